Background: an optimization exercise with open tools, aiming at small area. Do not read the settings as production practice.
The RTL was checked by simulation tests, not by an equivalence proof against the original design.
The runs stand in the order in which they began. Some may have run side by side, so a run need not build on the results above it, and the first need not be the original design.
The series may have gaps, and a smaller design here may also do less where the tests do not look.
Power is estimated from default activity; no workload was simulated. No driver is modelled on the clock port, so clocking that relies on it looks cheaper here than on a real chip.

File: flow/config.mk
export PLATFORM = sky130hd
export DESIGN_NAME = UART_TOP_own
export DESIGN_NICKNAME = UART_TOP_own
export VERILOG_FILES = /design/flow/design.v
export SDC_FILE = /design/flow/constraint.sdc
export NUM_CORES = 4
export LEC_CHECK = 0
export CAP_MARGIN = 20
export CORE_MARGIN = 2
export CORE_UTILIZATION = 40
export SLEW_MARGIN = 20
File: flow/constraint.sdc
create_clock -name core_clock -period 8.0 [get_ports {clk}]
set_input_delay 1.6000 -clock core_clock [delete_from_list [all_inputs] [get_ports {clk}]]
set_output_delay 1.6000 -clock core_clock [all_outputs]
set_load 0.01 [all_outputs]
File: flow/design.v
`timescale 1ns/1ps
module    UART_FIFO_own(
    input clk,                  
    input rstn,                 
    input fifo_rst,             
    input rd_en,                
    input wr_en,                 
    input [7:0] data_in,         
    output reg [7:0] data_out,   
    output wr_full,               
    output rd_empty,              
    output reg [4:0] fifo_cnt     
);
wire             full;
wire             empty;   
reg  [4:0]      wptr;                 
reg  [4:0]      rptr;                 
reg  [7:0]      ram[15:0];            
assign wr_full=full;
assign rd_empty=empty;
always@(posedge clk or negedge rstn) begin
    if(!rstn) begin
        data_out <= 8'd0;
        rptr   <= 5'd0;
    end
    else begin
        if(fifo_rst) begin
            rptr <= 5'd0;
        end
        else begin
            if(rd_en && !empty) begin
                data_out <= ram[rptr[3:0]];
                rptr   <= rptr + 1'b1;
            end
        end
    end
end
always@(posedge clk or negedge rstn) begin
    if(!rstn) begin
        wptr <= 5'd0;
    end
    else begin
        if(fifo_rst) begin
            wptr <= 5'd0;
        end
        else begin
            if(wr_en && !full) begin
                ram[wptr[3:0]] <= data_in;
                wptr            <= wptr + 1'b1; 
            end
        end
    end
end
always@(posedge clk or negedge rstn) begin
    if(!rstn) begin
        fifo_cnt <= 5'd0;
    end
    else begin
        fifo_cnt <= wptr - rptr;
    end
end
assign    full  = ({!wptr[4],wptr[3:0]}==rptr)? 1'b1 : 1'b0;
assign    empty = (wptr==rptr)? 1'b1:1'b0;
endmodule
`timescale 1ns/1ps
module    UART_BAUD_own(
    input           clk26m, 
    input           rstn, 
    input           tx_bps_en,  
    input           rx_bps_en,
    input    [9:0]  baud_div, 
    output          rx_bpsclk,  
    output          tx_bpsclk 
);
reg  [13:0]     cnt_value;            
reg  [13:0]     cnt_baud_rx;          
reg  [13:0]     cnt_baud_tx;          
always@(posedge clk26m or negedge rstn) begin
    if(!rstn) begin
        cnt_baud_rx <= 14'd0;
    end
    else begin
        if(rx_bps_en) begin
            if(cnt_baud_rx > cnt_value - 1'b1) begin
                cnt_baud_rx <= 14'd0;
            end
            else begin
                cnt_baud_rx <= cnt_baud_rx + 1'b1;
            end
        end
        else begin
            cnt_baud_rx <= 14'd0;
        end
    end
end
assign  rx_bpsclk = (cnt_baud_rx == (cnt_value/2))? 1'b1:1'b0;
always@(posedge clk26m or negedge rstn) begin
    if(!rstn) begin
        cnt_baud_tx <= 14'd0;
    end
    else begin
        if(tx_bps_en) begin
            if(cnt_baud_tx > cnt_value - 1'b1) begin
                cnt_baud_tx <= 14'd0;
            end
            else begin
                cnt_baud_tx <= cnt_baud_tx + 1'b1;
            end
        end
        else begin
            cnt_baud_tx <= 14'd0;
        end
    end
end
assign  tx_bpsclk = (cnt_baud_tx == (cnt_value/2))? 1'b1:1'b0;
always@(posedge clk26m or negedge rstn) begin
    if(!rstn) begin
        cnt_value <= (10'd338+ 1'b1) << 4;
    end
    else begin
        cnt_value <= (baud_div + 1'b1) << 4;
    end
end
endmodule
module UART_REG_IF_own (
    input               clk,
    input               rstn,
    input       [3:0]   paddr_i,    
    input       [31:0]  pwdata_i,   
    input               psel_i,     
    input               penable_i,
    input               pwrite_i,
    input               st_error,        
    input               p_error,         
    input               rx_fifo_rempty,  
    input       [4:0]   rx_fifo_cnt,     
    input       [7:0]   rx_data,         
    input               tx_fifo_wfull,   
    input       [4:0]   tx_fifo_cnt,     
    output  reg         uart_int_o,      
    output  reg [31:0]  prdata_o,
    output  reg         st_check,
    output  reg         p_error_ack,
    output  reg         st_error_ack,
    output  reg         rx_fifo_rst,
    output  reg         stop_bit,
    output  reg [3:0]   two_tx_delay,
    output  reg [7:0]   tx_data,
    output  reg          tx_fifo_rst,
    output reg          check,
    output reg          parity,
    output reg          rx_fifo_rd_en,
    output reg          tx_fifo_wr_en,
    output reg [9:0]    baud_div
);
reg  [31:0]     uart_tx;              
reg  [31:0]     uart_rx;              
reg  [31:0]     uart_baud;            
reg  [31:0]     uart_conf;            
reg  [31:0]     uart_rxtrig;          
reg  [31:0]     uart_txtrig;          
reg  [31:0]     uart_delay;           
reg  [31:0]     uart_status;          
reg  [31:0]     uart_rxfifo_stat;     
reg  [31:0]     uart_txfifo_stat;     
reg             rx_state;                
reg  [1:0]      tx_state;             
reg             rx_state_int;             
reg             tx_state_int;             
reg             uart_status3_delay1;
reg             uart_status3_delay2;
wire            neg_uart_status3;
reg             uart_status2_delay1;
reg             uart_status2_delay2;
wire            neg_uart_status2;
reg             st_error_syn1;
reg             st_error_syn2;
reg             st_error_syn3;
wire            st_error_syn;
reg             p_error_syn1;
reg             p_error_syn2;
reg             p_error_syn3;
wire            p_error_syn;
always@(posedge clk or negedge rstn) begin
    if(!rstn) begin
        uart_status3_delay1 <= 1'b0;
        uart_status3_delay2 <= 1'b0;
    end
    else begin
        uart_status3_delay1 <= uart_status[3];
        uart_status3_delay2 <= uart_status3_delay1;
    end
end
assign  neg_uart_status3 = (!uart_status3_delay1) && uart_status3_delay2;
always@(posedge clk or negedge rstn) begin
    if(!rstn) begin
        uart_status2_delay1 <= 1'b0;
        uart_status2_delay2 <= 1'b0;
    end
    else begin
        uart_status2_delay1 <= uart_status[2];
        uart_status2_delay2 <= uart_status2_delay1;
    end
end
assign  neg_uart_status2 = (!uart_status2_delay1) && uart_status2_delay2;
always@(posedge clk or negedge rstn) begin
    if(!rstn) begin
        p_error_syn1 <= 1'b0;
        p_error_syn2 <= 1'b0;
        p_error_syn3 <= 1'b0;
    end
    else begin
        p_error_syn1 <= p_error;
        p_error_syn2 <= p_error_syn1;
        p_error_syn3 <= p_error_syn2;
    end
end
assign  p_error_syn = p_error_syn2 && (!p_error_syn3);
always@(posedge clk or negedge rstn) begin
    if(!rstn) begin
        st_error_syn1 <= 1'b0;
        st_error_syn2 <= 1'b0;
        st_error_syn3 <= 1'b0;
    end
    else begin
        st_error_syn1 <= st_error;
        st_error_syn2 <= st_error_syn1;
        st_error_syn3 <= st_error_syn2;
    end
end
assign  st_error_syn = st_error_syn2 && (!st_error_syn3);
always@(posedge clk or negedge rstn) begin
    if(!rstn) begin
        uart_tx     <= 32'h0;
        uart_baud   <= 32'hf152;
        uart_conf   <= 32'h34;
        uart_rxtrig <= 32'h1;
        uart_txtrig <= 32'h0;
        uart_delay  <= 32'h2;
    end
    else begin
        if(psel_i && penable_i && pwrite_i) begin
            case(paddr_i)
            4'h0:
                uart_tx     <= pwdata_i;
            4'h2:
                uart_baud   <= pwdata_i;
            4'h3:
                uart_conf   <= pwdata_i;
            4'h4:
                uart_rxtrig <= pwdata_i;
            4'h5:
                uart_txtrig <= pwdata_i;
            4'h6:
                uart_delay  <= pwdata_i;
            endcase
        end
    end
end
always@(posedge clk or negedge rstn) begin
    if(!rstn) begin
        prdata_o <= 32'h0;
    end
    else begin
        if(psel_i && (!penable_i) && (!pwrite_i)) begin
            case(paddr_i)
            4'h0:
                prdata_o <= uart_tx;
            4'h1:
                prdata_o <= uart_rx;
            4'h2:
                prdata_o <= uart_baud;
            4'h3:
                prdata_o <= uart_conf;
            4'h4:
                prdata_o <= uart_rxtrig;
            4'h5:
                prdata_o <= uart_txtrig;
            4'h6:
                prdata_o <= uart_delay;
            4'h7:
                prdata_o <= uart_status;
            4'h8:
                prdata_o <= uart_rxfifo_stat;
            4'h9:
                prdata_o <= uart_txfifo_stat;
            endcase
        end
    end
end
always@(posedge clk or negedge rstn) begin
    if(!rstn) begin
        uart_rxfifo_stat <= 32'h0;
        uart_txfifo_stat <= 32'h0;
    end
    else begin
        uart_rxfifo_stat <= {27'b0,rx_fifo_cnt};
        uart_txfifo_stat <= {27'b0,tx_fifo_cnt};
    end
end
always@(posedge clk or negedge rstn) begin
    if(!rstn) begin
        rx_fifo_rd_en <= 1'b0;
        rx_state       <= 1'b0;
    end
    else begin
        case(rx_state)
        1'b0: begin
            if(psel_i && (!penable_i)&&(!pwrite_i)&&(paddr_i==4'h7)) begin
                if(uart_status[1] && !rx_fifo_rempty) begin
                    rx_fifo_rd_en <= 1'b1;
                    rx_state        <= 1'b1;
                end
            end
            if(psel_i &&(!penable_i)&&(!pwrite_i)&&(paddr_i==4'h1)) begin
                rx_fifo_rd_en <= 1'b1;
                rx_state        <= 1'b1;
            end
        end
        1'b1: begin
            rx_fifo_rd_en <= 1'b0;
            rx_state        <= 1'b0;
        end
        endcase
    end
end
always@(posedge clk or negedge rstn) begin
    if(!rstn) begin
        tx_fifo_wr_en <= 1'b0;
        tx_state     <= 2'b0;
    end
    else begin
        case(tx_state)
        2'b0: begin
            if(psel_i && penable_i && pwrite_i && (paddr_i==4'h0)) begin
                tx_state <= 2'b01;
            end
        end
        2'b01: begin
            tx_state    <= 2'b10;
            tx_fifo_wr_en <= 1'b1;
        end
        2'b10: begin
            tx_fifo_wr_en <= 1'b0;
            tx_state     <= 2'b0;
        end
        endcase
    end
end
always@(posedge clk or negedge rstn) begin
    if(!rstn) begin
        p_error_ack  <= 1'b0;
        st_error_ack <= 1'b0;
        uart_status  <= 32'h0;
        rx_state_int     <= 1'b0;
        tx_state_int     <= 1'b0;
    end
    else begin
        if(st_error_syn) begin
            uart_status[3]   <= 1'b1;
        end
        else begin
            if(neg_uart_status3) begin
                st_error_ack <= 1'b1;
            end
            else begin
                if(!st_error_syn2) begin
                    st_error_ack <= 1'b0;
                end
            end
        end
        if(p_error_syn) begin
            uart_status[2]   <= 1'b1;
        end
        else begin
            if(neg_uart_status2) begin
                p_error_ack  <= 1'b1;
            end
            else begin
                if(!p_error_syn2) begin
                    p_error_ack  <= 1'b0;
                end
            end
        end
        case(rx_state_int)
        1'b0: begin
            if(rx_fifo_cnt == (uart_rxtrig[3:0] - 1'b1)) begin
                rx_state_int      <= 1'b1;
            end
            else begin
                rx_state_int      <= 1'b0;
            end
        end
        1'b1: begin
            if(rx_fifo_cnt == uart_rxtrig[3:0]) begin
                uart_status[1] <= 1'b1;
                rx_state_int       <= 1'b0;
            end
            else begin
                rx_state_int       <= 1'b1;
            end
        end
        endcase
        case(tx_state_int)
        1'b0: begin
            if(tx_fifo_cnt == (uart_txtrig[3:0] + 1'b1)) begin
                tx_state_int       <= 1'b1;
            end
            else begin
                tx_state_int       <= 1'b0;
            end
        end
        1'b1: begin
            if(tx_fifo_cnt == uart_txtrig[3:0]) begin
                uart_status[0] <= 1'b1;
                tx_state_int       <= 1'b0;
            end
            else begin
                tx_state_int       <= 1'b1;
            end
        end
        endcase
        if(psel_i && penable_i && pwrite_i && (paddr_i==4'h7)) begin
            uart_status <= uart_status & (~pwdata_i);
        end
    end
end
always @(posedge clk or negedge rstn) begin
    if(!rstn) begin
	      uart_int_o <= 1'b0;
		end
	  else begin
	      if(|uart_status[3:0]) begin
            uart_int_o <= 1'b1;
        end
		    else begin
            uart_int_o <= 1'b0;
        end
		end
end
always@(posedge clk or negedge rstn) begin
    if(!rstn) begin
        uart_rx <= 8'h0;
    end
    else begin
        uart_rx <= {24'b0,rx_data};
    end
end
always@(posedge clk or negedge rstn) begin
    if(!rstn) begin
        tx_data         <= 8'h0;
        baud_div        <= 10'h152;
        rx_fifo_rst     <= 1'b0;
        tx_fifo_rst     <= 1'b0;
        st_check        <= 1'b0;
        stop_bit        <= 1'b0;
        parity          <= 1'b0;
        check           <= 1'b0;
        two_tx_delay    <= 4'h2;
    end
    else begin
        tx_data         <= uart_tx[7:0];
        baud_div        <= uart_baud[9:0];
        rx_fifo_rst     <= uart_conf[15];
        tx_fifo_rst     <= uart_conf[14];
        st_check        <= uart_conf[3];
        stop_bit        <= uart_conf[2];
        parity          <= uart_conf[1];
        check           <= uart_conf[0];
        two_tx_delay    <= uart_delay[3:0];
    end
end
endmodule
module UART_RX_own (
    input           clk,                 
    input           rstn,               
    input           clk26m,              
    input           rst26m_n,            
    input           rx_in,               
    input           rx_bps_clk,          
    input           st_check,            
    input           parity,              
    input           check_en,            
    input           p_error_ack,         
    input           st_error_ack,        
    input           rx_fifo_rst,         
    input           rx_fifo_rd_en,       
    output  reg     rx_bps_en,           
    output  reg     st_error,            
    output  reg     p_error,             
    output          rx_fifo_rempty,      
    output [4:0]    rx_fifo_cnt,         
    output [7:0]    data_to_regif        
);
    reg             rx_fifo_wr_en;       
    reg    [2:0]    state;
    reg    [2:0]    nextstate;
    reg    [1:0]    wdata_state;
    reg    [4:0]    data_cnt;
    reg    [7:0]    data_rx;
    wire            rx_fifo_wfull;
    wire            neg_rx_in;           
    reg             start_right;         
    reg             rx_start;            
    reg             rx_ack;              
    reg             rx_in_delay1;
    reg             rx_in_delay2;
    reg             rx_ack_delay1;
    reg             rx_ack_delay2;
    reg             st_error_ack_delay1;
    reg             st_error_ack_delay2;
    reg             p_error_ack_delay1;
    reg             p_error_ack_delay2;
    reg             rx_start_delay1;
    reg             rx_start_delay2;
    reg             st_check_syn1;
    reg             st_check_syn2;
    reg             parity_syn1;
    reg             parity_syn2;
    reg             check_en_syn1;
    reg             check_en_syn2;
parameter           IDLE        = 3'b000;
parameter           START       = 3'b001;
parameter           RX_DATA     = 3'b010;
parameter           CHECK_DATA  = 3'b011;
parameter           STOP        = 3'b110;
parameter           SEND        = 3'b111;
UART_FIFO_own   uart_rx_fifo(
    .clk(clk),
    .rstn(rstn),
    .fifo_rst(rx_fifo_rst),
    .rd_en(rx_fifo_rd_en),
    .wr_en(rx_fifo_wr_en),
    .data_in(data_rx),
    .data_out(data_to_regif),
    .wr_full(rx_fifo_wfull),
    .rd_empty(rx_fifo_rempty),
    .fifo_cnt(rx_fifo_cnt)
);
always @(posedge clk26m or negedge rst26m_n) begin
    if(!rst26m_n)begin
        rx_ack_delay1 <= 1'b0;
        rx_ack_delay2 <= 1'b0;
    end
    else begin
        rx_ack_delay1 <= rx_ack;
        rx_ack_delay2 <= rx_ack_delay1;
    end 
end
always @(posedge clk26m or negedge rst26m_n) begin
    if(!rst26m_n)begin
        st_error_ack_delay1 <= 1'b0;
        st_error_ack_delay2 <= 1'b0;
    end
    else begin
       st_error_ack_delay1 <= st_error_ack;
       st_error_ack_delay2 <= st_error_ack_delay1; 
    end
end
always @(posedge clk26m or negedge rst26m_n) begin
    if(!rst26m_n)begin
        p_error_ack_delay1 <= 1'b0;
        p_error_ack_delay2 <= 1'b0;
    end
    else begin
        p_error_ack_delay1 <= p_error_ack;
        p_error_ack_delay2 <= p_error_ack_delay1; 
    end
end
always @(posedge clk or negedge rstn) begin
    if(!rstn)begin
        rx_start_delay1 <= 1'b0;
        rx_start_delay2 <= 1'b0;       
    end
    else begin
       rx_start_delay1 <= rx_start;
       rx_start_delay2 <= rx_start_delay1; 
    end
end
always @(posedge clk26m or negedge rst26m_n) begin
    if(!rst26m_n)begin
        st_check_syn1 <= 1'b0;
        st_check_syn2 <= 1'b0;
    end
    else begin
        st_check_syn1 <= st_check;
        st_check_syn2 <= st_check_syn1;
    end
end
always @(posedge clk26m or negedge rst26m_n) begin
    if(!rst26m_n)begin
        parity_syn1 <= 1'b0;
        parity_syn2 <= 1'b0;
    end
    else begin
        parity_syn1 <= parity;
        parity_syn2 <= parity_syn1;
    end
end
always@(posedge clk26m or negedge rst26m_n)begin
    if(!rst26m_n)begin
        check_en_syn1 <= 1'b0;
        check_en_syn2 <= 1'b0;
    end
    else begin
        check_en_syn1 <= check_en;
        check_en_syn2 <= check_en_syn1;
    end
end
always @(posedge clk26m or negedge rst26m_n) begin
    if(!rst26m_n)begin
        rx_in_delay1 <= 1'b0;
        rx_in_delay2 <= 1'b0;
    end
    else begin
        rx_in_delay1 <= rx_in;
        rx_in_delay2 <= rx_in_delay1;
    end
end
assign neg_rx_in = !rx_in_delay1 && rx_in_delay2;
always @(posedge clk26m or negedge rst26m_n) begin
    if(!rst26m_n)begin
        state <= IDLE;
    end
    else begin
        state <= nextstate;
    end
end
always @(*) begin
    case(state)
    IDLE:begin
        if(neg_rx_in)begin
            nextstate = START;
        end
        else begin
            nextstate = IDLE; 
        end 
    end
    START:begin
        if(start_right==1)begin
            nextstate = RX_DATA;
        end
        else if(rx_bps_clk && rx_in)begin
            nextstate = IDLE;
        end
        else begin
            nextstate = START;
        end
    end
    RX_DATA:begin
        if(data_cnt < 4'd8)begin
            nextstate = RX_DATA;
        end
        else begin
            if(rx_bps_clk) begin 
                if(check_en_syn2) begin
                    nextstate = CHECK_DATA; 
                end
                else begin
                    nextstate = STOP;
                end
            end
            else begin
                nextstate = RX_DATA;
            end 
        end 
    end
    CHECK_DATA:begin
        if(p_error_ack_delay2)begin
            nextstate = IDLE;
        end
        else begin
            if(rx_bps_clk)begin
                    if(p_error)begin
                        nextstate = CHECK_DATA;  
                    end
                    else begin
                        if(st_check_syn2)begin
                            nextstate = STOP;
                        end
                        else begin
                            nextstate = SEND;
                        end
                end
            end
            else begin
                nextstate = CHECK_DATA;
            end
        end
    end
    STOP:begin
        if(st_error_ack_delay2)begin
            nextstate = IDLE;
        end
        else begin
            if(rx_bps_clk)begin
                if(st_error) begin
                    nextstate = STOP;
                end
                else begin
                    nextstate = SEND;
                end
            end
            else begin
                nextstate = STOP;
            end
        end    
    end
    SEND: begin
        if(rx_ack_delay2)begin
            nextstate = IDLE;
        end
        else begin
            nextstate = SEND;
        end
    end
    default:begin
        nextstate = IDLE;
    end
    endcase
end    
always @(posedge clk26m or negedge rst26m_n) begin
    if(!rst26m_n)begin
        rx_bps_en   <= 1'b0;
        st_error    <= 1'b0;
        p_error     <= 1'b0;
        data_cnt    <= 4'd0;
        data_rx     <= 8'd0;
        start_right <= 1'b0;
        rx_start    <= 1'b0;
    end
    else begin
        case(nextstate)
        IDLE:begin
            rx_bps_en   <= 1'b0;
            st_error    <= 1'b0;
            p_error     <= 1'b0;
            data_cnt    <= 4'b0;
            data_rx     <= 8'b0;
            start_right <= 1'b0;
            rx_start    <= 1'b0;
        end
        START:begin
            rx_bps_en   <= 1'b1;
            if(rx_bps_clk)begin
                if(rx_in == 1'b0)begin
                    start_right <= 1'b1;
                end
                else begin
                    start_right <= 1'b0;
                end
            end
        end
        RX_DATA:begin
            if(rx_bps_clk)begin
                data_rx[data_cnt] <= rx_in;
                data_cnt <=data_cnt +1'b1;
            end
        end
        CHECK_DATA:begin
            if(rx_bps_clk)begin
                if(parity_syn2)begin
                    if(^data_rx ==  rx_in) begin
                        p_error     <= 1'b1;
                        rx_bps_en   <= 1'b0;
                    end
                end
                else begin
                    if (^data_rx == !rx_in) begin
                        p_error     <= 1'b1;
                        rx_bps_en   <= 1'b0;
                    end
                end
            end
        end    
        STOP:begin
            if(rx_bps_clk)begin
                if(rx_in == 1'b0) begin
                    st_error    <= 1'b1;
                    rx_bps_en   <= 1'b0;
                end
            end
        end
        SEND:begin
            rx_start <= 1'b1;
        end
        endcase
    end
end
always @(posedge clk or negedge rstn) begin
    if(!rstn)begin
        rx_ack          <= 1'b0;
        rx_fifo_wr_en   <= 1'b0;
        wdata_state     <= 2'b0;
    end
    else begin
        case(wdata_state)
        2'b00:begin
            if(!rx_fifo_wfull && rx_start_delay2)begin
                rx_ack          <= 1'b1;
                rx_fifo_wr_en   <= 1'b1;
                wdata_state     <= 2'b01;
            end
        end
        2'b01:begin
            rx_fifo_wr_en       <=1'b0;
            if(!rx_start_delay2)begin
                rx_ack          <=1'b0;
                wdata_state     <=2'b10;
            end 
        end
        2'b10:begin
            wdata_state         <=2'b00;
        end
        endcase
    end
end
endmodule
 module UART_TX_own(
    input           clk,                 
    input           rstn,               
    input           clk26m,              
    input           rst26m_n,            
    input           tx_bps_clk,          
    input           check_en,            
    input           parity,              
    input           stop_bit,            
    input [7:0]     data_from_regif,     
    input [3:0]     two_tx_delay,        
    input           tx_fifo_rst,         
    input           tx_fifo_wr_en,       
    output  reg     tx_bps_en,           
    output  reg     tx_out,              
    output          tx_fifo_wfull,       
    output [4:0]    tx_fifo_cnt          
);
    reg  [2:0]      state;
    reg  [2:0]      nextstate;
    reg  [1:0]      rdata_state;
    reg  [3:0]      data_cnt;              
    reg  [3:0]      baud_cnt;              
    reg             tx_fifo_rd_en;         
    wire [7:0]      data_tx;               
    wire            tx_fifo_rempty;        
    reg             tx_ack;                
    reg             tx_start;             
    reg            tx_ack_delay1;
    reg            tx_ack_delay2;
    reg            tx_start_delay1;
    reg            tx_start_delay2;
    reg            stop_bit_syn1;
    reg            stop_bit_syn2;
    reg            check_en_syn1;
    reg            check_en_syn2;
    reg            parity_syn1;
    reg            parity_syn2;
    reg  [3:0]     two_tx_delay_syn1;
    reg  [3:0]     two_tx_delay_syn2;
    parameter     IDLE      = 3'b000;
    parameter     IRQ       = 3'b001;
    parameter     START_BIT = 3'b011;
    parameter     TX_DATA   = 3'b010;
    parameter     CHECK_BIT = 3'b110;
    parameter     STOP      = 3'b111;
    parameter     DELAY     = 3'b101;
UART_FIFO_own   uart_tx_fifo(
    .clk(clk),
    .rstn(rstn),
    .fifo_rst(tx_fifo_rst),
    .rd_en(tx_fifo_rd_en),
    .wr_en(tx_fifo_wr_en),
    .data_in(data_from_regif),
    .data_out(data_tx),
    .wr_full(tx_fifo_wfull),
    .rd_empty(tx_fifo_rempty),
    .fifo_cnt(tx_fifo_cnt)
);
always@(posedge clk26m or negedge rst26m_n) begin
    if(!rst26m_n) begin
        tx_ack_delay1 <= 1'b0;
        tx_ack_delay2 <= 1'b0;
    end
    else begin
        tx_ack_delay1 <= tx_ack;
        tx_ack_delay2 <= tx_ack_delay1;
    end
end
always@(posedge clk or negedge rstn) begin
    if(!rstn) begin
        tx_start_delay1 <= 1'b0;
        tx_start_delay2 <= 1'b0;
    end
    else begin
        tx_start_delay1 <= tx_start;
        tx_start_delay2 <= tx_start_delay1;
    end
end
always@(posedge clk26m or negedge rst26m_n) begin
    if(!rst26m_n) begin
        stop_bit_syn1 <= 1'b1;
        stop_bit_syn2 <= 1'b1;
    end
    else begin
        stop_bit_syn1 <= stop_bit;
        stop_bit_syn2 <= stop_bit_syn1;
    end
end
always@(posedge clk26m or negedge rst26m_n) begin
    if(!rst26m_n) begin
        check_en_syn1 <= 1'b0;
        check_en_syn2 <= 1'b0;
    end
    else begin
        check_en_syn1 <= check_en;
        check_en_syn2 <= check_en_syn1;
    end
end
always@(posedge clk26m or negedge rst26m_n) begin
    if(!rst26m_n) begin
        parity_syn1 <= 1'b0;
        parity_syn2 <= 1'b0;
    end
    else begin
        parity_syn1 <= parity;
        parity_syn2 <= parity_syn1;
    end
end
always@(posedge clk26m or negedge rst26m_n) begin
    if(!rst26m_n) begin
        two_tx_delay_syn1 <= 4'h2;
        two_tx_delay_syn2 <= 4'h2;
    end
    else begin
        two_tx_delay_syn1 <= two_tx_delay;
        two_tx_delay_syn2 <= two_tx_delay_syn1;
    end
end
always @(posedge clk26m or negedge rst26m_n) begin
    if(!rst26m_n)begin
        state <= IDLE;
    end
    else begin
        state <= nextstate;
    end
end
always@(*) begin
    case(state)
    IDLE: begin
        if(tx_ack_delay2) begin
            nextstate = IRQ;
        end
        else begin
            nextstate = IDLE;
        end
    end
    IRQ: begin
        if(tx_bps_clk) begin
            nextstate = START_BIT;
        end
        else begin
            nextstate = IRQ;
        end
    end
    START_BIT: begin
        if(tx_bps_clk) begin
            nextstate = TX_DATA;
        end
        else begin
            nextstate = START_BIT;
        end
    end
    TX_DATA: begin
        if(data_cnt < 4'd8) begin
            nextstate = TX_DATA;
        end
        else begin
            if(tx_bps_clk) begin
                if(check_en_syn2) begin
                    nextstate = CHECK_BIT;
                end
                else begin
                    nextstate = STOP;
                end
            end 
            else begin
                nextstate = TX_DATA;
            end
        end
    end
    CHECK_BIT: begin
        if(tx_bps_clk) begin
            if(stop_bit_syn2) begin
                nextstate = STOP;
            end
            else begin
                nextstate = DELAY;
            end
        end
        else begin
            nextstate = CHECK_BIT;
        end
    end
    STOP: begin
        if(tx_bps_clk) begin
            nextstate = DELAY;
        end
        else begin
            nextstate = STOP;
        end
    end
    DELAY: begin
        if(baud_cnt < two_tx_delay_syn2) begin
            nextstate = DELAY;
        end
        else begin
            nextstate = IDLE;
        end
    end
    default: begin
        nextstate = IDLE;
    end
    endcase
end
always@(posedge clk26m or negedge rst26m_n) begin
    if(!rst26m_n) begin
        tx_bps_en <= 1'b0;
        tx_start <= 1'b0;
        tx_out   <= 1'b1;
        data_cnt <= 4'd0;
        baud_cnt <= 4'd0;
    end
    else begin
        case(nextstate)
        IDLE: begin
            tx_start   <= 1'b1;
            baud_cnt   <= 4'd0;
            data_cnt   <= 4'd0;
        end
        IRQ: begin
            tx_bps_en   <= 1'b1;
            tx_start   <= 1'b0;
        end
        START_BIT: begin
            if(tx_bps_clk) begin
                tx_out <= 1'b0;
            end
        end
        TX_DATA: begin
            if(tx_bps_clk) begin
                tx_out   <= data_tx[data_cnt];
                data_cnt <= data_cnt + 1'b1;
            end
        end
        CHECK_BIT: begin
            if(tx_bps_clk) begin
                if(parity_syn2) begin
                    tx_out <= ^data_tx;
                end
                else begin
                    tx_out <= ^~data_tx;
                end
            end
        end
        STOP: begin
            if(tx_bps_clk) begin
                tx_out <= 1'b1;
            end
        end
        DELAY: begin
            if(tx_bps_clk) begin
                baud_cnt <= baud_cnt + 1'b1;
                tx_out   <= 1'b1;     
            end
        end
        endcase
    end
end
always @(posedge clk or negedge rstn) begin
    if(!rstn)begin
        tx_ack              <= 1'b0;
        tx_fifo_rd_en       <= 1'b0;
        rdata_state         <= 2'b0;
    end
    else begin
        case(rdata_state)
        2'b00: begin
            if(!tx_fifo_rempty && tx_start_delay2) begin
                tx_ack       <= 1'b1;
                tx_fifo_rd_en <= 1'b1;
                rdata_state  <= 2'b01;
            end
        end
        2'b01: begin
            tx_fifo_rd_en <= 1'b0;
            if(!tx_start_delay2) begin
                tx_ack      <= 1'b0;
                rdata_state <= 2'b10;
            end
        end
        2'b10: begin
            rdata_state <= 2'b0;
        end
        endcase
    end
end
endmodule
module UART_TOP_own (
    input               clk,
    input               rstn,
    input       [3:0]   paddr_i,    
    input       [31:0]  pwdata_i,   
    input               psel_i,     
    input               penable_i,
    input               pwrite_i,
    input               rx_in,
    output              tx_out,
    output              uart_int_o,
    output      [31:0]  prdata_o
);
    wire                clk26m   = clk;
    wire                rst26m_n = rstn;
    wire                rx_bps_clk;
    wire                st_check;
    wire                parity;
    wire                check_en;
    wire                p_error_ack;
    wire                st_error_ack;
    wire                rx_fifo_rst;
    wire                rx_fifo_rd_en;
    wire                rx_bps_en;
    wire                st_error;
    wire                p_error;
    wire                rx_fifo_rempty;
    wire        [4:0]   rx_fifo_cnt;
    wire        [7:0]   data_to_regif; 
    wire                tx_bps_clk;
    wire                stop_bit;
    wire        [3:0]   two_tx_delay;
    wire                tx_fifo_rst;
    wire                tx_fifo_wr_en;
    wire                tx_bps_en;
    wire                tx_fifo_wfull;
    wire        [4:0]   tx_fifo_cnt;
    wire        [7:0]   data_from_regif; 
    wire        [9:0]   baud_div;
    UART_RX_own    uart_rx(
        .clk(clk),
        .rstn(rstn),
        .clk26m(clk26m),
        .rst26m_n(rst26m_n),
        .rx_in(rx_in),
        .rx_bps_clk(rx_bps_clk),
        .st_check(st_check),
        .parity(parity),
        .check_en(check_en),
        .p_error_ack(p_error_ack),
        .st_error_ack(st_error_ack),
        .rx_fifo_rst(rx_fifo_rst),
        .rx_fifo_rd_en(rx_fifo_rd_en),
        .rx_bps_en(rx_bps_en),
        .st_error(st_error),
        .p_error(p_error),
        .rx_fifo_rempty(rx_fifo_rempty),
        .rx_fifo_cnt(rx_fifo_cnt),
        .data_to_regif(data_to_regif)
);
    UART_TX_own    uart_tx(
        .clk(clk),
        .rstn(rstn),
        .clk26m(clk26m),
        .rst26m_n(rst26m_n),
        .check_en(check_en),
        .parity(parity),
        .tx_bps_clk(tx_bps_clk),
        .stop_bit(stop_bit),
        .data_from_regif(data_from_regif),
        .two_tx_delay(two_tx_delay),
        .tx_fifo_rst(tx_fifo_rst),
        .tx_fifo_wr_en(tx_fifo_wr_en),
        .tx_bps_en(tx_bps_en),
        .tx_out(tx_out),
        .tx_fifo_wfull(tx_fifo_wfull),
        .tx_fifo_cnt(tx_fifo_cnt)
);
    UART_BAUD_own    uart_baud(
        .clk26m(clk26m),
        .rstn(rst26m_n),
        .tx_bps_en(tx_bps_en),
        .rx_bps_en(rx_bps_en),
        .baud_div(baud_div),
        .rx_bpsclk(rx_bps_clk),
        .tx_bpsclk(tx_bps_clk)
);
    UART_REG_IF_own uart_reg_if_own(
        .clk(clk),
        .rstn(rstn),
        .paddr_i(paddr_i),
        .pwdata_i(pwdata_i),
        .psel_i(psel_i),
        .penable_i(penable_i),
        .pwrite_i(pwrite_i),
        .st_error(st_error),
        .p_error(p_error),
        .rx_fifo_rempty(rx_fifo_rempty),
        .rx_fifo_cnt(rx_fifo_cnt),
        .rx_data(data_to_regif),
        .tx_fifo_wfull(tx_fifo_wfull),
        .tx_fifo_cnt(tx_fifo_cnt),
        .uart_int_o(uart_int_o),
        .prdata_o(prdata_o),
        .st_check(st_check),
        .p_error_ack(p_error_ack),
        .st_error_ack(st_error_ack),
        .rx_fifo_rst(rx_fifo_rst),
        .stop_bit(stop_bit),
        .two_tx_delay(two_tx_delay),
        .tx_data(data_from_regif),
        .tx_fifo_rst(tx_fifo_rst),
        .check(check_en),
        .parity(parity),
        .rx_fifo_rd_en(rx_fifo_rd_en),
        .tx_fifo_wr_en(tx_fifo_wr_en),
        .baud_div(baud_div)
);
endmodule
File: flow/run.sh
#!/bin/bash
# synth_recipe.tcl (not shown) runs the flow's synth.tcl, then flattens the netlist and writes it again
# the make line also repeats each setting of config.mk as NAME=value (left out here)
make -C /OpenROAD-flow-scripts/flow DESIGN_CONFIG=/design/flow/config.mk WORK_HOME=/design/flow/orfs CLKGATE_MAP_FILE= SYNTH_SCRIPT=/design/flow/synth_recipe.tcl finish
==> flow_metrics.tcl, run 1 <==
set metrics [dict create \
    status "no timing/DRC/antenna violations" \
    relSlewSlack 0.242 \
    die_x_um 285 \
    synth_area_mm2 0.0316 \
    worstPathRequired_ns 8.52 \
    synthArstFlopShare 0.652 \
    clockRootBuffer "clkbuf_16" \
    avgSynthCellArea_um2 12.9 \
    grt_max_degree 170 \
    timing.hold.ws_ns 0.340 \
    chipHeight_um 285 \
    place_congestion 0.852 \
    core_area_mm2 0.0786 \
    synth_cell_type_count 89 \
    yosys_register_bits 735 \
    synth_top_cells_by_area "dfrtp_1 (36%), edfxtp_1 (24%), mux2_2 (7.1%), ha_1 (2.9%), dfstp_2 (2.3%)" \
    synth_edf_count 256 \
    reg2reg_to "uart_tx.uart_tx_fifo.ram[10][1]" \
    leakage_uw 0.0146 \
    cts_tree "yes" \
    nFillCells 7021 \
    die_area_mm2 0.0812 \
    hold_start "uart_tx.two_tx_delay_syn1[0]" \
    arrival_ns 5.13 \
    h-tree-depth 3 \
    finalCritPeriodShare 0.576 \
    synth_ff_type "dfrtp_1" \
    cts_hold_buf 0 \
    yosys.area.top_type "dfrtp_1" \
    yosysTopAreaCellShare 0.357 \
    grt_usage 0.193 \
    tightest_slew_ns 1.13 \
    worst-path-max-fanout 24 \
    grt_pass1_wl_um 124000 \
    drt_drc_violations_left 0 \
    hold_viol 0 \
    port_buffers 75 \
    yosys-top-cells-count "dfrtp_1 (451), edfxtp_1 (256), mux2_2 (198), nand2_1 (133), o21ai_0 (131)" \
    cts_setup_buffers 0 \
    setup_viol 0 \
    hold_path_class "register to register" \
    viasPerCell 5.64 \
    clock_sinks 735 \
    worstSetupPathType "input port to register" \
    synth_nets 2564 \
    fmax_ghz 0.217 \
    row_count 103 \
    tns_ns 0 \
    fin_skew_ns 0.0208 \
    ys_seq_area_frac 0.624 \
    wl_per_cell_um 21.7 \
    min_to "uart_tx.two_tx_delay_syn2[0]" \
    clock_path_buffers 3 \
    num_vias 20419 \
    grt_pass1_vias 21245 \
    overflow 0 \
    ant_nets 0 \
    cp-end-kind "register" \
    yosysMostFrequentCell "dfrtp_1" \
    routed_wl_um 78400 \
    antenna_found_initial 5 \
    drt_iter0_markers 1711 \
    layout-drive-gt1-share 0.168 \
    synthCells 2447 \
    ff2ff_setup_slack_ns 3.92 \
    drtPass1Iterations 8 \
    cts_buffers 77 \
    slew_violations 0 \
    diodes 0 \
    ys_warn_count 6 \
    cts_resized 0 \
    synthToLayoutAreaGrowth_pct 14.2 \
    start_util 0.402 \
    r2r_start "uart_tx.uart_tx_fifo.rptr[2]" \
    dp.final_hpwl_um 48600 \
    power_density_mw_per_mm2 302 \
    clkTransAtPathRegs_ns 0.06 \
    io-pin-count 76 \
    cp-start-kind "input port" \
    hold_path_depth 0 \
    post-route-min-period_ns 4.61 \
    clk_latency_ns 0.62 \
    ir_worst_vdd_mv 0.167 \
    rsz0062_at_grt "no" \
    nets 2625 \
    maxCapViolCount 0 \
    r2r_cells 8 \
]
metal layers:
layer | vias to the layer above | GRT usage | part of all wire
met5 | - | 0 | 0.00013
met4 | 2 | 0.0500 | 0.015
met3 | 89 | 0.0329 | 0.061
met2 | 611 | 0.319 | 0.48
met1 | 10488 | 0.266 | 0.44
li1 | 9229 | - | -
how the worst max path moves through the flow:
stage	start	end	slack, ns
after global placement	paddr_i[0]	uart_reg_if_own.prdata_o[4]	2.85
after detailed placement	paddr_i[0]	uart_reg_if_own.prdata_o[4]	2.80
after floorplan	paddr_i[3]	uart_reg_if_own.uart_rxtrig[10]	4.67
final	paddr_i[0]	uart_reg_if_own.prdata_o[4]	3.39
after global routing	paddr_i[0]	uart_reg_if_own.prdata_o[4]	3.18
after CTS	paddr_i[0]	uart_reg_if_own.prdata_o[4]	3.44
final cells by class:
type                            count  area (um^2)  area share
Sequential cell                   735        19700       0.547
Multi-Input combinational cell   1495        11100       0.308
Clock inverter                     35          334     0.00926
Timing Repair Buffer              112         1070      0.0298
Clock buffer                      105         2190      0.0606
Tap cell                         1050         1310      0.0364
Inverter                           87          327     0.00906
power breakdown:
part	switching [uW]	internal, uW	total [uW]
clock	1480	2030	3510
combinational	1280	986	2270
sequential	561	4540	5100
cells by family (layout without fill, tap and decap cells):
| kind of cell | after synthesis | after routing | share of synthesized area |
|---|---|---|---|
| buffers and inverters | 217 | 339 | 0.0269 |
| adders and majority gates | 75 | 75 | 0.0302 |
| xor gates and xnor gates | 114 | 114 | 0.0330 |
| muxes | 216 | 216 | 0.0780 |
| and+or+nand+nor | 538 | 538 | 0.0857 |
| AOI/OAI and AO/OA | 552 | 552 | 0.122 |
| DFF | 735 | 735 | 0.624 |
sequential cells by signal (all words and copies together) (netlist names), 8 cells and up:
name                           cells
uart_rx.uart_rx_fifo.data_out      8
uart_baud.cnt_baud_tx             14
uart_reg_if_own.uart_conf         32
uart_tx.uart_tx_fifo.ram         128
uart_reg_if_own.tx_data            8
uart_reg_if_own.uart_tx           32
uart_reg_if_own.uart_rx            8
uart_reg_if_own.uart_status       32
uart_reg_if_own.uart_baud         32
uart_reg_if_own.uart_rxtrig       32
uart_baud.cnt_baud_rx             14
uart_baud.cnt_value               10
uart_reg_if_own.baud_div          10
uart_reg_if_own.uart_delay        32
uart_tx.uart_tx_fifo.data_out      8
uart_rx.data_rx                    8
uart_reg_if_own.uart_txtrig       32
uart_rx.uart_rx_fifo.ram         128
uart_reg_if_own.prdata_o          32
metrics by stage:
stage	setup WS [ns]	area [um^2]	total power, uW	std cells	util
after floorplan	4.67	31600	6570	2447	-
after global placement	2.85	33500	7320	3478	0.426
after detailed placement	2.80	33500	7420	3479	0.427
after CTS	3.44	36100	11000	3619	0.459
after global routing	3.18	36100	11500	3619	0.459
final	3.39	36100	10900	3619	0.459
layout by cell type, fill, tap and decap left out, drive strengths merged, types with 30 or more instances in the layout:
cell type        n
buf             38
mux2           201
ha              73
nand2          133
nand3           86
a21boi          30
clkdlybuf4s50   74
inv             88
edfxtp         256
nor2           128
clkbuf         105
nor3            31
a22oi           70
a221oi          44
a21oi           79
o21ai          134
dfrtp          451
a222oi          36
xnor2           85
worst max-delay path: stages:
cell	delay, ns
clkdlybuf4s50_1	1.16
clkinv_1	0.62
nor3_4	0.76
buf_4	0.39
a222oi_1	0.15
o21ai_0	0.13
a211oi_1	0.07
o31ai_1	0.24
==> run 2, diff against run 1 <==
==> flow/design.v (replaced) <==
module UART_TOP_own (
    input               clk,
    input               rstn,
    input       [3:0]   paddr_i,
    input       [31:0]  pwdata_i,
    input               psel_i,
    input               penable_i,
    input               pwrite_i,
    input               rx_in,
    output reg          tx_out,
    output reg          uart_int_o,
    output reg  [31:0]  prdata_o
);
wire apb_wr = psel_i & penable_i & pwrite_i;
wire apb_rs = psel_i & ~penable_i & ~pwrite_i;       
reg  [31:0] r_tx, r_baud, r_conf, r_rxtrig, r_txtrig, r_delay;
reg         wv_tx, wv_baud, wv_conf, wv_rxtrig, wv_txtrig, wv_delay;
always @(posedge clk) begin
    if (apb_wr && paddr_i == 4'h0) r_tx     <= pwdata_i;
    if (apb_wr && paddr_i == 4'h2) r_baud   <= pwdata_i;
    if (apb_wr && paddr_i == 4'h3) r_conf   <= pwdata_i;
    if (apb_wr && paddr_i == 4'h4) r_rxtrig <= pwdata_i;
    if (apb_wr && paddr_i == 4'h5) r_txtrig <= pwdata_i;
    if (apb_wr && paddr_i == 4'h6) r_delay  <= pwdata_i;
end
always @(posedge clk or negedge rstn) begin
    if (!rstn) begin
        wv_tx <= 1'b0; wv_baud <= 1'b0; wv_conf <= 1'b0;
        wv_rxtrig <= 1'b0; wv_txtrig <= 1'b0; wv_delay <= 1'b0;
    end else begin
        if (apb_wr && paddr_i == 4'h0) wv_tx     <= 1'b1;
        if (apb_wr && paddr_i == 4'h2) wv_baud   <= 1'b1;
        if (apb_wr && paddr_i == 4'h3) wv_conf   <= 1'b1;
        if (apb_wr && paddr_i == 4'h4) wv_rxtrig <= 1'b1;
        if (apb_wr && paddr_i == 4'h5) wv_txtrig <= 1'b1;
        if (apb_wr && paddr_i == 4'h6) wv_delay  <= 1'b1;
    end
end
wire [31:0] uart_tx     = wv_tx     ? r_tx     : 32'h0;
wire [31:0] uart_baud   = wv_baud   ? r_baud   : 32'hf152;
wire [31:0] uart_conf   = wv_conf   ? r_conf   : 32'h34;
wire [31:0] uart_rxtrig = wv_rxtrig ? r_rxtrig : 32'h1;
wire [31:0] uart_txtrig = wv_txtrig ? r_txtrig : 32'h0;
wire [31:0] uart_delay  = wv_delay  ? r_delay  : 32'h2;
reg  [7:0]  txm [0:15];
reg  [7:0]  rxm [0:15];
reg  [4:0]  tx_cnt, rx_cnt;        
reg  [4:0]  tx_fcnt, rx_fcnt;      
reg  [7:0]  tx_dout, rx_dout;
wire        tx_wr_en, tx_rd_en, rx_wr_en, rx_rd_en;
wire        tx_frst, rx_frst;
wire [7:0]  rx_din;
wire tx_empty = (tx_cnt == 5'd0);
wire tx_full  = tx_cnt[4];
wire rx_empty = (rx_cnt == 5'd0);
wire rx_full  = rx_cnt[4];
wire tx_we = tx_wr_en & ~tx_full  & ~tx_frst;
wire tx_re = tx_rd_en & ~tx_empty & ~tx_frst;
wire rx_we = rx_wr_en & ~rx_full  & ~rx_frst;
wire rx_re = rx_rd_en & ~rx_empty & ~rx_frst;
integer i;
always @(posedge clk) begin
    if (tx_we) begin
        txm[1] <= uart_tx[7:0];
        for (i = 2; i < 16; i = i + 1) txm[i] <= txm[i-1];
        txm[0] <= txm[15];
    end
    if (rx_we) begin
        rxm[1] <= rx_din;
        for (i = 2; i < 16; i = i + 1) rxm[i] <= rxm[i-1];
        rxm[0] <= rxm[15];
    end
end
always @(posedge clk or negedge rstn) begin
    if (!rstn) begin
        tx_cnt <= 5'd0; rx_cnt <= 5'd0;
        tx_fcnt <= 5'd0; rx_fcnt <= 5'd0;
        tx_dout <= 8'd0; rx_dout <= 8'd0;
    end else begin
        tx_fcnt <= tx_cnt;
        rx_fcnt <= rx_cnt;
        if (tx_frst) tx_cnt <= 5'd0;
        else if (tx_we & ~tx_re) tx_cnt <= tx_cnt + 5'd1;
        else if (tx_re & ~tx_we) tx_cnt <= tx_cnt - 5'd1;
        if (rx_frst) rx_cnt <= 5'd0;
        else if (rx_we & ~rx_re) rx_cnt <= rx_cnt + 5'd1;
        else if (rx_re & ~rx_we) rx_cnt <= rx_cnt - 5'd1;
        if (tx_re) tx_dout <= txm[tx_cnt[3:0]];
        if (rx_re) rx_dout <= rxm[rx_cnt[3:0]];
    end
end
reg  [3:0]  uart_status;
reg  [4:0]  rx_stat, tx_stat;        
reg         rx_fifo_rd_en;
reg         txw1, txw2;              
reg         rx_state_int, tx_state_int;
reg         st3_d1, st3_d2, st2_d1, st2_d2;
reg         pe_s1, pe_s2, pe_s3, se_s1, se_s2, se_s3;
reg         p_error_ack, st_error_ack;
wire        p_error, st_error;
assign rx_rd_en = rx_fifo_rd_en;
assign tx_wr_en = txw2;
wire pe_syn = pe_s2 & ~pe_s3;
wire se_syn = se_s2 & ~se_s3;
wire neg_st3 = ~st3_d1 & st3_d2;
wire neg_st2 = ~st2_d1 & st2_d2;
always @(posedge clk or negedge rstn) begin
    if (!rstn) begin
        st3_d1 <= 1'b0; st3_d2 <= 1'b0; st2_d1 <= 1'b0; st2_d2 <= 1'b0;
        pe_s1 <= 1'b0; pe_s2 <= 1'b0; pe_s3 <= 1'b0;
        se_s1 <= 1'b0; se_s2 <= 1'b0; se_s3 <= 1'b0;
        rx_stat <= 5'd0; tx_stat <= 5'd0;
        rx_fifo_rd_en <= 1'b0;
        txw1 <= 1'b0; txw2 <= 1'b0;
        p_error_ack <= 1'b0; st_error_ack <= 1'b0;
        uart_status <= 4'd0;
        rx_state_int <= 1'b0; tx_state_int <= 1'b0;
        uart_int_o <= 1'b0;
    end else begin
        st3_d1 <= uart_status[3]; st3_d2 <= st3_d1;
        st2_d1 <= uart_status[2]; st2_d2 <= st2_d1;
        pe_s1 <= p_error;  pe_s2 <= pe_s1; pe_s3 <= pe_s2;
        se_s1 <= st_error; se_s2 <= se_s1; se_s3 <= se_s2;
        rx_stat <= rx_fcnt;
        tx_stat <= tx_fcnt;
        rx_fifo_rd_en <= apb_rs & ~rx_fifo_rd_en &
                         ((paddr_i == 4'h1) | ((paddr_i == 4'h7) & uart_status[1] & ~rx_empty));
        txw1 <= apb_wr & (paddr_i == 4'h0);
        txw2 <= txw1;
        if (se_syn) uart_status[3] <= 1'b1;
        else if (neg_st3) st_error_ack <= 1'b1;
        else if (!se_s2) st_error_ack <= 1'b0;
        if (pe_syn) uart_status[2] <= 1'b1;
        else if (neg_st2) p_error_ack <= 1'b1;
        else if (!pe_s2) p_error_ack <= 1'b0;
        if (!rx_state_int) begin
            rx_state_int <= (rx_fcnt == ({1'b0, uart_rxtrig[3:0]} - 5'd1));
        end else if (rx_fcnt == {1'b0, uart_rxtrig[3:0]}) begin
            uart_status[1] <= 1'b1;
            rx_state_int <= 1'b0;
        end
        if (!tx_state_int) begin
            tx_state_int <= (tx_fcnt == ({1'b0, uart_txtrig[3:0]} + 5'd1));
        end else if (tx_fcnt == {1'b0, uart_txtrig[3:0]}) begin
            uart_status[0] <= 1'b1;
            tx_state_int <= 1'b0;
        end
        if (apb_wr && paddr_i == 4'h7)
            uart_status <= uart_status & ~pwdata_i[3:0];
        uart_int_o <= |uart_status;
    end
end
reg [4:0] cap;
always @(posedge clk)
    cap <= paddr_i[3] ? (paddr_i[0] ? tx_stat : rx_stat) : {1'b0, uart_status};
always @(*) begin
    case (paddr_i)
    4'h0: prdata_o = uart_tx;
    4'h1: prdata_o = {24'b0, rx_dout};
    4'h2: prdata_o = uart_baud;
    4'h3: prdata_o = uart_conf;
    4'h4: prdata_o = uart_rxtrig;
    4'h5: prdata_o = uart_txtrig;
    4'h6: prdata_o = uart_delay;
    default: prdata_o = {27'b0, cap};
    endcase
end
reg  [9:0]  baud_div;
reg         rx_fifo_rst, tx_fifo_rst, st_check, stop_bit, parity, check;
reg  [3:0]  two_tx_delay;
assign tx_frst = tx_fifo_rst;
assign rx_frst = rx_fifo_rst;
always @(posedge clk or negedge rstn) begin
    if (!rstn) begin
        baud_div <= 10'h152;
        rx_fifo_rst <= 1'b0; tx_fifo_rst <= 1'b0;
        st_check <= 1'b0; stop_bit <= 1'b0; parity <= 1'b0; check <= 1'b0;
        two_tx_delay <= 4'h2;
    end else begin
        baud_div     <= uart_baud[9:0];
        rx_fifo_rst  <= uart_conf[15];
        tx_fifo_rst  <= uart_conf[14];
        st_check     <= uart_conf[3];
        stop_bit     <= uart_conf[2];
        parity       <= uart_conf[1];
        check        <= uart_conf[0];
        two_tx_delay <= uart_delay[3:0];
    end
end
reg  [13:0] cnt_value, cnt_baud_rx, cnt_baud_tx;
reg         tx_bps_en, rx_bps_en;
always @(posedge clk or negedge rstn) begin
    if (!rstn) begin
        cnt_value <= (14'd338 + 14'd1) << 4;
        cnt_baud_rx <= 14'd0;
        cnt_baud_tx <= 14'd0;
    end else begin
        cnt_value <= {baud_div + 10'd1, 4'b0};
        if (rx_bps_en && !(cnt_baud_rx > cnt_value - 14'd1)) cnt_baud_rx <= cnt_baud_rx + 14'd1;
        else cnt_baud_rx <= 14'd0;
        if (tx_bps_en && !(cnt_baud_tx > cnt_value - 14'd1)) cnt_baud_tx <= cnt_baud_tx + 14'd1;
        else cnt_baud_tx <= 14'd0;
    end
end
wire rx_bps_clk = (cnt_baud_rx == {1'b0, cnt_value[13:1]});
wire tx_bps_clk = (cnt_baud_tx == {1'b0, cnt_value[13:1]});
localparam T_IDLE = 3'b000, T_IRQ = 3'b001, T_START = 3'b011, T_DATA = 3'b010,
           T_CHECK = 3'b110, T_STOP = 3'b111, T_DELAY = 3'b101;
reg  [2:0]  tstate, tnext;
reg  [1:0]  rdata_state;
reg  [3:0]  tdata_cnt, tbaud_cnt;
reg         tx_fifo_rd_en, tx_ack, tx_start;
reg         tx_ack_d1, tx_ack_d2, tx_start_d1, tx_start_d2;
reg         t_stop_s1, t_stop_s2, t_chk_s1, t_chk_s2, t_par_s1, t_par_s2;
reg  [3:0]  t_dly_s1, t_dly_s2;
assign tx_rd_en = tx_fifo_rd_en;
always @(posedge clk or negedge rstn) begin
    if (!rstn) begin
        tx_ack_d1 <= 1'b0; tx_ack_d2 <= 1'b0;
        tx_start_d1 <= 1'b0; tx_start_d2 <= 1'b0;
        t_stop_s1 <= 1'b1; t_stop_s2 <= 1'b1;
        t_chk_s1 <= 1'b0; t_chk_s2 <= 1'b0;
        t_par_s1 <= 1'b0; t_par_s2 <= 1'b0;
        t_dly_s1 <= 4'h2; t_dly_s2 <= 4'h2;
    end else begin
        tx_ack_d1 <= tx_ack; tx_ack_d2 <= tx_ack_d1;
        tx_start_d1 <= tx_start; tx_start_d2 <= tx_start_d1;
        t_stop_s1 <= stop_bit; t_stop_s2 <= t_stop_s1;
        t_chk_s1 <= check; t_chk_s2 <= t_chk_s1;
        t_par_s1 <= parity; t_par_s2 <= t_par_s1;
        t_dly_s1 <= two_tx_delay; t_dly_s2 <= t_dly_s1;
    end
end
always @(*) begin
    case (tstate)
    T_IDLE:  tnext = tx_ack_d2 ? T_IRQ : T_IDLE;
    T_IRQ:   tnext = tx_bps_clk ? T_START : T_IRQ;
    T_START: tnext = tx_bps_clk ? T_DATA : T_START;
    T_DATA:  tnext = (tdata_cnt < 4'd8) ? T_DATA :
                     (tx_bps_clk ? (t_chk_s2 ? T_CHECK : T_STOP) : T_DATA);
    T_CHECK: tnext = tx_bps_clk ? (t_stop_s2 ? T_STOP : T_DELAY) : T_CHECK;
    T_STOP:  tnext = tx_bps_clk ? T_DELAY : T_STOP;
    T_DELAY: tnext = (tbaud_cnt < t_dly_s2) ? T_DELAY : T_IDLE;
    default: tnext = T_IDLE;
    endcase
end
always @(posedge clk or negedge rstn) begin
    if (!rstn) begin
        tstate <= T_IDLE;
        tx_bps_en <= 1'b0;
        tx_start <= 1'b0;
        tx_out <= 1'b1;
        tdata_cnt <= 4'd0;
        tbaud_cnt <= 4'd0;
    end else begin
        tstate <= tnext;
        case (tnext)
        T_IDLE: begin
            tx_start <= 1'b1;
            tbaud_cnt <= 4'd0;
            tdata_cnt <= 4'd0;
        end
        T_IRQ: begin
            tx_bps_en <= 1'b1;
            tx_start <= 1'b0;
        end
        T_START: if (tx_bps_clk) tx_out <= 1'b0;
        T_DATA: if (tx_bps_clk) begin
            tx_out <= tx_dout[tdata_cnt[2:0]];
            tdata_cnt <= tdata_cnt + 4'd1;
        end
        T_CHECK: if (tx_bps_clk) tx_out <= t_par_s2 ? ^tx_dout : ~^tx_dout;
        T_STOP: if (tx_bps_clk) tx_out <= 1'b1;
        T_DELAY: if (tx_bps_clk) begin
            tbaud_cnt <= tbaud_cnt + 4'd1;
            tx_out <= 1'b1;
        end
        default: ;
        endcase
    end
end
always @(posedge clk or negedge rstn) begin
    if (!rstn) begin
        tx_ack <= 1'b0;
        tx_fifo_rd_en <= 1'b0;
        rdata_state <= 2'b00;
    end else begin
        case (rdata_state)
        2'b00: if (!tx_empty && tx_start_d2) begin
            tx_ack <= 1'b1;
            tx_fifo_rd_en <= 1'b1;
            rdata_state <= 2'b01;
        end
        2'b01: begin
            tx_fifo_rd_en <= 1'b0;
            if (!tx_start_d2) begin
                tx_ack <= 1'b0;
                rdata_state <= 2'b10;
            end
        end
        2'b10: rdata_state <= 2'b00;
        default: ;
        endcase
    end
end
localparam R_IDLE = 3'b000, R_START = 3'b001, R_DATA = 3'b010, R_CHECK = 3'b011,
           R_STOP = 3'b110, R_SEND = 3'b111;
reg  [2:0]  rstate, rnext;
reg  [1:0]  wdata_state;
reg  [3:0]  rdata_cnt;
reg  [7:0]  data_rx;
reg         r_fifo_wr_en, rx_ack, rx_start, start_right, p_err, st_err;
reg         rx_ack_d1, rx_ack_d2, sea_d1, sea_d2, pea_d1, pea_d2, rx_start_d1, rx_start_d2;
reg         r_stc_s1, r_stc_s2, r_par_s1, r_par_s2, r_chk_s1, r_chk_s2;
reg         rx_in_d1, rx_in_d2;
assign rx_wr_en = r_fifo_wr_en;
assign rx_din = data_rx;
assign p_error = p_err;
assign st_error = st_err;
always @(posedge clk or negedge rstn) begin
    if (!rstn) begin
        rx_ack_d1 <= 1'b0; rx_ack_d2 <= 1'b0;
        sea_d1 <= 1'b0; sea_d2 <= 1'b0;
        pea_d1 <= 1'b0; pea_d2 <= 1'b0;
        rx_start_d1 <= 1'b0; rx_start_d2 <= 1'b0;
        r_stc_s1 <= 1'b0; r_stc_s2 <= 1'b0;
        r_par_s1 <= 1'b0; r_par_s2 <= 1'b0;
        r_chk_s1 <= 1'b0; r_chk_s2 <= 1'b0;
        rx_in_d1 <= 1'b0; rx_in_d2 <= 1'b0;
    end else begin
        rx_ack_d1 <= rx_ack; rx_ack_d2 <= rx_ack_d1;
        sea_d1 <= st_error_ack; sea_d2 <= sea_d1;
        pea_d1 <= p_error_ack; pea_d2 <= pea_d1;
        rx_start_d1 <= rx_start; rx_start_d2 <= rx_start_d1;
        r_stc_s1 <= st_check; r_stc_s2 <= r_stc_s1;
        r_par_s1 <= parity; r_par_s2 <= r_par_s1;
        r_chk_s1 <= check; r_chk_s2 <= r_chk_s1;
        rx_in_d1 <= rx_in; rx_in_d2 <= rx_in_d1;
    end
end
wire neg_rx_in = ~rx_in_d1 & rx_in_d2;
always @(*) begin
    case (rstate)
    R_IDLE:  rnext = neg_rx_in ? R_START : R_IDLE;
    R_START: rnext = start_right ? R_DATA : ((rx_bps_clk && rx_in) ? R_IDLE : R_START);
    R_DATA:  rnext = (rdata_cnt < 4'd8) ? R_DATA :
                     (rx_bps_clk ? (r_chk_s2 ? R_CHECK : R_STOP) : R_DATA);
    R_CHECK: rnext = pea_d2 ? R_IDLE :
                     (rx_bps_clk ? (p_err ? R_CHECK : (r_stc_s2 ? R_STOP : R_SEND)) : R_CHECK);
    R_STOP:  rnext = sea_d2 ? R_IDLE :
                     (rx_bps_clk ? (st_err ? R_STOP : R_SEND) : R_STOP);
    R_SEND:  rnext = rx_ack_d2 ? R_IDLE : R_SEND;
    default: rnext = R_IDLE;
    endcase
end
always @(posedge clk or negedge rstn) begin
    if (!rstn) begin
        rstate <= R_IDLE;
        rx_bps_en <= 1'b0;
        st_err <= 1'b0;
        p_err <= 1'b0;
        rdata_cnt <= 4'd0;
        data_rx <= 8'd0;
        start_right <= 1'b0;
        rx_start <= 1'b0;
    end else begin
        rstate <= rnext;
        case (rnext)
        R_IDLE: begin
            rx_bps_en <= 1'b0;
            st_err <= 1'b0;
            p_err <= 1'b0;
            rdata_cnt <= 4'd0;
            data_rx <= 8'd0;
            start_right <= 1'b0;
            rx_start <= 1'b0;
        end
        R_START: begin
            rx_bps_en <= 1'b1;
            if (rx_bps_clk) start_right <= ~rx_in;
        end
        R_DATA: if (rx_bps_clk) begin
            data_rx[rdata_cnt[2:0]] <= rx_in;
            rdata_cnt <= rdata_cnt + 4'd1;
        end
        R_CHECK: if (rx_bps_clk) begin
            if (r_par_s2 ? (^data_rx == rx_in) : (^data_rx == !rx_in)) begin
                p_err <= 1'b1;
                rx_bps_en <= 1'b0;
            end
        end
        R_STOP: if (rx_bps_clk && !rx_in) begin
            st_err <= 1'b1;
            rx_bps_en <= 1'b0;
        end
        R_SEND: rx_start <= 1'b1;
        default: ;
        endcase
    end
end
always @(posedge clk or negedge rstn) begin
    if (!rstn) begin
        rx_ack <= 1'b0;
        r_fifo_wr_en <= 1'b0;
        wdata_state <= 2'b00;
    end else begin
        case (wdata_state)
        2'b00: if (!rx_full && rx_start_d2) begin
            rx_ack <= 1'b1;
            r_fifo_wr_en <= 1'b1;
            wdata_state <= 2'b01;
        end
        2'b01: begin
            r_fifo_wr_en <= 1'b0;
            if (!rx_start_d2) begin
                rx_ack <= 1'b0;
                wdata_state <= 2'b10;
            end
        end
        2'b10: wdata_state <= 2'b00;
        default: ;
        endcase
    end
end
endmodule
==> flow_metrics.tcl, run 2 <==
set metrics [dict create \
    fmax_ghz 0.157 \
    ir_worst_vdd_mv 0.199 \
    yosys-top-cells-count "edfxtp_1 (448), dfrtp_1 (189), nand2_1 (132), nor2_1 (108), o21ai_0 (98)" \
    synth_compound_area_frac 0.110 \
    ant_nets 0 \
    synth_edf_count 448 \
    clk_latency_ns 0.62 \
    layout-drive-gt1-share 0.100 \
    dpl-instance-area_mm2 0.0290 \
    setup_viol 0 \
    cts_hold_buf 0 \
    layout_common_cells "edfxtp_1 (448), dfrtp_1 (188), nand2_1 (132)" \
    finalCritPeriodShare 0.797 \
    drtPass1Iterations 7 \
    routed_wl_um 62100 \
    hold_path_class "register to register" \
    fin_skew_ns 0.0205 \
    synthToLayoutAreaGrowth_pct 15.6 \
    arrival_ns 4.78 \
    slew_violations 0 \
    wl_per_cell_um 20.8 \
    synth_area_mm2 0.0272 \
    viasPerCell 5.64 \
    die_area_mm2 0.0701 \
    grt_pass1_wl_um 98400 \
    placedCellCount 2849 \
    avgSynthCellArea_um2 13.8 \
    clkTransAtPathRegs_ns 0.06 \
    power_density_mw_per_mm2 312 \
    cts_resized 0 \
    grt_pass1_vias 16958 \
    rsz0062_at_grt "no" \
    drt_iter0_markers 1729 \
    yosysMostFrequentCell "edfxtp_1" \
    yosys_register_bits 657 \
    cpPeakStageDelay_ns 0.82 \
    synthSimpleGateAreaFrac 0.0961 \
    cts_buffers 70 \
    ys_seq_area_frac 0.687 \
    cp_top_family "buffers and inverters" \
    synthArstFlopShare 0.311 \
    start_util 0.404 \
    grt_max_degree 132 \
    yosys.area.top_type "edfxtp_1" \
    io-pin-count 76 \
    synth_cell_type_count 81 \
    crit_path_top_delay_cell "clkdlybuf4s50_1" \
    dp.final_hpwl_um 39000 \
    synth_adder_area_share 0.0240 \
    core_area_mm2 0.0673 \
    die_x_um 265 \
    cts_setup_buffers 0 \
    total_power_uw 9820 \
    hold_viol 0 \
    cp-end-kind "primary output" \
    place_congestion 0.845 \
    synth_top_cells_by_area "edfxtp_1 (49%), dfrtp_1 (17%), ha_1 (2.3%), a222oi_1 (2.0%), nand2_1 (1.8%)" \
    nFillCells 5941 \
    leakage_uw 0.0116 \
    cpMostUsedCell "clkdlybuf4s50_1" \
    drt_drc_violations_left 0 \
    synth_nets 2061 \
    final_common_cell "edfxtp_1" \
    clock_path_buffers 3 \
    grt_usage 0.178 \
    synthCells 1968 \
    clock_sinks 657 \
    worstPathRequired_ns 6.40 \
    tns_ns 0 \
    fin_area_mm2 0.0314 \
    antenna_found_initial 2 \
    chipHeight_um 265 \
    worst-path-max-fanout 22 \
    num_vias 16812 \
    synth_ff_type "edfxtp_1" \
    clockRootBuffer "clkbuf_16" \
    post-route-min-period_ns 6.38 \
    overflow 0 \
    yosysTopAreaCellShare 0.495 \
    path_cells "clkdlybuf4s50_1, nor2b_1, and3_1, buf_4, a221oi_1, o31ai_1, clkdlybuf4s50_1" \
    critPathBufInv 3 \
    h-tree-depth 3 \
    synthXorXnorAreaFrac 0.0312 \
    stdcell_count 2981 \
    port_buffers 75 \
    synth.area.mux_share 0.0304 \
    nets 2143 \
    ys_warn_count 3 \
    status "no timing/DRC/antenna violations" \
    tightest_slew_ns 1.01 \
    cts_tree "yes" \
    row_count 95 \
    worstSetupPathType "input port to primary output" \
    maxCapViolCount 0 \
    cp-start-kind "input port" \
    relSlewSlack 0.327 \
    synth_top_family_by_area "compound AO/OA/AOI/OAI gates" \
]
==> run 2: changes by cell type after synthesis, sizes merged, moves of 24 or more <==
| cell | change |
|---|---|
| dfrtp | -262 |
| inv | -29 |
| mux2 | -185 |
| edfxtp | +192 |
| mux2i | +33 |
| xnor2 | -35 |
| a22oi | -37 |
| nand3 | -25 |
| a221oi | -34 |
| a21boi | -27 |
| ha | -24 |
==> run 2: cells by family after synthesis <==
logic type / after synthesis
AO/OA/AOI/OAI: 426
XOR/XNOR: 96
adder cells (fa/ha/maj): 51
buffers and inverters: 153
flip-flops: 657
multiplexers: 69
AND/OR/NAND/NOR: 516
==> run 2: worst paths after layout <==
check,start,to,slack [ns],depth (start not counted)
setup / recovery,paddr_i[3],prdata_o[1],1.62,7
hold / removal,txw1,txw2,0.35,0
setup reg to reg,tx_cnt[1],tx_cnt[4],4.20,11
hold reg to reg,txw1,txw2,0.35,0
max in group asynchronous,rstn,tx_cnt[3],5.41,3
min in group asynchronous,rstn,wv_tx,0.83,1
==> run 2: report_power, final <==
| group | switching, uW | total [uW] | internal [uW] |
|---|---|---|---|
| Clock | 1360 | 3360 | 2000 |
| Sequential | 304 | 4330 | 4020 |
| Combinational | 1320 | 2130 | 815 |
==> run 2: per-stage QoR <==
step,hold WS [ns],utilization,setup slack (ns)
final,0.346,0.467,1.62
after global routing,0.352,0.467,1.46
after detailed placement,0.336,0.430,1.30
after floorplan,0.331,-,2.17
after CTS,0.344,0.466,1.28
after global placement,0.336,0.430,1.36
==> run 2: final cells by class <==
class / count / area, um^2 / share of cell area
antenna: 2 / 5.00 / 0.000159
clock buffer: 91 / 2000 / 0.0635
clock inverter: 37 / 423 / 0.0134
inverter: 58 / 218 / 0.00692
multi-input combinational: 1158 / 7990 / 0.254
sequential: 657 / 18700 / 0.594
tap: 873 / 1090 / 0.0347
timing repair buffer: 105 / 1040 / 0.0331
==> run 2: routing by layer <==
layer	global-route usage	up-vias	routed length (um)	share of wire
met3	0.0257	87	3350	0.054
met4	0.0597	0	1290	0.021
met1	0.255	8534	28200	0.45
met2	0.279	531	29200	0.47
met5	0	-	0	0
li1	-	7660	-	-
==> run 2: worst reg2reg max path, cell delays in order, from the launching register on <==
cell,delay (ns)
dfrtp_1,0.35
buf_4,0.29
nor2_1,0.70
nand2_1,0.63
nand2_1,0.31
nand2_1,0.16
ha_1,0.40
a21o_1,0.17
a21oi_1,0.24
nand2_1,0.08
a221oi_1,0.29
nor2_1,0.06
==> run 3, diff against run 2 <==
==> flow/design.v (replaced) <==
module UART_TOP_own (
    input               clk,
    input               rstn,
    input       [3:0]   paddr_i,
    input       [31:0]  pwdata_i,
    input               psel_i,
    input               penable_i,
    input               pwrite_i,
    input               rx_in,
    output reg          tx_out,
    output reg          uart_int_o,
    output reg  [31:0]  prdata_o
);
wire apb_wr = psel_i & penable_i & pwrite_i;
wire apb_rs = psel_i & ~penable_i & ~pwrite_i;       
wire wr_st  = apb_wr & (paddr_i == 4'h7);            
reg  [31:0] r_tx, r_baud, r_conf, r_rxtrig, r_txtrig, r_delay;
reg         wv_tx, wv_baud, wv_conf, wv_rxtrig, wv_txtrig, wv_delay;
always @(posedge clk) begin
    if (apb_wr && paddr_i == 4'h0) r_tx     <= pwdata_i;
    if (apb_wr && paddr_i == 4'h2) r_baud   <= pwdata_i;
    if (apb_wr && paddr_i == 4'h3) r_conf   <= pwdata_i;
    if (apb_wr && paddr_i == 4'h4) r_rxtrig <= pwdata_i;
    if (apb_wr && paddr_i == 4'h5) r_txtrig <= pwdata_i;
    if (apb_wr && paddr_i == 4'h6) r_delay  <= pwdata_i;
end
always @(posedge clk or negedge rstn) begin
    if (!rstn) begin
        wv_tx <= 1'b0; wv_baud <= 1'b0; wv_conf <= 1'b0;
        wv_rxtrig <= 1'b0; wv_txtrig <= 1'b0; wv_delay <= 1'b0;
    end else begin
        if (apb_wr && paddr_i == 4'h0) wv_tx     <= 1'b1;
        if (apb_wr && paddr_i == 4'h2) wv_baud   <= 1'b1;
        if (apb_wr && paddr_i == 4'h3) wv_conf   <= 1'b1;
        if (apb_wr && paddr_i == 4'h4) wv_rxtrig <= 1'b1;
        if (apb_wr && paddr_i == 4'h5) wv_txtrig <= 1'b1;
        if (apb_wr && paddr_i == 4'h6) wv_delay  <= 1'b1;
    end
end
wire [31:0] uart_tx     = wv_tx     ? r_tx     : 32'h0;
wire [31:0] uart_baud   = wv_baud   ? r_baud   : 32'hf152;
wire [31:0] uart_conf   = wv_conf   ? r_conf   : 32'h34;
wire [31:0] uart_rxtrig = wv_rxtrig ? r_rxtrig : 32'h1;
wire [31:0] uart_txtrig = wv_txtrig ? r_txtrig : 32'h0;
wire [31:0] uart_delay  = wv_delay  ? r_delay  : 32'h2;
reg         aw1, aw2, aw3;
reg  [9:0]  cv;              
reg  [3:0]  cfs;             
reg  [3:0]  dls;             
reg         rx_frst, tx_frst;
always @(posedge clk or negedge rstn) begin
    if (!rstn) begin
        aw1 <= 1'b0; aw2 <= 1'b0; aw3 <= 1'b0;
        cv  <= 10'd339;
        cfs <= 4'b0100;
        dls <= 4'h2;
        rx_frst <= 1'b0; tx_frst <= 1'b0;
    end else begin
        aw1 <= apb_wr; aw2 <= aw1; aw3 <= aw2;
        if (aw2) cv <= uart_baud[9:0] + 10'd1;
        if (aw3) begin
            cfs <= uart_conf[3:0];
            dls <= uart_delay[3:0];
        end
        rx_frst <= uart_conf[15];
        tx_frst <= uart_conf[14];
    end
end
wire c_check  = cfs[0];
wire c_parity = cfs[1];
wire c_stop   = cfs[2];
wire c_stchk  = cfs[3];
reg  [7:0]  txm [0:15];
reg  [7:0]  rxm [0:15];
reg  [4:0]  tx_cnt, rx_cnt;        
reg  [4:0]  tx_fcnt, rx_fcnt;      
reg  [7:0]  tx_dout, rx_dout;
wire        tx_wr_en, tx_rd_en, rx_wr_en, rx_rd_en;
wire [7:0]  rx_din;
wire tx_empty = (tx_cnt == 5'd0);
wire tx_full  = tx_cnt[4];
wire rx_empty = (rx_cnt == 5'd0);
wire rx_full  = rx_cnt[4];
wire tx_we = tx_wr_en & ~tx_full  & ~tx_frst;
wire tx_re = tx_rd_en & ~tx_empty & ~tx_frst;
wire rx_we = rx_wr_en & ~rx_full  & ~rx_frst;
wire rx_re = rx_rd_en & ~rx_empty & ~rx_frst;
function [7:0] mux16;
    input [127:0] d;
    input [3:0]   s;
    reg   [31:0]  l;
    integer k;
    begin
        for (k = 0; k < 4; k = k + 1)
            case (s[1:0])
            2'd0: l[k*8 +: 8] = d[(4*k+0)*8 +: 8];
            2'd1: l[k*8 +: 8] = d[(4*k+1)*8 +: 8];
            2'd2: l[k*8 +: 8] = d[(4*k+2)*8 +: 8];
            default: l[k*8 +: 8] = d[(4*k+3)*8 +: 8];
            endcase
        case (s[3:2])
        2'd0: mux16 = l[7:0];
        2'd1: mux16 = l[15:8];
        2'd2: mux16 = l[23:16];
        default: mux16 = l[31:24];
        endcase
    end
endfunction
wire [7:0] tx_q = mux16({txm[15], txm[14], txm[13], txm[12], txm[11], txm[10], txm[9], txm[8],
                         txm[7], txm[6], txm[5], txm[4], txm[3], txm[2], txm[1], txm[0]}, tx_cnt[3:0]);
wire [7:0] rx_q = mux16({rxm[15], rxm[14], rxm[13], rxm[12], rxm[11], rxm[10], rxm[9], rxm[8],
                         rxm[7], rxm[6], rxm[5], rxm[4], rxm[3], rxm[2], rxm[1], rxm[0]}, rx_cnt[3:0]);
integer i;
always @(posedge clk) begin
    if (tx_we) begin
        txm[1] <= uart_tx[7:0];
        for (i = 2; i < 16; i = i + 1) txm[i] <= txm[i-1];
        txm[0] <= txm[15];
    end
    if (rx_we) begin
        rxm[1] <= rx_din;
        for (i = 2; i < 16; i = i + 1) rxm[i] <= rxm[i-1];
        rxm[0] <= rxm[15];
    end
end
always @(posedge clk or negedge rstn) begin
    if (!rstn) begin
        tx_cnt <= 5'd0; rx_cnt <= 5'd0;
        tx_fcnt <= 5'd0; rx_fcnt <= 5'd0;
        tx_dout <= 8'd0; rx_dout <= 8'd0;
    end else begin
        tx_fcnt <= tx_cnt;
        rx_fcnt <= rx_cnt;
        if (tx_frst) tx_cnt <= 5'd0;
        else if (tx_we & ~tx_re) tx_cnt <= tx_cnt + 5'd1;
        else if (tx_re & ~tx_we) tx_cnt <= tx_cnt - 5'd1;
        if (rx_frst) rx_cnt <= 5'd0;
        else if (rx_we & ~rx_re) rx_cnt <= rx_cnt + 5'd1;
        else if (rx_re & ~rx_we) rx_cnt <= rx_cnt - 5'd1;
        if (tx_re) tx_dout <= tx_q;
        if (rx_re) rx_dout <= rx_q;
    end
end
reg  [13:0] cnt_rx, cnt_tx;
reg         tx_bps_en;
wire        rx_bps_en;
wire        cv_nz   = |cv;
wire        rx_wrap = cv_nz & (cnt_rx[13:4] >= cv);
wire        tx_wrap = cv_nz & (cnt_tx[13:4] >= cv);
always @(posedge clk or negedge rstn) begin
    if (!rstn) begin
        cnt_rx <= 14'd0;
        cnt_tx <= 14'd0;
    end else begin
        if (rx_bps_en && !rx_wrap) cnt_rx <= cnt_rx + 14'd1;
        else cnt_rx <= 14'd0;
        if (tx_bps_en && !tx_wrap) cnt_tx <= cnt_tx + 14'd1;
        else cnt_tx <= 14'd0;
    end
end
wire rx_tick = (cnt_rx == {1'b0, cv, 3'b0});
wire tx_tick = (cnt_tx == {1'b0, cv, 3'b0});
localparam T_IDLE = 3'b000, T_IRQ = 3'b001, T_START = 3'b011, T_DATA = 3'b010,
           T_CHECK = 3'b110, T_STOP = 3'b111, T_DELAY = 3'b101;
reg  [2:0]  ts, tn;
reg  [3:0]  tc;
assign tx_rd_en = (ts == T_IDLE) & (tc == 4'd3);
always @(*) begin
    case (ts)
    T_IDLE:  tn = (tc == 4'd5) ? T_IRQ : T_IDLE;
    T_IRQ:   tn = tx_tick ? T_START : T_IRQ;
    T_START: tn = tx_tick ? T_DATA : T_START;
    T_DATA:  tn = (!tc[3] || !tx_tick) ? T_DATA : (c_check ? T_CHECK : T_STOP);
    T_CHECK: tn = tx_tick ? (c_stop ? T_STOP : T_DELAY) : T_CHECK;
    T_STOP:  tn = tx_tick ? T_DELAY : T_STOP;
    T_DELAY: tn = (tc < dls) ? T_DELAY : T_IDLE;
    default: tn = T_IDLE;
    endcase
end
always @(posedge clk or negedge rstn) begin
    if (!rstn) begin
        ts <= T_IDLE;
        tc <= 4'd7;
        tx_bps_en <= 1'b0;
        tx_out <= 1'b1;
    end else begin
        ts <= tn;
        if (tn != ts) begin
            tc <= (tn == T_DATA || tn == T_DELAY) ? 4'd1 : 4'd0;
        end else if (ts == T_IDLE) begin
            if (tc == 4'd7) tc <= 4'd0;
            else if (!(tc == 4'd2 && tx_empty)) tc <= tc + 4'd1;
        end else if ((ts == T_DATA || ts == T_DELAY) && tx_tick) begin
            tc <= tc + 4'd1;
        end
        if (tn == T_IRQ) tx_bps_en <= 1'b1;
        if (tx_tick) begin
            case (tn)
            T_START: tx_out <= 1'b0;
            T_DATA:  tx_out <= tx_dout[tc[2:0]];
            T_CHECK: tx_out <= c_parity ? ^tx_dout : ~^tx_dout;
            T_STOP:  tx_out <= 1'b1;
            T_DELAY: tx_out <= 1'b1;
            default: ;
            endcase
        end
    end
end
localparam R_IDLE = 3'b000, R_START = 3'b001, R_DATA = 3'b010, R_CHECK = 3'b011,
           R_STOP = 3'b110, R_SEND = 3'b111, R_PERR = 3'b100, R_SERR = 3'b101;
reg  [2:0]  rs, rn;
reg  [3:0]  rc;
reg  [7:0]  data_rx;
reg         rx_in_d1, rx_in_d2;
reg  [3:0]  uart_status;
wire        neg_rx_in = ~rx_in_d1 & rx_in_d2;
wire        r_err     = (rs == R_PERR) | (rs == R_SERR);
wire        r_errbit  = (rs == R_PERR) ? uart_status[2] : uart_status[3];
wire        par_bad   = c_parity ? (^data_rx == rx_in) : (^data_rx == !rx_in);
assign rx_bps_en = (rs != R_IDLE) & ~r_err;
assign rx_wr_en  = (rs == R_SEND) & (rc == 4'd3);
assign rx_din    = data_rx;
always @(*) begin
    case (rs)
    R_IDLE:  rn = neg_rx_in ? R_START : R_IDLE;
    R_START: rn = rc[0] ? R_DATA : ((rx_tick && rx_in) ? R_IDLE : R_START);
    R_DATA:  rn = (!rc[3] || !rx_tick) ? R_DATA :
                  (c_check ? (par_bad ? R_PERR : R_CHECK) : (rx_in ? R_STOP : R_SERR));
    R_CHECK: rn = rx_tick ? (c_stchk ? (rx_in ? R_STOP : R_SERR) : R_SEND) : R_CHECK;
    R_STOP:  rn = rx_tick ? R_SEND : R_STOP;
    R_SEND:  rn = (rc == 4'd5) ? R_IDLE : R_SEND;
    default: rn = (rc == 4'd7) ? R_IDLE : rs;       
    endcase
end
always @(posedge clk) begin
    if (rn == R_DATA && rx_tick) data_rx <= {rx_in, data_rx[7:1]};
end
always @(posedge clk or negedge rstn) begin
    if (!rstn) begin
        rs <= R_IDLE;
        rc <= 4'd0;
        rx_in_d1 <= 1'b0;
        rx_in_d2 <= 1'b0;
    end else begin
        rx_in_d1 <= rx_in;
        rx_in_d2 <= rx_in_d1;
        rs <= rn;
        if (rn != rs) begin
            rc <= {3'b0, rx_tick & ((rn == R_DATA) | ((rn == R_START) & ~rx_in))};
        end else begin
            case (rs)
            R_START: if (rx_tick) rc[0] <= 1'b1;
            R_DATA:  if (rx_tick) rc <= rc + 4'd1;
            R_SEND:  if (!(rc == 4'd2 && rx_full)) rc <= rc + 4'd1;
            R_PERR, R_SERR: begin
                if (rc == 4'd2) rc <= wr_st ? 4'd8 : 4'd3;
                else if (rc == 4'd3) begin
                    if (!r_errbit) rc <= 4'd4;
                end else if (rc != 4'd8) rc <= rc + 4'd1;
            end
            default: ;
            endcase
        end
    end
end
reg  [4:0]  rx_stat, tx_stat;        
reg         rx_fifo_rd_en;
reg         txw1, txw2;              
reg         rx_state_int, tx_state_int;
assign rx_rd_en = rx_fifo_rd_en;
wire [4:0] rx_lvl = rx_state_int ? rx_fcnt : rx_fcnt + 5'd1;
wire [4:0] tx_lvl = tx_state_int ? tx_fcnt : tx_fcnt - 5'd1;
wire       rx_hit = (rx_lvl == {1'b0, uart_rxtrig[3:0]});
wire       tx_hit = (tx_lvl == {1'b0, uart_txtrig[3:0]});
assign tx_wr_en = txw2;
always @(posedge clk or negedge rstn) begin
    if (!rstn) begin
        rx_stat <= 5'd0; tx_stat <= 5'd0;
        rx_fifo_rd_en <= 1'b0;
        txw1 <= 1'b0; txw2 <= 1'b0;
        uart_status <= 4'd0;
        rx_state_int <= 1'b0; tx_state_int <= 1'b0;
        uart_int_o <= 1'b0;
    end else begin
        rx_stat <= rx_fcnt;
        tx_stat <= tx_fcnt;
        rx_fifo_rd_en <= apb_rs & ~rx_fifo_rd_en &
                         ((paddr_i == 4'h1) | ((paddr_i == 4'h7) & uart_status[1] & ~rx_empty));
        txw1 <= apb_wr & (paddr_i == 4'h0);
        txw2 <= txw1;
        if (rs == R_SERR && rc == 4'd2) uart_status[3] <= 1'b1;
        if (rs == R_PERR && rc == 4'd2) uart_status[2] <= 1'b1;
        if (!rx_state_int) begin
            rx_state_int <= rx_hit;
        end else if (rx_hit) begin
            uart_status[1] <= 1'b1;
            rx_state_int <= 1'b0;
        end
        if (!tx_state_int) begin
            tx_state_int <= tx_hit;
        end else if (tx_hit) begin
            uart_status[0] <= 1'b1;
            tx_state_int <= 1'b0;
        end
        if (wr_st)
            uart_status <= uart_status & ~pwdata_i[3:0];
        uart_int_o <= |uart_status;
    end
end
reg [4:0] cap;
always @(posedge clk)
    cap <= paddr_i[3] ? (paddr_i[0] ? tx_stat : rx_stat) : {1'b0, uart_status};
wire        a_0 = (paddr_i == 4'h0), a_1 = (paddr_i == 4'h1), a_2 = (paddr_i == 4'h2),
            a_3 = (paddr_i == 4'h3), a_4 = (paddr_i == 4'h4), a_5 = (paddr_i == 4'h5),
            a_6 = (paddr_i == 4'h6), a_c = paddr_i[3] | (paddr_i == 4'h7);
always @(*) begin
    prdata_o = ({32{a_0 & wv_tx}}     & r_tx)
             | ({32{a_2 & wv_baud}}   & r_baud)   | ({32{a_2 & ~wv_baud}}   & 32'hf152)
             | ({32{a_3 & wv_conf}}   & r_conf)   | ({32{a_3 & ~wv_conf}}   & 32'h34)
             | ({32{a_4 & wv_rxtrig}} & r_rxtrig) | ({32{a_4 & ~wv_rxtrig}} & 32'h1)
             | ({32{a_5 & wv_txtrig}} & r_txtrig)
             | ({32{a_6 & wv_delay}}  & r_delay)  | ({32{a_6 & ~wv_delay}}  & 32'h2)
             | {24'b0, {8{a_1}} & rx_dout}
             | {27'b0, {5{a_c}} & cap};
end
endmodule
--- a/flow/config.mk
+++ b/flow/config.mk
@@ -7,5 +7,7 @@
 export LEC_CHECK = 0
 export CAP_MARGIN = 20
 export CORE_MARGIN = 2
-export CORE_UTILIZATION = 40
+export CORE_UTILIZATION = 55
+export CTS_CLUSTER_DIAMETER = 80
+export CTS_CLUSTER_SIZE = 20
 export SLEW_MARGIN = 20
==> flow_metrics.tcl, run 3 <==
set metrics [dict create \
    slew_violations 0 \
    swShare 0.272 \
    synth_cell_type_count 73 \
    hold_path_class "register to register" \
    synth_nets 1660 \
    drt_drc_violations_left 0 \
    overflow 0 \
    leakage_uw 0.00947 \
    fin_area_mm2 0.0272 \
    setup_viol 0 \
    finalCritPeriodShare 0.844 \
    cts_buffers 37 \
    worstPathRequired_ns 6.40 \
    grt_pass1_vias 13875 \
    hold_viol 0 \
    final_common_cell "edfxtp_1" \
    nets 1739 \
    yosys.area.top_type "edfxtp_1" \
    cp-startpoint "paddr_i[3]" \
    drtPass1Iterations 5 \
    yosys_register_bits 592 \
    ir_worst_vdd_mv 0.201 \
    cp-end-kind "primary output" \
    yosys-top-cells-count "edfxtp_1 (456), dfrtp_1 (120), nor2_1 (93), a22oi_1 (80), mux4_2 (74)" \
    power_density_mw_per_mm2 257 \
    rsz0062_at_grt "no" \
    synth_edf_count 456 \
    nFillCells 3390 \
    clk_latency_ns 0.58 \
    synth_ff_type "edfxtp_1" \
    dp.final_hpwl_um 33100 \
    synthToLayoutAreaGrowth_pct 10.9 \
    status "no timing/DRC/antenna violations" \
    cts_tree "yes" \
    cts_resized 0 \
    pwr-share-seq 0.540 \
    clockRootBuffer "clkbuf_16" \
    synthCells 1573 \
    row_count 77 \
    p_int_uw 5080 \
    core_area_mm2 0.0441 \
    antenna_found_initial 3 \
    dpl-instance-area_mm2 0.0260 \
    drt_iter0_markers 1218 \
    ant_nets 0 \
    clock_sinks 592 \
    grt_max_degree 84 \
    cts_setup_buffers 0 \
    tns_ns 0 \
    fmax_ghz 0.148 \
    clock_path_buffers 3 \
    viasPerCell 6.01 \
    clkTransAtPathRegs_ns 0.08 \
    synth_area_mm2 0.0245 \
    layout-drive-gt1-share 0.123 \
    die_area_mm2 0.0463 \
    yosysMostFrequentCell "edfxtp_1" \
    synth_top_cells_by_area "edfxtp_1 (56%), dfrtp_1 (12%), mux4_2 (6.8%), a22oi_1 (2.4%), ha_1 (2.2%)" \
    h-tree-depth 2 \
    cp-start-kind "input port" \
    port_buffers 75 \
    relSlewSlack 0.286 \
    synthArstFlopShare 0.221 \
    r2r_start "tx_cnt[3]" \
    yosysTopAreaCellShare 0.558 \
    io-pin-count 76 \
    post-route-min-period_ns 6.75 \
    avgSynthCellArea_um2 15.6 \
    layout_common_cells "edfxtp_1 (456), dfrtp_1 (118), nor2_1 (91)" \
    maxCapViolCount 0 \
    switchingPower_uw 1900 \
    start_util 0.556 \
    fin_skew_ns 0.0180 \
    die_x_um 215 \
    routed_wl_um 52200 \
    wl_per_cell_um 22.9 \
    worstSetupPathType "input port to primary output" \
    worst-path-max-fanout 20 \
    grt_pass1_wl_um 81800 \
    p_clk_frac 0.283 \
    ys_seq_area_frac 0.697 \
    cts_hold_buf 0 \
    power_frac_comb 0.177 \
    tightest_slew_ns 1.07 \
    ys_warn_count 3 \
    hold_start "txw1" \
    place_congestion 0.878 \
    grt_usage 0.229 \
    arrival_ns 5.15 \
    chipHeight_um 215 \
    num_vias 13665 \
]
[run 3: changes by cell type after synthesis, sizes merged, moves of 14 or more]
| cell | previous run | this run |
|---|---|---|
| a21oi | 59 | 45 |
| a222oi | 55 | 3 |
| a22oi | 33 | 80 |
| a31oi | 20 | 6 |
| clkbuf | 72 | 45 |
| dfrtp | 189 | 120 |
| mux2i | 44 | 17 |
| mux4 | 9 | 74 |
| nand2 | 132 | 65 |
| nor2 | 109 | 94 |
| nor2b | 35 | 9 |
| nor3 | 36 | 15 |
| o21ai | 112 | 53 |
[run 3: final cells by class]
class	count	area (um^2)	share of cell area
multi-input cells	865	7040	0.259
inverters	52	198	0.00727
well taps	592	741	0.0272
clock buffers	60	1050	0.0388
repair buffers	104	970	0.0357
diodes	2	5.00	0.000184
flip-flops and latches	592	17100	0.628
clock inverters	8	95.1	0.00350
[run 3: cell families after synthesis]
group / Yosys count / share of synthesized area
AOI/OAI and AO/OA: 257 / 0.0702
xor gates and xnor gates: 87 / 0.0319
buffers and inverters: 116 / 0.0183
muxes: 106 / 0.0818
and+or+nand+nor: 370 / 0.0774
DFF: 592 / 0.697
adders and majority gates: 45 / 0.0236
[run 3: routing by layer]
layer	up-vias	GRT usage	wire length [um]
li1	6236	-	-
met3	75	0.0393	2510
met4	2	0.0662	1170
met5	-	0	13
met1	7016	0.330	23700
met2	336	0.362	24800
[run 3: worst max-delay path: stages]
cell and delay, ns:
clkdlybuf4s50_1 0.76, nand2b_1 0.46, nor2_1 0.26, and2_1 0.88, buf_4 0.34, a22oi_1 0.11, nand3_1 0.15, clkdlybuf4s50_1 0.58
[run 3: worst paths after layout]
check,slack (ns),to,cells past startpoint
min,0.35,txw2,0
min in group asynchronous,1.07,cnt_tx[12],1
max reg2reg,4.34,tx_cnt[4],12
max in group asynchronous,5.76,rx_cnt[0],2
max,1.25,prdata_o[25],8
min reg2reg,0.35,txw2,0
[run 3: power groups by stage]
| stage | Clock (uW) | Combinational (uW) | Sequential [uW] |
|---|---|---|---|
| 2_1_floorplan | 0 | 1000 | 3670 |
| 3_3_place_gp | 0 | 1220 | 3840 |
| 3_5_place_dp | 0 | 1250 | 3840 |
| 4_1_cts | 2030 | 1250 | 3770 |
| 5_1_grt | 2130 | 1370 | 3800 |
| 6_report | 1970 | 1240 | 3770 |
[run 3: stage by stage]
| step | util | power (uW) | cells | hold slack (ns) | worst slack [ns] |
|---|---|---|---|---|---|
| after floorplan | - | 4670 | 1573 | 0.331 | 1.46 |
| after global placement | 0.590 | 5060 | 2205 | 0.334 | 1.38 |
| after detailed placement | 0.590 | 5080 | 2205 | 0.336 | 1.31 |
| after CTS | 0.616 | 7050 | 2273 | 0.354 | 1.31 |
| after global routing | 0.616 | 7310 | 2275 | 0.358 | 1.08 |
| final | 0.616 | 6970 | 2275 | 0.351 | 1.25 |
==> run 4, diff against run 3 <==
--- a/flow/config.mk
+++ b/flow/config.mk
@@ -8,6 +8,6 @@
 export CAP_MARGIN = 20
 export CORE_MARGIN = 2
 export CORE_UTILIZATION = 55
-export CTS_CLUSTER_DIAMETER = 80
-export CTS_CLUSTER_SIZE = 20
+export CTS_CLUSTER_DIAMETER = 100
+export CTS_CLUSTER_SIZE = 24
 export SLEW_MARGIN = 20
==> flow_metrics.tcl, run 4 <==
set metrics [dict create \
    synth_cell_type_count 73 \
    ir_worst_vdd_mv 0.215 \
    h-tree-depth 1 \
    clockRootBuffer "clkbuf_16" \
    crit_path_top_delay_cell "and2_1" \
    ys_warn_count 3 \
    hold_path_class "register to register" \
    yosysTopAreaCellShare 0.558 \
    chipHeight_um 215 \
    relSlewSlack 0.324 \
    arrival_ns 5.13 \
    cts_tree "yes" \
    io-pin-count 76 \
    synth_edf_count 456 \
    switchingPower_uw 1810 \
    cpPeakStageDelay_ns 0.84 \
    core_area_mm2 0.0441 \
    total_power_uw 6600 \
    cts_hold_buf 0 \
    timing.hold.ws_ns 0.356 \
    start_util 0.556 \
    tns_ns 0 \
    yosysMostFrequentCell "edfxtp_1" \
    p_clk_frac 0.242 \
    post-route-util 0.608 \
    nets 1730 \
    cts_buffers 28 \
    yosys_register_bits 592 \
    cpMostUsedCell "clkdlybuf4s50_1" \
    drt_drc_violations_left 0 \
    grt_pass1_vias 13764 \
    synthCells 1573 \
    yosys-top-cells-count "edfxtp_1 (456), dfrtp_1 (120), nor2_1 (93), a22oi_1 (80), mux4_2 (74)" \
    rsz0062_at_grt "no" \
    layout_common_cells "edfxtp_1 (456), dfrtp_1 (118), nor2_1 (91)" \
    path_cells "clkdlybuf4s50_1, nand2b_1, nor2_1, and2_1, buf_4, a22oi_1, nand3_1, clkdlybuf4s50_1" \
    fmax_ghz 0.149 \
    finalCritPeriodShare 0.841 \
    row_count 77 \
    drtPass1Iterations 5 \
    hold_path_depth 0 \
    antenna_found_initial 3 \
    slew_violations 0 \
    synth_ff_type "edfxtp_1" \
    leakage_uw 0.00930 \
    multi_input_area_mm2 0.00704 \
    cp-start-kind "input port" \
    status "no timing/DRC/antenna violations" \
    die_area_mm2 0.0463 \
    worstSetupPathType "input port to primary output" \
    synthArstFlopShare 0.221 \
    ant_nets 0 \
    cts_resized 0 \
    synth_nets 1660 \
    tightest_slew_ns 1.01 \
    overflow 0 \
    die_x_um 215 \
    grt_usage 0.225 \
    final_common_cell "edfxtp_1" \
    p_int_uw 4790 \
    worstPathRequired_ns 6.40 \
    pwr-share-seq 0.571 \
    hold_viol 0 \
    wl_per_cell_um 22.9 \
    viasPerCell 6.01 \
    fin_skew_ns 0.0252 \
    worst-path-max-fanout 20 \
    yosys.area.top_type "edfxtp_1" \
    power_frac_comb 0.187 \
    setup_ws_ns 1.27 \
    cp-end-kind "primary output" \
    clk_latency_ns 0.61 \
    grt_max_degree 84 \
    clock_sinks 592 \
    swShare 0.274 \
    avgSynthCellArea_um2 15.6 \
    synthToLayoutAreaGrowth_pct 9.50 \
    grt_pass1_wl_um 81400 \
    clock_path_buffers 3 \
    r2r_cells 12 \
    synth_area_mm2 0.0245 \
    clkTransAtPathRegs_ns 0.10 \
    pre_cts_ws_ns 1.31 \
    setup_viol 0 \
    num_vias 13580 \
    layout-drive-gt1-share 0.115 \
    ys_seq_area_frac 0.697 \
    port_buffers 75 \
    dp.final_hpwl_um 33100 \
    synth_top_cells_by_area "edfxtp_1 (56%), dfrtp_1 (12%), mux4_2 (6.8%), a22oi_1 (2.4%), ha_1 (2.2%)" \
    seqCellArea_mm2 0.0171 \
    routed_wl_um 51700 \
    place_congestion 0.878 \
    cts_setup_buffers 0 \
    drt_iter0_markers 1347 \
    maxCapViolCount 0 \
    nFillCells 3419 \
    power_density_mw_per_mm2 246 \
    post-route-min-period_ns 6.73 \
]
-- run 4: final timing paths --
path / end / slack [ns] / start
worst max register to register: tx_cnt[4] / 4.34 / tx_cnt[3]
max in group asynchronous: rx_cnt[0] / 5.78 / rstn
worst max-delay path: prdata_o[25] / 1.27 / paddr_i[3]
worst min register to register: txw2 / 0.36 / txw1
min in group asynchronous: cnt_tx[8] / 1.05 / rstn
worst min-delay path: txw2 / 0.36 / txw1
-- run 4: layout make-up --
class / count / share of cell area
flip-flops and latches: 592 / 0.636
well taps: 592 / 0.0276
clock inverters: 2 / 0.000932
repair buffers: 104 / 0.0361
multi-input cells: 865 / 0.262
inverters: 52 / 0.00736
diodes: 2 / 0.000186
clock buffers: 50 / 0.0292
-- run 4: worst max-delay path: cells and delay by family --
family | cells | cell delay (ns)
and+or+nand+nor | 4 | 1.72
buffers and inverters | 3 | 1.68
AOI/OAI and AO/OA | 1 | 0.11
-- run 4: metrics by stage --
step / instance area [um^2] / instances
floorplan: 24500 / 1573
global route: 26800 / 2259
finish: 26800 / 2259
CTS: 26800 / 2257
detailed placement: 26000 / 2205
global placement: 26000 / 2205
-- run 4: power groups by stage --
stage / registers (uW) / clock network (uW) / logic (uW)
floorplan: 3670 / 0 / 1000
global placement: 3840 / 0 / 1220
detailed placement: 3840 / 0 / 1250
CTS: 3770 / 1650 / 1260
global route: 3800 / 1760 / 1370
finish: 3770 / 1600 / 1230
-- run 4: cell families after synthesis --
family                     count (synthesis)  synth area share
and+or+nand+nor                          370            0.0774
AOI/OAI and AO/OA                        257            0.0702
muxes                                    106            0.0818
adders and majority gates                 45            0.0236
xor gates and xnor gates                  87            0.0319
DFF                                      592             0.697
buffers and inverters                    116            0.0183
-- run 4: routing by layer --
layer / vias up / routed length, um / track usage
met4: 2 / 1080 / 0.0499
met2: 282 / 24800 / 0.364
li1: 6189 / - / -
met1: 7042 / 23900 / 0.333
met3: 65 / 1920 / 0.0293
met5: - / 11 / 0
==> run 5, diff against run 4 <==
==> flow/flow/run.sh (new file) <==
#!/bin/bash
# Layout flow: the standard flow (standard.sh, unchanged synthesis), with
# 1x buffers on the ports and an area-oriented clock tree (larger sink
# clusters, no dummy loads). The make output goes to standard_flow.log; ORFS
# writes each step's own log under orfs/logs.
set -euo pipefail
export BUFFER_PORTS_ARGS="-buffer_cell sky130_fd_sc_hd__buf_1"
export CTS_ARGS="-sink_clustering_enable -repair_clock_nets -sink_clustering_size 24 -sink_clustering_max_diameter 100 -dont_use_dummy_load"
bash standard.sh finish > standard_flow.log 2>&1
==> flow/standard.sh (new file) <==
#!/bin/bash
# synth_recipe.tcl (not shown) runs the flow's synth.tcl, then flattens the netlist and writes it again
# the make line also repeats each setting of config.mk as NAME=value (left out here)
make -C /OpenROAD-flow-scripts/flow DESIGN_CONFIG=/design/flow/config.mk WORK_HOME=/design/flow/orfs CLKGATE_MAP_FILE= SYNTH_SCRIPT=/design/flow/synth_recipe.tcl "${@:-finish}"
--- a/flow/config.mk
+++ b/flow/config.mk
@@ -8,6 +8,4 @@
 export CAP_MARGIN = 20
 export CORE_MARGIN = 2
 export CORE_UTILIZATION = 55
-export CTS_CLUSTER_DIAMETER = 100
-export CTS_CLUSTER_SIZE = 24
 export SLEW_MARGIN = 20
removed: flow/run.sh
==> flow_metrics.tcl, run 5 <==
set metrics [dict create \
    ys_warn_count 3 \
    chipHeight_um 215 \
    worst-path-max-fanout 28 \
    clk_latency_ns 0.61 \
    yosysMostFrequentCell "edfxtp_1" \
    synthArstFlopShare 0.221 \
    yosys.area.top_type "edfxtp_1" \
    fin_skew_ns 0.0453 \
    finalCritPeriodShare 0.717 \
    synth_ff_type "edfxtp_1" \
    worstSetupPathType "input port to primary output" \
    path_cells "buf_1, nand2b_1, nor3_1, and2_1, buf_4, a22o_1, a221oi_1, nand4_1, buf_1" \
    maxCapViolCount 0 \
    cts_resized 0 \
    routed_wl_um 51400 \
    ff2ff_setup_slack_ns 4.40 \
    clkTransAtPathRegs_ns 0.08 \
    diodes 0 \
    critPathCapture "prdata_o[6]" \
    worstPathRequired_ns 6.40 \
    drtPass1Iterations 7 \
    io-pin-count 76 \
    clock_path_buffers 3 \
    hold_viol 0 \
    multi_input_area_mm2 0.00704 \
    setup_viol 0 \
    grt_max_degree 93 \
    final_common_cell "edfxtp_1" \
    viasPerCell 6.03 \
    synth_edf_count 456 \
    r2r_cells 12 \
    synth_nets 1660 \
    yosys-top-cells-count "edfxtp_1 (456), dfrtp_1 (120), nor2_1 (93), a22oi_1 (80), mux4_2 (74)" \
    row_count 77 \
    hold_path_class "register to register" \
    yosysTopAreaCellShare 0.558 \
    cts_buffers 28 \
    cts_tree "yes" \
    drt_drc_violations_left 0 \
    wl_per_cell_um 23.1 \
    clock_sinks 592 \
    die_area_mm2 0.0463 \
    num_vias 13458 \
    h-tree-depth 1 \
    cp-startpoint "paddr_i[3]" \
    synth_area_mm2 0.0245 \
    fmax_ghz 0.174 \
    slew_violations 0 \
    power_density_mw_per_mm2 247 \
    tns_ns 0 \
    crit_path_top_delay_cell "buf_1" \
    total_power_uw 6490 \
    relSlewSlack 0.253 \
    leakage_uw 0.00906 \
    rsz0062_at_grt "no" \
    cp-end-kind "primary output" \
    ant_nets 0 \
    grt_pass1_wl_um 80500 \
    crit_cells 9 \
    port_buffers 75 \
    arrival_ns 4.13 \
    core_area_mm2 0.0441 \
    critPathBufInv 3 \
    status "no timing/DRC/antenna violations" \
    cp_top_family "simple AND/OR/NAND/NOR gates" \
    drt_iter0_markers 1241 \
    ys_seq_area_frac 0.697 \
    ir_worst_vdd_mv 0.192 \
    die_x_um 215 \
    post-route-min-period_ns 5.73 \
    grt_usage 0.224 \
    yosys_register_bits 592 \
    synthToLayoutAreaGrowth_pct 7.10 \
    nets 1728 \
    tightest_slew_ns 1.11 \
    grt_pass1_vias 13430 \
    start_util 0.556 \
    synth_top_cells_by_area "edfxtp_1 (56%), dfrtp_1 (12%), mux4_2 (6.8%), a22oi_1 (2.4%), ha_1 (2.2%)" \
    cpMostUsedCell "buf_1" \
    layout_common_cells "edfxtp_1 (456), dfrtp_1 (118), nor2_1 (91)" \
    antenna_found_initial 1 \
    reg2reg_to "tx_cnt[4]" \
    place_congestion 0.896 \
    clockRootBuffer "clkbuf_16" \
    synthCells 1573 \
    cpPeakStageDelay_ns 0.55 \
    overflow 0 \
    r2r_start "tx_cnt[3]" \
    dp.final_hpwl_um 32400 \
    nFillCells 3455 \
    seqCellArea_mm2 0.0171 \
    cp-start-kind "input port" \
    cts_hold_buf 0 \
    synth_cell_type_count 73 \
    avgSynthCellArea_um2 15.6 \
    layout-drive-gt1-share 0.115 \
    cts_setup_buffers 0 \
]
==> run 5: cell count changes in the layout (fill, tap and decap cells not counted), sizes merged <==
cell	before	now
clkdlybuf4s50	74	0
buf	30	101
clkbuf	50	29
diode	2	0
clkinv	1	0
inv	53	52
==> run 5: per-stage QoR <==
stage	util	worst slack, ns	cell area [um^2]	hold slack, ns	std cells
6_report	0.595	2.27	26300	0.354	2231
5_1_grt	0.595	2.16	26300	0.366	2231
4_1_cts	0.595	2.31	26300	0.354	2231
3_5_place_dp	0.579	2.32	25600	0.335	2203
3_3_place_gp	0.579	2.44	25600	0.334	2203
2_1_floorplan	-	1.46	24500	0.331	1573
==> run 5: layer usage <==
metal	up-vias	part of all wire	track usage
li1	6167	-	-
met1	6913	0.46	0.339
met2	313	0.47	0.352
met3	63	0.045	0.0309
met4	2	0.021	0.0469
met5	-	0.00019	0
==> run 5: power by group <==
part / internal [uW] / switching (uW) / total [uW] / leakage, uW
Clock: 624 / 881 / 1500 / 0.000345
Combinational: 602 / 611 / 1210 / 0.00288
Sequential: 3480 / 285 / 3770 / 0.00583
==> run 5: area by class of cell <==
type,instances,area share
multi-input combinational,865,0.268
tap,592,0.0282
timing repair buffer,102,0.0187
sequential,592,0.651
inverter,52,0.00753
clock buffer,28,0.0267
==> run 5: worst min-delay path by stage <==
stage	depth (start not counted)	end	start
after floorplan	0	aw2	aw1
after global placement	0	txw2	txw1
after detailed placement	0	txw2	txw1
after CTS	0	txw2	txw1
after global routing	0	txw2	txw1
final	0	txw2	txw1
==> run 5: logic make-up (layout without fill, tap and decap cells) <==
logic type | count (synthesis) | after routing | share of synthesized area
muxes | 106 | 106 | 0.0818
DFF | 592 | 592 | 0.697
AOI/OAI and AO/OA | 257 | 257 | 0.0702
and+or+nand+nor | 370 | 370 | 0.0774
xor gates and xnor gates | 87 | 87 | 0.0319
adders and majority gates | 45 | 45 | 0.0236
buffers and inverters | 116 | 182 | 0.0183
==> run 6, diff against run 5 <==
==> flow/flow/run.sh (replaced) <==
#!/bin/bash
# Layout flow: the standard flow (standard.sh, unchanged synthesis), with
# 1x buffers on the ports and an area-oriented clock tree (larger sink
# clusters, no dummy loads) and power recovery (downsizing off-critical cells)
# after global routing. The make output goes to standard_flow.log; ORFS
# writes each step's own log under orfs/logs.
set -euo pipefail
export BUFFER_PORTS_ARGS="-buffer_cell sky130_fd_sc_hd__buf_1"
export RECOVER_POWER=100
export CTS_ARGS="-sink_clustering_enable -repair_clock_nets -sink_clustering_size 28 -sink_clustering_max_diameter 120 -dont_use_dummy_load"
bash standard.sh finish > standard_flow.log 2>&1
--- a/flow/config.mk
+++ b/flow/config.mk
@@ -7,5 +7,5 @@
 export LEC_CHECK = 0
 export CAP_MARGIN = 20
 export CORE_MARGIN = 2
-export CORE_UTILIZATION = 55
+export CORE_UTILIZATION = 65
 export SLEW_MARGIN = 20
==> flow_metrics.tcl, run 6 <==
set metrics [dict create \
    hold_viol 0 \
    stdcell_count 2154 \
    nets 1726 \
    synth_edf_count 456 \
    setup_viol 0 \
    synth_top_cells_by_area "edfxtp_1 (56%), dfrtp_1 (12%), mux4_2 (6.8%), a22oi_1 (2.4%), ha_1 (2.2%)" \
    core_area_mm2 0.0374 \
    ys_seq_area_frac 0.697 \
    drtPass1Iterations 6 \
    clock_sinks 592 \
    yosys-top-cells-count "edfxtp_1 (456), dfrtp_1 (120), nor2_1 (93), a22oi_1 (80), mux4_2 (74)" \
    cpPeakStageDelay_ns 1.48 \
    clkTransAtPathRegs_ns 0.11 \
    cp-end-kind "primary output" \
    crit_path_top_delay_cell "nor3_1" \
    cts_buffers 25 \
    setup_ws_ns 1.59 \
    drt_iter0_markers 1169 \
    finalCritPeriodShare 0.801 \
    leakage_uw 0.00891 \
    cp-start-kind "input port" \
    ir_worst_vdd_mv 0.241 \
    row_count 71 \
    timing.hold.ws_ns 0.360 \
    tns_ns 0 \
    io-pin-count 76 \
    critPathBufInv 3 \
    antenna_found_initial 9 \
    worst-path-max-fanout 21 \
    h-tree-depth 1 \
    drt_drc_violations_left 0 \
    arrival_ns 4.81 \
    worstSetupPathType "input port to primary output" \
    switchingPower_uw 1720 \
    avgSynthCellArea_um2 15.6 \
    synthArstFlopShare 0.221 \
    die_area_mm2 0.0393 \
    yosysMostFrequentCell "edfxtp_1" \
    cts_setup_buffers 0 \
    yosysTopAreaCellShare 0.558 \
    overflow 0 \
    r2r_cells 4 \
    power_density_mw_per_mm2 246 \
    start_util 0.656 \
    port_buffers 75 \
    ant_nets 0 \
    status "finished with violations" \
    grt_usage 0.258 \
    place_congestion 0.916 \
    placedCellCount 2123 \
    num_vias 13619 \
    fmax_ghz 0.156 \
    synth_cell_type_count 73 \
    viasPerCell 6.32 \
    synthCells 1573 \
    layout-drive-gt1-share 0.0947 \
    cts_hold_buf 0 \
    synthToLayoutAreaGrowth_pct 5.94 \
    hold_path_depth 0 \
    rsz0062_at_grt "no" \
    wl_per_cell_um 22.9 \
    cts_tree "yes" \
    synth_area_mm2 0.0245 \
    so_faults "capacitance limit, slew limit" \
    final_common_cell "edfxtp_1" \
    tightest_slew_ns 4.17 \
    swShare 0.270 \
    dp.final_hpwl_um 31700 \
    fin_skew_ns 0.0609 \
    cp_top_family "simple AND/OR/NAND/NOR gates" \
    post-route-min-period_ns 6.41 \
    path_cells "clkbuf_1, nand2b_1, nor3_1, buf_4, a22oi_1, nand4_1, buf_1" \
    hold_path_class "register to register" \
    power_frac_comb 0.192 \
    layout_common_cells "edfxtp_1 (456), dfrtp_1 (118), nor2_1 (92)" \
    worstPathRequired_ns 6.40 \
    clock_path_buffers 3 \
    grt_pass1_vias 13484 \
    relSlewSlack -1.78 \
    chipHeight_um 198 \
    p_clk_frac 0.222 \
    pre_cts_ws_ns 2.09 \
    clockRootBuffer "clkbuf_16" \
    routed_wl_um 49300 \
    die_x_um 198 \
    grt_pass1_wl_um 77300 \
    grt_max_degree 83 \
    yosys_register_bits 592 \
    crit_cells 7 \
    ys_warn_count 3 \
    synth_nets 1660 \
    synth_ff_type "edfxtp_1" \
    pwr-share-seq 0.586 \
    clk_latency_ns 0.60 \
    slew_violations 634 \
    cts_resized 0 \
    maxCapViolCount 15 \
    p_int_uw 4660 \
    yosys.area.top_type "edfxtp_1" \
]
==> run 6: cell counts after synthesis <==
Identical to the previous run, type by type.
==> run 6: routing by layer <==
| metal | up-vias | global-route usage | share of wire |
|---|---|---|---|
| met5 | - | 0 | 0.0013 |
| met4 | 10 | 0.0730 | 0.029 |
| met3 | 85 | 0.0421 | 0.060 |
| met2 | 404 | 0.403 | 0.47 |
| met1 | 6936 | 0.385 | 0.44 |
| li1 | 6184 | - | - |
==> run 6: cell families (layout without fill, tap and decap cells) <==
family / count (synthesis) / after routing / share of synthesized area
and+or+nand+nor: 370 / 370 / 0.0774
buffers and inverters: 116 / 180 / 0.0183
xor gates and xnor gates: 87 / 87 / 0.0319
DFF: 592 / 592 / 0.697
muxes: 106 / 106 / 0.0818
other: 0 / 6 / 0
adders and majority gates: 45 / 45 / 0.0236
AOI/OAI and AO/OA: 257 / 257 / 0.0702
==> run 6: worst register-to-register path: cells and delay by family, from the launching register on <==
| kind | cells | cell delay, ns |
|---|---|---|
| buffers and inverters | 2 | 3.86 |
| and+or+nand+nor | 2 | 0.81 |
| DFF | 1 | 0.69 |
==> run 6: power by group through the flow <==
stage / Sequential (uW) / Clock, uW / Combinational (uW)
floorplan: 3670 / 0 / 1000
global placement: 3800 / 0 / 1200
detailed placement: 3810 / 0 / 1230
CTS: 3740 / 1450 / 1240
global route: 3770 / 1550 / 1370
finish: 3740 / 1420 / 1230
==> run 6: path summary, 6_finish.rpt <==
check                            from            to  slack, ns
max reg2reg                     rs[0]     rxm[1][3]       2.13
min in group asynchronous        rstn    cnt_tx[12]       1.35
min                              txw1          txw2       0.36
max in group asynchronous        rstn     tx_cnt[0]       2.37
min reg2reg                      txw1          txw2       0.36
max                        paddr_i[3]  prdata_o[14]       1.59
==> run 6: per-stage QoR <==
stage | cell area (um^2) | util | total power, uW
after CTS | 26100 | 0.697 | 6430
after detailed placement | 25500 | 0.681 | 5030
after global routing | 26000 | 0.694 | 6690
final | 26000 | 0.695 | 6380
after global placement | 25500 | 0.681 | 5000
after floorplan | 24500 | - | 4670
==> run 6: cell type report <==
cell class                      count  area (um^2)
Inverter                           52          196
Fill cell                        2556        11400
Timing Repair Buffer              103          414
Sequential cell                   592        17100
Multi-Input combinational cell    865         7000
Tap cell                          511          639
Clock buffer                       25          626
Antenna cell                        6         15.0
==> run 7, diff against run 6 <==
==> flow/flow/run.sh (replaced) <==
#!/bin/bash
# Layout flow: the standard flow (standard.sh, unchanged synthesis), with
# 1x buffers on the ports and an area-oriented clock tree (larger sink
# clusters, no dummy loads). The make output goes to standard_flow.log; ORFS
# writes each step's own log under orfs/logs.
set -euo pipefail
export BUFFER_PORTS_ARGS="-buffer_cell sky130_fd_sc_hd__buf_1"
export CTS_ARGS="-sink_clustering_enable -repair_clock_nets -sink_clustering_size 28 -sink_clustering_max_diameter 120 -dont_use_dummy_load"
bash standard.sh finish > standard_flow.log 2>&1
==> flow_metrics.tcl, run 7 <==
set metrics [dict create \
    status "no timing/DRC/antenna violations" \
    h-tree-depth 1 \
    yosysTopAreaCellShare 0.558 \
    cts_hold_buf 0 \
    synthCells 1573 \
    clock_path_buffers 3 \
    multi_input_area_mm2 0.00704 \
    clk_latency_ns 0.60 \
    synth_ff_type "edfxtp_1" \
    worstSetupPathType "input port to primary output" \
    rsz0062_at_grt "no" \
    met3_usage 0.0421 \
    routed_wl_um 49300 \
    fin_skew_ns 0.0638 \
    cp-start-kind "input port" \
    yosys_register_bits 592 \
    maxCapViolCount 0 \
    cts_tree "yes" \
    grt_pass1_wl_um 77300 \
    chipHeight_um 198 \
    final_common_cell "edfxtp_1" \
    tightest_slew_ns 1.03 \
    clockRootBuffer "clkbuf_16" \
    tns_ns 0 \
    synthArstFlopShare 0.221 \
    synth_nets 1660 \
    grt_max_degree 83 \
    wl_per_cell_um 22.9 \
    yosys.area.top_type "edfxtp_1" \
    finalCritPeriodShare 0.745 \
    grt_pass1_vias 13484 \
    antenna_found_initial 9 \
    drt_drc_violations_left 0 \
    nFillCells 2529 \
    synth_area_mm2 0.0245 \
    slew_violations 0 \
    worstPathRequired_ns 6.40 \
    yosys-top-cells-count "edfxtp_1 (456), dfrtp_1 (120), nor2_1 (93), a22oi_1 (80), mux4_2 (74)" \
    cts_buffers 25 \
    drtPass1Iterations 5 \
    cts_setup_buffers 0 \
    post-route-util 0.698 \
    timing.hold.ws_ns 0.360 \
    start_util 0.656 \
    avgSynthCellArea_um2 15.6 \
    setup_viol 0 \
    cts_resized 0 \
    ys_seq_area_frac 0.697 \
    grt_busiest_layer "met2" \
    leakage_uw 0.00903 \
    port_buffers 75 \
    num_vias 13587 \
    arrival_ns 4.36 \
    ys_warn_count 3 \
    cp-end-kind "primary output" \
    power_density_mw_per_mm2 244 \
    met1_usage 0.385 \
    ir_worst_vdd_mv 0.241 \
    hold_path_class "register to register" \
    row_count 71 \
    layout_common_cells "edfxtp_1 (456), dfrtp_1 (118), nor2_1 (91)" \
    io-pin-count 76 \
    fmax_ghz 0.168 \
    worst-path-max-fanout 19 \
    hold_viol 0 \
    synth_top_cells_by_area "edfxtp_1 (56%), dfrtp_1 (12%), mux4_2 (6.8%), a22oi_1 (2.4%), ha_1 (2.2%)" \
    die_area_mm2 0.0393 \
    grt_usage 0.258 \
    synth_cell_type_count 73 \
    post-route-min-period_ns 5.96 \
    viasPerCell 6.31 \
    drt_iter0_markers 1282 \
    overflow 0 \
    core_area_mm2 0.0374 \
    layout-drive-gt1-share 0.114 \
    clock_sinks 592 \
    synthToLayoutAreaGrowth_pct 6.45 \
    ant_nets 0 \
    dp.final_hpwl_um 31700 \
    yosysMostFrequentCell "edfxtp_1" \
    seqCellArea_mm2 0.0171 \
    place_congestion 0.916 \
    synth_edf_count 456 \
    use_met2 0.403 \
    relSlewSlack 0.312 \
    die_x_um 198 \
    clkTransAtPathRegs_ns 0.11 \
    nets 1726 \
]
run 7: cell count changes in the layout (fill, tap and decap cells not counted), sizes merged:
cell      before  now
inv           51   52
clkbuf        59   26
buf           69  102
clkinvlp       1    0
run 7: area by class of cell:
type / count / share of cell area
timing repair buffer: 103 / 0.0190
sequential: 592 / 0.655
clock buffer: 25 / 0.0240
tap: 511 / 0.0245
antenna: 6 / 0.000575
multi-input combinational: 865 / 0.270
inverter: 52 / 0.00757
run 7: logic make-up after synthesis:
group	after synthesis	synth area share
adder cells (fa/ha/maj)	45	0.0236
buffers and inverters	116	0.0183
flip-flops	592	0.697
multiplexers	106	0.0818
XOR/XNOR	87	0.0319
AND/OR/NAND/NOR	370	0.0774
AO/OA/AOI/OAI	257	0.0702
run 7: worst max-delay path, cell delays in order:
cell and delay [ns]:
buf_1 0.36, nand2b_1 0.44, nor3_1 0.49, and2_1 0.64, buf_4 0.36, a22oi_1 0.13, nand3_1 0.16, buf_1 0.16
run 7: layer usage:
layer  vias up  part of all wire
li1       6177                 -
met1      6904              0.44
met2       413              0.47
met3        83             0.063
met4        10             0.027
met5         -            0.0013
run 7: worst paths after layout:
| path | startpoint | endpoint | slack, ns | cells after the start |
|---|---|---|---|---|
| max | paddr_i[3] | prdata_o[9] | 2.04 | 8 |
| min | txw1 | txw2 | 0.36 | 0 |
| max reg2reg | rs[0] | rx_cnt[4] | 4.16 | 11 |
| min reg2reg | txw1 | txw2 | 0.36 | 0 |
| max in group asynchronous | rstn | tx_cnt[0] | 5.29 | 3 |
| min in group asynchronous | rstn | cnt_tx[12] | 0.95 | 1 |
run 7: power by group:
| group | internal (uW) | switching (uW) | leakage [uW] | total, uW |
|---|---|---|---|---|
| clock network | 561 | 858 | 0.000308 | 1420 |
| logic | 601 | 619 | 0.00289 | 1220 |
| registers | 3480 | 253 | 0.00583 | 3740 |
| total | 4650 | 1730 | 0.00903 | 6380 |
run 7: per-stage QoR:
stage               setup slack [ns]  cell area, um^2  instances  total power, uW
CTS                             2.09            26100       2148             6430
finish                          2.04            26100       2154             6380
detailed placement              2.09            25500       2123             5030
global placement                2.19            25500       2123             5000
global route                    1.85            26100       2150             6670
floorplan                       1.46            24500       1573             4670
==> run 8, diff against run 7 <==
==> flow/flow/run.sh (replaced) <==
#!/bin/bash
# Layout flow: the standard flow (standard.sh, with its synthesis unchanged)
# with these changes:
#  - after the floorplan, OpenROAD's restructure re-maps the combinational
#    logic for area (registers are not touched), using a copy of the liberty
#    file without the platform's don't-use cells;
#  - 1x buffers on the ports;
#  - an area-oriented clock tree (larger sink clusters, no dummy loads).
# Each tool's output goes to a log of its own in this folder; ORFS writes each
# step's own log under orfs/logs.
set -euo pipefail
HERE=$(pwd)
FLOWDIR=$(cd "$(dirname "$0")" && pwd)
export BUFFER_PORTS_ARGS="-buffer_cell sky130_fd_sc_hd__buf_1"
export CTS_ARGS="-sink_clustering_enable -repair_clock_nets -sink_clustering_size 28 -sink_clustering_max_diameter 120 -dont_use_dummy_load"

bash standard.sh floorplan > flow_floorplan.log 2>&1

python3 "$FLOWDIR/libfilter.py" "$FLOW_HOME/platforms/sky130hd/lib/sky130_fd_sc_hd__tt_025C_1v80.lib" \
  "$HERE/restructure.lib" 'sky130_fd_sc_hd__lpflow_*' 'sky130_fd_sc_hd__probe*' > libfilter.log 2>&1
mkdir -p "$HERE/restructure"
RES="$HERE/orfs/results/sky130hd/UART_TOP_own/base" LIB="$HERE/restructure.lib" WD="$HERE/restructure" \
  openroad -no_init -exit "$FLOWDIR/restructure.tcl" > restructure.log 2>&1

bash standard.sh finish > flow_finish.log 2>&1
==> flow/flow/libfilter.py (new file) <==
#!/usr/bin/env python3
"""Copy a liberty file without the cells whose names match the given patterns
(the platform's don't-use cells), for the area restructuring step."""
import fnmatch
import re
import sys

src, dst = sys.argv[1], sys.argv[2]
pats = sys.argv[3:]
cell_re = re.compile(r'^\s*cell\s*\(\s*"?([A-Za-z0-9_]+)"?\s*\)\s*\{')
out = []
skip = 0
depth = 0
with open(src) as f:
    for line in f:
        if skip:
            depth += line.count('{') - line.count('}')
            if depth <= 0:
                skip = 0
            continue
        m = cell_re.match(line)
        if m and any(fnmatch.fnmatch(m.group(1), p) for p in pats):
            depth = line.count('{') - line.count('}')
            skip = 1 if depth > 0 else 0
            continue
        out.append(line)
with open(dst, 'w') as f:
    f.writelines(out)
==> flow/flow/restructure.tcl (new file) <==
# Re-map the combinational logic of the floorplanned netlist for area with
# OpenROAD's restructure (ABC). Registers are not touched. Reads and rewrites
# 2_floorplan.odb in the ORFS results folder given by RES; LIB is the liberty
# file for ABC (the platform's, without its don't-use cells); WD a scratch folder.
set res $::env(RES)
set plat $::env(FLOW_HOME)/platforms/sky130hd
read_liberty $plat/lib/sky130_fd_sc_hd__tt_025C_1v80.lib
read_db $res/2_floorplan.odb
read_sdc $res/2_floorplan.sdc
source $plat/setRC.tcl
report_design_area
report_worst_slack -max
restructure -target area -liberty_file $::env(LIB) \
  -tielo_port sky130_fd_sc_hd__conb_1/LO -tiehi_port sky130_fd_sc_hd__conb_1/HI \
  -work_dir $::env(WD)
report_design_area
report_worst_slack -max
write_db $res/2_floorplan.odb
==> flow_metrics.tcl, run 8 <==
set metrics [dict create \
    status "no timing/DRC/antenna violations" \
    layout-drive-gt1-share 0.0484 \
    ant_nets 0 \
    overflow 0 \
    cp-end-kind "primary output" \
    drtPass1Iterations 6 \
    die_x_um 198 \
    clock_path_buffers 3 \
    synth_edf_count 456 \
    layout_common_cells "edfxtp_1 (456), clkinv_1 (140), dfrtp_1 (118)" \
    yosys.area.top_type "edfxtp_1" \
    ys_seq_area_frac 0.697 \
    wl_met2_um 23700 \
    routed_wl_um 52500 \
    cts_resized 0 \
    arrival_ns 4.80 \
    nets 1781 \
    synth_cell_type_count 73 \
    worstSetupPathType "input port to primary output" \
    post-route-min-period_ns 6.40 \
    cts_buffers 25 \
    cp-start-kind "input port" \
    tightest_slew_ns 1.06 \
    die_area_mm2 0.0393 \
    grt_pass1_wl_um 81900 \
    slew_violations 0 \
    yosys_register_bits 592 \
    grt_usage 0.269 \
    setup_viol 0 \
    clock_sinks 592 \
    post-route-util 0.672 \
    hold_path_class "register to register" \
    synth_area_mm2 0.0245 \
    row_count 71 \
    chipHeight_um 198 \
    maxCapViolCount 0 \
    dp.final_hpwl_um 32700 \
    clockRootBuffer "clkbuf_16" \
    worstPathRequired_ns 6.40 \
    hold_viol 0 \
    worst-path-max-fanout 18 \
    io-pin-count 76 \
    place_congestion 0.938 \
    final_common_cell "edfxtp_1" \
    clkTransAtPathRegs_ns 0.10 \
    grt_pass1_vias 14467 \
    synthArstFlopShare 0.221 \
    route.met3.wl_um 3800 \
    tns_ns 0 \
    synthCells 1573 \
    yosysTopAreaCellShare 0.558 \
    met1_length_um 23300 \
    finalCritPeriodShare 0.800 \
    leakage_uw 0.00812 \
    fmax_ghz 0.156 \
    antenna_found_initial 2 \
    start_util 0.656 \
    relSlewSlack 0.291 \
    avgSynthCellArea_um2 15.6 \
    port_buffers 75 \
    top_layer "met5" \
    drt_drc_violations_left 0 \
    yosysMostFrequentCell "edfxtp_1" \
    core_area_mm2 0.0374 \
    wl_per_cell_um 23.3 \
    synth_nets 1660 \
    cts_setup_buffers 0 \
    yosys-top-cells-count "edfxtp_1 (456), dfrtp_1 (120), nor2_1 (93), a22oi_1 (80), mux4_2 (74)" \
    viasPerCell 6.74 \
    drt_iter0_markers 1433 \
    ys_warn_count 3 \
    num_vias 15180 \
    cts_tree "yes" \
    power_density_mw_per_mm2 214 \
    clk_latency_ns 0.59 \
    ir_worst_vdd_mv 0.173 \
    synthToLayoutAreaGrowth_pct 2.57 \
    fin_skew_ns 0.0148 \
    grt_max_degree 84 \
    synth_ff_type "edfxtp_1" \
    synth_top_cells_by_area "edfxtp_1 (56%), dfrtp_1 (12%), mux4_2 (6.8%), a22oi_1 (2.4%), ha_1 (2.2%)" \
    cts_hold_buf 0 \
    h-tree-depth 1 \
    rsz0062_at_grt "no" \
]
-- run 8: changes by cell type in the layout (fill, tap and decap cells not counted), moves of 40 or more --
| cell | delta |
|---|---|
| o22ai_1 | +79 |
| nand3_1 | -46 |
| a221oi_1 | +56 |
| clkinv_1 | +140 |
| ha_1 | -43 |
| mux4_2 | -74 |
| inv_1 | -51 |
| o221ai_1 | +40 |
-- run 8: cell type report --
class | instances | area [um^2]
multi-input combinational | 875 | 5690
sequential | 592 | 17100
fill | 2648 | 12300
tap | 511 | 639
clock buffer | 25 | 626
timing repair buffer | 105 | 571
inverter | 140 | 526
antenna | 3 | 7.51
-- run 8: cell families after synthesis --
logic type | synth area share
compound gates | 0.0702
xor+xnor | 0.0319
fa+ha+maj | 0.0236
buf+inv | 0.0183
flops | 0.697
mux | 0.0818
simple gates | 0.0774
-- run 8: path summary, 6_finish.rpt --
kind	startpoint	to	slack (ns)	depth (start not counted)
max	paddr_i[0]	prdata_o[27]	1.60	9
min reg2reg	txw1	txw2	0.35	0
max reg2reg	rx_cnt[1]	rx_cnt[3]	4.07	11
min in group asynchronous	rstn	tx_dout[5]	1.11	1
min	txw1	txw2	0.35	0
max in group asynchronous	rstn	tx_cnt[1]	5.41	2
-- run 8: stage by stage --
stage | setup slack (ns) | cell area (um^2) | total power, uW | cells | hold slack (ns)
after detailed placement | 1.71 | 24500 | 4020 | 2221 | 0.343
after global placement | 1.66 | 24400 | 4010 | 2220 | 0.340
after CTS | 1.70 | 25100 | 5410 | 2246 | 0.362
after global routing | 1.28 | 25100 | 5580 | 2249 | 0.368
final | 1.60 | 25100 | 5380 | 2251 | 0.351
after floorplan | 1.46 | 24500 | 4670 | 1573 | 0.331
-- run 8: critical path: stages --
cell and delay [ns]:
buf_1 0.37, clkinv_1 0.46, nor3_1 0.54, clkinv_1 0.26
nor2_2 0.85, buf_4 0.32, a22oi_1 0.09, nand4_1 0.14
buf_1 0.16
-- run 8: per-layer routing --
layer	vias up	track usage
met1	7680	0.409
met5	-	0
met3	92	0.0433
li1	6826	-
met2	580	0.407
met4	2	0.0757
-- run 8: report_power, final --
| group | switching, uW | leakage [uW] | total [uW] | internal [uW] |
|---|---|---|---|---|
| Clock | 860 | 0.000308 | 1420 | 562 |
| Combinational | 280 | 0.00201 | 455 | 176 |
| Sequential | 113 | 0.00580 | 3510 | 3390 |
| Total | 1250 | 0.00812 | 5380 | 4130 |
==> run 9, diff against run 8 <==
--- a/flow/design.v
+++ b/flow/design.v
@@ -16,7 +16,9 @@
 wire wr_st  = apb_wr & (paddr_i == 4'h7);            
 reg  [31:0] r_tx, r_baud, r_conf, r_rxtrig, r_txtrig, r_delay;
 reg         wv_tx, wv_baud, wv_conf, wv_rxtrig, wv_txtrig, wv_delay;
+reg         wtx;                     
 always @(posedge clk) begin
+    if (apb_wr) wtx <= (paddr_i == 4'h0);
     if (apb_wr && paddr_i == 4'h0) r_tx     <= pwdata_i;
     if (apb_wr && paddr_i == 4'h2) r_baud   <= pwdata_i;
     if (apb_wr && paddr_i == 4'h3) r_conf   <= pwdata_i;
@@ -72,11 +74,18 @@
 wire c_stchk  = cfs[3];
 reg  [7:0]  txm [0:15];
 reg  [7:0]  rxm [0:15];
-reg  [4:0]  tx_cnt, rx_cnt;        
 reg  [4:0]  tx_fcnt, rx_fcnt;      
+reg  [1:0]  tx_op, rx_op;          
+wire [4:0]  tx_cnt, rx_cnt;        
 reg  [7:0]  tx_dout, rx_dout;
+reg         rx_pv;                 
 wire        tx_wr_en, tx_rd_en, rx_wr_en, rx_rd_en;
 wire [7:0]  rx_din;
+localparam OP_NONE = 2'd0, OP_INC = 2'd1, OP_DEC = 2'd2, OP_CLR = 2'd3;
+assign tx_cnt = (tx_op == OP_CLR) ? 5'd0 : (tx_op == OP_INC) ? tx_fcnt + 5'd1 :
+                (tx_op == OP_DEC) ? tx_fcnt - 5'd1 : tx_fcnt;
+assign rx_cnt = (rx_op == OP_CLR) ? 5'd0 : (rx_op == OP_INC) ? rx_fcnt + 5'd1 :
+                (rx_op == OP_DEC) ? rx_fcnt - 5'd1 : rx_fcnt;
 wire tx_empty = (tx_cnt == 5'd0);
 wire tx_full  = tx_cnt[4];
 wire rx_empty = (rx_cnt == 5'd0);
@@ -117,6 +126,7 @@
         for (i = 2; i < 16; i = i + 1) txm[i] <= txm[i-1];
         txm[0] <= txm[15];
     end
+    if (rx_re) rx_dout <= rx_q;
     if (rx_we) begin
         rxm[1] <= rx_din;
         for (i = 2; i < 16; i = i + 1) rxm[i] <= rxm[i-1];
@@ -125,20 +135,16 @@
 end
 always @(posedge clk or negedge rstn) begin
     if (!rstn) begin
-        tx_cnt <= 5'd0; rx_cnt <= 5'd0;
+        tx_op <= OP_NONE; rx_op <= OP_NONE;
         tx_fcnt <= 5'd0; rx_fcnt <= 5'd0;
-        tx_dout <= 8'd0; rx_dout <= 8'd0;
+        tx_dout <= 8'd0; rx_pv <= 1'b0;
     end else begin
         tx_fcnt <= tx_cnt;
         rx_fcnt <= rx_cnt;
-        if (tx_frst) tx_cnt <= 5'd0;
-        else if (tx_we & ~tx_re) tx_cnt <= tx_cnt + 5'd1;
-        else if (tx_re & ~tx_we) tx_cnt <= tx_cnt - 5'd1;
-        if (rx_frst) rx_cnt <= 5'd0;
-        else if (rx_we & ~rx_re) rx_cnt <= rx_cnt + 5'd1;
-        else if (rx_re & ~rx_we) rx_cnt <= rx_cnt - 5'd1;
+        tx_op <= tx_frst ? OP_CLR : (tx_we & ~tx_re) ? OP_INC : (tx_re & ~tx_we) ? OP_DEC : OP_NONE;
+        rx_op <= rx_frst ? OP_CLR : (rx_we & ~rx_re) ? OP_INC : (rx_re & ~rx_we) ? OP_DEC : OP_NONE;
         if (tx_re) tx_dout <= tx_q;
-        if (rx_re) rx_dout <= rx_q;
+        if (rx_re) rx_pv <= 1'b1;
     end
 end
 reg  [13:0] cnt_rx, cnt_tx;
@@ -180,7 +186,7 @@
 always @(posedge clk or negedge rstn) begin
     if (!rstn) begin
         ts <= T_IDLE;
-        tc <= 4'd7;
+        tc <= 4'd8;
         tx_bps_en <= 1'b0;
         tx_out <= 1'b1;
     end else begin
@@ -188,7 +194,7 @@
         if (tn != ts) begin
             tc <= (tn == T_DATA || tn == T_DELAY) ? 4'd1 : 4'd0;
         end else if (ts == T_IDLE) begin
-            if (tc == 4'd7) tc <= 4'd0;
+            if (tc[3]) tc <= 4'd0;
             else if (!(tc == 4'd2 && tx_empty)) tc <= tc + 4'd1;
         end else if ((ts == T_DATA || ts == T_DELAY) && tx_tick) begin
             tc <= tc + 4'd1;
@@ -265,19 +271,17 @@
 end
 reg  [4:0]  rx_stat, tx_stat;        
 reg         rx_fifo_rd_en;
-reg         txw1, txw2;              
 reg         rx_state_int, tx_state_int;
 assign rx_rd_en = rx_fifo_rd_en;
 wire [4:0] rx_lvl = rx_state_int ? rx_fcnt : rx_fcnt + 5'd1;
 wire [4:0] tx_lvl = tx_state_int ? tx_fcnt : tx_fcnt - 5'd1;
 wire       rx_hit = (rx_lvl == {1'b0, uart_rxtrig[3:0]});
 wire       tx_hit = (tx_lvl == {1'b0, uart_txtrig[3:0]});
-assign tx_wr_en = txw2;
+assign tx_wr_en = aw2 & wtx;         
 always @(posedge clk or negedge rstn) begin
     if (!rstn) begin
         rx_stat <= 5'd0; tx_stat <= 5'd0;
         rx_fifo_rd_en <= 1'b0;
-        txw1 <= 1'b0; txw2 <= 1'b0;
         uart_status <= 4'd0;
         rx_state_int <= 1'b0; tx_state_int <= 1'b0;
         uart_int_o <= 1'b0;
@@ -286,8 +290,6 @@
         tx_stat <= tx_fcnt;
         rx_fifo_rd_en <= apb_rs & ~rx_fifo_rd_en &
                          ((paddr_i == 4'h1) | ((paddr_i == 4'h7) & uart_status[1] & ~rx_empty));
-        txw1 <= apb_wr & (paddr_i == 4'h0);
-        txw2 <= txw1;
         if (rs == R_SERR && rc == 4'd2) uart_status[3] <= 1'b1;
         if (rs == R_PERR && rc == 4'd2) uart_status[2] <= 1'b1;
         if (!rx_state_int) begin
@@ -320,7 +322,7 @@
              | ({32{a_4 & wv_rxtrig}} & r_rxtrig) | ({32{a_4 & ~wv_rxtrig}} & 32'h1)
              | ({32{a_5 & wv_txtrig}} & r_txtrig)
              | ({32{a_6 & wv_delay}}  & r_delay)  | ({32{a_6 & ~wv_delay}}  & 32'h2)
-             | {24'b0, {8{a_1}} & rx_dout}
+             | {24'b0, {8{a_1 & rx_pv}} & rx_dout}
              | {27'b0, {5{a_c}} & cap};
 end
 endmodule
==> flow_metrics.tcl, run 9 <==
set metrics [dict create \
    arrival_ns 4.47 \
    maxCapViolCount 0 \
    drtPass1Iterations 6 \
    chipHeight_um 200 \
    relSlewSlack 0.266 \
    status "no timing/DRC/antenna violations" \
    hold_path_depth 0 \
    drt_iter0_markers 1693 \
    cts_setup_buffers 0 \
    ir_worst_vdd_mv 0.148 \
    ant_nets 0 \
    dp.final_hpwl_um 33600 \
    nFillCells 2779 \
    slew_violations 0 \
    rsz0062_at_grt "no" \
    synthCells 1958 \
    yosysMostFrequentCell "edfxtp_1" \
    drt_drc_violations_left 0 \
    clk_latency_ns 0.58 \
    avgSynthCellArea_um2 12.8 \
    grt_pass1_wl_um 82700 \
    setup_viol 0 \
    hold_path_class "register to register" \
    antenna_found_initial 3 \
    cts_resized 0 \
    fin_skew_ns 0.0224 \
    grt_max_degree 84 \
    die_area_mm2 0.0402 \
    num_vias 14941 \
    worstSetupPathType "input port to primary output" \
    synth_nets 2039 \
    h-tree-depth 1 \
    tightest_slew_ns 1.10 \
    cts_hold_buf 0 \
    die_x_um 200 \
    clockRootBuffer "clkbuf_16" \
    cts_buffers 24 \
    wl_per_cell_um 24.0 \
    core_area_mm2 0.0378 \
    synthArstFlopShare 0.198 \
    grt_pass1_vias 14264 \
    post-route-min-period_ns 6.07 \
    ys_seq_area_frac 0.677 \
    start_util 0.663 \
    finalCritPeriodShare 0.759 \
    synth_edf_count 465 \
    cts_tree "yes" \
    cp-start-kind "input port" \
    tns_ns 0 \
    power_density_mw_per_mm2 248 \
    nets 1754 \
    pre_cts_ws_ns 2.01 \
    yosys-top-cells-count "edfxtp_1 (465), nand2_1 (308), nand3_1 (121), dfrtp_1 (107), a22oi_1 (76)" \
    layout-drive-gt1-share 0.0468 \
    synthToLayoutAreaGrowth_pct -0.469 \
    clock_path_buffers 3 \
    final_common_cell "edfxtp_1" \
    hold_viol 0 \
    fmax_ghz 0.165 \
    leakage_uw 0.00783 \
    routed_wl_um 53300 \
    setup_ws_ns 1.93 \
    synth_ff_type "edfxtp_1" \
    worst-path-max-fanout 22 \
    yosys.area.top_type "edfxtp_1" \
    overflow 0 \
    port_buffers 75 \
    ys_warn_count 3 \
    yosysTopAreaCellShare 0.557 \
    io-pin-count 76 \
    yosys_register_bits 586 \
    grt_usage 0.261 \
    clkTransAtPathRegs_ns 0.11 \
    viasPerCell 6.72 \
    synth_area_mm2 0.0251 \
    cp-end-kind "primary output" \
    worstPathRequired_ns 6.40 \
    clock_sinks 586 \
    place_congestion 0.936 \
    row_count 71 \
    layout_common_cells "edfxtp_1 (465), clkinv_1 (149), dfrtp_1 (107)" \
    synth_cell_type_count 81 \
    synth_top_cells_by_area "edfxtp_1 (56%), dfrtp_1 (11%), nand2_1 (4.6%), nand3_1 (2.4%), a22oi_1 (2.3%)" \
    r2r_cells 12 \
]
## run 9: changes by cell type in the layout (fill, tap and decap cells not counted), sizes merged, moves of 10 or more
cell | before | now
a22oi | 75 | 23
o221ai | 42 | 90
o22ai | 86 | 49
a222oi | 17 | 47
o21ai | 65 | 82
a221oi | 62 | 46
dfrtp | 120 | 107
nand4 | 28 | 15
a31o | 2 | 13
a22o | 17 | 7
## run 9: power breakdown
| group | switching, uW | leakage (uW) | internal, uW | total [uW] |
|---|---|---|---|---|
| Combinational | 771 | 0.00190 | 424 | 1190 |
| Sequential | 171 | 0.00563 | 3450 | 3620 |
| Clock | 847 | 0.000296 | 540 | 1390 |
## run 9: logic make-up after synthesis
| logic type | share of synthesized area |
|---|---|
| AOI/OAI and AO/OA | 0.0968 |
| DFF | 0.677 |
| and+or+nand+nor | 0.134 |
| adders and majority gates | 0.0195 |
| xor gates and xnor gates | 0.0309 |
| muxes | 0.0160 |
| buffers and inverters | 0.0262 |
## run 9: metrics by stage
stage	area (um^2)	hold slack, ns	total power, uW	util	std cells
after detailed placement	24400	0.335	4870	0.644	2197
final	25000	0.360	6200	0.660	2223
after CTS	25000	0.361	6230	0.660	2221
after floorplan	25100	0.331	4860	-	1958
after global placement	24300	0.337	4840	0.642	2195
after global routing	25000	0.375	6470	0.660	2223
## run 9: critical path: stages
cell	delay (ns)
buf_1	0.25
clkinv_1	0.23
nor3_1	0.74
clkinv_1	0.43
nor2_2	0.21
buf_4	0.37
clkinv_1	0.16
o22ai_1	0.17
nand3b_1	0.14
buf_1	0.16
## run 9: worst paths after layout
| check | startpoint | slack, ns | end |
|---|---|---|---|
| min | aw1 | 0.36 | aw2 |
| max in group asynchronous | rstn | 5.59 | cnt_tx[5] |
| min reg2reg | aw1 | 0.36 | aw2 |
| max reg2reg | cnt_rx[0] | 3.77 | rc[0] |
| max | paddr_i[1] | 1.93 | prdata_o[0] |
| min in group asynchronous | rstn | 1.07 | tx_dout[4] |
## run 9: layer usage
| layer | part of all wire | global-route usage | vias up |
|---|---|---|---|
| met5 | 0.00015 | 0 | - |
| met4 | 0.022 | 0.0616 | 2 |
| met1 | 0.44 | 0.389 | 7498 |
| li1 | - | - | 6780 |
| met2 | 0.47 | 0.419 | 592 |
| met3 | 0.064 | 0.0305 | 69 |
## run 9: final cells by class
type | instances | area, um^2 | area share
Timing Repair Buffer | 102 | 528 | 0.0211
Inverter | 149 | 559 | 0.0224
Clock buffer | 24 | 601 | 0.0241
Sequential cell | 586 | 17000 | 0.680
Multi-Input combinational cell | 849 | 5660 | 0.227
Antenna cell | 2 | 5.00 | 0.000200
Tap cell | 511 | 639 | 0.0256
==> run 10, diff against run 9 <==
--- a/flow/config.mk
+++ b/flow/config.mk
@@ -5,7 +5,7 @@
 export SDC_FILE = /design/flow/constraint.sdc
 export NUM_CORES = 4
 export LEC_CHECK = 0
-export CAP_MARGIN = 20
+export CAP_MARGIN = 0
 export CORE_MARGIN = 2
 export CORE_UTILIZATION = 65
-export SLEW_MARGIN = 20
+export SLEW_MARGIN = 0
==> flow_metrics.tcl, run 10 <==
set metrics [dict create \
    status "no timing/DRC/antenna violations" \
    leakage_uw 0.00781 \
    fmax_ghz 0.162 \
    final_common_cell "edfxtp_1" \
    hold_start "aw1" \
    place_congestion 0.936 \
    core_area_mm2 0.0378 \
    drtPass1Iterations 8 \
    cts_tree "yes" \
    relSlewSlack 0.214 \
    cp-start-kind "input port" \
    h-tree-depth 1 \
    io-pin-count 76 \
    wl_per_cell_um 24.0 \
    clockRootBuffer "clkbuf_16" \
    cts_resized 0 \
    yosys.area.top_type "edfxtp_1" \
    port_buffers 75 \
    cp-end-kind "primary output" \
    yosysMostFrequentCell "edfxtp_1" \
    slew_violations 0 \
    rsz0062_at_grt "no" \
    cts_buffers 24 \
    clk_latency_ns 0.58 \
    tightest_slew_ns 1.18 \
    routed_wl_um 53200 \
    dpl-instance-area_mm2 0.0243 \
    min_to "aw2" \
    ys_seq_area_frac 0.677 \
    r2r_cells 12 \
    hold_viol 0 \
    finalCritPeriodShare 0.770 \
    drt_iter0_markers 1709 \
    worstSetupPathType "input port to primary output" \
    ff2ff_setup_slack_ns 3.82 \
    overflow 0 \
    dp.final_hpwl_um 33300 \
    hold_path_depth 0 \
    num_vias 14922 \
    layout_common_cells "edfxtp_1 (465), clkinv_1 (149), dfrtp_1 (107)" \
    maxCapViolCount 0 \
    synthToLayoutAreaGrowth_pct -0.689 \
    arrival_ns 4.56 \
    grt_usage 0.261 \
    r2r_start "cnt_rx[0]" \
    layout-drive-gt1-share 0.0457 \
    nets 1752 \
    synth_area_mm2 0.0251 \
    cts_setup_buffers 0 \
    synth_edf_count 465 \
    antenna_found_initial 3 \
    reg2reg_to "rc[0]" \
    fin_area_mm2 0.0249 \
    start_util 0.663 \
    ant_nets 0 \
    grt_max_degree 84 \
    placedCellCount 2195 \
    row_count 71 \
    cts_hold_buf 0 \
    yosys_register_bits 586 \
    synth_nets 2039 \
    power_density_mw_per_mm2 249 \
    fin_skew_ns 0.0138 \
    synthCells 1958 \
    post-route-min-period_ns 6.16 \
    yosys-top-cells-count "edfxtp_1 (465), nand2_1 (308), nand3_1 (121), dfrtp_1 (107), a22oi_1 (76)" \
    clock_sinks 586 \
    viasPerCell 6.72 \
    post-route-util 0.658 \
    drt_drc_violations_left 0 \
    synth_cell_type_count 81 \
    die_x_um 200 \
    tns_ns 0 \
    ir_worst_vdd_mv 0.198 \
    stdcell_count 2221 \
    chipHeight_um 200 \
    ys_warn_count 3 \
    synthArstFlopShare 0.198 \
    yosysTopAreaCellShare 0.557 \
    setup_viol 0 \
    clkTransAtPathRegs_ns 0.11 \
    synth_top_cells_by_area "edfxtp_1 (56%), dfrtp_1 (11%), nand2_1 (4.6%), nand3_1 (2.4%), a22oi_1 (2.3%)" \
    worst-path-max-fanout 22 \
    grt_pass1_wl_um 82500 \
    synth_ff_type "edfxtp_1" \
    die_area_mm2 0.0402 \
    clock_path_buffers 3 \
    worstPathRequired_ns 6.40 \
    avgSynthCellArea_um2 12.8 \
    hold_path_class "register to register" \
    grt_pass1_vias 14216 \
]
[run 10: cell counts after synthesis]
Identical to the previous run, type by type.
[run 10: layout make-up]
| cell class | count | area (um^2) |
|---|---|---|
| well taps | 511 | 639 |
| multi-input cells | 849 | 5660 |
| diodes | 2 | 5.00 |
| clock buffers | 24 | 601 |
| inverters | 149 | 559 |
| flip-flops and latches | 586 | 17000 |
| repair buffers | 100 | 473 |
| fillers | 2793 | 12900 |
[run 10: power breakdown]
group / total, uW / internal [uW] / switching (uW)
logic: 1190 / 423 / 770
registers: 3620 / 3450 / 169
clock network: 1400 / 541 / 856
[run 10: worst max path at each step]
stage             endpoint  depth (start not counted)        from
6_report       prdata_o[0]                         10  paddr_i[1]
5_1_grt        prdata_o[0]                         10  paddr_i[1]
4_1_cts        prdata_o[0]                         10  paddr_i[1]
3_5_place_dp   prdata_o[0]                         10  paddr_i[1]
3_3_place_gp   prdata_o[0]                         10  paddr_i[1]
2_1_floorplan    txm[0][0]                          7  tx_fcnt[0]
[run 10: critical path, stage by stage]
cell and delay [ns]:
buf_1 0.26, clkinv_1 0.22, nor3_1 0.79, clkinv_1 0.45, nor2_2 0.20, buf_4 0.37
clkinv_1 0.17, o22ai_1 0.19, nand3b_1 0.14, buf_1 0.16
[run 10: metrics by stage]
step,total power [uW],hold WS (ns),setup WS [ns]
2_1_floorplan,4860,0.331,0.451
3_3_place_gp,4840,0.337,2.21
3_5_place_dp,4860,0.340,1.98
4_1_cts,6230,0.366,1.96
5_1_grt,6460,0.370,1.68
6_report,6210,0.362,1.84
[run 10: layer usage]
metal	up-vias	track usage	share of wire	wire [um]
met5	-	0	0.00015	8
met4	2	0.0667	0.023	1200
met3	68	0.0295	0.061	3250
met2	589	0.418	0.48	25400
met1	7485	0.389	0.44	23300
li1	6778	-	-	-
[run 10: cell families (layout without fill, tap and decap cells)]
| family | Yosys count | count (layout) | share of synthesized area |
|---|---|---|---|
| muxes | 32 | 0 | 0.0160 |
| adders and majority gates | 39 | 0 | 0.0195 |
| DFF | 586 | 586 | 0.677 |
| xor gates and xnor gates | 87 | 7 | 0.0309 |
| buffers and inverters | 165 | 273 | 0.0262 |
| and+or+nand+nor | 700 | 291 | 0.134 |
| other | 0 | 2 | 0 |
| AOI/OAI and AO/OA | 349 | 551 | 0.0968 |
==> run 11, diff against run 10 <==
--- a/flow/config.mk
+++ b/flow/config.mk
@@ -5,7 +5,7 @@
 export SDC_FILE = /design/flow/constraint.sdc
 export NUM_CORES = 4
 export LEC_CHECK = 0
-export CAP_MARGIN = 0
+export CAP_MARGIN = 20
 export CORE_MARGIN = 2
-export CORE_UTILIZATION = 65
-export SLEW_MARGIN = 0
+export CORE_UTILIZATION = 72
+export SLEW_MARGIN = 20
==> flow_metrics.tcl, run 11 <==
set metrics [dict create \
    arrival_ns 4.71 \
    fmax_ghz 0.158 \
    synth_area_mm2 0.0251 \
    yosys_register_bits 586 \
    grt_max_degree 88 \
    yosys-top-cells-count "edfxtp_1 (465), nand2_1 (308), nand3_1 (121), dfrtp_1 (107), a22oi_1 (76)" \
    worstPathRequired_ns 6.40 \
    synthArstFlopShare 0.198 \
    cts_resized 0 \
    synth_top_cells_by_area "edfxtp_1 (56%), dfrtp_1 (11%), nand2_1 (4.6%), nand3_1 (2.4%), a22oi_1 (2.3%)" \
    place_congestion 0.974 \
    start_util 0.728 \
    cp-end-kind "primary output" \
    final_common_cell "edfxtp_1" \
    reg2reg_to "tc[3]" \
    clk_latency_ns 0.57 \
    cts_buffers 24 \
    ys_seq_area_frac 0.677 \
    die_x_um 191 \
    power_density_mw_per_mm2 249 \
    layout-drive-gt1-share 0.0473 \
    tightest_slew_ns 1.09 \
    cts_setup_buffers 0 \
    synthCells 1958 \
    chipHeight_um 191 \
    hold_path_depth 0 \
    viasPerCell 7.02 \
    drt_drc_violations_left 0 \
    worst-path-max-fanout 16 \
    synth_edf_count 465 \
    num_vias 15210 \
    avgSynthCellArea_um2 12.8 \
    cts_hold_buf 0 \
    ant_nets 0 \
    yosysMostFrequentCell "edfxtp_1" \
    wl_per_cell_um 23.8 \
    clkTransAtPathRegs_ns 0.11 \
    leakage_uw 0.00784 \
    ys_warn_count 3 \
    grt_pass1_wl_um 80000 \
    nets 1755 \
    timing.hold.ws_ns 0.366 \
    hold_viol 0 \
    post-route-util 0.723 \
    stdcell_count 2167 \
    drt_iter0_markers 1902 \
    yosysTopAreaCellShare 0.557 \
    dp.final_hpwl_um 32300 \
    post-route-min-period_ns 6.31 \
    clock_path_buffers 3 \
    antenna_found_initial 2 \
    io-pin-count 76 \
    ff2ff_setup_slack_ns 3.85 \
    ir_worst_vdd_mv 0.210 \
    port_buffers 75 \
    die_area_mm2 0.0363 \
    setup_viol 0 \
    worstSetupPathType "input port to primary output" \
    placedCellCount 2139 \
    slew_violations 0 \
    overflow 0 \
    min_to "aw2" \
    cts_tree "yes" \
    yosys.area.top_type "edfxtp_1" \
    rsz0062_at_grt "no" \
    r2r_cells 14 \
    tns_ns 0 \
    status "no timing/DRC/antenna violations" \
    fin_skew_ns 0.0287 \
    hold_path_class "register to register" \
    synth_nets 2039 \
    row_count 68 \
    synthToLayoutAreaGrowth_pct -0.699 \
    grt_usage 0.283 \
    synth_ff_type "edfxtp_1" \
    synth_cell_type_count 81 \
    relSlewSlack 0.275 \
    routed_wl_um 51500 \
    r2r_start "tx_fcnt[1]" \
    cp-start-kind "input port" \
    h-tree-depth 1 \
    clockRootBuffer "clkbuf_16" \
    core_area_mm2 0.0345 \
    hold_start "aw1" \
    grt_pass1_vias 14286 \
    layout_common_cells "edfxtp_1 (465), clkinv_1 (149), dfrtp_1 (107)" \
    finalCritPeriodShare 0.789 \
    drtPass1Iterations 7 \
    maxCapViolCount 0 \
    clock_sinks 586 \
]
-- run 11: cell counts after synthesis --
Identical to the previous run, type by type.
-- run 11: metal layers --
| metal | track usage | wire [um] |
|---|---|---|
| met4 | 0.0850 | 1430 |
| met3 | 0.0339 | 3750 |
| met1 | 0.421 | 21700 |
| met5 | 0 | 9 |
| met2 | 0.448 | 24600 |
-- run 11: worst max path at each step --
stage                     from      endpoint  slack [ns]
finish              paddr_i[0]  prdata_o[15]        1.69
global route        paddr_i[0]  prdata_o[15]        1.51
CTS                 paddr_i[0]  prdata_o[15]        1.82
detailed placement  paddr_i[0]  prdata_o[15]        1.83
global placement    paddr_i[0]  prdata_o[15]        1.98
floorplan           tx_fcnt[0]     txm[0][0]        0.45
-- run 11: logic make-up after synthesis --
| group | Yosys count | synth area share |
|---|---|---|
| compound gates | 349 | 0.0968 |
| xor+xnor | 87 | 0.0309 |
| fa+ha+maj | 39 | 0.0195 |
| buf+inv | 165 | 0.0262 |
| flops | 586 | 0.677 |
| mux | 32 | 0.0160 |
| simple gates | 700 | 0.134 |
-- run 11: power breakdown --
part | internal [uW] | total, uW | leakage (uW) | switching [uW]
combinational | 427 | 1200 | 0.00191 | 774
sequential | 3450 | 3620 | 0.00563 | 170
clock | 540 | 1380 | 0.000296 | 839
-- run 11: through the flow --
stage                     setup slack, ns  cell area, um^2  power (uW)
after global routing                 1.51            24900        6460
after detailed placement             1.83            24200        4860
after global placement               1.98            24200        4830
final                                1.69            24900        6200
after floorplan                     0.451            25100        4860
after CTS                            1.82            24800        6210
-- run 11: cell type report --
cell class | count | area, um^2
sequential | 586 | 17000
fill | 2263 | 9550
multi-input combinational | 849 | 5650
clock buffer | 24 | 601
tap | 455 | 569
inverter | 149 | 559
timing repair buffer | 103 | 548
antenna | 1 | 2.50
-- run 11: critical path, stage by stage --
cell,delay [ns]
buf_1,0.20
clkinv_1,0.27
nand2_1,0.22
nor2_1,0.50
clkinv_1,0.29
nor2_2,0.82
buf_4,0.35
a222oi_1,0.14
nand4_1,0.13
buf_1,0.19
==> run 12, diff against run 11 <==
--- a/flow/design.v
+++ b/flow/design.v
@@ -73,7 +73,10 @@
 wire c_stop   = cfs[2];
 wire c_stchk  = cfs[3];
 reg  [7:0]  txm [0:15];
-reg  [7:0]  rxm [0:15];
+reg  [7:0]  rxr [0:15];
+reg  [3:0]  rph;                   
+reg  [3:0]  rxh;                   
+reg         rx_pend;               
 reg  [4:0]  tx_fcnt, rx_fcnt;      
 reg  [1:0]  tx_op, rx_op;          
 wire [4:0]  tx_cnt, rx_cnt;        
@@ -117,8 +120,13 @@
 endfunction
 wire [7:0] tx_q = mux16({txm[15], txm[14], txm[13], txm[12], txm[11], txm[10], txm[9], txm[8],
                          txm[7], txm[6], txm[5], txm[4], txm[3], txm[2], txm[1], txm[0]}, tx_cnt[3:0]);
-wire [7:0] rx_q = mux16({rxm[15], rxm[14], rxm[13], rxm[12], rxm[11], rxm[10], rxm[9], rxm[8],
-                         rxm[7], rxm[6], rxm[5], rxm[4], rxm[3], rxm[2], rxm[1], rxm[0]}, rx_cnt[3:0]);
+wire [3:0] rx_hpos = rxh + rph;                   
+wire [3:0] rx_ipos = rxh + rx_cnt[3:0] + rph;      
+wire       rx_inj  = rx_pend & (rx_ipos[2:0] == 3'd0);
+wire       rx_byp  = rx_pend & (rx_cnt == 5'd1);   
+wire [7:0] rx_q = rx_byp ? rx_din :
+                  mux16({rxr[15], rxr[14], rxr[13], rxr[12], rxr[11], rxr[10], rxr[9], rxr[8],
+                         rxr[7], rxr[6], rxr[5], rxr[4], rxr[3], rxr[2], rxr[1], rxr[0]}, rx_hpos);
 integer i;
 always @(posedge clk) begin
     if (tx_we) begin
@@ -127,17 +135,17 @@
         txm[0] <= txm[15];
     end
     if (rx_re) rx_dout <= rx_q;
-    if (rx_we) begin
-        rxm[1] <= rx_din;
-        for (i = 2; i < 16; i = i + 1) rxm[i] <= rxm[i-1];
-        rxm[0] <= rxm[15];
-    end
+    for (i = 1; i < 16; i = i + 1) rxr[i] <= rxr[i-1];
+    rxr[0] <= (rx_inj && !rx_ipos[3]) ? rx_din : rxr[15];
+    rxr[8] <= (rx_inj &&  rx_ipos[3]) ? rx_din : rxr[7];
+    rph <= rph + 4'd1;
+    if (rx_re) rxh <= rxh + 4'd1;
 end
 always @(posedge clk or negedge rstn) begin
     if (!rstn) begin
         tx_op <= OP_NONE; rx_op <= OP_NONE;
         tx_fcnt <= 5'd0; rx_fcnt <= 5'd0;
-        tx_dout <= 8'd0; rx_pv <= 1'b0;
+        tx_dout <= 8'd0; rx_pv <= 1'b0; rx_pend <= 1'b0;
     end else begin
         tx_fcnt <= tx_cnt;
         rx_fcnt <= rx_cnt;
@@ -145,6 +153,8 @@
         rx_op <= rx_frst ? OP_CLR : (rx_we & ~rx_re) ? OP_INC : (rx_re & ~rx_we) ? OP_DEC : OP_NONE;
         if (tx_re) tx_dout <= tx_q;
         if (rx_re) rx_pv <= 1'b1;
+        if (rx_we) rx_pend <= 1'b1;
+        else if (rx_inj || rx_frst || (rx_re && rx_byp)) rx_pend <= 1'b0;
     end
 end
 reg  [13:0] cnt_rx, cnt_tx;
--- a/flow/config.mk
+++ b/flow/config.mk
@@ -7,5 +7,5 @@
 export LEC_CHECK = 0
 export CAP_MARGIN = 20
 export CORE_MARGIN = 2
-export CORE_UTILIZATION = 72
+export CORE_UTILIZATION = 65
 export SLEW_MARGIN = 20
==> flow_metrics.tcl, run 12 <==
set metrics [dict create \
    status "no timing/DRC/antenna violations" \
    fin_area_mm2 0.0243 \
    layout_common_cells "edfxtp_1 (341), o22ai_1 (158), clkinv_1 (152)" \
    overflow 0 \
    synth_nets 1837 \
    clock_path_buffers 3 \
    arrival_ns 4.71 \
    worstSetupPathType "input port to primary output" \
    hold_viol 0 \
    ys_seq_area_frac 0.652 \
    tightest_slew_ns 1.09 \
    clk_latency_ns 0.60 \
    row_count 70 \
    routed_wl_um 51200 \
    synth_cell_type_count 91 \
    dpl-instance-area_mm2 0.0236 \
    grt_max_degree 88 \
    num_vias 15104 \
    place_congestion 0.890 \
    relSlewSlack 0.270 \
    chipHeight_um 198 \
    viasPerCell 6.64 \
    drt_drc_violations_left 0 \
    cp_top_family "buffers and inverters" \
    ys_warn_count 3 \
    slew_violations 0 \
    nets 1848 \
    worstPathRequired_ns 6.40 \
    ant_nets 0 \
    setup_viol 0 \
    fmax_ghz 0.158 \
    hold_path_class "register to register" \
    grt_pass1_vias 14556 \
    synth_area_mm2 0.0244 \
    ir_worst_vdd_mv 0.181 \
    fin_skew_ns 0.0559 \
    drt_iter0_markers 1512 \
    avgSynthCellArea_um2 14.0 \
    synth_edf_count 341 \
    cp-start-kind "input port" \
    h-tree-depth 1 \
    clockRootBuffer "clkbuf_16" \
    cts_resized 0 \
    yosys-top-cells-count "edfxtp_1 (341), dfxtp_1 (137), nand2_1 (121), dfrtp_1 (108), a22oi_1 (76)" \
    cts_buffers 25 \
    port_buffers 75 \
    cp-end-kind "primary output" \
    clock_sinks 595 \
    cts_tree "yes" \
    yosysMostFrequentCell "edfxtp_1" \
    yosys_register_bits 595 \
    layout-drive-gt1-share 0.0466 \
    clkTransAtPathRegs_ns 0.11 \
    synth_ff_type "edfxtp_1" \
    final_common_cell "edfxtp_1" \
    nFillCells 2749 \
    cts_hold_buf 0 \
    core_area_mm2 0.0368 \
    antenna_found_initial 2 \
    synthCells 1745 \
    synth_top_cells_by_area "edfxtp_1 (42%), dfxtp_1 (11%), dfrtp_1 (11%), mux4_2 (4.7%), mux2_2 (2.5%)" \
    tns_ns 0 \
    maxCapViolCount 0 \
    drtPass1Iterations 6 \
    path_cells "buf_1, clkinv_1, nor3_1, clkinv_1, nor2_2, buf_4, clkinv_1, o22ai_1, a221oi_1, nand2_1, buf_1" \
    cpMostUsedCell "clkinv_1" \
    crit_path_top_delay_cell "nor3_1" \
    cts_setup_buffers 0 \
    grt_pass1_wl_um 80900 \
    die_x_um 198 \
    dp.final_hpwl_um 33100 \
    io-pin-count 76 \
    start_util 0.664 \
    synthToLayoutAreaGrowth_pct -0.599 \
    grt_usage 0.264 \
    finalCritPeriodShare 0.789 \
    worst-path-max-fanout 20 \
    power_density_mw_per_mm2 242 \
    die_area_mm2 0.0391 \
    yosysTopAreaCellShare 0.419 \
    wl_per_cell_um 22.5 \
    leakage_uw 0.00785 \
    post-route-min-period_ns 6.31 \
    rsz0062_at_grt "no" \
    synthArstFlopShare 0.197 \
    critPathBufInv 6 \
    cpPeakStageDelay_ns 0.80 \
    yosys.area.top_type "edfxtp_1" \
]
## run 12: worst paths after layout
check	start	to	slack [ns]	cells past startpoint
setup / recovery	paddr_i[1]	prdata_o[7]	1.69	11
hold / removal	rxr[13][1]	rxr[14][1]	0.34	0
setup reg to reg	rxh[0]	rx_dout[0]	4.37	11
hold reg to reg	rxr[13][1]	rxr[14][1]	0.34	0
max in group asynchronous	rstn	rx_in_d2	5.43	3
min in group asynchronous	rstn	tx_dout[5]	0.95	1
## run 12: area by class of cell
cell class / count / area [um^2] / share of cell area
sequential: 595 / 15900 / 0.656
timing repair buffer: 104 / 523 / 0.0215
antenna: 1 / 2.50 / 0.000103
tap: 468 / 586 / 0.0241
clock buffer: 25 / 626 / 0.0258
multi-input combinational: 927 / 6040 / 0.249
inverter: 153 / 574 / 0.0237
## run 12: worst register-to-register path, stage by stage (launching register included)
cell      delay, ns
edfxtp_1       0.42
clkinv_1       0.14
nor2_1         0.32
clkinv_1       0.22
o22ai_4        0.22
clkinv_1       0.61
buf_4          0.55
a22oi_1        0.24
o22ai_1        0.09
o221a_1        0.26
a31oi_1        0.19
o22ai_1        0.11
## run 12: metal layers
layer | up-vias | share of wire | routed length, um | global-route usage
li1 | 7015 | - | - | -
met1 | 7471 | 0.44 | 22600 | 0.381
met2 | 528 | 0.46 | 23600 | 0.416
met3 | 88 | 0.067 | 3450 | 0.0451
met4 | 2 | 0.030 | 1550 | 0.0802
met5 | - | 0.00025 | 13 | 0
## run 12: cells by family (layout without fill, tap and decap cells)
| kind of cell | count (synthesis) | after routing | share of synthesized area |
|---|---|---|---|
| AO/OA/AOI/OAI | 305 | 627 | 0.0842 |
| flip-flops | 595 | 595 | 0.652 |
| multiplexers | 156 | 1 | 0.0929 |
| adder cells (fa/ha/maj) | 50 | 0 | 0.0272 |
| AND/OR/NAND/NOR | 404 | 291 | 0.0856 |
| XOR/XNOR | 90 | 8 | 0.0328 |
| other | 0 | 1 | 0 |
| buffers and inverters | 145 | 282 | 0.0253 |
## run 12: where the power goes
| group | leakage [uW] | switching (uW) | total, uW | internal, uW |
|---|---|---|---|---|
| logic | 0.00194 | 567 | 906 | 338 |
| clock network | 0.000308 | 855 | 1420 | 561 |
| registers | 0.00560 | 172 | 3560 | 3390 |
| total | 0.00785 | 1590 | 5880 | 4290 |
## run 12: through the flow
| step | util | hold WS, ns | worst slack, ns | cells | power [uW] |
|---|---|---|---|---|---|
| 3_3_place_gp | 0.642 | 0.333 | 1.86 | 2246 | 4500 |
| 5_1_grt | 0.660 | 0.346 | 1.51 | 2272 | 6150 |
| 2_1_floorplan | - | 0.326 | 0.912 | 1745 | 5240 |
| 3_5_place_dp | 0.643 | 0.336 | 1.79 | 2247 | 4520 |
| 4_1_cts | 0.660 | 0.338 | 1.77 | 2272 | 5910 |
| 6_report | 0.660 | 0.342 | 1.69 | 2273 | 5880 |
==> run 13, diff against run 12 <==
--- a/flow/design.v
+++ b/flow/design.v
@@ -14,18 +14,46 @@
 wire apb_wr = psel_i & penable_i & pwrite_i;
 wire apb_rs = psel_i & ~penable_i & ~pwrite_i;       
 wire wr_st  = apb_wr & (paddr_i == 4'h7);            
-reg  [31:0] r_tx, r_baud, r_conf, r_rxtrig, r_txtrig, r_delay;
+reg  [9:0]  r_tx, r_baud;
+reg  [15:0] r_conf, r_delay;         
+reg  [3:0]  r_rxtrig, r_txtrig;
 reg         wv_tx, wv_baud, wv_conf, wv_rxtrig, wv_txtrig, wv_delay;
 reg         wtx;                     
+reg  [3:0]  rph;                     
+wire        ph = rph[0];
+wire        apb_ws = psel_i & pwrite_i;                  
+reg  [21:0] pa0, pa1;                
+reg  [25:0] pb0, pb1;                
+reg  [27:0] pc0, pc1;                
+wire        inj_a = apb_ws & (((paddr_i == 4'h0) & ph) | ((paddr_i == 4'h2) & ~ph));
+wire        inj_b = apb_ws & (((paddr_i == 4'h3) & ph) | ((paddr_i == 4'h6) & ~ph));
+wire        inj_c = apb_ws & (((paddr_i == 4'h4) & ph) | ((paddr_i == 4'h5) & ~ph));
+always @(posedge clk) begin
+    pa1 <= pa0; pa0 <= inj_a ? pwdata_i[31:10] : pa1;
+    pb1 <= pb0; pb0 <= inj_b ? {pwdata_i[31:16], pwdata_i[13:4]} : pb1;
+    pc1 <= pc0; pc0 <= inj_c ? pwdata_i[31:4] : pc1;
+end
+wire [21:0] tx_hi     = ph ? pa1 : pa0;
+wire [21:0] baud_hi   = ph ? pa0 : pa1;
+wire [25:0] conf_hi   = ph ? pb1 : pb0;
+wire [25:0] delay_hi  = ph ? pb0 : pb1;
+wire [27:0] rxtrig_hi = ph ? pc1 : pc0;
+wire [27:0] txtrig_hi = ph ? pc0 : pc1;
 always @(posedge clk) begin
     if (apb_wr) wtx <= (paddr_i == 4'h0);
-    if (apb_wr && paddr_i == 4'h0) r_tx     <= pwdata_i;
-    if (apb_wr && paddr_i == 4'h2) r_baud   <= pwdata_i;
-    if (apb_wr && paddr_i == 4'h3) r_conf   <= pwdata_i;
-    if (apb_wr && paddr_i == 4'h4) r_rxtrig <= pwdata_i;
-    if (apb_wr && paddr_i == 4'h5) r_txtrig <= pwdata_i;
-    if (apb_wr && paddr_i == 4'h6) r_delay  <= pwdata_i;
-end
+    if (apb_wr && paddr_i == 4'h0) r_tx[9:0]     <= pwdata_i[9:0];
+    if (apb_wr && paddr_i == 4'h2) r_baud[9:0]   <= pwdata_i[9:0];
+    if (apb_wr && paddr_i == 4'h3) begin r_conf[15:14] <= pwdata_i[15:14]; r_conf[3:0] <= pwdata_i[3:0]; end
+    if (apb_wr && paddr_i == 4'h4) r_rxtrig[3:0] <= pwdata_i[3:0];
+    if (apb_wr && paddr_i == 4'h5) r_txtrig[3:0] <= pwdata_i[3:0];
+    if (apb_wr && paddr_i == 4'h6) begin r_delay[15:14] <= pwdata_i[15:14]; r_delay[3:0] <= pwdata_i[3:0]; end
+end
+wire [31:0] v_tx     = {tx_hi, r_tx[9:0]};
+wire [31:0] v_baud   = {baud_hi, r_baud[9:0]};
+wire [31:0] v_conf   = {conf_hi[25:10], r_conf[15:14], conf_hi[9:0], r_conf[3:0]};
+wire [31:0] v_delay  = {delay_hi[25:10], r_delay[15:14], delay_hi[9:0], r_delay[3:0]};
+wire [31:0] v_rxtrig = {rxtrig_hi, r_rxtrig[3:0]};
+wire [31:0] v_txtrig = {txtrig_hi, r_txtrig[3:0]};
 always @(posedge clk or negedge rstn) begin
     if (!rstn) begin
         wv_tx <= 1'b0; wv_baud <= 1'b0; wv_conf <= 1'b0;
@@ -39,12 +67,12 @@
         if (apb_wr && paddr_i == 4'h6) wv_delay  <= 1'b1;
     end
 end
-wire [31:0] uart_tx     = wv_tx     ? r_tx     : 32'h0;
-wire [31:0] uart_baud   = wv_baud   ? r_baud   : 32'hf152;
-wire [31:0] uart_conf   = wv_conf   ? r_conf   : 32'h34;
-wire [31:0] uart_rxtrig = wv_rxtrig ? r_rxtrig : 32'h1;
-wire [31:0] uart_txtrig = wv_txtrig ? r_txtrig : 32'h0;
-wire [31:0] uart_delay  = wv_delay  ? r_delay  : 32'h2;
+wire [31:0] uart_tx     = wv_tx     ? v_tx     : 32'h0;
+wire [31:0] uart_baud   = wv_baud   ? v_baud   : 32'hf152;
+wire [31:0] uart_conf   = wv_conf   ? v_conf   : 32'h34;
+wire [31:0] uart_rxtrig = wv_rxtrig ? v_rxtrig : 32'h1;
+wire [31:0] uart_txtrig = wv_txtrig ? v_txtrig : 32'h0;
+wire [31:0] uart_delay  = wv_delay  ? v_delay  : 32'h2;
 reg         aw1, aw2, aw3;
 reg  [9:0]  cv;              
 reg  [3:0]  cfs;             
@@ -74,7 +102,6 @@
 wire c_stchk  = cfs[3];
 reg  [7:0]  txm [0:15];
 reg  [7:0]  rxr [0:15];
-reg  [3:0]  rph;                   
 reg  [3:0]  rxh;                   
 reg         rx_pend;               
 reg  [4:0]  tx_fcnt, rx_fcnt;      
@@ -325,13 +352,25 @@
 wire        a_0 = (paddr_i == 4'h0), a_1 = (paddr_i == 4'h1), a_2 = (paddr_i == 4'h2),
             a_3 = (paddr_i == 4'h3), a_4 = (paddr_i == 4'h4), a_5 = (paddr_i == 4'h5),
             a_6 = (paddr_i == 4'h6), a_c = paddr_i[3] | (paddr_i == 4'h7);
+wire sa0 = (a_0 & wv_tx & ~ph)     | (a_2 & wv_baud & ph);
+wire sa1 = (a_0 & wv_tx & ph)      | (a_2 & wv_baud & ~ph);
+wire sb0 = (a_3 & wv_conf & ~ph)   | (a_6 & wv_delay & ph);
+wire sb1 = (a_3 & wv_conf & ph)    | (a_6 & wv_delay & ~ph);
+wire sc0 = (a_4 & wv_rxtrig & ~ph) | (a_5 & wv_txtrig & ph);
+wire sc1 = (a_4 & wv_rxtrig & ph)  | (a_5 & wv_txtrig & ~ph);
 always @(*) begin
-    prdata_o = ({32{a_0 & wv_tx}}     & r_tx)
-             | ({32{a_2 & wv_baud}}   & r_baud)   | ({32{a_2 & ~wv_baud}}   & 32'hf152)
-             | ({32{a_3 & wv_conf}}   & r_conf)   | ({32{a_3 & ~wv_conf}}   & 32'h34)
-             | ({32{a_4 & wv_rxtrig}} & r_rxtrig) | ({32{a_4 & ~wv_rxtrig}} & 32'h1)
-             | ({32{a_5 & wv_txtrig}} & r_txtrig)
-             | ({32{a_6 & wv_delay}}  & r_delay)  | ({32{a_6 & ~wv_delay}}  & 32'h2)
+    prdata_o = ({32{a_0 & wv_tx}}     & {22'b0, r_tx})
+             | ({32{a_2 & wv_baud}}   & {22'b0, r_baud})   | ({32{a_2 & ~wv_baud}}   & 32'hf152)
+             | ({32{a_3 & wv_conf}}   & {16'b0, r_conf[15:14], 10'b0, r_conf[3:0]})
+             | ({32{a_3 & ~wv_conf}}  & 32'h34)
+             | ({32{a_4 & wv_rxtrig}} & {28'b0, r_rxtrig}) | ({32{a_4 & ~wv_rxtrig}} & 32'h1)
+             | ({32{a_5 & wv_txtrig}} & {28'b0, r_txtrig})
+             | ({32{a_6 & wv_delay}}  & {16'b0, r_delay[15:14], 10'b0, r_delay[3:0]})
+             | ({32{a_6 & ~wv_delay}} & 32'h2)
+             | {({22{sa0}} & pa0) | ({22{sa1}} & pa1), 10'b0}
+             | {({16{sb0}} & pb0[25:10]) | ({16{sb1}} & pb1[25:10]), 2'b0,
+                ({10{sb0}} & pb0[9:0]) | ({10{sb1}} & pb1[9:0]), 4'b0}
+             | {({28{sc0}} & pc0) | ({28{sc1}} & pc1), 4'b0}
              | {24'b0, {8{a_1 & rx_pv}} & rx_dout}
              | {27'b0, {5{a_c}} & cap};
 end
==> flow_metrics.tcl, run 13 <==
set metrics [dict create \
    arrival_ns 5.18 \
    r2r_start "rph[0]" \
    synth_cell_type_count 79 \
    final_common_cell "dfxtp_1" \
    cp-start-kind "input port" \
    relSlewSlack 0.355 \
    status "no timing/DRC/antenna violations" \
    core_area_mm2 0.0357 \
    nFillCells 2729 \
    cts_tree "yes" \
    antenna_found_initial 1 \
    chipHeight_um 195 \
    tightest_slew_ns 0.962 \
    dp.final_hpwl_um 35600 \
    cts_hold_buf 0 \
    viasPerCell 6.65 \
    layout-drive-gt1-share 0.0401 \
    yosysMostFrequentCell "dfxtp_1" \
    fmax_ghz 0.148 \
    yosys_register_bits 595 \
    drt_iter0_markers 1674 \
    row_count 69 \
    drt_drc_violations_left 0 \
    yosys-top-cells-count "dfxtp_1 (289), nand2_1 (216), edfxtp_1 (189), nand3_1 (129), dfrtp_1 (108)" \
    slew_violations 0 \
    h-tree-depth 1 \
    setup_viol 0 \
    clock_sinks 595 \
    power_density_mw_per_mm2 239 \
    port_buffers 75 \
    cp-startpoint "paddr_i[0]" \
    place_congestion 0.918 \
    worst-path-max-fanout 22 \
    clockRootBuffer "clkbuf_16" \
    grt_max_degree 69 \
    cts_buffers 25 \
    leakage_uw 0.00814 \
    synth_edf_count 189 \
    synthCells 1929 \
    start_util 0.663 \
    synthToLayoutAreaGrowth_pct 1.20 \
    finalCritPeriodShare 0.847 \
    yosys.area.top_type "dfxtp_1" \
    post-route-util 0.671 \
    die_x_um 195 \
    yosysTopAreaCellShare 0.244 \
    grt_pass1_vias 15449 \
    cp-end-kind "primary output" \
    num_vias 16011 \
    rsz0062_at_grt "no" \
    hold_viol 0 \
    post-route-min-period_ns 6.78 \
    grt_usage 0.280 \
    hold_path_class "register to register" \
    fin_skew_ns 0.0480 \
    die_area_mm2 0.0380 \
    maxCapViolCount 0 \
    ys_seq_area_frac 0.608 \
    layout_common_cells "dfxtp_1 (289), clkinv_1 (254), edfxtp_1 (189)" \
    ant_nets 0 \
    avgSynthCellArea_um2 12.3 \
    clk_latency_ns 0.58 \
    ff2ff_setup_slack_ns 3.74 \
    worstSetupPathType "input port to primary output" \
    nets 1989 \
    synth_ff_type "dfxtp_1" \
    routed_wl_um 53700 \
    synth_nets 2021 \
    critPathCapture "prdata_o[27]" \
    io-pin-count 76 \
    overflow 0 \
    drtPass1Iterations 7 \
    clkTransAtPathRegs_ns 0.10 \
    ir_worst_vdd_mv 0.196 \
    reg2reg_to "rx_dout[2]" \
    cts_resized 0 \
    synth_top_cells_by_area "dfxtp_1 (24%), edfxtp_1 (24%), dfrtp_1 (11%), mux2_2 (5.0%), mux4_2 (4.1%)" \
    clock_path_buffers 3 \
    ys_warn_count 3 \
    worstPathRequired_ns 6.40 \
    diodes 0 \
    tns_ns 0 \
    grt_pass1_wl_um 85500 \
    r2r_cells 11 \
    wl_per_cell_um 22.3 \
    synthArstFlopShare 0.197 \
    cts_setup_buffers 0 \
    synth_area_mm2 0.0237 \
]
run 13: worst max-delay path, cell delays in order:
cell      delay [ns]
buf_1           0.24
clkinv_1        0.27
nor3_1          0.10
buf_4           0.17
clkinv_1        0.07
nor2_1          0.13
o22ai_1         0.54
clkinv_1        0.92
a22o_1          0.50
a221oi_1        0.23
o221ai_1        0.22
buf_1           0.18
run 13: routing by layer:
layer,up-vias,part of all wire,global-route usage
met4,0,0.030,0.0817
met3,100,0.062,0.0442
li1,7476,-,-
met5,-,0,0
met2,607,0.46,0.443
met1,7828,0.45,0.402
run 13: how the worst min path moves through the flow:
stage / from / to / slack, ns / depth (start not counted)
floorplan: rxr[10][0] / rxr[11][0] / 0.33 / 0
global placement: rxr[6][7] / rxr[7][7] / 0.33 / 0
detailed placement: pc0[7] / pc1[7] / 0.34 / 0
CTS: rxr[4][2] / rxr[5][2] / 0.29 / 0
global route: rxr[4][2] / rxr[5][2] / 0.30 / 0
finish: rxr[4][2] / rxr[5][2] / 0.29 / 0
run 13: cell type report:
type	count	area (um^2)	share of cell area
Tap cell	461	577	0.0241
Inverter	254	953	0.0398
Sequential cell	595	14400	0.601
Clock buffer	25	626	0.0261
Timing Repair Buffer	105	510	0.0213
Multi-Input combinational cell	966	6910	0.288
run 13: logic make-up after synthesis:
family	count (synthesis)	synth area share
AOI/OAI and AO/OA	280	0.0851
xor gates and xnor gates	97	0.0368
buffers and inverters	154	0.0259
muxes	160	0.0959
and+or+nand+nor	593	0.120
DFF	595	0.608
adders and majority gates	50	0.0280
run 13: power breakdown:
part | total (uW) | internal [uW] | switching, uW | leakage, uW
registers | 3440 | 3270 | 170 | 0.00547
logic | 849 | 306 | 543 | 0.00236
clock network | 1430 | 562 | 866 | 0.000308
run 13: through the flow:
step / instances / hold slack (ns) / setup WS [ns] / cell area (um^2) / total power [uW]
floorplan: 1929 / 0.326 / 0.499 / 23700 / 4920
global placement: 2381 / 0.333 / 1.51 / 23300 / 4320
detailed placement: 2381 / 0.336 / 1.44 / 23300 / 4340
CTS: 2406 / 0.293 / 1.42 / 24000 / 5730
global route: 2406 / 0.301 / 1.13 / 24000 / 5970
finish: 2406 / 0.293 / 1.22 / 24000 / 5720
==> run 14, diff against run 13 <==
--- a/flow/flow/run.sh
+++ b/flow/flow/run.sh
@@ -12,7 +12,7 @@
 HERE=$(pwd)
 FLOWDIR=$(cd "$(dirname "$0")" && pwd)
 export BUFFER_PORTS_ARGS="-buffer_cell sky130_fd_sc_hd__buf_1"
-export CTS_ARGS="-sink_clustering_enable -repair_clock_nets -sink_clustering_size 28 -sink_clustering_max_diameter 120 -dont_use_dummy_load"
+export CTS_ARGS="-sink_clustering_enable -repair_clock_nets -sink_clustering_size 32 -sink_clustering_max_diameter 140 -dont_use_dummy_load"
 
 bash standard.sh floorplan > flow_floorplan.log 2>&1
 
==> flow_metrics.tcl, run 14 <==
set metrics [dict create \
    cts_setup_buffers 0 \
    clockRootBuffer "clkbuf_16" \
    die_x_um 195 \
    place_congestion 0.918 \
    final_common_cell "dfxtp_1" \
    nFillCells 2747 \
    chipHeight_um 195 \
    num_vias 15968 \
    leakage_uw 0.00810 \
    hold_path_class "register to register" \
    grt_usage 0.278 \
    cp-end-kind "primary output" \
    relSlewSlack 0.341 \
    grt_pass1_wl_um 85100 \
    nets 1986 \
    io-pin-count 76 \
    tightest_slew_ns 0.983 \
    cts_resized 0 \
    start_util 0.663 \
    pre_cts_ws_ns 1.44 \
    viasPerCell 6.64 \
    rsz0062_at_grt "no" \
    dp.final_hpwl_um 35600 \
    ant_nets 0 \
    total_power_uw 5630 \
    antenna_found_initial 1 \
    fin_skew_ns 0.0333 \
    clock_sinks 595 \
    grt_pass1_vias 15387 \
    post-route-min-period_ns 6.71 \
    seqCellArea_mm2 0.0144 \
    drt_iter0_markers 1686 \
    status "no timing/DRC/antenna violations" \
    clk_latency_ns 0.57 \
    setup_viol 0 \
    finalCritPeriodShare 0.838 \
    port_buffers 75 \
    synth_edf_count 189 \
    clkTransAtPathRegs_ns 0.11 \
    avgSynthCellArea_um2 12.3 \
    ys_warn_count 3 \
    placedCellCount 2381 \
    synth_nets 2021 \
    drtPass1Iterations 10 \
    synth_top_cells_by_area "dfxtp_1 (24%), edfxtp_1 (24%), dfrtp_1 (11%), mux2_2 (5.0%), mux4_2 (4.1%)" \
    slew_violations 0 \
    use_met2 0.436 \
    stdcell_count 2404 \
    fmax_ghz 0.149 \
    wl_per_cell_um 22.2 \
    row_count 69 \
    drt_drc_violations_left 0 \
    routed_wl_um 53300 \
    layout-drive-gt1-share 0.0386 \
    layout_common_cells "dfxtp_1 (289), clkinv_1 (254), edfxtp_1 (189)" \
    clock_path_buffers 3 \
    h-tree-depth 1 \
    core_area_mm2 0.0357 \
    worstSetupPathType "input port to primary output" \
    arrival_ns 5.11 \
    synth_area_mm2 0.0237 \
    yosys_register_bits 595 \
    ys_seq_area_frac 0.608 \
    grt_max_degree 69 \
    synth_cell_type_count 79 \
    yosysMostFrequentCell "dfxtp_1" \
    cp-start-kind "input port" \
    multi_input_area_mm2 0.00691 \
    cts_tree "yes" \
    setup_ws_ns 1.29 \
    synth_ff_type "dfxtp_1" \
    synthToLayoutAreaGrowth_pct 0.893 \
    yosysTopAreaCellShare 0.244 \
    met3_usage 0.0432 \
    die_area_mm2 0.0380 \
    worstPathRequired_ns 6.40 \
    yosys-top-cells-count "dfxtp_1 (289), nand2_1 (216), edfxtp_1 (189), nand3_1 (129), dfrtp_1 (108)" \
    hold_viol 0 \
    tns_ns 0 \
    power_density_mw_per_mm2 236 \
    cts_hold_buf 0 \
    met1_usage 0.401 \
    grt_busiest_layer "met2" \
    yosys.area.top_type "dfxtp_1" \
    synthArstFlopShare 0.197 \
    ir_worst_vdd_mv 0.198 \
    overflow 0 \
    maxCapViolCount 0 \
    cts_buffers 22 \
    worst-path-max-fanout 22 \
    synthCells 1929 \
]
## run 14: cell types whose count changed in the layout (fill, tap and decap cells not counted)
cell | previous run | this run
diode_2 | 0 | 1
clkbuf_16 | 25 | 22
## run 14: worst max-delay path, cell delays in order
cell and delay, ns:
buf_1 0.24, clkinv_1 0.26, nor3_1 0.10, buf_4 0.17
clkinv_1 0.07, nor2_1 0.12, o22ai_1 0.53, clkinv_1 0.90
a22o_1 0.50, a221oi_1 0.21, o221ai_1 0.21, buf_1 0.18
## run 14: layout make-up
type / count / share of cell area
Multi-Input combinational cell: 966 / 0.289
Inverter: 254 / 0.0399
Clock buffer: 22 / 0.0230
Timing Repair Buffer: 105 / 0.0214
Tap cell: 461 / 0.0241
Antenna cell: 1 / 0.000105
Sequential cell: 595 / 0.603
## run 14: cell families after synthesis
kind of cell               synth area share
AOI/OAI and AO/OA                    0.0851
xor gates and xnor gates             0.0368
adders and majority gates            0.0280
buffers and inverters                0.0259
DFF                                   0.608
muxes                                0.0959
and+or+nand+nor                       0.120
## run 14: metrics by stage
step | area, um^2 | hold slack (ns) | utilization
after floorplan | 23700 | 0.326 | -
after global placement | 23300 | 0.333 | 0.653
after detailed placement | 23300 | 0.336 | 0.653
after CTS | 23900 | 0.316 | 0.668
after global routing | 23900 | 0.323 | 0.669
final | 23900 | 0.319 | 0.669
## run 14: worst paths after layout
kind                       startpoint            end  slack [ns]  cells after the start
max in group asynchronous        rstn  rx_fifo_rd_en        5.55                      2
min reg2reg                rxr[14][2]     rxr[15][2]        0.32                      0
max reg2reg                    rph[0]     rx_dout[2]        3.72                     11
min in group asynchronous        rstn     tx_dout[3]        1.15                      1
max                        paddr_i[0]   prdata_o[27]        1.29                     12
min                        rxr[14][2]     rxr[15][2]        0.32                      0
## run 14: power breakdown
| part | switching [uW] | total (uW) | internal [uW] |
|---|---|---|---|
| logic | 542 | 848 | 306 |
| clock network | 843 | 1340 | 499 |
| registers | 169 | 3440 | 3270 |
| total | 1550 | 5630 | 4080 |
## run 14: metal layers
layer,up-vias,part of all wire
met1,7794,0.45
met4,0,0.031
met3,93,0.065
met5,-,0
li1,7481,-
met2,600,0.46
==> run 15, diff against run 14 <==
--- a/flow/design.v
+++ b/flow/design.v
@@ -78,13 +78,16 @@
 reg  [3:0]  cfs;             
 reg  [3:0]  dls;             
 reg         rx_frst, tx_frst;
+always @(posedge clk) begin
+    rx_frst <= uart_conf[15];
+    tx_frst <= uart_conf[14];
+end
 always @(posedge clk or negedge rstn) begin
     if (!rstn) begin
         aw1 <= 1'b0; aw2 <= 1'b0; aw3 <= 1'b0;
         cv  <= 10'd339;
         cfs <= 4'b0100;
         dls <= 4'h2;
-        rx_frst <= 1'b0; tx_frst <= 1'b0;
     end else begin
         aw1 <= apb_wr; aw2 <= aw1; aw3 <= aw2;
         if (aw2) cv <= uart_baud[9:0] + 10'd1;
@@ -92,8 +95,6 @@
             cfs <= uart_conf[3:0];
             dls <= uart_delay[3:0];
         end
-        rx_frst <= uart_conf[15];
-        tx_frst <= uart_conf[14];
     end
 end
 wire c_check  = cfs[0];
@@ -190,16 +191,11 @@
 wire        cv_nz   = |cv;
 wire        rx_wrap = cv_nz & (cnt_rx[13:4] >= cv);
 wire        tx_wrap = cv_nz & (cnt_tx[13:4] >= cv);
-always @(posedge clk or negedge rstn) begin
-    if (!rstn) begin
-        cnt_rx <= 14'd0;
-        cnt_tx <= 14'd0;
-    end else begin
-        if (rx_bps_en && !rx_wrap) cnt_rx <= cnt_rx + 14'd1;
-        else cnt_rx <= 14'd0;
-        if (tx_bps_en && !tx_wrap) cnt_tx <= cnt_tx + 14'd1;
-        else cnt_tx <= 14'd0;
-    end
+always @(posedge clk) begin
+    if (rx_bps_en && !rx_wrap) cnt_rx <= cnt_rx + 14'd1;
+    else cnt_rx <= 14'd0;
+    if (tx_bps_en && !tx_wrap) cnt_tx <= cnt_tx + 14'd1;
+    else cnt_tx <= 14'd0;
 end
 wire rx_tick = (cnt_rx == {1'b0, cv, 3'b0});
 wire tx_tick = (cnt_tx == {1'b0, cv, 3'b0});
--- a/flow/flow/run.sh
+++ b/flow/flow/run.sh
@@ -12,7 +12,7 @@
 HERE=$(pwd)
 FLOWDIR=$(cd "$(dirname "$0")" && pwd)
 export BUFFER_PORTS_ARGS="-buffer_cell sky130_fd_sc_hd__buf_1"
-export CTS_ARGS="-sink_clustering_enable -repair_clock_nets -sink_clustering_size 32 -sink_clustering_max_diameter 140 -dont_use_dummy_load"
+export CTS_ARGS="-sink_clustering_enable -repair_clock_nets -sink_clustering_size 28 -sink_clustering_max_diameter 120 -dont_use_dummy_load"
 
 bash standard.sh floorplan > flow_floorplan.log 2>&1
 
==> flow_metrics.tcl, run 15 <==
set metrics [dict create \
    dp.final_hpwl_um 36300 \
    post-route-min-period_ns 6.97 \
    yosys_register_bits 595 \
    synth_edf_count 189 \
    pre_cts_ws_ns 1.20 \
    viasPerCell 6.71 \
    maxCapViolCount 0 \
    fin_skew_ns 0.0534 \
    overflow 0 \
    port_buffers 75 \
    fin_area_mm2 0.0239 \
    clock_path_buffers 3 \
    p_int_uw 4180 \
    grt_usage 0.286 \
    setup_viol 0 \
    dpl-instance-area_mm2 0.0232 \
    grt_pass1_vias 15759 \
    clkTransAtPathRegs_ns 0.10 \
    worst-path-max-fanout 21 \
    tightest_slew_ns 1.11 \
    synth_nets 1984 \
    clock_sinks 595 \
    die_x_um 195 \
    die_area_mm2 0.0379 \
    switchingPower_uw 1640 \
    yosys.area.top_type "dfxtp_1" \
    worstSetupPathType "input port to primary output" \
    leakage_uw 0.00801 \
    yosysTopAreaCellShare 0.270 \
    synth_area_mm2 0.0236 \
    fmax_ghz 0.143 \
    row_count 69 \
    drtPass1Iterations 9 \
    status "no timing/DRC/antenna violations" \
    ant_nets 0 \
    rsz0062_at_grt "no" \
    grt_pass1_wl_um 87000 \
    chipHeight_um 195 \
    final_common_cell "dfxtp_1" \
    worstPathRequired_ns 6.40 \
    cp-start-kind "input port" \
    setup_ws_ns 1.03 \
    slew_violations 0 \
    core_area_mm2 0.0357 \
    tns_ns 0 \
    wl_per_cell_um 22.7 \
    ys_warn_count 3 \
    ir_worst_vdd_mv 0.160 \
    total_power_uw 5820 \
    synthToLayoutAreaGrowth_pct 1.08 \
    hold_viol 0 \
    synthCells 1892 \
    hold_path_class "register to register" \
    synth_cell_type_count 89 \
    cts_hold_buf 0 \
    drt_drc_violations_left 0 \
    cts_tree "yes" \
    routed_wl_um 54600 \
    yosysMostFrequentCell "dfxtp_1" \
    synth_top_cells_by_area "dfxtp_1 (27%), edfxtp_1 (24%), dfrtp_1 (8.3%), mux4_2 (4.9%), mux2_2 (4.2%)" \
    drt_iter0_markers 1575 \
    power_density_mw_per_mm2 244 \
    layout_common_cells "dfxtp_1 (319), clkinv_1 (259), edfxtp_1 (189)" \
    place_congestion 0.931 \
    layout-drive-gt1-share 0.0395 \
    yosys-top-cells-count "dfxtp_1 (319), nand2_1 (203), edfxtp_1 (189), mux2_2 (89), nor2_1 (87)" \
    antenna_found_initial 1 \
    pwr-share-seq 0.595 \
    clk_latency_ns 0.59 \
    ys_seq_area_frac 0.604 \
    power_frac_comb 0.160 \
    start_util 0.662 \
    cts_resized 0 \
    cts_setup_buffers 0 \
    cp-end-kind "primary output" \
    grt_max_degree 82 \
    io-pin-count 76 \
    cts_buffers 25 \
    num_vias 16172 \
    timing.hold.ws_ns 0.295 \
    arrival_ns 5.37 \
    avgSynthCellArea_um2 12.5 \
    synthArstFlopShare 0.146 \
    swShare 0.282 \
    p_clk_frac 0.245 \
    synth_ff_type "dfxtp_1" \
    h-tree-depth 1 \
    nets 1992 \
    relSlewSlack 0.254 \
    finalCritPeriodShare 0.871 \
    clockRootBuffer "clkbuf_16" \
]
## run 15: path summary, 6_finish.rpt
| path | depth (start not counted) | slack, ns | start | end |
|---|---|---|---|---|
| setup / recovery | 9 | 1.03 | paddr_i[0] | prdata_o[25] |
| hold / removal | 0 | 0.29 | rxr[6][3] | rxr[7][3] |
| setup reg to reg | 12 | 3.00 | rph[0] | rxr[0][3] |
| hold reg to reg | 0 | 0.29 | rxr[6][3] | rxr[7][3] |
| max in group asynchronous | 2 | 5.87 | rstn | ts[1] |
| min in group asynchronous | 1 | 0.88 | rstn | rc[1] |
## run 15: worst max-delay path, cell delays in order
cell and delay (ns):
buf_1 0.45, clkinv_1 0.49, nor4_1 1.04, o22a_1 0.91, buf_4 0.31, a22o_1 0.15
a221oi_1 0.05, o221ai_1 0.16, buf_1 0.20
## run 15: power by group through the flow
stage	Sequential, uW	Combinational, uW	Clock, uW
floorplan	3760	1430	0
global placement	3520	895	0
detailed placement	3520	916	0
CTS	3460	924	1460
global route	3480	1020	1550
finish	3460	933	1430
## run 15: layout make-up
type,instances,area (um^2)
Multi-Input combinational cell,966,6940
Tap cell,461,577
Inverter,259,972
Fill cell,2711,11800
Antenna cell,1,2.50
Clock buffer,25,626
Timing Repair Buffer,103,495
Sequential cell,595,14200
## run 15: per-layer routing
| metal | part of all wire | GRT usage | vias to the layer above |
|---|---|---|---|
| met1 | 0.44 | 0.411 | 7927 |
| li1 | - | - | 7513 |
| met4 | 0.032 | 0.0883 | 2 |
| met3 | 0.063 | 0.0389 | 95 |
| met2 | 0.46 | 0.455 | 635 |
| met5 | 0.00020 | 0 | - |
## run 15: per-stage QoR
stage | cells | util
3_3_place_gp | 2384 | 0.651
5_1_grt | 2409 | 0.669
3_5_place_dp | 2384 | 0.651
6_report | 2410 | 0.669
4_1_cts | 2409 | 0.669
2_1_floorplan | 1892 | -
## run 15: kinds of logic (layout without fill, tap and decap cells)
logic type      count (synthesis)  count (layout)  synth area share
buf+inv                       146             387            0.0251
other cells                     0               1                 0
compound gates                281             687            0.0835
flops                         595             595             0.604
mux                           184               0             0.111
fa+ha+maj                      50               0            0.0281
simple gates                  543             270             0.113
xor+xnor                       93               9            0.0357
==> run 16, diff against run 15 <==
--- a/flow/flow/run.sh
+++ b/flow/flow/run.sh
@@ -12,7 +12,7 @@
 HERE=$(pwd)
 FLOWDIR=$(cd "$(dirname "$0")" && pwd)
 export BUFFER_PORTS_ARGS="-buffer_cell sky130_fd_sc_hd__buf_1"
-export CTS_ARGS="-sink_clustering_enable -repair_clock_nets -sink_clustering_size 28 -sink_clustering_max_diameter 120 -dont_use_dummy_load"
+export CTS_ARGS="-sink_clustering_enable -repair_clock_nets -sink_clustering_size 32 -sink_clustering_max_diameter 140 -dont_use_dummy_load"
 
 bash standard.sh floorplan > flow_floorplan.log 2>&1
 
==> flow_metrics.tcl, run 16 <==
set metrics [dict create \
    drt_drc_violations_left 0 \
    antenna_found_initial 1 \
    post-route-min-period_ns 6.96 \
    h-tree-depth 1 \
    hold_viol 0 \
    clk_latency_ns 0.58 \
    nets 1989 \
    grt_usage 0.284 \
    cts_resized 0 \
    status "no timing/DRC/antenna violations" \
    ant_nets 0 \
    synthToLayoutAreaGrowth_pct 0.758 \
    dpl-instance-area_mm2 0.0232 \
    core_area_mm2 0.0357 \
    die_area_mm2 0.0379 \
    leakage_uw 0.00798 \
    ys_seq_area_frac 0.604 \
    cpPeakStageDelay_ns 1.04 \
    setup_viol 0 \
    drtPass1Iterations 9 \
    synthArstFlopShare 0.146 \
    synth_area_mm2 0.0236 \
    crit_path_top_delay_cell "nor4_1" \
    port_buffers 75 \
    viasPerCell 6.73 \
    place_congestion 0.931 \
    clockRootBuffer "clkbuf_16" \
    synth_nets 1984 \
    worst-path-max-fanout 21 \
    start_util 0.662 \
    avgSynthCellArea_um2 12.5 \
    yosys_register_bits 595 \
    tns_ns 0 \
    rsz0062_at_grt "no" \
    drt_iter0_markers 1538 \
    grt_pass1_vias 15850 \
    maxCapViolCount 0 \
    cts_hold_buf 0 \
    arrival_ns 5.36 \
    grt_max_degree 82 \
    fin_skew_ns 0.0438 \
    cts_tree "yes" \
    cts_buffers 22 \
    finalCritPeriodShare 0.870 \
    relSlewSlack 0.255 \
    total_power_uw 5750 \
    nFillCells 2707 \
    row_count 69 \
    yosysMostFrequentCell "dfxtp_1" \
    dp.final_hpwl_um 36300 \
    die_x_um 195 \
    synth_top_cells_by_area "dfxtp_1 (27%), edfxtp_1 (24%), dfrtp_1 (8.3%), mux4_2 (4.9%), mux2_2 (4.2%)" \
    worstSetupPathType "input port to primary output" \
    chipHeight_um 195 \
    yosys.area.top_type "dfxtp_1" \
    synth_ff_type "dfxtp_1" \
    timing.hold.ws_ns 0.310 \
    layout_common_cells "dfxtp_1 (319), clkinv_1 (259), edfxtp_1 (189)" \
    hold_path_class "register to register" \
    clock_path_buffers 3 \
    yosysTopAreaCellShare 0.270 \
    power_density_mw_per_mm2 242 \
    final_common_cell "dfxtp_1" \
    io-pin-count 76 \
    worstPathRequired_ns 6.40 \
    cp-end-kind "primary output" \
    synth_cell_type_count 89 \
    fmax_ghz 0.144 \
    clock_sinks 595 \
    wl_per_cell_um 22.7 \
    overflow 0 \
    cts_setup_buffers 0 \
    synthCells 1892 \
    path_cells "buf_1, clkinv_1, nor4_1, o22a_1, buf_4, a22o_1, a221oi_1, o221ai_1, buf_1" \
    tightest_slew_ns 1.11 \
    slew_violations 0 \
    synth_edf_count 189 \
    cpMostUsedCell "buf_1" \
    ys_warn_count 3 \
    routed_wl_um 54600 \
    clkTransAtPathRegs_ns 0.11 \
    num_vias 16192 \
    yosys-top-cells-count "dfxtp_1 (319), nand2_1 (203), edfxtp_1 (189), mux2_2 (89), nor2_1 (87)" \
    fin_area_mm2 0.0238 \
    ir_worst_vdd_mv 0.189 \
    grt_pass1_wl_um 86800 \
    layout-drive-gt1-share 0.0380 \
    cp-start-kind "input port" \
]
[run 16: cell types whose count changed in the layout (fill, tap and decap cells not counted), sizes merged]
cell	change
clkbuf	-3
[run 16: kinds of logic (layout without fill, tap and decap cells)]
family,count (synthesis),after routing,synth area share
flops,595,595,0.604
simple gates,543,270,0.113
compound gates,281,687,0.0835
mux,184,0,0.111
buf+inv,146,384,0.0251
xor+xnor,93,9,0.0357
fa+ha+maj,50,0,0.0281
other cells,0,1,0
[run 16: critical path, delay by kind of cell]
kind / cells / cell delay (ns)
buffers and inverters: 4 / 1.45
AO/OA/AOI/OAI: 4 / 1.26
AND/OR/NAND/NOR: 1 / 1.04
[run 16: per-layer routing]
metal,GRT usage,vias to the layer above,wire (um)
li1,-,7516,-
met1,0.405,7966,24100
met2,0.454,603,25100
met3,0.0411,105,3750
met4,0.0880,2,1620
met5,0,-,11
[run 16: final timing paths]
kind / start / endpoint / slack, ns / cells past startpoint
hold reg to reg: rxr[8][1] / rxr[9][1] / 0.31 / 0
setup / recovery: paddr_i[0] / prdata_o[25] / 1.04 / 9
min in group asynchronous: rstn / rx_in_d1 / 0.88 / 1
hold / removal: rxr[8][1] / rxr[9][1] / 0.31 / 0
setup reg to reg: rph[0] / rxr[0][4] / 3.03 / 12
max in group asynchronous: rstn / rx_pv / 5.86 / 2
[run 16: cell type report]
type	count	area [um^2]	share of cell area
timing repair buffer	103	495	0.0208
inverter	259	972	0.0409
antenna	1	2.50	0.000105
multi-input combinational	966	6940	0.292
sequential	595	14200	0.599
clock buffer	22	551	0.0231
tap	461	577	0.0242
[run 16: stage by stage]
step                       util  setup slack (ns)  instances
final                     0.667              1.04       2407
after global routing      0.667             0.870       2406
after CTS                 0.667              1.18       2406
after detailed placement  0.651              1.20       2384
after global placement    0.651              1.35       2384
after floorplan               -             0.999       1892
[run 16: power by group]
| part | total, uW | leakage (uW) | internal (uW) | switching, uW |
|---|---|---|---|---|
| logic | 934 | 0.00238 | 347 | 587 |
| clock network | 1360 | 0.000271 | 499 | 856 |
| registers | 3460 | 0.00533 | 3270 | 188 |
==> run 17, diff against run 16 <==
--- a/flow/config.mk
+++ b/flow/config.mk
@@ -8,4 +8,5 @@
 export CAP_MARGIN = 20
 export CORE_MARGIN = 2
 export CORE_UTILIZATION = 65
+export GPL_TIMING_DRIVEN = 0
 export SLEW_MARGIN = 20
==> flow_metrics.tcl, run 17 <==
set metrics [dict create \
    route.met3.wl_um 3160 \
    synthToLayoutAreaGrowth_pct 2.69 \
    multi_input_area_mm2 0.00704 \
    maxCapViolCount 0 \
    start_util 0.662 \
    grt_pass1_wl_um 85900 \
    synth_edf_count 189 \
    cts_setup_buffers 0 \
    port_buffers 75 \
    die_x_um 195 \
    finalCritPeriodShare 0.898 \
    wl_per_cell_um 22.1 \
    num_vias 16111 \
    status "no timing/DRC/antenna violations" \
    nFillCells 2700 \
    tns_ns 0 \
    cp-start-kind "input port" \
    grt_max_degree 47 \
    yosysMostFrequentCell "dfxtp_1" \
    drt_iter0_markers 1400 \
    setup_viol 0 \
    ys_seq_area_frac 0.604 \
    layout_common_cells "dfxtp_1 (319), clkinv_1 (256), edfxtp_1 (189)" \
    crit_path_top_delay_cell "o22a_1" \
    hold_viol 0 \
    clkTransAtPathRegs_ns 0.11 \
    top_layer "met4" \
    clock_path_buffers 3 \
    hold_path_class "register to register" \
    r2r_start "tx_fcnt[0]" \
    relSlewSlack 0.266 \
    antenna_found_initial 2 \
    worst-path-max-fanout 22 \
    routed_wl_um 53700 \
    dpl-instance-area_mm2 0.0237 \
    yosysTopAreaCellShare 0.270 \
    stdcell_count 2426 \
    chipHeight_um 195 \
    yosys-top-cells-count "dfxtp_1 (319), nand2_1 (203), edfxtp_1 (189), mux2_2 (89), nor2_1 (87)" \
    path_cells "buf_1, clkinv_1, nor3_2, clkinv_1, nor2_1, o22a_1, a222oi_1, o2111ai_1, buf_1" \
    synthArstFlopShare 0.146 \
    clockRootBuffer "clkbuf_16" \
    reg2reg_to "txm[12][1]" \
    grt_pass1_vias 15620 \
    fin_area_mm2 0.0242 \
    ant_nets 0 \
    clock_sinks 595 \
    ys_warn_count 3 \
    overflow 0 \
    power_density_mw_per_mm2 237 \
    placedCellCount 2402 \
    layout-drive-gt1-share 0.0535 \
    clk_latency_ns 0.56 \
    leakage_uw 0.00819 \
    drtPass1Iterations 8 \
    fmax_ghz 0.139 \
    pre_cts_ws_ns 1.00 \
    cts_buffers 22 \
    nets 2007 \
    cp-startpoint "paddr_i[1]" \
    critPathCapture "prdata_o[13]" \
    grt_usage 0.280 \
    ir_worst_vdd_mv 0.192 \
    seqCellArea_mm2 0.0142 \
    setup_ws_ns 0.815 \
    synth_top_cells_by_area "dfxtp_1 (27%), edfxtp_1 (24%), dfrtp_1 (8.3%), mux4_2 (4.9%), mux2_2 (4.2%)" \
    cts_tree "yes" \
    rsz0062_at_grt "no" \
    die_area_mm2 0.0379 \
    cp-end-kind "primary output" \
    row_count 69 \
    synth_ff_type "dfxtp_1" \
    arrival_ns 5.58 \
    avgSynthCellArea_um2 12.5 \
    core_area_mm2 0.0357 \
    met1_length_um 23800 \
    h-tree-depth 1 \
    slew_violations 0 \
    viasPerCell 6.64 \
    synthCells 1892 \
    fin_skew_ns 0.0382 \
    post-route-util 0.680 \
    r2r_cells 15 \
    cts_resized 0 \
    synth_area_mm2 0.0236 \
    yosys.area.top_type "dfxtp_1" \
    cts_hold_buf 0 \
    ff2ff_setup_slack_ns 3.19 \
    dp.final_hpwl_um 37000 \
    synth_cell_type_count 89 \
    cpPeakStageDelay_ns 0.95 \
    place_congestion 0.914 \
    yosys_register_bits 595 \
    synth_nets 1984 \
    final_common_cell "dfxtp_1" \
    tightest_slew_ns 1.10 \
    worstSetupPathType "input port to primary output" \
    wl_met2_um 25300 \
    worstPathRequired_ns 6.40 \
    drt_drc_violations_left 0 \
    io-pin-count 76 \
    post-route-min-period_ns 7.18 \
]
[run 17: cell counts after synthesis]
No cell type changed its count.
[run 17: area by class of cell]
class                      instances  area share
tap                              461      0.0238
buffer                             1    0.000155
multi-input combinational        966       0.290
clock buffer                      22      0.0227
timing repair buffer             120      0.0349
antenna                            2    0.000206
sequential                       595       0.588
inverter                         259      0.0403
[run 17: worst min path at each step]
stage | from | endpoint | slack [ns] | cells after the start
after detailed placement | pa0[4] | pa1[4] | 0.34 | 0
after floorplan | rxr[10][0] | rxr[11][0] | 0.33 | 0
after global placement | rxr[12][6] | rxr[13][6] | 0.33 | 0
after CTS | rxr[4][1] | rxr[5][1] | 0.32 | 0
final | rxr[4][1] | rxr[5][1] | 0.31 | 0
after global routing | rxr[4][1] | rxr[5][1] | 0.32 | 0
[run 17: routing by layer]
metal  GRT usage  vias up
li1            -     7553
met1       0.402     7907
met2       0.453      565
met3      0.0326       86
met4      0.0795        0
met5           0        -
[run 17: stage by stage]
stage / total power [uW] / hold slack (ns)
3_5_place_dp: 4440 / 0.337
6_report: 5740 / 0.310
5_1_grt: 5990 / 0.317
3_3_place_gp: 4410 / 0.333
2_1_floorplan: 5200 / 0.326
4_1_cts: 5760 / 0.316
[run 17: power by group]
group          switching (uW)  total [uW]  leakage [uW]  internal [uW]
clock                     839        1340      0.000271            500
combinational             579         940       0.00260            361
sequential                185        3460       0.00533           3270
total                    1600        5740       0.00819           4130
[run 17: cell families after synthesis]
logic type,after synthesis,synth area share
adder cells (fa/ha/maj),50,0.0281
XOR/XNOR,93,0.0357
multiplexers,184,0.111
AND/OR/NAND/NOR,543,0.113
flip-flops,595,0.604
buffers and inverters,146,0.0251
AO/OA/AOI/OAI,281,0.0835
[run 17: worst max-delay path, delay by kind of cell]
family	cells	cell delay (ns)
simple gates	2	1.36
compound gates	3	1.39
buf+inv	4	1.20
==> run 18, diff against run 17 <==
--- a/flow/design.v
+++ b/flow/design.v
@@ -101,7 +101,10 @@
 wire c_parity = cfs[1];
 wire c_stop   = cfs[2];
 wire c_stchk  = cfs[3];
-reg  [7:0]  txm [0:15];
+reg  [7:0]  tq0 [0:7];
+reg  [7:0]  tq1 [0:7];
+reg  [3:0]  txh;                   
+reg         tx_pushed;             
 reg  [7:0]  rxr [0:15];
 reg  [3:0]  rxh;                   
 reg         rx_pend;               
@@ -146,8 +149,13 @@
         endcase
     end
 endfunction
-wire [7:0] tx_q = mux16({txm[15], txm[14], txm[13], txm[12], txm[11], txm[10], txm[9], txm[8],
-                         txm[7], txm[6], txm[5], txm[4], txm[3], txm[2], txm[1], txm[0]}, tx_cnt[3:0]);
+wire [7:0] tx_q = mux16({tq1[7], tq0[7], tq1[6], tq0[6], tq1[5], tq0[5], tq1[4], tq0[4],
+                         tq1[3], tq0[3], tq1[2], tq0[2], tq1[1], tq0[1], tq1[0], tq0[0]},
+                        {txh[3:1], txh[0] ^ ph});
+wire [3:0] tx_tail = txh + tx_cnt[3:0];           
+wire       tx_ins  = wtx & (((aw1 | aw2) & ~tx_full) | (aw3 & tx_pushed));
+wire [3:0] tx_slot = aw3 ? tx_tail - 4'd1 : tx_tail;
+wire       tx_inj  = tx_ins & (tx_slot[0] != ph);
 wire [3:0] rx_hpos = rxh + rph;                   
 wire [3:0] rx_ipos = rxh + rx_cnt[3:0] + rph;      
 wire       rx_inj  = rx_pend & (rx_ipos[2:0] == 3'd0);
@@ -157,11 +165,11 @@
                          rxr[7], rxr[6], rxr[5], rxr[4], rxr[3], rxr[2], rxr[1], rxr[0]}, rx_hpos);
 integer i;
 always @(posedge clk) begin
-    if (tx_we) begin
-        txm[1] <= uart_tx[7:0];
-        for (i = 2; i < 16; i = i + 1) txm[i] <= txm[i-1];
-        txm[0] <= txm[15];
+    for (i = 0; i < 8; i = i + 1) begin
+        tq1[i] <= tq0[i];
+        tq0[i] <= (tx_inj && tx_slot[3:1] == i) ? r_tx[7:0] : tq1[i];
     end
+    if (tx_re) txh <= txh + 4'd1;
     if (rx_re) rx_dout <= rx_q;
     for (i = 1; i < 16; i = i + 1) rxr[i] <= rxr[i-1];
     rxr[0] <= (rx_inj && !rx_ipos[3]) ? rx_din : rxr[15];
@@ -173,13 +181,14 @@
     if (!rstn) begin
         tx_op <= OP_NONE; rx_op <= OP_NONE;
         tx_fcnt <= 5'd0; rx_fcnt <= 5'd0;
-        tx_dout <= 8'd0; rx_pv <= 1'b0; rx_pend <= 1'b0;
+        tx_dout <= 8'd0; rx_pv <= 1'b0; rx_pend <= 1'b0; tx_pushed <= 1'b0;
     end else begin
         tx_fcnt <= tx_cnt;
         rx_fcnt <= rx_cnt;
         tx_op <= tx_frst ? OP_CLR : (tx_we & ~tx_re) ? OP_INC : (tx_re & ~tx_we) ? OP_DEC : OP_NONE;
         rx_op <= rx_frst ? OP_CLR : (rx_we & ~rx_re) ? OP_INC : (rx_re & ~rx_we) ? OP_DEC : OP_NONE;
         if (tx_re) tx_dout <= tx_q;
+        tx_pushed <= tx_we;
         if (rx_re) rx_pv <= 1'b1;
         if (rx_we) rx_pend <= 1'b1;
         else if (rx_inj || rx_frst || (rx_re && rx_byp)) rx_pend <= 1'b0;
--- a/flow/flow/run.sh
+++ b/flow/flow/run.sh
@@ -12,7 +12,7 @@
 HERE=$(pwd)
 FLOWDIR=$(cd "$(dirname "$0")" && pwd)
 export BUFFER_PORTS_ARGS="-buffer_cell sky130_fd_sc_hd__buf_1"
-export CTS_ARGS="-sink_clustering_enable -repair_clock_nets -sink_clustering_size 32 -sink_clustering_max_diameter 140 -dont_use_dummy_load"
+export CTS_ARGS="-sink_clustering_enable -repair_clock_nets -sink_clustering_size 28 -sink_clustering_max_diameter 120 -dont_use_dummy_load"
 
 bash standard.sh floorplan > flow_floorplan.log 2>&1
 
--- a/flow/config.mk
+++ b/flow/config.mk
@@ -8,5 +8,4 @@
 export CAP_MARGIN = 20
 export CORE_MARGIN = 2
 export CORE_UTILIZATION = 65
-export GPL_TIMING_DRIVEN = 0
 export SLEW_MARGIN = 20
==> flow_metrics.tcl, run 18 <==
set metrics [dict create \
    status "no timing/DRC/antenna violations" \
    cts_setup_buffers 0 \
    fin_skew_ns 0.0878 \
    slew_violations 0 \
    grt_pass1_vias 15628 \
    leakage_uw 0.00784 \
    clock_path_buffers 3 \
    port_buffers 75 \
    yosys-top-cells-count "dfxtp_1 (447), mux2_2 (182), nand2_1 (106), mux4_2 (83), dfrtp_1 (79)" \
    ir_worst_vdd_mv 0.225 \
    worstSetupPathType "input port to primary output" \
    avgSynthCellArea_um2 12.8 \
    cts_resized 0 \
    rsz0062_at_grt "no" \
    viasPerCell 6.57 \
    clockRootBuffer "clkbuf_16" \
    synth_top_cells_by_area "dfxtp_1 (39%), mux2_2 (8.9%), dfrtp_1 (8.5%), edfxtp_1 (8.4%), mux4_2 (8.1%)" \
    start_util 0.656 \
    ant_nets 0 \
    cp-start-kind "input port" \
    finalCritPeriodShare 0.800 \
    clk_latency_ns 0.60 \
    worstPathRequired_ns 6.40 \
    nets 2107 \
    worst-path-max-fanout 15 \
    arrival_ns 4.80 \
    place_congestion 0.915 \
    total_power_uw 6170 \
    chipHeight_um 193 \
    synth_edf_count 65 \
    fmax_ghz 0.156 \
    clock_sinks 600 \
    post-route-min-period_ns 6.40 \
    io-pin-count 76 \
    h-tree-depth 1 \
    relSlewSlack 0.281 \
    setup_viol 0 \
    layout_common_cells "dfxtp_1 (447), clkinv_1 (239), o22ai_1 (218)" \
    tns_ns 0 \
    synth_nets 1900 \
    hold_path_depth 0 \
    ys_warn_count 4 \
    drtPass1Iterations 6 \
    yosys.area.top_type "dfxtp_1" \
    die_x_um 193 \
    grt_max_degree 73 \
    ys_seq_area_frac 0.567 \
    grt_pass1_wl_um 86600 \
    final_common_cell "dfxtp_1" \
    core_area_mm2 0.0353 \
    row_count 69 \
    cp-end-kind "primary output" \
    synth_ff_type "dfxtp_1" \
    clkTransAtPathRegs_ns 0.10 \
    hold_viol 0 \
    drt_iter0_markers 1535 \
    die_area_mm2 0.0371 \
    tightest_slew_ns 1.08 \
    synthArstFlopShare 0.147 \
    r2r_cells 11 \
    power_density_mw_per_mm2 266 \
    wl_per_cell_um 21.5 \
    cts_buffers 25 \
    synthToLayoutAreaGrowth_pct 0.168 \
    synth_area_mm2 0.0231 \
    maxCapViolCount 0 \
    num_vias 16578 \
    antenna_found_initial 2 \
    ff2ff_setup_slack_ns 2.71 \
    cts_tree "yes" \
    cts_hold_buf 0 \
    layout-drive-gt1-share 0.0359 \
    overflow 0 \
    synthCells 1802 \
    drt_drc_violations_left 0 \
    largest_register "rxr" \
    yosysMostFrequentCell "dfxtp_1" \
    yosysTopAreaCellShare 0.387 \
    routed_wl_um 54200 \
    largest_reg_flops 128 \
    yosys_register_bits 600 \
    dp.final_hpwl_um 36500 \
    synth_cell_type_count 79 \
    grt_usage 0.294 \
    hold_path_class "register to register" \
]
-- run 18: cell count changes after synthesis, moves of 25 or more --
| cell | change |
|---|---|
| dfxtp_1 | +128 |
| edfxtp_1 | -124 |
| nand2_1 | -97 |
| mux2_2 | +93 |
| a22oi_1 | -49 |
| a222oi_1 | +42 |
| and3_1 | -39 |
| a31oi_1 | -34 |
| mux4_2 | +32 |
| nor2_1 | -30 |
| a21oi_1 | +26 |
| mux2_1 | -25 |
-- run 18: through the flow --
stage          instance area [um^2]  hold WS (ns)   util  cells  setup slack, ns
6_report                      23200         0.299  0.657   2525             1.60
5_1_grt                       23200         0.305  0.657   2525             1.27
4_1_cts                       23200         0.297  0.656   2524             1.58
3_5_place_dp                  22500         0.336  0.638   2499             1.59
3_3_place_gp                  22500         0.332  0.638   2499             1.72
2_1_floorplan                 23100         0.326      -   1802             3.11
-- run 18: logic make-up after synthesis --
family / share of synthesized area
DFF: 0.567
and+or+nand+nor: 0.0803
muxes: 0.175
AOI/OAI and AO/OA: 0.0832
buffers and inverters: 0.0236
xor gates and xnor gates: 0.0392
adders and majority gates: 0.0322
-- run 18: layer usage --
metal | routed length (um) | vias to the layer above | global-route usage
li1 | - | 7946 | -
met5 | 14 | - | 0
met2 | 25200 | 551 | 0.470
met3 | 3260 | 95 | 0.0355
met4 | 1640 | 2 | 0.102
met1 | 24100 | 7984 | 0.416
-- run 18: final timing paths --
path / from / endpoint
max in group asynchronous: rstn / rx_op[0]
min in group asynchronous: rstn / tx_dout[2]
worst min-delay path: rxr[9][4] / rxr[10][4]
worst max register to register: rph[0] / rx_dout[3]
worst min register to register: rxr[9][4] / rxr[10][4]
worst max-delay path: paddr_i[0] / prdata_o[11]
-- run 18: where the power goes --
part,internal [uW],switching (uW)
sequential,3450,303
clock,562,864
combinational,438,556
total,4450,1720
-- run 18: critical path, stage by stage --
cell and delay, ns:
buf_1 0.23, nor4_1 0.79, clkinv_1 0.24, nor2_1 0.14, buf_4 0.18, clkinv_1 0.16, o22ai_2 0.78, buf_4 0.31
a222oi_1 0.08, nand2_1 0.11, buf_1 0.15
-- run 18: final cells by class --
cell class                      count  area, um^2
Timing Repair Buffer              100         473
Fill cell                        2835       12100
Tap cell                          461         577
Sequential cell                   600       13100
Antenna cell                        1        2.50
Inverter                          239         897
Multi-Input combinational cell   1099        7500
Clock buffer                       25         626
==> run 19, diff against run 18 <==
--- a/flow/flow/run.sh
+++ b/flow/flow/run.sh
@@ -12,7 +12,7 @@
 HERE=$(pwd)
 FLOWDIR=$(cd "$(dirname "$0")" && pwd)
 export BUFFER_PORTS_ARGS="-buffer_cell sky130_fd_sc_hd__buf_1"
-export CTS_ARGS="-sink_clustering_enable -repair_clock_nets -sink_clustering_size 28 -sink_clustering_max_diameter 120 -dont_use_dummy_load"
+export CTS_ARGS="-sink_clustering_enable -repair_clock_nets -sink_clustering_size 30 -sink_clustering_max_diameter 130 -dont_use_dummy_load"
 
 bash standard.sh floorplan > flow_floorplan.log 2>&1
 
==> flow_metrics.tcl, run 19 <==
set metrics [dict create \
    status "no timing/DRC/antenna violations" \
    yosys.area.top_type "dfxtp_1" \
    synthArstFlopShare 0.147 \
    drt_iter0_markers 1600 \
    cts_buffers 23 \
    leakage_uw 0.00782 \
    power_density_mw_per_mm2 264 \
    largest_register "rxr" \
    cp-startpoint "paddr_i[0]" \
    start_util 0.656 \
    clk_latency_ns 0.57 \
    yosysTopAreaCellShare 0.387 \
    fmax_ghz 0.155 \
    io-pin-count 76 \
    row_count 69 \
    hold_start "rxr[9][4]" \
    die_area_mm2 0.0371 \
    cts_setup_buffers 0 \
    synth_edf_count 65 \
    grt_max_degree 73 \
    synthCells 1802 \
    post-route-util 0.655 \
    cp-start-kind "input port" \
    r2r_start "rph[0]" \
    synth_area_mm2 0.0231 \
    grt_usage 0.293 \
    overflow 0 \
    synth_top_cells_by_area "dfxtp_1 (39%), mux2_2 (8.9%), dfrtp_1 (8.5%), edfxtp_1 (8.4%), mux4_2 (8.1%)" \
    drt_drc_violations_left 0 \
    antenna_found_initial 2 \
    hold_viol 0 \
    synth_nets 1900 \
    avgSynthCellArea_um2 12.8 \
    cts_hold_buf 0 \
    ir_worst_vdd_mv 0.243 \
    worst-path-max-fanout 15 \
    cts_resized 0 \
    finalCritPeriodShare 0.806 \
    synthToLayoutAreaGrowth_pct -0.0488 \
    arrival_ns 4.84 \
    ant_nets 0 \
    fin_skew_ns 0.0250 \
    routed_wl_um 54100 \
    clkTransAtPathRegs_ns 0.10 \
    core_area_mm2 0.0353 \
    worstPathRequired_ns 6.40 \
    final_common_cell "dfxtp_1" \
    yosysMostFrequentCell "dfxtp_1" \
    place_congestion 0.915 \
    cp-end-kind "primary output" \
    clock_path_buffers 3 \
    slew_violations 0 \
    cts_tree "yes" \
    yosys-top-cells-count "dfxtp_1 (447), mux2_2 (182), nand2_1 (106), mux4_2 (83), dfrtp_1 (79)" \
    largest_reg_flops 128 \
    post-route-min-period_ns 6.44 \
    dp.final_hpwl_um 36500 \
    nets 2105 \
    nFillCells 2853 \
    chipHeight_um 193 \
    synth_cell_type_count 79 \
    port_buffers 75 \
    grt_pass1_wl_um 86300 \
    ys_warn_count 4 \
    ys_seq_area_frac 0.567 \
    viasPerCell 6.58 \
    drtPass1Iterations 8 \
    maxCapViolCount 0 \
    die_x_um 193 \
    tns_ns 0 \
    layout-drive-gt1-share 0.0349 \
    tightest_slew_ns 1.06 \
    relSlewSlack 0.286 \
    num_vias 16604 \
    synth_ff_type "dfxtp_1" \
    worstSetupPathType "input port to primary output" \
    clock_sinks 600 \
    rsz0062_at_grt "no" \
    clockRootBuffer "clkbuf_16" \
    wl_per_cell_um 21.4 \
    layout_common_cells "dfxtp_1 (447), clkinv_1 (239), o22ai_1 (218)" \
    setup_viol 0 \
    h-tree-depth 1 \
    hold_path_class "register to register" \
    yosys_register_bits 600 \
    grt_pass1_vias 15613 \
]
[run 19: cell counts after synthesis]
No cell type changed its count.
[run 19: path summary, 6_finish.rpt]
kind	slack, ns	to	cells after the start
max in group asynchronous	5.91	wv_rxtrig	2
hold reg to reg	0.35	rxr[10][4]	0
setup reg to reg	2.80	rx_dout[3]	11
setup / recovery	1.56	prdata_o[12]	10
hold / removal	0.35	rxr[10][4]	0
min in group asynchronous	0.91	tx_dout[0]	1
[run 19: report_power, final]
part	total, uW	internal, uW	switching (uW)
Sequential	3750	3450	304
Combinational	991	438	553
Clock	1370	520	851
[run 19: metal layers]
layer,vias to the layer above,wire length [um],GRT usage
li1,7947,-,-
met1,7993,24100,0.415
met2,563,25200,0.471
met3,99,3280,0.0393
met4,2,1550,0.0866
met5,-,13,0
[run 19: kinds of logic after synthesis]
logic type | share of synthesized area
mux | 0.175
simple gates | 0.0803
xor+xnor | 0.0392
buf+inv | 0.0236
compound gates | 0.0832
flops | 0.567
fa+ha+maj | 0.0322
[run 19: final cells by class]
type	instances	area [um^2]	area share
well taps	461	577	0.0249
diodes	1	2.50	0.000108
repair buffers	100	473	0.0204
flip-flops and latches	600	13100	0.567
clock buffers	23	576	0.0249
multi-input cells	1099	7500	0.324
inverters	239	897	0.0388
[run 19: stage by stage]
stage / hold WS, ns / instance area (um^2) / std cells / setup WS, ns / total power (uW)
finish: 0.347 / 23100 / 2523 / 1.56 / 6110
global placement: 0.332 / 22500 / 2499 / 1.72 / 4740
CTS: 0.336 / 23100 / 2522 / 1.59 / 6120
floorplan: 0.326 / 23100 / 1802 / 3.11 / 4870
detailed placement: 0.336 / 22500 / 2499 / 1.59 / 4770
global route: 0.341 / 23100 / 2523 / 1.24 / 6410
[run 19: worst max-delay path, cell delays in order]
cell and delay [ns]:
buf_1 0.23, nor4_1 0.80, clkinv_1 0.25, nor2_1 0.15, buf_4 0.19, clkinv_1 0.17, o22ai_2 0.78, a222oi_1 0.28
o211ai_1 0.20, buf_1 0.19
==> run 20, diff against run 19 <==
--- a/flow/design.v
+++ b/flow/design.v
@@ -169,19 +169,17 @@
         tq1[i] <= tq0[i];
         tq0[i] <= (tx_inj && tx_slot[3:1] == i) ? r_tx[7:0] : tq1[i];
     end
-    if (tx_re) txh <= txh + 4'd1;
     if (rx_re) rx_dout <= rx_q;
     for (i = 1; i < 16; i = i + 1) rxr[i] <= rxr[i-1];
     rxr[0] <= (rx_inj && !rx_ipos[3]) ? rx_din : rxr[15];
     rxr[8] <= (rx_inj &&  rx_ipos[3]) ? rx_din : rxr[7];
-    rph <= rph + 4'd1;
-    if (rx_re) rxh <= rxh + 4'd1;
 end
 always @(posedge clk or negedge rstn) begin
     if (!rstn) begin
         tx_op <= OP_NONE; rx_op <= OP_NONE;
         tx_fcnt <= 5'd0; rx_fcnt <= 5'd0;
         tx_dout <= 8'd0; rx_pv <= 1'b0; rx_pend <= 1'b0; tx_pushed <= 1'b0;
+        rph <= 4'd0; txh <= 4'd0; rxh <= 4'd0;
     end else begin
         tx_fcnt <= tx_cnt;
         rx_fcnt <= rx_cnt;
@@ -189,6 +187,9 @@
         rx_op <= rx_frst ? OP_CLR : (rx_we & ~rx_re) ? OP_INC : (rx_re & ~rx_we) ? OP_DEC : OP_NONE;
         if (tx_re) tx_dout <= tx_q;
         tx_pushed <= tx_we;
+        rph <= rph + 4'd1;
+        if (tx_re) txh <= txh + 4'd1;
+        if (rx_re) rxh <= rxh + 4'd1;
         if (rx_re) rx_pv <= 1'b1;
         if (rx_we) rx_pend <= 1'b1;
         else if (rx_inj || rx_frst || (rx_re && rx_byp)) rx_pend <= 1'b0;
--- a/flow/flow/run.sh
+++ b/flow/flow/run.sh
@@ -12,7 +12,7 @@
 HERE=$(pwd)
 FLOWDIR=$(cd "$(dirname "$0")" && pwd)
 export BUFFER_PORTS_ARGS="-buffer_cell sky130_fd_sc_hd__buf_1"
-export CTS_ARGS="-sink_clustering_enable -repair_clock_nets -sink_clustering_size 30 -sink_clustering_max_diameter 130 -dont_use_dummy_load"
+export CTS_ARGS="-sink_clustering_enable -repair_clock_nets -sink_clustering_size 28 -sink_clustering_max_diameter 120 -dont_use_dummy_load"
 
 bash standard.sh floorplan > flow_floorplan.log 2>&1
 
==> flow_metrics.tcl, run 20 <==
set metrics [dict create \
    status "no timing/DRC/antenna violations" \
    grt_pass1_wl_um 86400 \
    synth_nets 1933 \
    nets 2134 \
    fin_skew_ns 0.0481 \
    arrival_ns 5.24 \
    reg2reg_to "rx_dout[7]" \
    grt_pass1_vias 15764 \
    fmax_ghz 0.146 \
    min_to "rxr[2][1]" \
    row_count 68 \
    tightest_slew_ns 1.03 \
    swShare 0.278 \
    yosys_register_bits 600 \
    pwr-share-seq 0.610 \
    drtPass1Iterations 7 \
    cts_hold_buf 0 \
    cp_top_family "buffers and inverters" \
    grt_usage 0.295 \
    crit_path_top_delay_cell "nor4_1" \
    r2r_cells 13 \
    core_area_mm2 0.0347 \
    ys_seq_area_frac 0.568 \
    wl_per_cell_um 21.4 \
    worstSetupPathType "input port to primary output" \
    synth_top_cells_by_area "dfxtp_1 (38%), dfrtp_1 (9.9%), mux2_2 (8.6%), edfxtp_1 (7.4%), mux4_2 (6.9%)" \
    rsz0062_at_grt "no" \
    yosysTopAreaCellShare 0.385 \
    clkTransAtPathRegs_ns 0.11 \
    path_cells "buf_1, clkinv_1, nor4_1, clkinv_1, o22ai_2, clkinv_1, o2111ai_1, buf_1" \
    synthArstFlopShare 0.167 \
    ff2ff_setup_slack_ns 3.69 \
    layout_common_cells "dfxtp_1 (443), clkinv_1 (249), o22ai_1 (211)" \
    clock_sinks 600 \
    grt_max_degree 66 \
    start_util 0.664 \
    power_density_mw_per_mm2 259 \
    antenna_found_initial 0 \
    cp-start-kind "input port" \
    ant_nets 0 \
    cp-end-kind "primary output" \
    drt_iter0_markers 1652 \
    p_int_uw 4370 \
    synth_ff_type "dfxtp_1" \
    leakage_uw 0.00797 \
    clk_latency_ns 0.58 \
    diodes 0 \
    critPathBufInv 5 \
    routed_wl_um 54500 \
    cts_setup_buffers 0 \
    io-pin-count 76 \
    post-route-util 0.672 \
    port_buffers 75 \
    drt_drc_violations_left 0 \
    h-tree-depth 1 \
    maxCapViolCount 0 \
    avgSynthCellArea_um2 12.6 \
    largest_reg_flops 128 \
    synth_edf_count 57 \
    cts_buffers 25 \
    tns_ns 0 \
    slew_violations 0 \
    final_common_cell "dfxtp_1" \
    post-route-min-period_ns 6.84 \
    switchingPower_uw 1680 \
    r2r_start "rph[0]" \
    yosys-top-cells-count "dfxtp_1 (443), mux2_2 (177), nand2_1 (108), nor2_1 (95), dfrtp_1 (91)" \
    clockRootBuffer "clkbuf_16" \
    hold_viol 0 \
    relSlewSlack 0.315 \
    clock_path_buffers 3 \
    die_x_um 192 \
    yosysMostFrequentCell "dfxtp_1" \
    cpMostUsedCell "clkinv_1" \
    chipHeight_um 192 \
    largest_register "rxr" \
    dp.final_hpwl_um 37200 \
    hold_start "rxr[1][1]" \
    ys_warn_count 4 \
    num_vias 16715 \
    cts_tree "yes" \
    worst-path-max-fanout 13 \
    yosys.area.top_type "dfxtp_1" \
    setup_viol 0 \
    p_clk_frac 0.237 \
    synthCells 1835 \
    power_frac_comb 0.153 \
    ir_worst_vdd_mv 0.228 \
    place_congestion 0.929 \
    synth_cell_type_count 84 \
    nFillCells 2687 \
    synth_area_mm2 0.0231 \
    die_area_mm2 0.0370 \
    hold_path_depth 0 \
    worstPathRequired_ns 6.40 \
    cpPeakStageDelay_ns 0.67 \
    viasPerCell 6.57 \
    hold_path_class "register to register" \
    overflow 0 \
    layout-drive-gt1-share 0.0378 \
    cts_resized 0 \
    synthToLayoutAreaGrowth_pct 1.11 \
    finalCritPeriodShare 0.855 \
]
==> run 20: cells by family after synthesis <==
logic type                 Yosys count  share of synthesized area
AOI/OAI and AO/OA                  275                     0.0871
xor gates and xnor gates           108                     0.0416
adders and majority gates           56                     0.0323
buffers and inverters              143                     0.0239
DFF                                600                      0.568
muxes                              266                      0.164
and+or+nand+nor                    387                     0.0834
==> run 20: metal layers <==
metal	global-route usage	vias to the layer above	share of wire
met4	0.0898	0	0.031
met3	0.0266	94	0.050
met2	0.489	543	0.47
met5	0	-	0
li1	-	8003	-
met1	0.412	8075	0.45
==> run 20: metrics by stage <==
step                instance area [um^2]  setup slack, ns  cells  hold WS [ns]  power [uW]
finish                             23300             1.16   2545         0.290        6050
global route                       23300            0.963   2545         0.294        6310
CTS                                23300             1.27   2544         0.290        6060
detailed placement                 22700             1.27   2519         0.336        4650
global placement                   22700             1.39   2519         0.333        4630
floorplan                          23100             2.86   1835         0.326        4750
==> run 20: cell type report <==
type | count | area (um^2) | share of cell area
Multi-Input combinational cell | 1112 | 7580 | 0.325
Sequential cell | 600 | 13100 | 0.562
Clock buffer | 25 | 626 | 0.0268
Inverter | 249 | 935 | 0.0401
Timing Repair Buffer | 104 | 510 | 0.0219
Tap cell | 455 | 569 | 0.0244
==> run 20: how the worst max path moves through the flow <==
stage | from | to | slack, ns | cells after the start
floorplan | paddr_i[3] | prdata_o[22] | 2.86 | 10
global placement | paddr_i[0] | prdata_o[23] | 1.39 | 9
detailed placement | paddr_i[0] | prdata_o[23] | 1.27 | 9
CTS | paddr_i[0] | prdata_o[12] | 1.27 | 12
global route | paddr_i[0] | prdata_o[11] | 0.96 | 12
finish | paddr_i[0] | prdata_o[4] | 1.16 | 8
==> run 20: power by group through the flow <==
| stage | Clock (uW) | Sequential (uW) | Combinational [uW] |
|---|---|---|---|
| after global routing | 1560 | 3730 | 1020 |
| after global placement | 0 | 3740 | 890 |
| after detailed placement | 0 | 3740 | 911 |
| after floorplan | 0 | 3720 | 1020 |
| final | 1430 | 3690 | 927 |
| after CTS | 1460 | 3680 | 917 |
==> run 20: worst reg2reg max path, cell delays in order, from the launching register on <==
cell	delay, ns
dfrtp_1	0.34
buf_4	0.30
clkinv_1	0.15
nor2_1	0.37
clkinv_1	0.25
o22ai_4	0.22
buf_4	0.56
clkinv_1	0.57
buf_4	0.44
a22oi_1	0.30
o22ai_1	0.10
o22ai_1	0.19
o22a_1	0.20
o22ai_1	0.08
==> run 21, diff against run 20 <==
--- a/flow/flow/run.sh
+++ b/flow/flow/run.sh
@@ -12,7 +12,7 @@
 HERE=$(pwd)
 FLOWDIR=$(cd "$(dirname "$0")" && pwd)
 export BUFFER_PORTS_ARGS="-buffer_cell sky130_fd_sc_hd__buf_1"
-export CTS_ARGS="-sink_clustering_enable -repair_clock_nets -sink_clustering_size 28 -sink_clustering_max_diameter 120 -dont_use_dummy_load"
+export CTS_ARGS="-sink_clustering_enable -repair_clock_nets -sink_clustering_size 30 -sink_clustering_max_diameter 130 -dont_use_dummy_load"
 
 bash standard.sh floorplan > flow_floorplan.log 2>&1
 
==> flow_metrics.tcl, run 21 <==
set metrics [dict create \
    status "no timing/DRC/antenna violations" \
    hold_viol 0 \
    cp-start-kind "input port" \
    synth_top_cells_by_area "dfxtp_1 (38%), dfrtp_1 (9.9%), mux2_2 (8.6%), edfxtp_1 (7.4%), mux4_2 (6.9%)" \
    slew_violations 0 \
    die_x_um 192 \
    largest_reg_flops 128 \
    worstPathRequired_ns 6.40 \
    finalCritPeriodShare 0.854 \
    chipHeight_um 192 \
    synth_area_mm2 0.0231 \
    dpl-instance-area_mm2 0.0227 \
    ys_warn_count 4 \
    worst-path-max-fanout 17 \
    drt_drc_violations_left 0 \
    place_congestion 0.929 \
    synth_ff_type "dfxtp_1" \
    leakage_uw 0.00794 \
    drt_iter0_markers 1738 \
    wl_per_cell_um 21.4 \
    fmax_ghz 0.146 \
    ys_seq_area_frac 0.568 \
    drtPass1Iterations 6 \
    cts_buffers 23 \
    cts_hold_buf 0 \
    routed_wl_um 54400 \
    avgSynthCellArea_um2 12.6 \
    clk_latency_ns 0.58 \
    yosys-top-cells-count "dfxtp_1 (443), mux2_2 (177), nand2_1 (108), nor2_1 (95), dfrtp_1 (91)" \
    grt_max_degree 66 \
    setup_viol 0 \
    arrival_ns 5.23 \
    clock_path_buffers 3 \
    yosys_register_bits 600 \
    grt_usage 0.293 \
    post-route-min-period_ns 6.83 \
    ir_worst_vdd_mv 0.274 \
    synthArstFlopShare 0.167 \
    clock_sinks 600 \
    yosysTopAreaCellShare 0.385 \
    cts_setup_buffers 0 \
    fin_skew_ns 0.0292 \
    core_area_mm2 0.0347 \
    num_vias 16577 \
    die_area_mm2 0.0370 \
    row_count 68 \
    h-tree-depth 1 \
    relSlewSlack 0.240 \
    synth_cell_type_count 84 \
    hold_path_class "register to register" \
    diodes 0 \
    port_buffers 75 \
    yosysMostFrequentCell "dfxtp_1" \
    yosys.area.top_type "dfxtp_1" \
    total_power_uw 5990 \
    ant_nets 0 \
    fin_area_mm2 0.0233 \
    dp.final_hpwl_um 37200 \
    power_density_mw_per_mm2 258 \
    start_util 0.664 \
    synth_nets 1933 \
    synthCells 1835 \
    io-pin-count 76 \
    final_common_cell "dfxtp_1" \
    post-route-util 0.670 \
    antenna_found_initial 0 \
    cp-end-kind "primary output" \
    grt_pass1_wl_um 86100 \
    synthToLayoutAreaGrowth_pct 0.830 \
    tns_ns 0 \
    maxCapViolCount 0 \
    rsz0062_at_grt "no" \
    synth_edf_count 57 \
    layout_common_cells "dfxtp_1 (443), clkinv_1 (249), o22ai_1 (211)" \
    worstSetupPathType "input port to primary output" \
    clockRootBuffer "clkbuf_16" \
    nets 2131 \
    overflow 0 \
    cts_tree "yes" \
    timing.hold.ws_ns 0.350 \
    viasPerCell 6.52 \
    layout-drive-gt1-share 0.0364 \
    largest_register "rxr" \
    clkTransAtPathRegs_ns 0.11 \
    tightest_slew_ns 1.14 \
    cts_resized 0 \
    grt_pass1_vias 15726 \
]
run 21: routing by layer:
layer	part of all wire	track usage	up-vias
met5	0	0	-
met1	0.45	0.406	7975
met4	0.025	0.0737	0
met3	0.050	0.0276	83
li1	-	-	7993
met2	0.48	0.497	526
run 21: final timing paths:
path,from,depth (start not counted),slack [ns],end
min in group asynchronous,rstn,1,1.04,ts[0]
min reg2reg,rxr[14][1],0,0.35,rxr[15][1]
max reg2reg,rx_fcnt[2],16,3.68,rxh[3]
min,rxr[14][1],0,0.35,rxr[15][1]
max in group asynchronous,rstn,2,5.73,cfs[1]
max,paddr_i[0],12,1.17,prdata_o[12]
run 21: cell families (layout without fill, tap and decap cells):
family                   Yosys count  after routing  synth area share
AO/OA/AOI/OAI                    275            811            0.0871
XOR/XNOR                         108              4            0.0416
adder cells (fa/ha/maj)           56              0            0.0323
buffers and inverters            143            375            0.0239
flip-flops                       600            600             0.568
multiplexers                     266              0             0.164
AND/OR/NAND/NOR                  387            297            0.0834
run 21: area by class of cell:
cell class	count	area, um^2
clock buffer	23	576
fill	2714	11500
inverter	249	935
multi-input combinational	1112	7580
sequential	600	13100
tap	455	569
timing repair buffer	103	495
run 21: power by group:
| part | switching, uW | internal (uW) | leakage, uW | total (uW) |
|---|---|---|---|---|
| combinational | 535 | 392 | 0.00230 | 927 |
| sequential | 273 | 3410 | 0.00535 | 3690 |
| clock | 858 | 521 | 0.000283 | 1380 |
| total | 1670 | 4330 | 0.00794 | 5990 |
run 21: critical path: stages:
cell       delay [ns]
buf_1            0.47
clkinv_1         0.48
nor3_1           0.29
buf_4            0.20
clkinv_1         0.09
nor2_1           0.28
clkinv_1         0.24
o22ai_2          0.83
buf_4            0.34
a22oi_1          0.09
o2111ai_1        0.10
buf_1            0.21
run 21: per-stage QoR:
stage,instances,worst slack [ns]
floorplan,1835,2.86
CTS,2542,1.26
finish,2542,1.17
detailed placement,2519,1.27
global placement,2519,1.39
global route,2542,0.964

## afterwards: timing with drivers on the ports
The results above use ideal ports. As a check the final layouts listed here were re-extracted and re-timed, cells and wires unchanged.
Step 1 (the two cells are an assumption about what drives the block):
set clk [get_ports {clk}]
set_driving_cell -lib_cell sky130_fd_sc_hd__clkbuf_16 $clk
set_driving_cell -lib_cell sky130_fd_sc_hd__buf_2 [delete_from_list [all_inputs] $clk]
Step 2 also shifts input and output timing later by t, the mid clock arrival at the registers, as if the neighbouring blocks saw the same clock.
Three values: no drivers, after step 1, after step 2; two values: the first two.
| run | t (ns) | setup slack, ns | pins driven straight from the clock port |
|---|---|---|---|
| run 1 | 0.673 | 3.389 / 3.422 / 2.748 | 1 |
| run 2 | 0.667 | 1.623 / 1.597 / 1.597 | 1 |
| run 3 | 0.633 | 1.245 / 1.183 / 1.183 | 1 |
| run 4 | 0.659 | 1.273 / 1.211 / 1.211 | 1 |
| run 5 | 0.643 | 2.267 / 2.185 / 2.185 | 1 |
| run 6 | 0.623 | 1.590 / 1.531 / 1.531 | 1 |
| run 7 | 0.624 | 2.041 / 1.983 / 1.983 | 1 |
| run 8 | 0.604 | 1.598 / 1.510 / 1.510 | 1 |
| run 9 | 0.623 | 1.931 / 1.851 / 1.851 | 1 |
| run 10 | 0.630 | 1.841 / 1.756 / 1.756 | 1 |
| run 11 | 0.618 | 1.685 / 1.631 / 1.631 | 1 |
| run 12 | 0.627 | 1.687 / 1.628 / 1.628 | 1 |
| run 13 | 0.621 | 1.220 / 1.182 / 1.182 | 1 |
| run 14 | 0.615 | 1.292 / 1.254 / 1.254 | 1 |
| run 15 | 0.619 | 1.030 / 0.978 / 0.978 | 1 |
| run 16 | 0.618 | 1.036 / 0.984 / 0.984 | 1 |
| run 17 | 0.603 | 0.815 / 0.745 / 0.745 | 1 |
| run 18 | 0.611 | 1.603 / 1.544 / 1.544 | 1 |
| run 19 | 0.615 | 1.555 / 1.498 / 1.498 | 1 |
| run 20 | 0.615 | 1.162 / 1.110 / 1.110 | 1 |
| run 21 | 0.615 | 1.167 / 1.114 / 1.114 | 1 |
For run 1, which loses most, drivers alone change the setup slack by +0.033 ns; drivers and shift together by -0.641 ns.
